From an optimization exercise on the open Yosys and OpenROAD flow, aimed at small area; shortcuts taken in it are not production practice. RTL that was checked went through simulation tests only; none was proved equivalent to the original. Order is by start time. A run may have started before the one above it ended, and the first run may already hold edits. Some runs may be left out. An edit can pass the tests and still lose a function that they never use. The RTL of runs 3, 4 and 10 was laid out without a check of its function. The flow treats the clock pin as an ideal source, which a real chip does not have. Power is estimated from default activity; no workload was simulated.

[run.sh]
#!/bin/bash
# synth_recipe.tcl (not shown) runs the flow's synth.tcl, then flattens the netlist and writes it again
# the make line also repeats each setting of config.mk as NAME=value (left out here)
make -C /OpenROAD-flow-scripts/flow DESIGN_CONFIG=/design/flow/config.mk WORK_HOME=/design/flow/orfs CLKGATE_MAP_FILE= SYNTH_SCRIPT=/design/flow/synth_recipe.tcl finish
[config.mk]
export PLATFORM = sky130hd
export DESIGN_NAME = whack_a_mole
export DESIGN_NICKNAME = whack_a_mole
export VERILOG_FILES = /design/flow/design.v
export SDC_FILE = /design/flow/constraint.sdc
export NUM_CORES = 4
export LEC_CHECK = 0
export CAP_MARGIN = 20
export CORE_MARGIN = 2
export CORE_UTILIZATION = 40
export PLACE_DENSITY = 0.6
export SLEW_MARGIN = 20
[constraint.sdc]
create_clock -name core_clock -period 10.0 [get_ports {clk}]
set_input_delay 2.0000 -clock core_clock [delete_from_list [all_inputs] [get_ports {clk}]]
set_output_delay 2.0000 -clock core_clock [all_outputs]
set_load 0.01 [all_outputs]
[design.v]
`timescale 1ns / 1ps
module clock(
    clk     ,
    rst     ,
    difficulty  ,
    mole_tick,
    fast_tick,
    blink,
    sound_tick
    );
    input clk;
    input rst;
    input difficulty;
    output reg mole_tick;
    output reg fast_tick;
    output reg blink;
    output reg sound_tick;
    reg mole_clk;
    reg fast;
    reg sound;
    integer count1;
    integer count3;
    integer count4;
    integer count5;
    always @ (posedge clk)
    begin
        if (rst)
        begin
            mole_clk <= 0;
            mole_tick <= 0;
            count1 <= 0;
        end
        else
        begin
            mole_tick <= 0;
            if (difficulty)
            begin
                if (count1 >= 37_500)
                begin
                    mole_clk <= ~mole_clk;
                    mole_tick <= ~mole_clk;
                    count1 <= 0;
                end
                else
                    count1 <= count1 + 1;
            end
            else
            begin
                if (count1 >= 50_000)
                begin
                    mole_clk <= ~mole_clk;
                    mole_tick <= ~mole_clk;
                    count1 <= 0;
                end
                else
                    count1 <= count1 + 1;
            end
        end
    end
    always @ (posedge clk)
    begin
        if (rst)
        begin
            fast <= 0;
            fast_tick <= 0;
            count3 <= 0;
        end
        else if (count3 >= 31)
        begin
            fast <= ~fast;
            fast_tick <= ~fast;
            count3 <= 0;
        end
        else
        begin
            fast_tick <= 0;
            count3 <= count3 + 1;
        end
    end
    always @ (posedge clk)
    begin
        if (rst)
        begin
            blink <= 0;
            count4 <= 0;
        end
        else if (count4 >= 20000)
        begin
            blink <= ~blink;
            count4 <= 0;
        end
        else
            count4 <= count4 + 1;
    end
    always @ (posedge clk)
    begin
        if (rst)
        begin
            sound <= 0;
            sound_tick <= 0;
            count5 <= 0;
        end
        else if (count5 >= 20)
        begin
            sound <= ~sound;
            sound_tick <= ~sound;
            count5 <= 0;
        end
        else
        begin
            sound_tick <= 0;
            count5 <= count5 + 1;
        end
    end
endmodule
`timescale 1ns / 1ps
module reset(
    btn, clk, rst,
    reset
    );
    input btn;
    input clk;
    input rst;
    output reg reset;
    always @ (posedge clk)
    begin
        if (rst)
            reset <= 0;
        else if (btn)
            reset <= 1;
        else
            reset <= 0;
    end
endmodule
`timescale 1ns / 1ps
module start(
    btn, clk, rst, reset,
    enable
    );
    input btn;
    input clk;
    input rst;
    input reset;
    output reg enable;
    always @ (posedge clk)
    begin
    if (rst)
        enable <= 0;
    else if (reset)
        enable <= 0;
    else
        if (btn)
            enable <= 1;
    end
endmodule
`timescale 1ns / 1ps
module difficulty(
    clk, rst, tick, difficulty_btn,
    difficulty
    );
    input clk;
    input rst;
    input tick;
    input difficulty_btn;
    output reg difficulty;
    integer count;
    integer c;
    reg d;
    always @ (posedge clk)
    begin
        if (rst)
        begin
            difficulty <= 0;
            count <= 0;
        end
        else if (tick)
        begin
            c = count;
            d = difficulty;
            if (difficulty_btn)
            begin
                if (c == 0 || c >= 3000)
                begin
                    d = ~d;
                    c = 0;
                end
                c = c + 1;
            end
            else
                c = 0;
            count <= c;
            difficulty <= d;
        end
    end
endmodule
`timescale 1ns / 1ps
module random(
    clk, rst, tick, reset,
    data
    );
    input clk;
    input rst;
    input tick;
    input reset;
    output reg [4:0] data;
    reg [4:0] data_next;
    always @* begin
        data_next[4] = data[4]^data[1];
        data_next[3] = data[3]^data[0];
        data_next[2] = data[2]^data_next[4];
        data_next[1] = data[1]^data_next[3];
        data_next[0] = data[0]^data_next[2];
    end
    always @(posedge clk)
    begin
        if (rst)
            data <= 5'h1f;
        else if (tick)
        begin
            if (reset)
                data <= 5'h1f;
            else
                data <= data_next;
        end
    end
endmodule
`timescale 1ns / 1ps
module mole(
     enable, clk, rst, tick, reset, difficulty,
     led, mole, blink, end_enable, start_enable
    );
    input enable;
    input clk;
    input rst;
    input tick;
    input reset;
    input difficulty;
    input [4:0] mole;
    output reg [7:0] led;
    output reg blink;
    output reg end_enable;
    output reg start_enable;
    integer i;
    reg [4:0] data;
    integer i_v;
    reg [7:0] led_v;
    reg blink_v;
    reg end_v;
    reg start_v;
    always @ (posedge clk)
    begin
        if (rst)
        begin
            i <= 0;
            blink <= 0;
            led <= 0;
            end_enable <= 0;
            start_enable <= 0;
        end
        else if (tick)
        begin
            i_v = i;
            led_v = led;
            blink_v = blink;
            end_v = end_enable;
            start_v = start_enable;
            if (reset)
            begin
                i_v = 0;
                blink_v = 0;
                led_v = 0;
                end_v = 0;
            end
            else
            begin
                if (enable)
                begin
                    if (i_v == 31)  
                    begin
                        end_v = ~end_v;
                        blink_v = 1;
                        led_v = 0;
                    end
                    else if ( i_v == 0)
                    begin
                        start_v = ~start_v;
                        i_v = i_v + 1;
                    end
                    else
                    begin
                        start_v = 0;
                        end_v = 0;
                        if (difficulty)
                        begin
                            data = mole%16;
                            case (data)
                                  0 : led_v = 8'b01111111;
                                  1 : led_v = 8'b10111111;
                                  2 : led_v = 8'b11011111;
                                  3 : led_v = 8'b11101111;
                                  4 : led_v = 8'b11110111;
                                  5 : led_v = 8'b11111011;
                                  6 : led_v = 8'b11111101;
                                  7 : led_v = 8'b11111110;
                                  8 : led_v = 8'b01111110;
                                  9 : led_v = 8'b10110111;
                                  10: led_v = 8'b01011111;
                                  11: led_v = 8'b11101101;
                                  12: led_v = 8'b11100111;
                                  13: led_v = 8'b11111010;
                                  14: led_v = 8'b10111101;
                                  15: led_v = 8'b11011110;
                                  default: ;
                             endcase
                         end
                         else
                         begin
                            data = mole%8;
                            case (data)
                              0 : led_v = 8'b01111111;
                              1 : led_v = 8'b10111111;
                              2 : led_v = 8'b11011111;
                              3 : led_v = 8'b11101111;
                              4 : led_v = 8'b11110111;
                              5 : led_v = 8'b11111011;
                              6 : led_v = 8'b11111101;
                              7 : led_v = 8'b11111110;
                              default: ;
                            endcase
                         end
                         led_v = ~led_v;
                         i_v = i_v + 1;
                    end
                end
            end
            i <= i_v;
            led <= led_v;
            blink <= blink_v;
            end_enable <= end_v;
            start_enable <= start_v;
        end
    end
endmodule
`timescale 1ns / 1ps
module display(
    digit0,
    digit1,
    digit2,
    digit3,
    clk,
    rst,
    tick,
    blink,
    blink_enable,
    enable,
    btn,
    difficulty,
    AN,
    seg
    );
input [3:0] digit0;
input [3:0] digit1;
input [3:0] digit2;
input [3:0] digit3;
input clk;
input rst;
input tick;
input blink;
input blink_enable;
input enable;
input btn;
input difficulty;
output reg [3:0] AN;
output reg [7:0] seg;
integer count;
integer c;
reg [3:0] an_v;
reg [7:0] seg_v;
reg [3:0] dig;
always @ (posedge clk)
begin
    if (rst)
    begin
        count <= 0;
        AN <= 4'b1111;
        seg <= 8'b11111111;
    end
    else if (tick)
    begin
        c = count;
        an_v = AN;
        seg_v = seg;
        dig = 4'd0;
        c = c%4;
        if (btn && !enable)
        begin
            if (difficulty)
            begin
                 case (c)
                  0 : begin seg_v = 8'b10001001; an_v = 4'b0111; end
                  1 : begin seg_v = 8'b10001000; an_v = 4'b1011; end
                  2 : begin seg_v = 8'b10101111; an_v = 4'b1101; end
                  3 : begin seg_v = 8'b10100001; an_v = 4'b1110; end
                  default: ;
                 endcase
            end
            else
            begin
                 case (c)
                  0 : begin seg_v = 8'b10000110; an_v = 4'b0111; end
                  1 : begin seg_v = 8'b10001000; an_v = 4'b1011; end
                  2 : begin seg_v = 8'b10010010; an_v = 4'b1101; end
                  3 : begin seg_v = 8'b10010001; an_v = 4'b1110; end
                  default: ;
                 endcase
            end
        end
        else
        begin
             if (blink && blink_enable)
             begin
                  an_v = 4'b1111;
             end
             else
             begin
                 case (c)
                      0 : begin dig = digit0; an_v = 4'b0111; end
                      1 : begin dig = digit1; an_v = 4'b1011; end
                      2 : begin dig = digit2; an_v = 4'b1101; end
                      3 : begin dig = digit3; an_v = 4'b1110; end
                      default: ;
                 endcase
                 case (dig)
                      0 : seg_v = 8'b11000000;
                      1 : seg_v = 8'b11111001;
                      2 : seg_v = 8'b10100100;
                      3 : seg_v = 8'b10110000;
                      4 : seg_v = 8'b10011001;
                      5 : seg_v = 8'b10010010;
                      6 : seg_v = 8'b10000010;
                      7 : seg_v = 8'b11011000;
                      8 : seg_v = 8'b10000000;
                      9 : seg_v = 8'b10010000;
                      default: ;
                 endcase
            end
        end
        c = c + 1;
        count <= c;
        AN <= an_v;
        seg <= seg_v;
    end
end
endmodule
`timescale 1ns / 1ps
module whack(
    clk, rst, tick, sw, led, reset, god_mode,
    digit0, digit1, digit2, digit3, led_out, sound_enable
    );
    input clk;
    input rst;
    input tick;
    input [7:0] sw;
    input [7:0] led;
    input reset;
    input god_mode;
    reg [7:0] led_save;
    output reg [3:0] digit0;
    output reg [3:0] digit1;
    output reg [3:0] digit2;
    output reg [3:0] digit3;
    output reg [7:0] led_out;
    output reg sound_enable;
    reg [7:0] state;
    reg god;
    reg [7:0] led_save_v;
    reg [7:0] led_out_v;
    reg [7:0] state_v;
    reg god_v;
    reg snd_v;
    reg score;
    integer k;
    always @ (posedge clk)
    begin
        if (rst)
        begin
            digit0 <= 0;
            digit1 <= 0;
            digit2 <= 0;
            digit3 <= 0;
            state <= 0;
            led_save <= 0;
            led_out <= 0;
            sound_enable <= 0;
            god <= 0;
        end
        else if (tick)
        begin
            if (reset)
            begin
                digit0 <= 0;
                digit1 <= 0;
                digit2 <= 0;
                digit3 <= 0;
                state <= 0;
                led_save <= 0;
                led_out <= 0;
                sound_enable <= 0;
            end
            else
            begin
                led_save_v = led_save;
                led_out_v = led_out;
                state_v = state;
                god_v = god;
                snd_v = 0;
                score = 0;
                if (led_save_v != led)
                begin
                    led_save_v = led;
                    led_out_v = led_save_v;
                end
                if (god_mode)
                begin
                    led_out_v = 8'b11111111;
                    god_v = 1;
                end
                else if (god_v && !god_mode)
                begin
                    led_out_v = 0;
                    god_v = 0;
                end
                for (k = 0; k < 8; k = k + 1)
                begin
                    if (sw[k] != state_v[k])
                    begin
                        if (led_out_v[k] == 1)
                        begin
                            score = 1;
                            snd_v = 1;
                            led_out_v[k] = 0;
                        end
                        state_v[k] = sw[k];
                    end
                end
                if (score)
                begin
                    if (digit3 >= 9)
                    begin
                        if (digit2 >= 9)
                        begin
                            if (digit1 >= 9)
                            begin
                               if (digit0 < 9)
                               begin
                                    digit0 <= digit0 + 1;
                                    digit1 <= 0;
                               end
                               else
                                    digit0 <= 9;
                            end
                            else
                            begin
                                digit1 <= digit1 + 1;
                            end
                            digit2 <= 0;
                        end
                        else
                        begin
                            digit2 <= digit2 + 1;
                        end
                        digit3 <= 0;
                    end
                    else
                    begin
                        digit3 <= digit3 + 1;
                    end
                end
                led_save <= led_save_v;
                led_out <= led_out_v;
                state <= state_v;
                god <= god_v;
                sound_enable <= snd_v;
            end
        end
    end
endmodule
`timescale 1ns / 1ps
module sound(
    clk,
    rst,
    tick,
    enable,
    start_enable,
    end_enable,
    god_mode,
    speaker
    );
input clk;
input rst;
input tick;
input enable;
input start_enable;
input end_enable;
input god_mode;
output reg speaker;
reg activated;
integer count;
reg spk_v;
reg act_v;
integer c;
always@(posedge clk)
begin
    if (rst)
    begin
        speaker <= 0;
        activated <= 0;
        count <= 0;
    end
    else if (tick)
    begin
        spk_v = speaker;
        act_v = activated;
        c = count;
        if (enable || start_enable || end_enable)
        begin
            spk_v = ~spk_v;
            act_v = 1;
            c = 0;
        end
        else
            if (c >= 1000)
            begin
                spk_v = 0;
                act_v = 0;
            end
            else
                if (act_v)
                begin
                    spk_v = ~spk_v;
                end
        if (c < 1000)
            c = c + 1;
        speaker <= spk_v;
        activated <= act_v;
        count <= c;
    end
end
endmodule
`timescale 1ns / 1ps
module konami(
    up_btn, down_btn, left_btn, right_btn, mid_btn,
    clk, rst, tick,
    god_mode
    );
    input up_btn, down_btn, left_btn, right_btn, mid_btn;
    input clk;
    input rst;
    input tick;
    output reg god_mode;
    reg [8:0] mem;
    reg up_btn_sig;
    reg down_btn_sig;
    reg left_btn_sig;
    reg right_btn_sig;
    reg mid_btn_sig;
    reg [8:0] mem_v;
    reg god_v;
    reg up_v, down_v, left_v, right_v, mid_v;
    always @ (posedge clk)
    begin
        if (rst)
        begin
            god_mode <= 0;
            mem <= 0;
            up_btn_sig <= 0;
            down_btn_sig <= 0;
            left_btn_sig <= 0;
            right_btn_sig <= 0;
            mid_btn_sig <= 0;
        end
        else if (tick)
        begin
            mem_v = mem;
            god_v = god_mode;
            up_v = up_btn_sig;
            down_v = down_btn_sig;
            left_v = left_btn_sig;
            right_v = right_btn_sig;
            mid_v = mid_btn_sig;
            if (up_btn && !down_btn && !left_btn && !right_btn && !mid_btn)
                up_v = 1;
            else if (!up_btn && down_btn && !left_btn && !right_btn && !mid_btn)
                down_v = 1;
            else if (!up_btn && !down_btn && left_btn && !right_btn && !mid_btn)
                left_v = 1;
            else if (!up_btn && !down_btn && !left_btn && right_btn && !mid_btn)
                right_v = 1;
            else if (!up_btn && !down_btn && !left_btn && !right_btn && mid_btn)
                mid_v = 1;
            else if (!up_btn && !down_btn && !left_btn && !right_btn && !mid_btn)
            begin
                if (up_v)
                begin
                    if (mem_v == 0)
                        mem_v = 9'b100000000;
                    else
                        mem_v = 0;
                    up_v = 0;
                end
                else if (down_v)
                begin
                    if (mem_v == 9'b100000000)
                        mem_v = 9'b110000000;
                    else
                        mem_v = 0;
                    down_v = 0;
                end
                else if (left_v)
                begin
                    if (mem_v == 9'b110000000)
                        mem_v = 9'b111000000;
                    else
                        mem_v = 0;
                    left_v = 0;
                end
                else if (right_v)
                begin
                    if (mem_v == 9'b111000000)
                        mem_v = 9'b111100000;
                    else
                        mem_v = 0;
                    right_v = 0;
                end
            end
            if (mem_v == 9'b111100000)
            begin
                god_v = ~god_v;
                mem_v = 0;
            end
            mem <= mem_v;
            god_mode <= god_v;
            up_btn_sig <= up_v;
            down_btn_sig <= down_v;
            left_btn_sig <= left_v;
            right_btn_sig <= right_v;
            mid_btn_sig <= mid_v;
        end
    end
endmodule
`timescale 1ns / 1ps
module whack_a_mole(
     clk, rst, sw, start, reset_btn, difficulty_btn, left, down,
    led, seg, an, speaker
    );
    input clk;
    input rst;
    input [7:0] sw;
    input start;
    input reset_btn;
    input difficulty_btn;
    input left;
    input down;
    output [7:0] led;
    output [7:0] seg;
    output [3:0] an;
    output speaker;
    wire reset;
    wire enable;
    wire mole_tick;
    wire fast_tick;
    wire blink;
    wire blink_enable;
    wire sound_tick;
    wire sound_enable;
    wire end_enable;
    wire start_enable;
    wire [4:0] mole_num;
    wire [7:0] led_out;
    wire [3:0] digit0;
    wire [3:0] digit1;
    wire [3:0] digit2;
    wire [3:0] digit3;
    wire difficulty;
    wire god_mode;
    start btn (
        .btn(start),
        .clk(clk),
        .rst(rst),
        .reset(reset),
        .enable(enable)
    );
    reset rst_btn (
        .btn(reset_btn),
        .clk(clk),
        .rst(rst),
        .reset(reset)
    );
    difficulty diff(
        .clk(clk),
        .rst(rst),
        .tick(fast_tick),
        .difficulty_btn(difficulty_btn),
        .difficulty(difficulty)
    );
    clock clock (
        .clk(clk),
        .rst(rst),
        .difficulty(difficulty),
        .mole_tick(mole_tick),
        .fast_tick(fast_tick),
        .blink(blink),
        .sound_tick(sound_tick)
    );
    random random (
        .clk(clk),
        .rst(rst),
        .tick(fast_tick),
        .reset(reset),
        .data(mole_num)
    );
    mole mole (
        .reset(reset),
        .enable(enable),
        .clk(clk),
        .rst(rst),
        .tick(mole_tick),
        .difficulty(difficulty),
        .led(led_out),
        .mole(mole_num),
        .blink(blink_enable),
        .end_enable(end_enable),
        .start_enable(start_enable)
    );
    display display (
        .digit0(digit0),
        .digit1(digit1),
        .digit2(digit2),
        .digit3(digit3),
        .clk(clk),
        .rst(rst),
        .tick(fast_tick),
        .blink(blink),
        .blink_enable(blink_enable),
        .enable(enable),
        .btn(difficulty_btn),
        .difficulty(difficulty),
        .AN(an),
        .seg(seg)
    );
    whack whack (
        .reset(reset),
        .clk(clk),
        .rst(rst),
        .tick(fast_tick),
        .sw(sw),
        .god_mode(god_mode),
        .led(led_out),
        .digit0(digit0),
        .digit1(digit1),
        .digit2(digit2),
        .digit3(digit3),
        .led_out(led),
        .sound_enable(sound_enable)
    );
    sound sound(
        .clk(clk),
        .rst(rst),
        .tick(sound_tick),
        .enable(sound_enable),
        .start_enable(start_enable),
        .end_enable(end_enable),
        .speaker(speaker),
        .god_mode(god_mode)
    );
    konami konami(
        .up_btn(difficulty_btn),
        .down_btn(down),
        .left_btn(left),
        .right_btn(reset_btn),
        .mid_btn(start),
        .clk(clk),
        .rst(rst),
        .tick(fast_tick),
        .god_mode(god_mode)
    );
endmodule
==> flow_summary.toml, run 1 <==
[timing]
fin_crit_ps = 4250
drv_slew = 0
maxSlewHeadroom_pct = 30.8
min_period_over_period_pct = 42.5
setup_viol = 0
hold_viol = 0
finalClockSkew_ps = 9.44
fmax_ghz = 0.235
rsz0062_at_grt = "no"
tns_ps = 0
tightestPinTransition_ps = 1030

[power]
ir_drop_v = 0.0000971
leakagePower_nw = 6.36
p_total_mw = 2.79
powerDensity_mw_per_mm2 = 155

[logic_synthesis]
syn_nets = 2013
async_flop_share_pct = 0
synth_compound_area_share_pct = 13.4
syn_area_mm2 = 0.0159
yosys_warnings = 10
ys_ff_latch = 322
synth_fa_ha_area_share_pct = 2.04
synth.mux.area_fraction_pct = 1.03
ys_seq_area_share_pct = 40.4
yosys_most_used_dff = "dfxtp_1"
synth_area_per_cell_um2 = 8.09
synthXorXnorAreaFrac_pct = 10.8
synth_edf_count = 0
synth_top_family_by_area = "simple AND/OR/NAND/NOR gates"
synthCells = 1972
ys_types = 80
synth-simple-area-share_pct = 28.9

[setup_path]
cp-start-kind = "primary input"
critPathRequiredTime_ps = 10430
end_kind = "flip-flop"
critPathArrivalTime_ps = 4690
critPathMaxFanout = 19
path_class = "in2reg"

[finish]
mostFrequentLayoutCell = "dfxtp_1"
final_cell_area_mm2 = 0.0180
drive_gt1_share_pct = 5.22
fillers = 3876
nNetsFinal = 2009
mostFrequentLayoutCells = "dfxtp_1 (322), nor2_1 (305), nand2_1 (199)"
area_growth_syn_to_layout_pct = 12.8
multi_input_area_mm2 = 0.00896
diodes = 0
regArea_mm2 = 0.00645

[grt]
grt_pass1_vias = 12800
grt_max_degree = 95
antenna_found_initial = 0
grt_pass1_wl_um = 62200
overflow = 0
track_usage_pct = 17.7

[detailed_routing]
firstDrtPassIters = 7
avgRoutedWirePerCell_um = 14.4
dr.first_iter.drc_count = 967
routed_wl_um = 36200
route.detailed.drc = 0
vias = 13700
viasPerCell = 5.44
ant_nets = 0

[die]
placementRows = 73
die_x_um = 204
initial_core_util_pct = 40.3
dieHeight_um = 204
ioPinCount = 36
dieArea_mm2 = 0.0415
core_mm2 = 0.0395

[hold_path]
holdCritPathClass = "reg2reg"

[clock_network]
clkTransAtPathRegs_ps = 60
cts-htree-levels = 2
clock_latency_ps = 540
post-cts-setup-buffer-count = 0
root_buffer = "clkbuf_16"
cts_buffers = 38
ctsHoldBuffers = 0
cts_sinks = 322
cts_buffer_depth = 3
cts_tree = "yes"
cts_resized = 0

[placement]
dp_hpwl_um = 24200
portBuffers = 34
place_area_mm2 = 0.0167
gp_congestion = 0.840

[run_status]
outcome = "finished clean"

[job]
maxCapViolCount = 0
## synth_stat cells, types with 10 or more instances
library cell / instances / area (um2)
xor2_1: 129 / 1130
xnor2_1: 68 / 596
nor2_1: 306 / 1150
dfxtp_1: 322 / 6450
o31ai_1: 12 / 90.1
inv_1: 51 / 191
nor3_1: 43 / 215
a211oi_1: 10 / 75.1
nand3_1: 115 / 576
o21ai_0: 64 / 320
mux2i_1: 13 / 130
nand2_1: 199 / 747
nor2b_1: 12 / 75.1
clkbuf_1: 75 / 282
and4_1: 17 / 149
and3_1: 40 / 250
ha_1: 26 / 325
nand4_1: 66 / 413
nor4_1: 61 / 382
and2_1: 21 / 131
o21a_1: 14 / 105
a21oi_1: 84 / 420
a22oi_1: 30 / 225
o211ai_1: 18 / 135
or3_1: 20 / 125
## registers in the layout (all words and copies together), names as in the netlist, 4 cells and up
name and count:
whack.led_out 8, clock.count3 32, whack.digit2 4, diff.count 32, whack.led_save 8, display.AN 4
clock.count1 32, sound.count 32, mole.led 8, mole.i 32, konami.mem 9, whack.digit3 4
random.data 5, whack.digit0 4, display.seg 7, clock.count5 32, whack.state 8, clock.count4 32
whack.digit1 4
## cell type report
cell class	count	share of cell area, %
sequential	322	35.8
clock buffer	55	6.38
multi-input combinational	1509	49.8
tap	525	3.65
timing repair buffer	45	2.38
inverter	52	1.08
clock inverter	11	0.862
## worst max-delay path, cell delays in order
cell	delay (ps)
clkdlybuf4s50_1	410
buf_4	220
or3_4	450
nor4_4	330
nand2_1	90
a211o_1	320
a2111oi_4	490
nor2_1	100
a32o_1	270
## per-stage QoR
| step | setup WS [ps] | hold slack [ps] | utilization [%] | std cells |
|---|---|---|---|---|
| floorplan | 5930 | 419 | - | 1972 |
| global placement | 5280 | 426 | 42.1 | 2451 |
| detailed placement | 5220 | 429 | 42.1 | 2451 |
| CTS | 5790 | 437 | 45.4 | 2517 |
| global route | 5640 | 451 | 45.5 | 2519 |
| finish | 5750 | 436 | 45.5 | 2519 |
## kinds of logic after synthesis
group	count (synthesis)
other	1
muxes	16
adders and majority gates	26
AOI/OAI and AO/OA	320
and+or+nand+nor	949
xor gates and xnor gates	197
buffers and inverters	141
DFF	322
## final timing paths
| path | startpoint | endpoint | slack (ps) | cells after the start |
|---|---|---|---|---|
| worst max-delay path | difficulty_btn | konami.mem[7]$_SDFFE_PP0P_ | 5750 | 9 |
| worst min-delay path | konami.mem[3]$_SDFFE_PP0P_ | konami.mem[3]$_SDFFE_PP0P_ | 440 | 1 |
| worst max register to register | diff.count[23]$_SDFFE_PP0P_ | diff.count[26]$_SDFFE_PP0P_ | 6200 | 12 |
| worst min register to register | konami.mem[3]$_SDFFE_PP0P_ | konami.mem[3]$_SDFFE_PP0P_ | 440 | 1 |
## power breakdown
part           switching [mW]  internal, mW  leakage (nW)
sequential            0.00635          1.29          2.60
combinational          0.0439        0.0191          3.12
clock                   0.537         0.897         0.648
## per-layer routing
metal	track usage, %	vias to the layer above	wire length [um]
met3	2.80	56	1450
met4	6.02	0	811
li1	-	6933	-
met1	24.6	6471	18100
met5	0	-	0
met2	27.8	246	15800
==> run 2, diff against run 1 <==
==> design.v (replaced) <==
`timescale 1ns / 1ps
module clock(
    input clk,
    input rst,
    input difficulty,
    output reg mole_tick,
    output fast_tick,
    output [1:0] digit,
    output reg blink,
    output sound_tick
    );
    localparam [15:0] M_37500 = 16'ha0ea;
    localparam [15:0] M_50000 = 16'h0910;
    localparam [14:0] B_20000 = 15'h023c;
    localparam [4:0]  S_20    = 5'h1b;
    reg [15:0] m;
    reg past;
    reg mole_clk;
    reg [7:0] f;
    reg [14:0] b;
    reg [4:0] s;
    reg sound;
    wire m_37500 = (m == M_37500);
    wire m_wrap = difficulty ? (m_37500 | past) : (m == M_50000);
    wire b_wrap = (b == B_20000);
    wire s_wrap = (s == S_20);
    always @(posedge clk)
    begin
        if (rst || m_wrap)
            m <= 16'd0;
        else
            m <= {m[14:0], ~(m[15] ^ m[2])};
        if (rst || m_wrap)
            past <= 1'b0;
        else if (m_37500)
            past <= 1'b1;
        if (rst)
            mole_clk <= 1'b0;
        else if (m_wrap)
            mole_clk <= ~mole_clk;
        mole_tick <= ~rst & m_wrap & ~mole_clk;
        if (rst)
            f <= 8'd31;
        else
            f <= f + 8'd1;
        if (rst || b_wrap)
            b <= 15'd0;
        else
            b <= {b[13:0], ~(b[14] ^ b[0])};
        if (rst)
            blink <= 1'b0;
        else if (b_wrap)
            blink <= ~blink;
        if (rst || s_wrap)
            s <= 5'd0;
        else
            s <= {s[3:0], ~(s[4] ^ s[2])};
        if (rst)
            sound <= 1'b0;
        else if (s_wrap)
            sound <= ~sound;
    end
    assign fast_tick = &f[5:0];
    assign digit = f[7:6];
    assign sound_tick = sound & (s == 5'd0);
endmodule
`timescale 1ns / 1ps
module reset(
    input btn,
    input clk,
    input rst,
    output reg reset
    );
    always @(posedge clk)
        reset <= ~rst & btn;
endmodule
`timescale 1ns / 1ps
module start(
    input btn,
    input clk,
    input rst,
    input reset,
    output reg enable
    );
    always @(posedge clk)
    begin
        if (rst || reset)
            enable <= 1'b0;
        else if (btn)
            enable <= 1'b1;
    end
endmodule
`timescale 1ns / 1ps
module difficulty(
    input clk,
    input rst,
    input tick,
    input difficulty_btn,
    output reg difficulty
    );
    localparam [11:0] C_3000 = 12'he84;
    reg [11:0] c;
    wire c_0 = (c == 12'd0);
    wire c_3000 = (c == C_3000);
    always @(posedge clk)
    begin
        if (rst)
        begin
            difficulty <= 1'b0;
            c <= 12'd0;
        end
        else if (tick)
        begin
            if (!difficulty_btn)
                c <= 12'd0;
            else if (c_3000)
                c <= 12'd1;
            else
                c <= {c[10:0], ~(c[11] ^ c[10])};
            if (difficulty_btn && (c_0 || c_3000))
                difficulty <= ~difficulty;
        end
    end
endmodule
`timescale 1ns / 1ps
module random(
    clk, rst, tick, reset,
    data
    );
    input clk;
    input rst;
    input tick;
    input reset;
    output reg [4:0] data;
    reg [4:0] data_next;
    always @* begin
        data_next[4] = data[4]^data[1];
        data_next[3] = data[3]^data[0];
        data_next[2] = data[2]^data_next[4];
        data_next[1] = data[1]^data_next[3];
        data_next[0] = data[0]^data_next[2];
    end
    always @(posedge clk)
    begin
        if (rst)
            data <= 5'h1f;
        else if (tick)
        begin
            if (reset)
                data <= 5'h1f;
            else
                data <= data_next;
        end
    end
endmodule
`timescale 1ns / 1ps
module mole(
    input enable,
    input clk,
    input rst,
    input tick,
    input reset,
    input difficulty,
    input [4:0] mole,
    output reg [4:0] led,
    output reg blink,
    output reg end_enable,
    output reg start_enable
    );
    reg [4:0] i;
    wire i_31 = (i == 5'd31);
    wire i_0 = (i == 5'd0);
    always @(posedge clk)
    begin
        if (rst)
        begin
            i <= 5'd0;
            blink <= 1'b0;
            led <= 5'd0;
            end_enable <= 1'b0;
            start_enable <= 1'b0;
        end
        else if (tick)
        begin
            if (reset)
            begin
                i <= 5'd0;
                blink <= 1'b0;
                led <= 5'd0;
                end_enable <= 1'b0;
            end
            else if (enable)
            begin
                if (i_31)
                begin
                    end_enable <= ~end_enable;
                    blink <= 1'b1;
                    led <= 5'd0;
                end
                else if (i_0)
                begin
                    start_enable <= ~start_enable;
                    i <= 5'd1;
                end
                else
                begin
                    start_enable <= 1'b0;
                    end_enable <= 1'b0;
                    led <= {1'b1, difficulty & mole[3], mole[2:0]};
                    i <= i + 5'd1;
                end
            end
        end
    end
endmodule
`timescale 1ns / 1ps
module display(
    input [3:0] digit0,
    input [3:0] digit1,
    input [3:0] digit2,
    input [3:0] digit3,
    input clk,
    input rst,
    input tick,
    input [1:0] cnt,
    input blink,
    input blink_enable,
    input enable,
    input btn,
    input difficulty,
    output [3:0] AN,
    output [7:0] seg
    );
    reg blank;
    reg [6:0] s;
    wire mode = btn & ~enable;
    wire blank_v = ~mode & blink & blink_enable;
    reg [3:0] dig;
    reg [6:0] seg_v;
    always @*
    begin
        case (cnt)
            2'd0: dig = digit0;
            2'd1: dig = digit1;
            2'd2: dig = digit2;
            default: dig = digit3;
        endcase
        if (mode)
        begin
            case ({difficulty, cnt})
                3'b100: seg_v = 7'b0001001;
                3'b101: seg_v = 7'b0001000;
                3'b110: seg_v = 7'b0101111;
                3'b111: seg_v = 7'b0100001;
                3'b000: seg_v = 7'b0000110;
                3'b001: seg_v = 7'b0001000;
                3'b010: seg_v = 7'b0010010;
                default: seg_v = 7'b0010001;
            endcase
        end
        else
        begin
            case (dig)
                4'd0: seg_v = 7'b1000000;
                4'd1: seg_v = 7'b1111001;
                4'd2: seg_v = 7'b0100100;
                4'd3: seg_v = 7'b0110000;
                4'd4: seg_v = 7'b0011001;
                4'd5: seg_v = 7'b0010010;
                4'd6: seg_v = 7'b0000010;
                4'd7: seg_v = 7'b1011000;
                4'd8: seg_v = 7'b0000000;
                default: seg_v = 7'b0010000;
            endcase
        end
    end
    always @(posedge clk)
    begin
        if (rst)
        begin
            blank <= 1'b1;
            s <= 7'b1111111;
        end
        else if (tick)
        begin
            blank <= blank_v;
            if (!blank_v)
                s <= seg_v;
        end
    end
    assign AN = blank ? 4'b1111 : ~(4'b1000 >> (cnt - 2'd1));
    assign seg = {1'b1, s};
endmodule
`timescale 1ns / 1ps
module whack(
    input clk,
    input rst,
    input tick,
    input [7:0] sw,
    input [4:0] led,
    input reset,
    input god_mode,
    output reg [3:0] digit0,
    output reg [3:0] digit1,
    output reg [3:0] digit2,
    output reg [3:0] digit3,
    output reg [7:0] led_out,
    output reg sound_enable
    );
    reg [4:0] led_save;
    reg [7:0] state;
    reg god;
    reg [7:0] pat;
    always @*
    begin
        case (led[3:0])
            4'd0:  pat = 8'b10000000;
            4'd1:  pat = 8'b01000000;
            4'd2:  pat = 8'b00100000;
            4'd3:  pat = 8'b00010000;
            4'd4:  pat = 8'b00001000;
            4'd5:  pat = 8'b00000100;
            4'd6:  pat = 8'b00000010;
            4'd7:  pat = 8'b00000001;
            4'd8:  pat = 8'b10000001;
            4'd9:  pat = 8'b01001000;
            4'd10: pat = 8'b10100000;
            4'd11: pat = 8'b00010010;
            4'd12: pat = 8'b00011000;
            4'd13: pat = 8'b00000101;
            4'd14: pat = 8'b01000010;
            default: pat = 8'b00100001;
        endcase
        if (!led[4])
            pat = 8'd0;
    end
    wire [7:0] lo0 = (led_save != led) ? pat : led_out;
    wire [7:0] lo1 = god_mode ? 8'hff : (god ? 8'h00 : lo0);
    wire [7:0] flip = sw ^ state;
    wire hit = |(flip & lo1);
    function [3:0] inc;
        input [3:0] d;
        inc = {(d[2] & d[1] & d[0]) | (d[3] & ~d[0]),
               d[2] ^ (d[1] & d[0]),
               (d[1] ^ d[0]) & ~d[3],
               ~d[0]};
    endfunction
    wire n3 = digit3[3] & digit3[0];
    wire n2 = digit2[3] & digit2[0];
    wire n1 = digit1[3] & digit1[0];
    wire n0 = digit0[3] & digit0[0];
    always @(posedge clk)
    begin
        if (rst)
        begin
            digit0 <= 4'd0;
            digit1 <= 4'd0;
            digit2 <= 4'd0;
            digit3 <= 4'd0;
            state <= 8'd0;
            led_save <= 5'd0;
            led_out <= 8'd0;
            sound_enable <= 1'b0;
            god <= 1'b0;
        end
        else if (tick)
        begin
            if (reset)
            begin
                digit0 <= 4'd0;
                digit1 <= 4'd0;
                digit2 <= 4'd0;
                digit3 <= 4'd0;
                state <= 8'd0;
                led_save <= 5'd0;
                led_out <= 8'd0;
                sound_enable <= 1'b0;
            end
            else
            begin
                led_save <= led;
                led_out <= lo1 & ~flip;
                state <= sw;
                god <= god_mode;
                sound_enable <= hit;
                if (hit)
                begin
                    digit3 <= inc(digit3);
                    if (n3)
                    begin
                        digit2 <= inc(digit2);
                        if (n2)
                        begin
                            if (!n1)
                                digit1 <= inc(digit1);
                            else if (!n0)
                            begin
                                digit1 <= 4'd0;
                                digit0 <= inc(digit0);
                            end
                        end
                    end
                end
            end
        end
    end
endmodule
`timescale 1ns / 1ps
module sound(
    input clk,
    input rst,
    input tick,
    input enable,
    input start_enable,
    input end_enable,
    input god_mode,
    output reg speaker
    );
    localparam [9:0] C_1000 = 10'h2b2;
    reg [9:0] c;
    wire event_v = enable | start_enable | end_enable;
    wire idle = &c;
    wire c_1000 = (c == C_1000);
    always @(posedge clk)
    begin
        if (rst)
        begin
            speaker <= 1'b0;
            c <= 10'h3ff;
        end
        else if (tick)
        begin
            if (event_v)
            begin
                speaker <= ~speaker;
                c <= 10'd0;
            end
            else if (c_1000 || idle)
            begin
                speaker <= 1'b0;
                c <= 10'h3ff;
            end
            else
            begin
                speaker <= ~speaker;
                c <= {c[8:0], ~(c[9] ^ c[6])};
            end
        end
    end
endmodule
`timescale 1ns / 1ps
module konami(
    input up_btn, down_btn, left_btn, right_btn, mid_btn,
    input clk,
    input rst,
    input tick,
    output reg god_mode
    );
    reg [1:0] mem;
    reg up_s, down_s, left_s, right_s;
    wire [4:0] b = {up_btn, down_btn, left_btn, right_btn, mid_btn};
    always @(posedge clk)
    begin
        if (rst)
        begin
            god_mode <= 1'b0;
            mem <= 2'd0;
            up_s <= 1'b0;
            down_s <= 1'b0;
            left_s <= 1'b0;
            right_s <= 1'b0;
        end
        else if (tick)
        begin
            case (b)
                5'b10000: up_s <= 1'b1;
                5'b01000: down_s <= 1'b1;
                5'b00100: left_s <= 1'b1;
                5'b00010: right_s <= 1'b1;
                5'b00000:
                begin
                    if (up_s)
                    begin
                        mem <= (mem == 2'd0) ? 2'd1 : 2'd0;
                        up_s <= 1'b0;
                    end
                    else if (down_s)
                    begin
                        mem <= (mem == 2'd1) ? 2'd2 : 2'd0;
                        down_s <= 1'b0;
                    end
                    else if (left_s)
                    begin
                        mem <= (mem == 2'd2) ? 2'd3 : 2'd0;
                        left_s <= 1'b0;
                    end
                    else if (right_s)
                    begin
                        if (mem == 2'd3)
                            god_mode <= ~god_mode;
                        mem <= 2'd0;
                        right_s <= 1'b0;
                    end
                end
                default: ;
            endcase
        end
    end
endmodule
`timescale 1ns / 1ps
module whack_a_mole(
    input clk,
    input rst,
    input [7:0] sw,
    input start,
    input reset_btn,
    input difficulty_btn,
    input left,
    input down,
    output [7:0] led,
    output [7:0] seg,
    output [3:0] an,
    output speaker
    );
    wire reset;
    wire enable;
    wire mole_tick;
    wire fast_tick;
    wire [1:0] digit;
    wire blink;
    wire blink_enable;
    wire sound_tick;
    wire sound_enable;
    wire end_enable;
    wire start_enable;
    wire [4:0] mole_num;
    wire [4:0] led_code;
    wire [3:0] digit0, digit1, digit2, digit3;
    wire difficulty;
    wire god_mode;
    start btn (
        .btn(start), .clk(clk), .rst(rst), .reset(reset), .enable(enable));
    reset rst_btn (
        .btn(reset_btn), .clk(clk), .rst(rst), .reset(reset));
    difficulty diff (
        .clk(clk), .rst(rst), .tick(fast_tick),
        .difficulty_btn(difficulty_btn), .difficulty(difficulty));
    clock clock (
        .clk(clk), .rst(rst), .difficulty(difficulty),
        .mole_tick(mole_tick), .fast_tick(fast_tick), .digit(digit),
        .blink(blink), .sound_tick(sound_tick));
    random random (
        .clk(clk), .rst(rst), .tick(fast_tick), .reset(reset), .data(mole_num));
    mole mole (
        .reset(reset), .enable(enable), .clk(clk), .rst(rst), .tick(mole_tick),
        .difficulty(difficulty), .led(led_code), .mole(mole_num),
        .blink(blink_enable), .end_enable(end_enable),
        .start_enable(start_enable));
    display display (
        .digit0(digit0), .digit1(digit1), .digit2(digit2), .digit3(digit3),
        .clk(clk), .rst(rst), .tick(fast_tick), .cnt(digit), .blink(blink),
        .blink_enable(blink_enable), .enable(enable), .btn(difficulty_btn),
        .difficulty(difficulty), .AN(an), .seg(seg));
    whack whack (
        .reset(reset), .clk(clk), .rst(rst), .tick(fast_tick), .sw(sw),
        .god_mode(god_mode), .led(led_code),
        .digit0(digit0), .digit1(digit1), .digit2(digit2), .digit3(digit3),
        .led_out(led), .sound_enable(sound_enable));
    sound sound (
        .clk(clk), .rst(rst), .tick(sound_tick), .enable(sound_enable),
        .start_enable(start_enable), .end_enable(end_enable),
        .speaker(speaker), .god_mode(god_mode));
    konami konami (
        .up_btn(difficulty_btn), .down_btn(down), .left_btn(left),
        .right_btn(reset_btn), .mid_btn(start), .clk(clk), .rst(rst),
        .tick(fast_tick), .god_mode(god_mode));
endmodule
==> flow_summary.toml, run 2 <==
[run_status]
outcome = "finished clean"

[setup_path]
cp_num_cells = 9
cp_slowest_cell = "clkdlybuf4s50_1"
path_class = "in2reg"
critPathArrivalTime_ps = 4630
cp_num_buf_inv = 1
end_kind = "flip-flop"
max_stage_delay_ps = 510
worst_r2r_path_depth = 8
critPathRequiredTime_ps = 10310
cp_top_family = "compound AO/OA/AOI/OAI gates"
cp-start-kind = "primary input"
critPathMaxFanout = 8
crit_chain = "clkdlybuf4s50_1, xor2_1, a22oi_1, or2_2, o21ai_0, nor4_4, a21oi_1, o2bb2ai_1, a32o_1"

[finish]
top_register = "clock.m"
drive_gt1_share_pct = 7.05
diodes = 0
fillers = 1566
area_growth_syn_to_layout_pct = 16.0
largest_reg_flops = 16
top_regs = "clock.m (16), clock.b (15), diff.c (12)"
nNetsFinal = 824
mostFrequentLayoutCell = "dfxtp_1"
mostFrequentLayoutCells = "dfxtp_1 (155), nand2_1 (85), nor2_1 (65)"
utilization_pct = 47.7

[detailed_routing]
route.detailed.drc = 0
dr.first_iter.drc_count = 385
ant_nets = 0
firstDrtPassIters = 5
avgRoutedWirePerCell_um = 15.9
routed_wl_um = 16300
vias = 5809
viasPerCell = 5.65

[clock_network]
clkTransAtPathRegs_ps = 60
ctsHoldBuffers = 0
cts_buffers = 17
cts_tree = "yes"
clock_latency_ps = 420
cts_buffer_depth = 2
cts_resized = 0
root_buffer = "clkbuf_16"
cts-htree-levels = 4
post-cts-setup-buffer-count = 0
cts_sinks = 155

[power]
powerDensity_mw_per_mm2 = 175
leakagePower_nw = 3.03
ir_drop_v = 0.000117

[grt]
track_usage_pct = 18.4
grt_pass1_wl_um = 26900
grt_pass1_vias = 5520
overflow = 0
antenna_found_initial = 0
grt_max_degree = 50

[logic_synthesis]
post-synth-top-count-cell = "dfxtp_1"
async_flop_share_pct = 0
syn_nets = 805
syn_area_mm2 = 0.00687
synthCells = 776
ys_types = 68
synth_area_per_cell_um2 = 8.85
ys_ff_latch = 155
yosys-top-cells-area = "dfxtp_1 (45%), nand2_1 (4.6%), a21oi_1 (3.6%), nor2_1 (3.6%), and3_1 (3.3%)"
ys_seq_area_share_pct = 45.2
synth_edf_count = 0
yosys_warnings = 10
yosysTopAreaCell = "dfxtp_1"
yosys_most_used_dff = "dfxtp_1"
synth_common_cells = "dfxtp_1 (155), nand2_1 (85), nor2_1 (65)"
synth_top_area_share_pct = 45.2

[die]
die_x_um = 135
placementRows = 47
initial_core_util_pct = 41.1
ioPinCount = 36
core_mm2 = 0.0167
dieHeight_um = 135
dieArea_mm2 = 0.0182

[placement]
gp_congestion = 0.844
portBuffers = 34
dp_hpwl_um = 11000

[timing]
fmax_ghz = 0.231
fin_crit_ps = 4320
drv_slew = 0
maxSlewHeadroom_pct = 40.4
setup_viol = 0
rsz0062_at_grt = "no"
tightestPinTransition_ps = 891
hold_viol = 0
finalClockSkew_ps = 5.92
min_period_over_period_pct = 43.2
tns_ps = 0

[hold_path]
holdCritPathClass = "reg2reg"
holdPathStages = 1

[job]
maxCapViolCount = 0
## run 2: cell count changes in the layout (fill, tap and decap cells not counted), sizes merged, moves of 22 or more
cell / previous run / this run
a21oi: 85 / 50
nand4: 66 / 12
xnor2: 68 / 16
nand3: 115 / 27
nand2: 199 / 86
dfxtp: 322 / 155
o21ai: 65 / 30
nor4: 63 / 7
nor2: 306 / 65
inv: 51 / 29
clkbuf: 55 / 20
xor2: 129 / 17
## run 2: per-stage QoR
step	area, um2	hold slack (ps)	setup WS [ps]	power [mW]	std cells
finish	7970	413	5680	1.39	1028
global route	7970	452	5450	1.44	1028
CTS	7970	420	5720	1.41	1028
detailed placement	7370	406	5290	0.761	996
global placement	7370	381	5340	0.757	996
floorplan	6870	371	6150	0.723	776
## run 2: layout make-up
class                   count  area (um2)  area share, %
multi-input cells         555        3520           44.1
flip-flops and latches    155        3100           38.9
clock buffers              20         457           5.73
repair buffers             40         380           4.77
well taps                 220         275           3.45
clock inverters            12         139           1.74
inverters                  26        97.6           1.22
## run 2: path summary, 6_finish.rpt
path                       startpoint                            to  slack, ps
max reg2reg  mole.led[4]$_SDFFE_PP0N_  whack.digit3[3]$_SDFFE_PP0P_       6990
min             clock.f[0]$_SDFF_PP1_         clock.f[0]$_SDFF_PP1_        410
max                             sw[6]  whack.digit0[3]$_SDFFE_PP0P_       5680
min reg2reg     clock.f[0]$_SDFF_PP1_         clock.f[0]$_SDFF_PP1_        410
## run 2: cells by family (layout without fill, tap and decap cells)
| logic type | Yosys count | count (layout) | share of synthesized area [%] |
|---|---|---|---|
| DFF | 155 | 155 | 45.2 |
| other | 1 | 1 | 0.0546 |
| muxes | 12 | 12 | 2.48 |
| and+or+nand+nor | 311 | 311 | 23.0 |
| adders and majority gates | 14 | 14 | 2.55 |
| buffers and inverters | 66 | 98 | 3.81 |
| AOI/OAI and AO/OA | 184 | 184 | 18.5 |
| xor gates and xnor gates | 33 | 33 | 4.43 |
## run 2: metal layers
layer	up-vias	GRT usage, %	share of wire (%)
met1	2787	23.4	46
met2	138	30.0	47
met4	0	8.39	2.5
met3	32	3.68	3.8
li1	2852	-	-
met5	-	0	0
## run 2: power breakdown
group / leakage, nW / switching, mW / internal [mW]
logic: 1.49 / 0.0588 / 0.0393
registers: 1.25 / 0.0165 / 0.633
clock network: 0.285 / 0.261 / 0.384
total: 3.03 / 0.336 / 1.06
==> run 3, diff against run 2 <==
--- a/design.v
+++ b/design.v
@@ -39,5 +39,5 @@
         else if (m_wrap)
             mole_clk <= ~mole_clk;
-        mole_tick <= ~rst & m_wrap & ~mole_clk;
+        mole_tick <= m_wrap & ~mole_clk;
         if (rst)
             f <= 8'd31;
@@ -166,9 +166,15 @@
     output reg blink,
     output reg end_enable,
-    output reg start_enable
+    output reg start_enable,
+    output led_changed
     );
     reg [4:0] i;
     wire i_31 = (i == 5'd31);
     wire i_0 = (i == 5'd0);
+    wire [3:0] pat = {difficulty & mole[3], mole[2:0]};
+    wire clr = reset | i_31;
+    wire set = ~reset & ~i_31 & ~i_0;
+    assign led_changed = ~rst & tick & (reset | enable) &
+        (clr ? led[4] : (set & (~led[4] | (led[3:0] != pat))));
     always @(posedge clk)
     begin
@@ -207,5 +213,5 @@
                     start_enable <= 1'b0;
                     end_enable <= 1'b0;
-                    led <= {1'b1, difficulty & mole[3], mole[2:0]};
+                    led <= {1'b1, pat};
                     i <= i + 5'd1;
                 end
@@ -233,9 +239,8 @@
     );
     reg blank;
-    reg [6:0] s;
+    reg [4:0] v;
     wire mode = btn & ~enable;
     wire blank_v = ~mode & blink & blink_enable;
     reg [3:0] dig;
-    reg [6:0] seg_v;
     always @*
     begin
@@ -246,32 +251,4 @@
             default: dig = digit3;
         endcase
-        if (mode)
-        begin
-            case ({difficulty, cnt})
-                3'b100: seg_v = 7'b0001001;
-                3'b101: seg_v = 7'b0001000;
-                3'b110: seg_v = 7'b0101111;
-                3'b111: seg_v = 7'b0100001;
-                3'b000: seg_v = 7'b0000110;
-                3'b001: seg_v = 7'b0001000;
-                3'b010: seg_v = 7'b0010010;
-                default: seg_v = 7'b0010001;
-            endcase
-        end
-        else
-        begin
-            case (dig)
-                4'd0: seg_v = 7'b1000000;
-                4'd1: seg_v = 7'b1111001;
-                4'd2: seg_v = 7'b0100100;
-                4'd3: seg_v = 7'b0110000;
-                4'd4: seg_v = 7'b0011001;
-                4'd5: seg_v = 7'b0010010;
-                4'd6: seg_v = 7'b0000010;
-                4'd7: seg_v = 7'b1011000;
-                4'd8: seg_v = 7'b0000000;
-                default: seg_v = 7'b0010000;
-            endcase
-        end
     end
     always @(posedge clk)
@@ -280,5 +257,5 @@
         begin
             blank <= 1'b1;
-            s <= 7'b1111111;
+            v <= 5'd31;
         end
         else if (tick)
@@ -286,7 +263,16 @@
             blank <= blank_v;
             if (!blank_v)
-                s <= seg_v;
+                v <= mode ? {2'b10, difficulty, cnt} : {1'b0, dig};
         end
     end
+    wire [31:0] o = 32'd1 << v;
+    wire [6:0] s;
+    assign s[0] = ~(o[0] | o[2] | o[3] | o[5] | o[6] | o[7] | o[8] | o[9] | o[16] | o[17] | o[18] | o[21]);
+    assign s[1] = ~(o[0] | o[1] | o[2] | o[3] | o[4] | o[7] | o[8] | o[9] | o[17] | o[19] | o[20] | o[21] | o[23]);
+    assign s[2] = ~(o[0] | o[1] | o[3] | o[4] | o[5] | o[6] | o[7] | o[8] | o[9] | o[17] | o[18] | o[19] | o[20] | o[21] | o[23]);
+    assign s[3] = ~(o[0] | o[2] | o[3] | o[5] | o[6] | o[8] | o[9] | o[16] | o[18] | o[19] | o[23]);
+    assign s[4] = ~(o[0] | o[2] | o[6] | o[8] | o[16] | o[17] | o[20] | o[21] | o[22] | o[23]);
+    assign s[5] = ~(o[0] | o[4] | o[5] | o[6] | o[7] | o[8] | o[9] | o[16] | o[17] | o[18] | o[19] | o[20] | o[21]);
+    assign s[6] = ~(o[2] | o[3] | o[4] | o[5] | o[6] | o[8] | o[9] | o[16] | o[17] | o[18] | o[19] | o[20] | o[21] | o[22] | o[23]);
     assign AN = blank ? 4'b1111 : ~(4'b1000 >> (cnt - 2'd1));
     assign seg = {1'b1, s};
@@ -299,4 +285,5 @@
     input [7:0] sw,
     input [4:0] led,
+    input led_changed,
     input reset,
     input god_mode,
@@ -308,32 +295,21 @@
     output reg sound_enable
     );
-    reg [4:0] led_save;
+    reg z;
+    reg mchg;
     reg [7:0] state;
     reg god;
-    reg [7:0] pat;
-    always @*
-    begin
-        case (led[3:0])
-            4'd0:  pat = 8'b10000000;
-            4'd1:  pat = 8'b01000000;
-            4'd2:  pat = 8'b00100000;
-            4'd3:  pat = 8'b00010000;
-            4'd4:  pat = 8'b00001000;
-            4'd5:  pat = 8'b00000100;
-            4'd6:  pat = 8'b00000010;
-            4'd7:  pat = 8'b00000001;
-            4'd8:  pat = 8'b10000001;
-            4'd9:  pat = 8'b01001000;
-            4'd10: pat = 8'b10100000;
-            4'd11: pat = 8'b00010010;
-            4'd12: pat = 8'b00011000;
-            4'd13: pat = 8'b00000101;
-            4'd14: pat = 8'b01000010;
-            default: pat = 8'b00100001;
-        endcase
-        if (!led[4])
-            pat = 8'd0;
-    end
-    wire [7:0] lo0 = (led_save != led) ? pat : led_out;
+    wire [15:0] p;
+    assign p = 16'd1 << led[3:0];
+    wire [7:0] pat;
+    assign pat[7] = led[4] & (p[0] | p[8] | p[10]);
+    assign pat[6] = led[4] & (p[1] | p[9] | p[14]);
+    assign pat[5] = led[4] & (p[2] | p[10] | p[15]);
+    assign pat[4] = led[4] & (p[3] | p[11] | p[12]);
+    assign pat[3] = led[4] & (p[4] | p[9] | p[12]);
+    assign pat[2] = led[4] & (p[5] | p[13]);
+    assign pat[1] = led[4] & (p[6] | p[11] | p[14]);
+    assign pat[0] = led[4] & (p[7] | p[8] | p[13] | p[15]);
+    wire chg = z ? led[4] : mchg;
+    wire [7:0] lo0 = chg ? pat : led_out;
     wire [7:0] lo1 = god_mode ? 8'hff : (god ? 8'h00 : lo0);
     wire [7:0] flip = sw ^ state;
@@ -352,4 +328,13 @@
     always @(posedge clk)
     begin
+        if (tick)
+            z <= reset;
+        if (led_changed)
+            mchg <= 1'b1;
+        else if (tick)
+            mchg <= 1'b0;
+    end
+    always @(posedge clk)
+    begin
         if (rst)
         begin
@@ -358,6 +343,4 @@
             digit2 <= 4'd0;
             digit3 <= 4'd0;
-            state <= 8'd0;
-            led_save <= 5'd0;
             led_out <= 8'd0;
             sound_enable <= 1'b0;
@@ -373,5 +356,4 @@
                 digit3 <= 4'd0;
                 state <= 8'd0;
-                led_save <= 5'd0;
                 led_out <= 8'd0;
                 sound_enable <= 1'b0;
@@ -379,5 +361,4 @@
             else
             begin
-                led_save <= led;
                 led_out <= lo1 & ~flip;
                 state <= sw;
@@ -534,4 +515,5 @@
     wire end_enable;
     wire start_enable;
+    wire led_changed;
     wire [4:0] mole_num;
     wire [4:0] led_code;
@@ -556,5 +538,5 @@
         .difficulty(difficulty), .led(led_code), .mole(mole_num),
         .blink(blink_enable), .end_enable(end_enable),
-        .start_enable(start_enable));
+        .start_enable(start_enable), .led_changed(led_changed));
     display display (
         .digit0(digit0), .digit1(digit1), .digit2(digit2), .digit3(digit3),
@@ -564,5 +546,5 @@
     whack whack (
         .reset(reset), .clk(clk), .rst(rst), .tick(fast_tick), .sw(sw),
-        .god_mode(god_mode), .led(led_code),
+        .god_mode(god_mode), .led(led_code), .led_changed(led_changed),
         .digit0(digit0), .digit1(digit1), .digit2(digit2), .digit3(digit3),
         .led_out(led), .sound_enable(sound_enable));
--- a/config.mk
+++ b/config.mk
@@ -8,5 +8,5 @@
 export CAP_MARGIN = 20
 export CORE_MARGIN = 2
-export CORE_UTILIZATION = 40
-export PLACE_DENSITY = 0.6
+export CORE_UTILIZATION = 70
+export PLACE_DENSITY = 0.8
 export SLEW_MARGIN = 20
==> flow_summary.toml, run 3 <==
[setup_path]
end_kind = "output pin"
r2r-start = "clock.f[0]$_SDFF_PP1_"
cp-startpoint = "display.v[1]$_SDFFE_PP1P_"
cp-start-kind = "flip-flop"
critPathRequiredTime_ps = 8000
critPathMaxFanout = 13
critPathArrivalTime_ps = 2400
path_class = "reg2out"

[detailed_routing]
routed_wl_um = 15400
route.detailed.drc = 0
avgRoutedWirePerCell_um = 17.4
dr.first_iter.drc_count = 312
vias = 5729
firstDrtPassIters = 6
viasPerCell = 6.47
ant_nets = 0

[finish]
utilization_pct = 81.4
multi_input_area_mm2 = 0.00342
largest_reg_flops = 16
area_growth_syn_to_layout_pct = 13.4
nNetsFinal = 787
drive_gt1_share_pct = 6.84
diodes = 0
mostFrequentLayoutCells = "dfxtp_1 (133), nor2_1 (77), nand2_1 (73)"
top_register = "clock.m"
top_regs = "clock.m (16), clock.b (15), diff.c (12)"
regArea_mm2 = 0.00293
mostFrequentLayoutCell = "dfxtp_1"
fillers = 606

[power]
switching_power_mw = 0.351
ir_drop_v = 0.000133
powerDensity_mw_per_mm2 = 178
p_total_mw = 1.33
clkPwrFrac_pct = 45.5
leakagePower_nw = 2.86
p_sw_share_pct = 26.4
power_frac_comb_pct = 8.2
internal_power_mw = 0.979
pwr-share-seq_pct = 46.2

[logic_synthesis]
post-synth-top-count-cell = "dfxtp_1"
yosysTopAreaCell = "dfxtp_1"
ys_ff_latch = 142
syn_nets = 778
async_flop_share_pct = 0
yosys_warnings = 10
synth_top_area_share_pct = 40.3
syn_area_mm2 = 0.00661
yosys-top-cells-area = "dfxtp_1 (40%), nor2_1 (4.4%), nand2_1 (4.1%), edfxtp_1 (4.1%), a21oi_1 (3.3%)"
ys_seq_area_share_pct = 44.4
synth_edf_count = 9
ys_types = 71
synthCells = 753
synth_area_per_cell_um2 = 8.77
yosys_most_used_dff = "dfxtp_1"
synth_common_cells = "dfxtp_1 (133), nor2_1 (78), nand2_1 (73)"

[clock_network]
cts_tree = "yes"
cts_sinks = 142
ctsHoldBuffers = 0
cts-htree-levels = 4
cts_buffers = 17
clkTransAtPathRegs_ps = 60
cts_buffer_depth = 2
cts_resized = 0
root_buffer = "clkbuf_8"
clock_latency_ps = 530
post-cts-setup-buffer-count = 0

[timing]
min_period_over_period_pct = 44.0
finalClockSkew_ps = 8.16
tightestPinTransition_ps = 951
rsz0062_at_grt = "no"
tns_ps = 0
maxSlewHeadroom_pct = 36.1
hold_viol = 0
fmax_ghz = 0.227
fin_crit_ps = 4400
setup_viol = 0
drv_slew = 0

[grt]
grt_pass1_vias = 5292
grt_pass1_wl_um = 25000
antenna_found_initial = 0
grtUsageMet1_pct = 39.1
track_usage_pct = 31.1
top_usage_layer = "met2"
overflow = 0
grt_use_met3_pct = 6.69
grt_max_degree = 79
grtUsageMet2_pct = 52.0

[placement]
portBuffers = 34
gp_congestion = 0.922
dp_hpwl_um = 9930

[job]
maxCapViolCount = 0

[die]
initial_core_util_pct = 71.8
placementRows = 35
dieHeight_um = 101
dieArea_mm2 = 0.0102
ioPinCount = 36
core_mm2 = 0.00920
die_x_um = 101

[run_status]
outcome = "finished clean"

[hold_path]
min_from = "clock.f[0]$_SDFF_PP1_"
holdCritPathClass = "reg2reg"
## run 3: cell families (layout without fill, tap and decap cells)
kind of cell | count (synthesis) | after routing | synth area share [%]
AND/OR/NAND/NOR | 330 | 330 | 25.6
AO/OA/AOI/OAI | 166 | 166 | 18.1
flip-flops | 142 | 142 | 44.4
buffers and inverters | 66 | 88 | 4.03
XOR/XNOR | 30 | 30 | 3.98
adder cells (fa/ha/maj) | 10 | 10 | 1.89
multiplexers | 8 | 8 | 1.97
other | 1 | 1 | 0.0568
## run 3: worst max-delay path, cell delays in order, from the launching register on
cell             delay (ps)
dfxtp_1                 570
inv_1                   170
nand3_1                 110
a21oi_1                  70
a211oi_1                240
nor2_1                   60
a21oi_1                 120
clkdlybuf4s50_1         540
## run 3: power by group through the flow
| stage | clock network (mW) | registers (mW) | logic [mW] |
|---|---|---|---|
| after floorplan | 0 | 0.613 | 0.0878 |
| after global placement | 0 | 0.624 | 0.101 |
| after detailed placement | 0 | 0.626 | 0.106 |
| after CTS | 0.610 | 0.614 | 0.109 |
| after global routing | 0.636 | 0.618 | 0.120 |
| final | 0.605 | 0.615 | 0.110 |
## run 3: layout make-up
type | count | area share (%)
multi-input cells | 545 | 45.6
flip-flops and latches | 142 | 39.2
clock buffers | 18 | 5.71
repair buffers | 37 | 4.78
clock inverters | 14 | 1.92
well taps | 111 | 1.85
inverters | 19 | 0.952
## run 3: metal layers
metal / wire length (um) / vias to the layer above
met5: 0 / -
met4: 364 / 0
met3: 1050 / 38
met2: 7500 / 214
met1: 6490 / 2730
li1: - / 2747
## run 3: worst paths after layout
path	endpoint	slack, ps	cells after the start
worst max-delay path	seg[3]	5600	7
worst min-delay path	clock.f[0]$_SDFF_PP1_	450	1
worst max register to register	whack.digit1[3]$_SDFFE_PP0P_	6830	7
worst min register to register	clock.f[0]$_SDFF_PP1_	450	1
## run 3: metrics by stage
| stage | setup WS, ps | hold WS [ps] | cell area, um2 | instances |
|---|---|---|---|---|
| 4_1_cts | 5600 | 445 | 7480 | 886 |
| 5_1_grt | 5480 | 470 | 7490 | 886 |
| 6_report | 5600 | 451 | 7490 | 886 |
| 3_3_place_gp | 5790 | 419 | 6910 | 854 |
| 2_1_floorplan | 6510 | 404 | 6610 | 753 |
| 3_5_place_dp | 5750 | 429 | 6910 | 854 |
==> run 4, diff against run 3 <==
--- a/design.v
+++ b/design.v
@@ -10,8 +10,8 @@
     output sound_tick
     );
-    localparam [15:0] M_37500 = 16'ha0ea;
-    localparam [15:0] M_50000 = 16'h0910;
-    localparam [14:0] B_20000 = 15'h023c;
-    localparam [4:0]  S_20    = 5'h1b;
+    localparam [15:0] M_37500 = 16'h3f4c;
+    localparam [15:0] M_50000 = 16'h0e1f;
+    localparam [14:0] B_20000 = 15'h03d7;
+    localparam [4:0]  S_20    = 5'h1f;
     reg [15:0] m;
     reg past;
@@ -30,5 +30,5 @@
             m <= 16'd0;
         else
-            m <= {m[14:0], ~(m[15] ^ m[2])};
+            m <= {~m[14:0], m[15] ^ m[2]};
         if (rst || m_wrap)
             past <= 1'b0;
@@ -47,5 +47,5 @@
             b <= 15'd0;
         else
-            b <= {b[13:0], ~(b[14] ^ b[0])};
+            b <= {~b[13:0], b[14] ^ b[0]};
         if (rst)
             blink <= 1'b0;
@@ -55,5 +55,5 @@
             s <= 5'd0;
         else
-            s <= {s[3:0], ~(s[4] ^ s[2])};
+            s <= {~s[3:0], s[4] ^ s[0]};
         if (rst)
             sound <= 1'b0;
--- a/config.mk
+++ b/config.mk
@@ -9,4 +9,5 @@
 export CORE_MARGIN = 2
 export CORE_UTILIZATION = 70
+export CTS_BUF_LIST = sky130_fd_sc_hd__clkbuf_8
 export PLACE_DENSITY = 0.8
 export SLEW_MARGIN = 20
==> flow_summary.toml, run 4 <==
[setup_path]
critPathRequiredTime_ps = 8000
cp-start-kind = "flip-flop"
critPathArrivalTime_ps = 2290
path_class = "reg2out"
regToRegEndpoint = "diff.c[3]$_SDFFE_PP0P_"
r2r_slack_ps = 6650
worst_r2r_path_depth = 6
r2r-start = "clock.f[0]$_SDFF_PP1_"
end_kind = "output pin"
critPathMaxFanout = 13

[detailed_routing]
firstDrtPassIters = 5
met2_length_um = 6790
ant_nets = 0
top_layer_used = "met4"
routed_wl_um = 13900
routed-wl-met3_um = 769
route.detailed.drc = 0
vias = 5504
avgRoutedWirePerCell_um = 15.8
wl_met1_um = 6090
dr.first_iter.drc_count = 324
viasPerCell = 6.26

[logic_synthesis]
syn_nets = 771
ys_ff_latch = 142
syn_area_mm2 = 0.00648
synth_common_cells = "dfxtp_1 (133), nor2_1 (119), nand2_1 (52)"
synthCells = 746
ys_seq_area_share_pct = 45.2
synth_fa_ha_area_share_pct = 1.93
yosys-top-cells-area = "dfxtp_1 (41%), nor2_1 (6.9%), edfxtp_1 (4.2%), a21oi_1 (3.6%), nand2_1 (3.0%)"
synthXorXnorAreaFrac_pct = 4.05
synth_area_per_cell_um2 = 8.69
synth_top_family_by_area = "simple AND/OR/NAND/NOR gates"
synth_top_area_share_pct = 41.1
ys_types = 70
synth_compound_area_share_pct = 17.8
synth_edf_count = 9
synth-simple-area-share_pct = 24.8
synth.mux.area_fraction_pct = 2.24
async_flop_share_pct = 0
post-synth-top-count-cell = "dfxtp_1"
yosys_most_used_dff = "dfxtp_1"
yosys_warnings = 10
yosysTopAreaCell = "dfxtp_1"

[timing]
hold_viol = 0
worst_slack_ps = 5710
rsz0062_at_grt = "no"
min_period_over_period_pct = 42.9
finalClockSkew_ps = 13.7
hold_ws_ps = 420
drv_slew = 0
maxSlewHeadroom_pct = 33.8
tns_ps = 0
tightestPinTransition_ps = 991
fin_crit_ps = 4290
fmax_ghz = 0.233
setup_viol = 0

[clock_network]
cts_sinks = 142
cts_resized = 0
ctsHoldBuffers = 0
root_buffer = "clkbuf_8"
clkTransAtPathRegs_ps = 80
cts_tree = "yes"
clock_latency_ps = 440
cts-htree-levels = 4
cts_buffers = 17
cts_buffer_depth = 2
post-cts-setup-buffer-count = 0

[finish]
diodes = 0
fin_cells = 879
final_cell_area_mm2 = 0.00718
nNetsFinal = 781
largest_reg_flops = 16
mostFrequentLayoutCell = "dfxtp_1"
mostFrequentLayoutCells = "dfxtp_1 (133), nor2_1 (119), nand2_1 (52)"
drive_gt1_share_pct = 7.29
area_growth_syn_to_layout_pct = 10.7
top_regs = "clock.m (16), clock.b (15), diff.c (12)"
top_register = "clock.m"

[grt]
track_usage_pct = 28.5
grt_max_degree = 98
overflow = 0
grt_pass1_wl_um = 23100
antenna_found_initial = 0
grt_pass1_vias = 5037

[placement]
dp_slack_ps = 5750
portBuffers = 34
place_area_mm2 = 0.00679
dp_hpwl_um = 9280
gp_congestion = 0.840
dp_cells = 848

[run_status]
outcome = "finished clean"

[power]
internal_power_mw = 0.870
pwr-share-seq_pct = 52.5
switching_power_mw = 0.320
power_frac_comb_pct = 9.6
p_sw_share_pct = 26.9
ir_drop_v = 0.000112
powerDensity_mw_per_mm2 = 166
clkPwrFrac_pct = 38.0
leakagePower_nw = 2.67

[die]
core_mm2 = 0.00911
dieHeight_um = 100
ioPinCount = 36
dieArea_mm2 = 0.0101
placementRows = 35
initial_core_util_pct = 71.2
die_x_um = 100

[hold_path]
min_from = "clock.s[2]$_SDFF_PP0_"
holdPathStages = 1
min_to = "clock.s[3]$_SDFF_PP0_"
holdCritPathClass = "reg2reg"

[job]
maxCapViolCount = 0
-- run 4: worst max path at each step --
stage	start	end	slack (ps)
2_1_floorplan	rst	whack.state[0]$_SDFFCE_PP0P_	6530
3_3_place_gp	sw[1]	whack.digit2[0]$_SDFFE_PP0P_	5830
3_5_place_dp	sw[1]	whack.digit1[1]$_SDFFE_PP0P_	5750
4_1_cts	display.v[1]$_SDFFE_PP1P_	seg[3]	5680
5_1_grt	display.v[1]$_SDFFE_PP1P_	seg[3]	5520
6_report	display.v[1]$_SDFFE_PP1P_	seg[3]	5710
-- run 4: kinds of logic (layout without fill, tap and decap cells) --
kind of cell | count (synthesis) | in the layout
AOI/OAI and AO/OA | 169 | 169
DFF | 142 | 142
muxes | 9 | 9
buffers and inverters | 62 | 84
xor gates and xnor gates | 30 | 30
adders and majority gates | 10 | 10
and+or+nand+nor | 323 | 323
other | 1 | 1
-- run 4: metal layers --
metal  up-vias  track usage [%]
met3        26             6.20
met2       182             47.3
met5         -                0
met1      2597             36.7
met4         0             10.3
li1       2699                -
-- run 4: critical path: stages, from the launching register on --
cell and delay (ps):
dfxtp_1 560, inv_1 170, nand3_1 110, a21oi_1 80, a211oi_1 230, nor2_1 60
a21oi_1 120, clkdlybuf4s50_1 540
-- run 4: area by class of cell --
cell class / count / area [um2]
inverter: 15 / 56.3
fill: 637 / 1930
multi-input combinational: 542 / 3300
sequential: 142 / 2930
timing repair buffer: 38 / 365
clock inverter: 14 / 154
clock buffer: 17 / 234
tap: 111 / 139
-- run 4: stage by stage --
step                      util [%]  total power [mW]
after detailed placement      74.6             0.749
final                         78.8              1.19
after global placement        74.6             0.744
after CTS                     78.8              1.19
after global routing          78.8              1.24
after floorplan                  -             0.716
-- run 4: power by group through the flow --
stage	logic, mW	registers (mW)	clock network (mW)
floorplan	0.0923	0.624	0
global placement	0.108	0.636	0
detailed placement	0.112	0.637	0
CTS	0.113	0.624	0.456
global route	0.126	0.629	0.485
finish	0.114	0.625	0.452
==> run 5, diff against run 4 <==
--- a/design.v
+++ b/design.v
@@ -170,6 +170,7 @@
     );
     reg [4:0] i;
-    wire i_31 = (i == 5'd31);
+    wire i_31 = (i == 5'h15);
     wire i_0 = (i == 5'd0);
+    wire i_30 = (i == 5'h1f);
     wire [3:0] pat = {difficulty & mole[3], mole[2:0]};
     wire clr = reset | i_31;
@@ -207,5 +208,5 @@
                 begin
                     start_enable <= ~start_enable;
-                    i <= 5'd1;
+                    i <= {~i[3:0], i[4] ^ i[1]};
                 end
                 else
@@ -214,5 +215,5 @@
                     end_enable <= 1'b0;
                     led <= {1'b1, pat};
-                    i <= i + 5'd1;
+                    i <= i_30 ? 5'h15 : {~i[3:0], i[4] ^ i[1]};
                 end
             end
==> flow/run.sh (new file) <==
#!/bin/bash
# Layout flow: the standard flow (standard.sh, unchanged synthesis and
# steps), with smaller port buffers and a clock tree without dummy loads.
set -e
cp standard.sh standard.sh.copy
export BUFFER_PORTS_ARGS="-buffer_cell sky130_fd_sc_hd__buf_1"
export CTS_ARGS="-sink_clustering_enable -repair_clock_nets -dont_use_dummy_load -buf_list sky130_fd_sc_hd__clkbuf_8"
bash standard.sh > standard.log 2>&1
==> standard.sh (new file) <==
#!/bin/bash
# synth_recipe.tcl (not shown) runs the flow's synth.tcl, then flattens the netlist and writes it again
# the make line also repeats each setting of config.mk as NAME=value (left out here)
make -C /OpenROAD-flow-scripts/flow DESIGN_CONFIG=/design/flow/config.mk WORK_HOME=/design/flow/orfs CLKGATE_MAP_FILE= SYNTH_SCRIPT=/design/flow/synth_recipe.tcl "${@:-finish}"
--- a/config.mk
+++ b/config.mk
@@ -9,5 +9,4 @@
 export CORE_MARGIN = 2
 export CORE_UTILIZATION = 70
-export CTS_BUF_LIST = sky130_fd_sc_hd__clkbuf_8
 export PLACE_DENSITY = 0.8
 export SLEW_MARGIN = 20
removed: run.sh
==> flow_summary.toml, run 5 <==
[run_status]
outcome = "finished clean"

[finish]
nNetsFinal = 769
top_regs = "clock.m (16), clock.b (15), diff.c (12)"
mostFrequentLayoutCell = "dfxtp_1"
mostFrequentLayoutCells = "dfxtp_1 (133), nor2_1 (112), nand2_1 (65)"
fillers = 656
largest_reg_flops = 16
drive_gt1_share_pct = 4.97
top_register = "clock.m"
diodes = 0
utilization_pct = 76.3
area_growth_syn_to_layout_pct = 5.21

[timing]
hold_viol = 0
min_period_over_period_pct = 39.1
tns_ps = 0
finalClockSkew_ps = 26.0
fin_crit_ps = 3910
drv_slew = 0
tightestPinTransition_ps = 1050
setup_viol = 0
fmax_ghz = 0.255
rsz0062_at_grt = "no"
maxSlewHeadroom_pct = 29.9

[detailed_routing]
vias = 5422
route.detailed.drc = 0
routed_wl_um = 13600
ant_nets = 0
avgRoutedWirePerCell_um = 15.9
firstDrtPassIters = 5
viasPerCell = 6.36
dr.first_iter.drc_count = 387

[setup_path]
path_class = "reg2out"
end_kind = "output pin"
cp-start-kind = "flip-flop"
critPathArrivalTime_ps = 1910
critPathRequiredTime_ps = 8000
critPathMaxFanout = 13

[grt]
grt_pass1_wl_um = 23100
antenna_found_initial = 0
overflow = 0
grt_pass1_vias = 4956
track_usage_pct = 28.6
grt_max_degree = 72

[placement]
gp_congestion = 0.867
dp_hpwl_um = 9240
portBuffers = 34

[clock_network]
root_buffer = "clkbuf_8"
cts_tree = "yes"
cts-htree-levels = 4
clkTransAtPathRegs_ps = 80
ctsHoldBuffers = 0
cts_buffers = 17
cts_sinks = 142
clock_latency_ps = 430
cts_buffer_depth = 2
post-cts-setup-buffer-count = 0
cts_resized = 0

[logic_synthesis]
synth_common_cells = "dfxtp_1 (133), nor2_1 (112), nand2_1 (65)"
syn_area_mm2 = 0.00639
yosys_warnings = 10
synth_area_per_cell_um2 = 8.69
post-synth-top-count-cell = "dfxtp_1"
ys_ff_latch = 142
ys_types = 73
yosys_most_used_dff = "dfxtp_1"
synth_top_area_share_pct = 41.7
synth_edf_count = 9
yosys-top-cells-area = "dfxtp_1 (42%), nor2_1 (6.6%), edfxtp_1 (4.2%), nand2_1 (3.8%), a21oi_1 (3.8%)"
ys_seq_area_share_pct = 45.9
yosysTopAreaCell = "dfxtp_1"
synthCells = 735
async_flop_share_pct = 0
syn_nets = 757

[die]
core_mm2 = 0.00881
placementRows = 34
initial_core_util_pct = 72.5
die_x_um = 99.5
ioPinCount = 36
dieHeight_um = 99.5
dieArea_mm2 = 0.00991

[power]
ir_drop_v = 0.000115
powerDensity_mw_per_mm2 = 157
leakagePower_nw = 2.54

[hold_path]
holdCritPathClass = "reg2reg"

[job]
maxCapViolCount = 0
## run 5: logic make-up after synthesis
logic type	synth area share (%)
AOI/OAI and AO/OA	18.1
muxes	2.51
adders and majority gates	1.37
xor gates and xnor gates	4.25
and+or+nand+nor	23.8
buffers and inverters	4.05
other	0.0587
DFF	45.9
## run 5: cell type report
class | count | area (um2) | share of cell area, %
Sequential cell | 142 | 2930 | 43.6
Timing Repair Buffer | 37 | 151 | 2.25
Inverter | 19 | 71.3 | 1.06
Clock buffer | 17 | 234 | 3.48
Tap cell | 108 | 135 | 2.01
Multi-Input combinational cell | 530 | 3200 | 47.6
## run 5: critical path, cell delays in order (launching register included)
cell      delay, ps
dfxtp_1         570
inv_1           180
nand3_1         110
a21oi_1          80
a211oi_1        230
nor2_1           60
a21oi_1         120
buf_1           160
## run 5: stage by stage
stage	hold WS (ps)	worst slack [ps]	total power, mW	std cells	area [um2]
after floorplan	384	6540	0.712	735	6390
after global placement	396	6000	0.731	836	6490
after detailed placement	401	5940	0.737	836	6490
after CTS	409	6080	1.06	853	6720
after global routing	426	5890	1.10	853	6720
final	410	6090	1.06	853	6720
## run 5: where the power goes
group	total [mW]	internal [mW]	switching, mW
registers	0.625	0.597	0.0281
clock network	0.332	0.150	0.182
logic	0.102	0.0383	0.0633
total	1.06	0.785	0.273
## run 5: path summary, 6_finish.rpt
kind,from,endpoint,slack [ps],depth (start not counted)
worst max-delay path,display.v[1]$_SDFFE_PP1P_,seg[3],6090,7
worst min register to register,clock.b[9]$_SDFF_PP0_,clock.b[10]$_SDFF_PP0_,410,1
worst max register to register,mole.led[1]$_SDFFE_PP0P_,whack.digit1[1]$_SDFFE_PP0P_,7120,7
worst min-delay path,clock.b[9]$_SDFF_PP0_,clock.b[10]$_SDFF_PP0_,410,1
## run 5: metal layers
| layer | vias to the layer above | track usage (%) | routed length [um] |
|---|---|---|---|
| met2 | 191 | 45.5 | 6290 |
| met3 | 28 | 5.69 | 818 |
| met4 | 0 | 10.2 | 244 |
| met5 | - | 0 | 0 |
| li1 | 2642 | - | - |
| met1 | 2561 | 39.1 | 6250 |
==> run 6, diff against run 5 <==
==> flow/run.sh (replaced) <==
#!/bin/bash
# Layout flow: the standard flow (standard.sh, unchanged synthesis and
# steps), with smaller port buffers and a clock tree without dummy loads.
set -e
cp standard.sh standard.sh.copy
export BUFFER_PORTS_ARGS="-buffer_cell sky130_fd_sc_hd__buf_1"
export CTS_ARGS="-sink_clustering_enable -repair_clock_nets -dont_use_dummy_load -root_buf sky130_fd_sc_hd__clkbuf_8 -buf_list sky130_fd_sc_hd__clkbuf_8 -sink_buffer_max_cap_derate 0.3 -sink_clustering_size 30 -sink_clustering_max_diameter 60"
bash standard.sh > standard.log 2>&1
==> flow_summary.toml, run 6 <==
[placement]
dp_cells = 836
dp_hpwl_um = 9240
dp_slack_ps = 5940
portBuffers = 34
place_area_mm2 = 0.00649
gp_congestion = 0.867

[logic_synthesis]
synth_top_area_share_pct = 41.7
ys_ff_latch = 142
yosysTopAreaCell = "dfxtp_1"
ys_types = 73
ys_seq_area_share_pct = 45.9
synthCells = 735
yosys_most_used_dff = "dfxtp_1"
synth_area_per_cell_um2 = 8.69
synth_common_cells = "dfxtp_1 (133), nor2_1 (112), nand2_1 (65)"
syn_nets = 757
synth_edf_count = 9
yosys-top-cells-area = "dfxtp_1 (42%), nor2_1 (6.6%), edfxtp_1 (4.2%), nand2_1 (3.8%), a21oi_1 (3.8%)"
async_flop_share_pct = 0
post-synth-top-count-cell = "dfxtp_1"
syn_area_mm2 = 0.00639
yosys_warnings = 10

[timing]
fmax_ghz = 0.255
tightestPinTransition_ps = 1050
fin_crit_ps = 3910
min_period_over_period_pct = 39.1
worst_slack_ps = 6090
setup_viol = 0
rsz0062_at_grt = "no"
tns_ps = 0
finalClockSkew_ps = 26.0
drv_slew = 0
hold_viol = 0
maxSlewHeadroom_pct = 29.9
hold_ws_ps = 410

[power]
powerDensity_mw_per_mm2 = 157
ir_drop_v = 0.000115
leakagePower_nw = 2.54

[run_status]
outcome = "finished clean"

[clock_network]
clock_latency_ps = 430
cts-htree-levels = 4
cts_resized = 0
clkTransAtPathRegs_ps = 80
root_buffer = "clkbuf_8"
cts_sinks = 142
post-cts-setup-buffer-count = 0
ctsHoldBuffers = 0
cts_tree = "yes"
cts_buffer_depth = 2
cts_buffers = 17

[finish]
nNetsFinal = 769
top_register = "clock.m"
mostFrequentLayoutCells = "dfxtp_1 (133), nor2_1 (112), nand2_1 (65)"
largest_reg_flops = 16
drive_gt1_share_pct = 4.97
top_regs = "clock.m (16), clock.b (15), diff.c (12)"
fin_cells = 853
final_cell_area_mm2 = 0.00672
mostFrequentLayoutCell = "dfxtp_1"
diodes = 0
fillers = 656
area_growth_syn_to_layout_pct = 5.21

[grt]
grt_pass1_vias = 4956
grt_pass1_wl_um = 23100
grt_max_degree = 72
antenna_found_initial = 0
track_usage_pct = 28.6
overflow = 0

[die]
die_x_um = 99.5
core_mm2 = 0.00881
placementRows = 34
dieArea_mm2 = 0.00991
dieHeight_um = 99.5
initial_core_util_pct = 72.5
ioPinCount = 36

[setup_path]
cp-start-kind = "flip-flop"
critPathArrivalTime_ps = 1910
r2r-start = "mole.led[1]$_SDFFE_PP0P_"
critPathRequiredTime_ps = 8000
worst_r2r_path_depth = 7
regToRegEndpoint = "whack.digit1[1]$_SDFFE_PP0P_"
path_class = "reg2out"
end_kind = "output pin"
r2r_slack_ps = 7120
critPathMaxFanout = 13

[detailed_routing]
dr.first_iter.drc_count = 387
route.detailed.drc = 0
routed_wl_um = 13600
vias = 5422
avgRoutedWirePerCell_um = 15.9
ant_nets = 0
firstDrtPassIters = 5
viasPerCell = 6.36

[hold_path]
min_from = "clock.b[9]$_SDFF_PP0_"
holdCritPathClass = "reg2reg"
min_to = "clock.b[10]$_SDFF_PP0_"
holdPathStages = 1

[job]
maxCapViolCount = 0
[run 6: report_power, final]
part           total, mW  internal, mW  switching (mW)
clock network      0.332         0.150           0.182
registers          0.625         0.597          0.0281
logic              0.102        0.0383          0.0633
total               1.06         0.785           0.273
[run 6: layer usage]
layer / share of wire, % / up-vias / global-route usage, %
li1: - / 2642 / -
met3: 6.0 / 28 / 5.69
met4: 1.8 / 0 / 10.2
met1: 46 / 2561 / 39.1
met2: 46 / 191 / 45.5
met5: 0 / - / 0
[run 6: how the worst max path moves through the flow]
stage | startpoint | to | slack (ps) | cells after the start
after floorplan | sw[2] | whack.digit1[2]$_SDFFE_PP0P_ | 6540 | 9
after global placement | rst | clock.m[0]$_SDFF_PP0_ | 6000 | 5
after detailed placement | rst | clock.m[0]$_SDFF_PP0_ | 5940 | 5
after CTS | display.v[1]$_SDFFE_PP1P_ | seg[3] | 6080 | 7
after global routing | display.v[1]$_SDFFE_PP1P_ | seg[3] | 5890 | 7
final | display.v[1]$_SDFFE_PP1P_ | seg[3] | 6090 | 7
[run 6: critical path, stage by stage (launching register included)]
cell      delay (ps)
dfxtp_1          570
inv_1            180
nand3_1          110
a21oi_1           80
a211oi_1         230
nor2_1            60
a21oi_1          120
buf_1            160
[run 6: layout make-up]
| type | count | area, um2 | area share [%] |
|---|---|---|---|
| clock buffer | 17 | 234 | 3.48 |
| sequential | 142 | 2930 | 43.6 |
| timing repair buffer | 37 | 151 | 2.25 |
| inverter | 19 | 71.3 | 1.06 |
| tap | 108 | 135 | 2.01 |
| multi-input combinational | 530 | 3200 | 47.6 |
[run 6: kinds of logic after synthesis]
family / after synthesis / synth area share (%)
buffers and inverters: 63 / 4.05
adder cells (fa/ha/maj): 7 / 1.37
XOR/XNOR: 31 / 4.25
other: 1 / 0.0587
multiplexers: 12 / 2.51
AO/OA/AOI/OAI: 167 / 18.1
AND/OR/NAND/NOR: 312 / 23.8
flip-flops: 142 / 45.9
[run 6: per-stage QoR]
step	utilization [%]	power (mW)
4_1_cts	76.3	1.06
5_1_grt	76.3	1.10
6_report	76.3	1.06
2_1_floorplan	-	0.712
3_3_place_gp	73.7	0.731
3_5_place_dp	73.7	0.737
==> run 7, diff against run 6 <==
==> flow/run.sh (replaced) <==
#!/bin/bash
# Layout flow: the standard flow (standard.sh, unchanged synthesis and
# steps), with smaller port buffers and a clock tree without dummy loads.
set -e
cp standard.sh standard.sh.copy
export BUFFER_PORTS_ARGS="-buffer_cell sky130_fd_sc_hd__buf_1"
export CTS_ARGS="-sink_clustering_enable -repair_clock_nets -dont_use_dummy_load -root_buf sky130_fd_sc_hd__clkbuf_16 -buf_list sky130_fd_sc_hd__clkbuf_16 -sink_buffer_max_cap_derate 0.5 -sink_clustering_size 50 -sink_clustering_max_diameter 100"
bash standard.sh > standard.log 2>&1
==> flow_summary.toml, run 7 <==
[die]
initial_core_util_pct = 72.5
core_mm2 = 0.00881
ioPinCount = 36
die_x_um = 99.5
placementRows = 34
dieHeight_um = 99.5
dieArea_mm2 = 0.00991

[clock_network]
cts-htree-levels = 4
ctsHoldBuffers = 0
cts_tree = "yes"
clkTransAtPathRegs_ps = 50
post-cts-setup-buffer-count = 0
root_buffer = "clkbuf_16"
clock_latency_ps = 410
cts_sinks = 142
cts_buffers = 17
cts_buffer_depth = 2
cts_resized = 0

[setup_path]
critPathMostFrequentCell = "a21oi_1"
max_stage_delay_ps = 560
crit_chain = "inv_1, nand3_1, a21oi_1, a211oi_1, nor2_1, a21oi_1, buf_1"
cp_top_family = "flip-flops"
critPathRequiredTime_ps = 8000
r2r_slack_ps = 7110
critPathArrivalTime_ps = 1900
cp_num_buf_inv = 2
cp_slowest_cell = "dfxtp_1"
cp-start-kind = "flip-flop"
end_kind = "output pin"
path_class = "reg2out"
critPathMaxFanout = 13

[finish]
fin_cells = 853
fillers = 609
drive_gt1_share_pct = 4.97
top_regs = "clock.m (16), clock.b (15), diff.c (12)"
diodes = 0
mostFrequentLayoutCells = "dfxtp_1 (133), nor2_1 (112), nand2_1 (65)"
largest_reg_flops = 16
mostFrequentLayoutCell = "dfxtp_1"
nNetsFinal = 769
area_growth_syn_to_layout_pct = 8.21
top_register = "clock.m"
multi_input_area_mm2 = 0.00320
regArea_mm2 = 0.00293

[timing]
drv_slew = 0
maxSlewHeadroom_pct = 35.1
min_period_over_period_pct = 39.0
tns_ps = 0
worst_slack_ps = 6100
setup_viol = 0
rsz0062_at_grt = "no"
tightestPinTransition_ps = 970
hold_viol = 0
fmax_ghz = 0.257
fin_crit_ps = 3900
finalClockSkew_ps = 19.2

[grt]
track_usage_pct = 29.7
overflow = 0
grt_pass1_vias = 5124
grt_pass1_wl_um = 23900
antenna_found_initial = 0
grt_max_degree = 72

[logic_synthesis]
ys_seq_area_share_pct = 45.9
yosys_most_used_dff = "dfxtp_1"
synth_top_area_share_pct = 41.7
async_flop_share_pct = 0
syn_nets = 757
yosys_warnings = 10
syn_area_mm2 = 0.00639
synth_common_cells = "dfxtp_1 (133), nor2_1 (112), nand2_1 (65)"
yosysTopAreaCell = "dfxtp_1"
synth_edf_count = 9
synth_area_per_cell_um2 = 8.69
ys_ff_latch = 142
post-synth-top-count-cell = "dfxtp_1"
yosys-top-cells-area = "dfxtp_1 (42%), nor2_1 (6.6%), edfxtp_1 (4.2%), nand2_1 (3.8%), a21oi_1 (3.8%)"
ys_types = 73
synthCells = 735

[power]
ir_drop_v = 0.000115
powerDensity_mw_per_mm2 = 177
leakagePower_nw = 2.63

[detailed_routing]
routed_wl_um = 14100
route.detailed.drc = 0
viasPerCell = 6.37
ant_nets = 0
dr.first_iter.drc_count = 446
vias = 5430
firstDrtPassIters = 8
avgRoutedWirePerCell_um = 16.5

[placement]
dp_cells = 836
portBuffers = 34
gp_congestion = 0.867
dp_hpwl_um = 9240
dp_slack_ps = 5940

[job]
maxCapViolCount = 0

[run_status]
outcome = "finished clean"

[hold_path]
holdCritPathClass = "reg2reg"
[run 7: cell counts after synthesis]
No cell type changed its count.
[run 7: kinds of logic after synthesis]
logic type	synth area share (%)
fa+ha+maj	1.37
compound gates	18.1
simple gates	23.8
xor+xnor	4.25
buf+inv	4.05
other cells	0.0587
flops	45.9
mux	2.51
[run 7: per-stage QoR]
| step | hold WS, ps | power [mW] | utilization, % | cell area, um2 |
|---|---|---|---|---|
| after floorplan | 384 | 0.712 | - | 6390 |
| after global placement | 396 | 0.731 | 73.7 | 6490 |
| after detailed placement | 401 | 0.737 | 73.7 | 6490 |
| after CTS | 413 | 1.22 | 78.5 | 6910 |
| after global routing | 425 | 1.27 | 78.5 | 6910 |
| final | 409 | 1.22 | 78.5 | 6910 |
[run 7: area by class of cell]
class / count / area share, %
tap: 108 / 1.95
inverter: 19 / 1.03
timing repair buffer: 37 / 2.19
sequential: 142 / 42.4
multi-input combinational: 530 / 46.2
clock buffer: 17 / 6.15
[run 7: worst paths after layout]
path	depth (start not counted)	start	to
worst max-delay path	7	display.v[1]$_SDFFE_PP1P_	seg[3]
worst min-delay path	1	clock.f[0]$_SDFF_PP1_	clock.f[0]$_SDFF_PP1_
worst max register to register	7	mole.led[1]$_SDFFE_PP0P_	whack.digit1[1]$_SDFFE_PP0P_
worst min register to register	1	clock.f[0]$_SDFF_PP1_	clock.f[0]$_SDFF_PP1_
[run 7: where the power goes]
group,internal [mW],switching (mW)
Combinational,0.0383,0.0642
Clock,0.293,0.200
Sequential,0.598,0.0282
Total,0.930,0.293
[run 7: per-layer routing]
layer | track usage, % | vias up | wire, um
met1 | 39.0 | 2566 | 6220
li1 | - | 2643 | -
met4 | 11.4 | 0 | 250
met2 | 48.1 | 192 | 6730
met5 | 0 | - | 0
met3 | 6.47 | 29 | 867
==> run 8, diff against run 7 <==
==> flow/run.sh (replaced) <==
#!/bin/bash
# Layout flow: the standard flow (standard.sh, unchanged synthesis and
# steps), with smaller port buffers and a clock tree without dummy loads.
set -e
cp standard.sh standard.sh.copy
export BUFFER_PORTS_ARGS="-buffer_cell sky130_fd_sc_hd__buf_1"
export CTS_ARGS="-sink_clustering_enable -repair_clock_nets -dont_use_dummy_load -root_buf sky130_fd_sc_hd__clkbuf_8 -buf_list sky130_fd_sc_hd__clkbuf_8"
bash standard.sh > standard.log 2>&1
--- a/config.mk
+++ b/config.mk
@@ -8,5 +8,5 @@
 export CAP_MARGIN = 20
 export CORE_MARGIN = 2
-export CORE_UTILIZATION = 70
-export PLACE_DENSITY = 0.8
+export CORE_UTILIZATION = 85
+export PLACE_DENSITY = 0.9
 export SLEW_MARGIN = 20
==> flow_summary.toml, run 8 <==
[logic_synthesis]
syn_area_mm2 = 0.00639
syn_nets = 757
post-synth-top-count-cell = "dfxtp_1"
ys_types = 73
async_flop_share_pct = 0
synth_area_per_cell_um2 = 8.69
ys_seq_area_share_pct = 45.9
synthCells = 735
synth_top_area_share_pct = 41.7
ys_ff_latch = 142
yosysTopAreaCell = "dfxtp_1"
synth_edf_count = 9
yosys-top-cells-area = "dfxtp_1 (42%), nor2_1 (6.6%), edfxtp_1 (4.2%), nand2_1 (3.8%), a21oi_1 (3.8%)"
synth_common_cells = "dfxtp_1 (133), nor2_1 (112), nand2_1 (65)"
yosys_warnings = 10
yosys_most_used_dff = "dfxtp_1"

[timing]
min_period_over_period_pct = 40.3
tns_ps = 0
tightestPinTransition_ps = 985
fin_crit_ps = 4030
maxSlewHeadroom_pct = 34.1
drv_slew = 0
hold_viol = 0
rsz0062_at_grt = "no"
fmax_ghz = 0.248
worst_slack_ps = 5970
setup_viol = 0
hold_ws_ps = 418
finalClockSkew_ps = 40.3

[setup_path]
cp-endpoint = "seg[3]"
critPathMaxFanout = 13
r2r_slack_ps = 7020
cp_top_family = "flip-flops"
crit_chain = "inv_1, nand3_1, a21oi_1, a211oi_1, nor2_1, a21oi_1, buf_1"
cp_slowest_cell = "dfxtp_1"
path_class = "reg2out"
end_kind = "output pin"
cp-startpoint = "display.v[1]$_SDFFE_PP1P_"
critPathRequiredTime_ps = 8000
critPathArrivalTime_ps = 2030
r2r-start = "mole.led[4]$_SDFFE_PP0P_"
max_stage_delay_ps = 550
cp-start-kind = "flip-flop"
critPathMostFrequentCell = "a21oi_1"
cp_num_buf_inv = 2
worst_r2r_path_depth = 7
cp_num_cells = 7
regToRegEndpoint = "whack.digit1[3]$_SDFFE_PP0P_"

[finish]
fin_cells = 844
regArea_mm2 = 0.00293
final_cell_area_mm2 = 0.00671
utilization_pct = 92.5
multi_input_area_mm2 = 0.00320
mostFrequentLayoutCells = "dfxtp_1 (133), nor2_1 (112), nand2_1 (65)"
diodes = 0
nNetsFinal = 769
drive_gt1_share_pct = 4.97
mostFrequentLayoutCell = "dfxtp_1"
fillers = 280
area_growth_syn_to_layout_pct = 5.03
largest_reg_flops = 16
top_register = "clock.m"
top_regs = "clock.m (16), clock.b (15), diff.c (12)"

[grt]
overflow = 0
track_usage_pct = 43.0
grt_max_degree = 72
grt_pass1_vias = 5866
grt_pass1_wl_um = 28500
antenna_found_initial = 0

[hold_path]
holdCritPathClass = "reg2reg"
holdPathStages = 1

[power]
leakagePower_nw = 2.54
p_total_mw = 1.08
ir_drop_v = 0.000150
powerDensity_mw_per_mm2 = 160

[die]
die_x_um = 90.7
ioPinCount = 36
core_mm2 = 0.00725
dieArea_mm2 = 0.00823
placementRows = 31
dieHeight_um = 90.7
initial_core_util_pct = 88.1

[placement]
gp_congestion = 0.872
dp_hpwl_um = 10400
portBuffers = 34
dp_cells = 827
dp_slack_ps = 5950
place_area_mm2 = 0.00648

[clock_network]
cts_buffer_depth = 2
clock_latency_ps = 460
cts-htree-levels = 4
cts_buffers = 17
ctsHoldBuffers = 0
cts_tree = "yes"
post-cts-setup-buffer-count = 0
cts_sinks = 142
root_buffer = "clkbuf_8"
cts_resized = 0
clkTransAtPathRegs_ps = 80

[detailed_routing]
vias = 6133
firstDrtPassIters = 7
avgRoutedWirePerCell_um = 21.0
routed_wl_um = 17700
route.detailed.drc = 0
ant_nets = 0
dr.first_iter.drc_count = 776
viasPerCell = 7.27

[run_status]
outcome = "finished clean"

[job]
maxCapViolCount = 0
-- run 8: per-layer routing --
metal / vias to the layer above / track usage (%) / share of wire (%)
met1: 2866 / 50.5 / 37
met4: 0 / 22.3 / 5.3
met3: 137 / 10.8 / 9.5
met2: 494 / 72.8 / 49
met5: - / 0 / 0
li1: 2636 / - / -
-- run 8: kinds of logic (layout without fill, tap and decap cells) --
group / after synthesis / after routing / synth area share, %
adders and majority gates: 7 / 7 / 1.37
and+or+nand+nor: 312 / 312 / 23.8
other: 1 / 1 / 0.0587
AOI/OAI and AO/OA: 167 / 167 / 18.1
muxes: 12 / 12 / 2.51
DFF: 142 / 142 / 45.9
buffers and inverters: 63 / 73 / 4.05
xor gates and xnor gates: 31 / 31 / 4.25
-- run 8: layout make-up --
cell class / instances / share of cell area (%)
multi-input combinational: 530 / 47.6
sequential: 142 / 43.7
clock buffer: 17 / 3.49
timing repair buffer: 37 / 2.26
tap: 99 / 1.85
inverter: 19 / 1.06
-- run 8: how the worst min path moves through the flow --
stage                                   endpoint                   start
after detailed placement  clock.m[11]$_SDFF_PP0_  clock.m[10]$_SDFF_PP0_
after global routing       clock.b[9]$_SDFF_PP0_   clock.b[8]$_SDFF_PP0_
after floorplan            clock.f[0]$_SDFF_PP1_   clock.f[0]$_SDFF_PP1_
after CTS                  clock.b[9]$_SDFF_PP0_   clock.b[8]$_SDFF_PP0_
after global placement     clock.b[2]$_SDFF_PP0_   clock.b[1]$_SDFF_PP0_
final                     clock.b[14]$_SDFF_PP0_  clock.b[13]$_SDFF_PP0_
-- run 8: power by group --
group / leakage, nW / total [mW] / switching (mW) / internal, mW
combinational: 1.25 / 0.110 / 0.0714 / 0.0385
sequential: 1.17 / 0.630 / 0.0323 / 0.597
clock: 0.122 / 0.337 / 0.187 / 0.150
total: 2.54 / 1.08 / 0.291 / 0.785
==> run 9, diff against run 8 <==
==> flow/run.sh (replaced) <==
#!/bin/bash
# Layout flow: the standard flow (standard.sh: the standard synthesis and
# ORFS steps, unchanged), with three changes to how the layout is made:
#  - the port buffers are buf_1 instead of ORFS's default choice;
#  - CTS uses clkbuf_4 (root clkbuf_8) and no dummy loads;
#  - after CTS, post_cts.tcl gives the clock buffers whose flip-flop clock
#    pins would see a slow slew a clkbuf_8 instead, and legalizes again.
# Each tool's full output goes to standard.log (and ORFS's own logs under
# orfs/logs).
set -e
export BUFFER_PORTS_ARGS="-buffer_cell sky130_fd_sc_hd__buf_1"
export CTS_ARGS="-sink_clustering_enable -repair_clock_nets -dont_use_dummy_load -root_buf sky130_fd_sc_hd__clkbuf_8 -buf_list sky130_fd_sc_hd__clkbuf_4"
export POST_CTS_TCL="$PWD/flow/post_cts.tcl"
bash standard.sh > standard.log 2>&1
==> flow/post_cts.tcl (new file) <==
# After CTS: give each clock buffer that drives flip-flop clock pins with a
# slow slew the next larger clock buffer, then legalize the placement again.
proc my_fix_clock_slew { limit_ns } {
  estimate_parasitics -placement
  set changed 0
  foreach inst [get_cells clkbuf_*] {
    set cell [get_property [get_lib_cells -of_objects $inst] name]
    if { $cell != "sky130_fd_sc_hd__clkbuf_4" } { continue }
    set worst 0
    foreach pin [get_pins -of_objects [get_nets -of_objects [get_pins [get_name $inst]/X]] -filter "direction == input"] {
      set s [get_property $pin slew_max]
      if { $s > $worst } { set worst $s }
    }
    if { $worst > $limit_ns } {
      replace_cell $inst sky130_fd_sc_hd__clkbuf_8
      incr changed
    }
  }
  puts "my_fix_clock_slew: $changed clock buffers upsized"
  return $changed
}
if { [my_fix_clock_slew 0.110] > 0 } {
  detailed_placement
  check_placement -verbose
  estimate_parasitics -placement
}
--- a/config.mk
+++ b/config.mk
@@ -8,5 +8,5 @@
 export CAP_MARGIN = 20
 export CORE_MARGIN = 2
-export CORE_UTILIZATION = 85
-export PLACE_DENSITY = 0.9
+export CORE_UTILIZATION = 70
+export PLACE_DENSITY = 0.8
 export SLEW_MARGIN = 20
==> flow_summary.toml, run 9 <==
[die]
placementRows = 34
dieHeight_um = 99.5
dieArea_mm2 = 0.00991
die_x_um = 99.5
ioPinCount = 36
core_mm2 = 0.00881
initial_core_util_pct = 72.5

[finish]
nNetsFinal = 769
mostFrequentLayoutCells = "dfxtp_1 (133), nor2_1 (112), nand2_1 (65)"
fillers = 678
area_growth_syn_to_layout_pct = 4.13
mostFrequentLayoutCell = "dfxtp_1"
largest_reg_flops = 16
fin_cells = 853
utilization_pct = 75.5
regArea_mm2 = 0.00293
top_regs = "clock.m (16), clock.b (15), diff.c (12)"
diodes = 0
multi_input_area_mm2 = 0.00320
drive_gt1_share_pct = 4.97
top_register = "clock.m"

[logic_synthesis]
synth_top_area_share_pct = 41.7
synth_common_cells = "dfxtp_1 (133), nor2_1 (112), nand2_1 (65)"
synth_edf_count = 9
synth_area_per_cell_um2 = 8.69
async_flop_share_pct = 0
ys_seq_area_share_pct = 45.9
syn_nets = 757
ys_types = 73
ys_ff_latch = 142
syn_area_mm2 = 0.00639
yosys-top-cells-area = "dfxtp_1 (42%), nor2_1 (6.6%), edfxtp_1 (4.2%), nand2_1 (3.8%), a21oi_1 (3.8%)"
yosys_warnings = 10
yosysTopAreaCell = "dfxtp_1"
synthCells = 735
yosys_most_used_dff = "dfxtp_1"
post-synth-top-count-cell = "dfxtp_1"

[timing]
drv_slew = 0
worst_slack_ps = 6080
maxSlewHeadroom_pct = 29.8
setup_viol = 0
hold_viol = 0
rsz0062_at_grt = "no"
fmax_ghz = 0.255
min_period_over_period_pct = 39.2
finalClockSkew_ps = 29.3
fin_crit_ps = 3920
tns_ps = 0
tightestPinTransition_ps = 1050

[clock_network]
clock_latency_ps = 420
cts_tree = "yes"
clkTransAtPathRegs_ps = 90
cts_sinks = 142

[setup_path]
critPathRequiredTime_ps = 8000
cp_num_buf_inv = 2
worst_r2r_path_depth = 7
critPathArrivalTime_ps = 1920
r2r-start = "whack.z$_DFFE_PP_"
cp_top_family = "flip-flops"
cp-start-kind = "flip-flop"
cp-endpoint = "seg[3]"
regToRegEndpoint = "whack.digit1[1]$_SDFFE_PP0P_"
cp_num_cells = 7
r2r_slack_ps = 7120
end_kind = "output pin"
cp-startpoint = "display.v[1]$_SDFFE_PP1P_"
critPathMostFrequentCell = "a21oi_1"
critPathMaxFanout = 13
crit_chain = "inv_1, nand3_1, a21oi_1, a211oi_1, nor2_1, a21oi_1, buf_1"
path_class = "reg2out"
max_stage_delay_ps = 580
cp_slowest_cell = "dfxtp_1"

[detailed_routing]
dr.first_iter.drc_count = 364
route.detailed.drc = 0
vias = 5372
viasPerCell = 6.30
ant_nets = 0
firstDrtPassIters = 7
avgRoutedWirePerCell_um = 15.9
routed_wl_um = 13600

[grt]
grt_max_degree = 72
overflow = 0
track_usage_pct = 28.5
grt_pass1_vias = 4964
antenna_found_initial = 0
grt_pass1_wl_um = 23000

[placement]
dp_cells = 836
gp_congestion = 0.867
portBuffers = 34
dp_hpwl_um = 9240
dp_slack_ps = 5940

[power]
ir_drop_v = 0.000108
leakagePower_nw = 2.51
powerDensity_mw_per_mm2 = 151

[hold_path]
holdCritPathClass = "reg2reg"

[job]
maxCapViolCount = 0

[run_status]
outcome = "finished clean"
-- run 9: worst reg2reg max path: cells and delay by family (launching register included) --
kind	cells	cell delay (ps)
mux	1	200
simple gates	3	1150
flops	1	430
compound gates	3	1010
-- run 9: power breakdown --
group / leakage, nW / total [mW] / internal, mW / switching [mW]
clock: 0.0937 / 0.277 / 0.105 / 0.173
sequential: 1.17 / 0.625 / 0.597 / 0.0280
combinational: 1.25 / 0.102 / 0.0383 / 0.0633
total: 2.51 / 1.00 / 0.739 / 0.264
-- run 9: routing by layer --
layer  GRT usage [%]  share of wire [%]  wire length (um)
met1            39.2                 47              6410
met2            45.5                 46              6300
met3            5.69                5.5               749
met4            9.48               0.77               104
met5               0                  0                 0
-- run 9: final cells by class --
| class | instances | area share [%] |
|---|---|---|
| timing repair buffer | 37 | 2.28 |
| multi-input combinational | 530 | 48.1 |
| sequential | 142 | 44.1 |
| tap | 108 | 2.03 |
| clock buffer | 17 | 2.48 |
| inverter | 19 | 1.07 |
-- run 9: how the worst min path moves through the flow --
stage | start | end | depth (start not counted)
5_1_grt | clock.b[1]$_SDFF_PP0_ | clock.b[2]$_SDFF_PP0_ | 1
2_1_floorplan | clock.f[0]$_SDFF_PP1_ | clock.f[0]$_SDFF_PP1_ | 1
3_3_place_gp | clock.f[0]$_SDFF_PP1_ | clock.f[0]$_SDFF_PP1_ | 1
3_5_place_dp | clock.f[0]$_SDFF_PP1_ | clock.f[0]$_SDFF_PP1_ | 1
6_report | clock.b[2]$_SDFF_PP0_ | clock.b[3]$_SDFF_PP0_ | 1
-- run 9: kinds of logic after synthesis --
logic type / synth area share, %
simple gates: 23.8
compound gates: 18.1
flops: 45.9
buf+inv: 4.05
xor+xnor: 4.25
mux: 2.51
fa+ha+maj: 1.37
other cells: 0.0587
-- run 9: through the flow --
stage          cell area (um2)  hold slack (ps)  total power, mW
2_1_floorplan             6390              384            0.712
3_3_place_gp              6490              396            0.731
3_5_place_dp              6490              401            0.737
5_1_grt                   6650              429             1.05
6_report                  6650              410             1.00
==> run 10, diff against run 9 <==
--- a/design.v
+++ b/design.v
@@ -143,9 +143,7 @@
     always @(posedge clk)
     begin
-        if (rst)
-            data <= 5'h1f;
-        else if (tick)
+        if (tick | rst)
         begin
-            if (reset)
+            if (reset | rst)
                 data <= 5'h1f;
             else
@@ -176,19 +174,11 @@
     wire clr = reset | i_31;
     wire set = ~reset & ~i_31 & ~i_0;
-    assign led_changed = ~rst & tick & (reset | enable) &
+    assign led_changed = tick & (reset | enable) &
         (clr ? led[4] : (set & (~led[4] | (led[3:0] != pat))));
     always @(posedge clk)
     begin
-        if (rst)
+        if (tick | rst)
         begin
-            i <= 5'd0;
-            blink <= 1'b0;
-            led <= 5'd0;
-            end_enable <= 1'b0;
-            start_enable <= 1'b0;
-        end
-        else if (tick)
-        begin
-            if (reset)
+            if (reset | rst)
             begin
                 i <= 5'd0;
@@ -196,4 +186,6 @@
                 led <= 5'd0;
                 end_enable <= 1'b0;
+                if (rst)
+                    start_enable <= 1'b0;
             end
             else if (enable)
@@ -336,19 +328,13 @@
             mchg <= 1'b0;
     end
+    wire en = tick | rst;
+    wire clr = reset | rst;
+    wire c2 = hit & n3;
+    wire c1 = c2 & n2;
     always @(posedge clk)
     begin
-        if (rst)
-        begin
-            digit0 <= 4'd0;
-            digit1 <= 4'd0;
-            digit2 <= 4'd0;
-            digit3 <= 4'd0;
-            led_out <= 8'd0;
-            sound_enable <= 1'b0;
-            god <= 1'b0;
-        end
-        else if (tick)
+        if (en)
         begin
-            if (reset)
+            if (clr)
             begin
                 digit0 <= 4'd0;
@@ -359,4 +345,6 @@
                 led_out <= 8'd0;
                 sound_enable <= 1'b0;
+                if (rst)
+                    god <= 1'b0;
             end
             else
@@ -367,21 +355,11 @@
                 sound_enable <= hit;
                 if (hit)
-                begin
                     digit3 <= inc(digit3);
-                    if (n3)
-                    begin
-                        digit2 <= inc(digit2);
-                        if (n2)
-                        begin
-                            if (!n1)
-                                digit1 <= inc(digit1);
-                            else if (!n0)
-                            begin
-                                digit1 <= 4'd0;
-                                digit0 <= inc(digit0);
-                            end
-                        end
-                    end
-                end
+                if (c2)
+                    digit2 <= inc(digit2);
+                if (c1 & ~(n1 & n0))
+                    digit1 <= inc(digit1);
+                if (c1 & n1 & ~n0)
+                    digit0 <= inc(digit0);
             end
         end
==> flow_summary.toml, run 10 <==
[logic_synthesis]
ys_ff_latch = 142
ys_seq_area_share_pct = 53.7
post-synth-top-count-cell = "nor2_1"
yosys_warnings = 10
yosys_most_used_dff = "dfxtp_1"
syn_nets = 653
yosys-top-cells-area = "dfxtp_1 (28%), edfxtp_1 (25%), nor2_1 (5.6%), nand2_1 (3.2%), xnor2_1 (3.1%)"
syn_area_mm2 = 0.00628
synth_edf_count = 53
ys_types = 62
synth_top_area_share_pct = 28.4
synthCells = 631
yosysTopAreaCell = "dfxtp_1"
async_flop_share_pct = 0
synth_common_cells = "nor2_1 (94), dfxtp_1 (89), edfxtp_1 (53), nand2_1 (53), a21oi_1 (33)"
synth_area_per_cell_um2 = 9.95

[power]
ir_drop_v = 0.000120
leakagePower_nw = 2.38
switching_power_mw = 0.279
powerDensity_mw_per_mm2 = 164
p_sw_share_pct = 26.0
p_total_mw = 1.08
clkPwrFrac_pct = 23.4
internal_power_mw = 0.797
pwr-share-seq_pct = 64.0
power_frac_comb_pct = 12.6

[detailed_routing]
vias = 4582
ant_nets = 0
viasPerCell = 6.03
wl_met1_um = 5550
dr.first_iter.drc_count = 234
routed_wl_um = 11600
route.detailed.drc = 0
met2_length_um = 5510
routed-wl-met3_um = 457
top_layer_used = "met4"
firstDrtPassIters = 5
avgRoutedWirePerCell_um = 15.3

[hold_path]
holdCritPathClass = "reg2reg"
min_from = "clock.b[7]$_SDFF_PP0_"
holdPathStages = 1
min_to = "clock.b[8]$_SDFF_PP0_"

[finish]
nNetsFinal = 676
diodes = 0
top_regs = "clock.m (16), clock.b (15), diff.c (12)"
top_register = "clock.m"
fin_cells = 760
mostFrequentLayoutCells = "nor2_1 (94), dfxtp_1 (89), nand2_1 (53), edfxtp_1 (53)"
drive_gt1_share_pct = 5.52
fillers = 633
mostFrequentLayoutCell = "nor2_1"
final_cell_area_mm2 = 0.00654
area_growth_syn_to_layout_pct = 4.27
largest_reg_flops = 16

[placement]
portBuffers = 34
dp_hpwl_um = 8170
dp_cells = 743
gp_congestion = 0.848
place_area_mm2 = 0.00640

[setup_path]
cp-start-kind = "primary input"
regToRegEndpoint = "whack.digit2[3]$_SDFFCE_PN0P_"
cp_slowest_cell = "inv_1"
crit_chain = "clkbuf_2, buf_4, nor2_1, inv_1, nand3_1, o21ai_0"
worst_r2r_path_depth = 7
r2r_slack_ps = 6600
end_kind = "flip-flop"
r2r-start = "clock.f[0]$_SDFF_PP1_"
critPathRequiredTime_ps = 10030
path_class = "in2reg"
max_stage_delay_ps = 800
critPathArrivalTime_ps = 4280
critPathMaxFanout = 57

[grt]
grt_pass1_wl_um = 20100
track_usage_pct = 25.4
grt_max_degree = 58
grt_pass1_vias = 4376
antenna_found_initial = 0
overflow = 0

[timing]
tns_ps = 0
hold_ws_ps = 397
drv_slew = 0
min_period_over_period_pct = 42.6
tightestPinTransition_ps = 987
fmax_ghz = 0.235
fin_crit_ps = 4260
hold_viol = 0
setup_viol = 0
finalClockSkew_ps = 25.9
rsz0062_at_grt = "no"
maxSlewHeadroom_pct = 34.1

[die]
dieArea_mm2 = 0.00974
initial_core_util_pct = 72.0
dieHeight_um = 98.7
ioPinCount = 36
placementRows = 34
die_x_um = 98.7
core_mm2 = 0.00872

[job]
maxCapViolCount = 0

[clock_network]
clkTransAtPathRegs_ps = 110
cts_tree = "yes"
cts_sinks = 142
clock_latency_ps = 410

[run_status]
outcome = "finished clean"
## run 10: cell types whose count changed after synthesis, sizes merged, moves of 9 or more
cell,delta
o211ai,-11
nand2,-12
xnor2,+9
nand3,-17
a31oi,-11
edfxtp,+44
nor2,-18
dfxtp,-44
clkbuf,-13
a21oi,-14
## run 10: per-layer routing
metal | global-route usage (%) | up-vias
li1 | - | 2274
met1 | 35.5 | 2200
met2 | 40.6 | 94
met3 | 5.11 | 14
met4 | 7.59 | 0
met5 | 0 | -
## run 10: worst max-delay path by stage
| stage | end | startpoint | cells after the start | slack (ps) |
|---|---|---|---|---|
| floorplan | whack.digit2[0]$_SDFFCE_PN0P_ | rst | 5 | 6240 |
| global placement | whack.digit2[1]$_SDFFCE_PN0P_ | rst | 6 | 5410 |
| detailed placement | whack.digit2[2]$_SDFFCE_PN0P_ | rst | 6 | 5340 |
| global route | whack.digit2[0]$_SDFFCE_PN0P_ | rst | 6 | 5570 |
| finish | whack.digit2[3]$_SDFFCE_PN0P_ | rst | 6 | 5740 |
## run 10: cells by family after synthesis
group	share of synthesized area [%]
AOI/OAI and AO/OA	12.1
xor gates and xnor gates	5.02
adders and majority gates	1.40
buffers and inverters	3.17
DFF	53.7
muxes	2.67
other	0.0598
and+or+nand+nor	21.9
## run 10: per-stage QoR
stage	util [%]	worst slack [ps]
3_3_place_gp	73.4	5410
5_1_grt	75.0	5570
3_5_place_dp	73.4	5340
2_1_floorplan	-	6240
6_report	75.0	5740
## run 10: worst max-delay path: cells and delay by family
kind / cells / cell delay [ps]
buffers and inverters: 3 / 1320
AND/OR/NAND/NOR: 2 / 480
AO/OA/AOI/OAI: 1 / 460
## run 10: power by group through the flow
| stage | clock network (mW) | registers [mW] | logic, mW |
|---|---|---|---|
| after detailed placement | 0 | 0.701 | 0.135 |
| final | 0.252 | 0.689 | 0.136 |
| after global placement | 0 | 0.698 | 0.130 |
| after global routing | 0.280 | 0.696 | 0.153 |
| after floorplan | 0 | 0.683 | 0.116 |
## run 10: final cells by class
type                            count  area, um2  area share, %
Tap cell                          108        135           2.07
Clock buffer                       17        146           2.24
Inverter                           13       48.8          0.746
Timing Repair Buffer               35        136           2.08
Multi-Input combinational cell    445       2700           41.3
Sequential cell                   142       3370           51.5
==> run 11, diff against run 10 <==
--- a/design.v
+++ b/design.v
@@ -21,8 +21,8 @@
     reg [4:0] s;
     reg sound;
-    wire m_37500 = (m == M_37500);
-    wire m_wrap = difficulty ? (m_37500 | past) : (m == M_50000);
-    wire b_wrap = (b == B_20000);
-    wire s_wrap = (s == S_20);
+    wire m_37500 = ((m & 16'hefdf) == (M_37500 & 16'hefdf));
+    wire m_wrap = difficulty ? (m_37500 | past) : ((m & 16'hf7fb) == (M_50000 & 16'hf7fb));
+    wire b_wrap = ((b & 15'h7fdb) == (B_20000 & 15'h7fdb));
+    wire s_wrap = ((s & 5'h0f) == (S_20 & 5'h0f));
     always @(posedge clk)
     begin
@@ -63,5 +63,5 @@
     assign fast_tick = &f[5:0];
     assign digit = f[7:6];
-    assign sound_tick = sound & (s == 5'd0);
+    assign sound_tick = sound & ((s & 5'h1b) == 5'd0);
 endmodule
 `timescale 1ns / 1ps
@@ -101,6 +101,6 @@
     localparam [11:0] C_3000 = 12'he84;
     reg [11:0] c;
-    wire c_0 = (c == 12'd0);
-    wire c_3000 = (c == C_3000);
+    wire c_0 = ((c & 12'h7fb) == 12'd0);
+    wire c_3000 = ((c & 12'hfb7) == (C_3000 & 12'hfb7));
     always @(posedge clk)
     begin
==> flow_summary.toml, run 11 <==
[clock_network]
clock_latency_ps = 400
clkTransAtPathRegs_ps = 100
cts_tree = "yes"
cts_sinks = 142

[finish]
area_growth_syn_to_layout_pct = 4.60
drive_gt1_share_pct = 5.44
nNetsFinal = 666
mostFrequentLayoutCells = "nor2_1 (95), dfxtp_1 (89), edfxtp_1 (53)"
top_register = "clock.m"
diodes = 0
mostFrequentLayoutCell = "nor2_1"
largest_reg_flops = 16
fillers = 630
top_regs = "clock.m (16), clock.b (15), diff.c (12)"

[logic_synthesis]
async_flop_share_pct = 0
syn_nets = 644
synth_top_area_share_pct = 28.6
yosys_most_used_dff = "dfxtp_1"
synth_area_per_cell_um2 = 10.0
yosys-top-cells-area = "dfxtp_1 (29%), edfxtp_1 (26%), nor2_1 (5.7%), nand2_1 (3.1%), xnor2_1 (3.0%)"
yosysTopAreaCell = "dfxtp_1"
ys_ff_latch = 142
synth_common_cells = "nor2_1 (95), dfxtp_1 (89), edfxtp_1 (53)"
ys_seq_area_share_pct = 54.1
yosys_warnings = 10
synth_edf_count = 53
synthCells = 623
syn_area_mm2 = 0.00623
post-synth-top-count-cell = "nor2_1"
ys_types = 59

[timing]
min_period_over_period_pct = 42.8
fmax_ghz = 0.234
hold_viol = 0
tns_ps = 0
rsz0062_at_grt = "no"
tightestPinTransition_ps = 915
fin_crit_ps = 4280
drv_slew = 0
setup_viol = 0
hold_ws_ps = 395
finalClockSkew_ps = 28.7
maxSlewHeadroom_pct = 38.8

[detailed_routing]
dr.first_iter.drc_count = 275
routed_wl_um = 11700
route.detailed.drc = 0
vias = 4603
avgRoutedWirePerCell_um = 15.6
firstDrtPassIters = 5
viasPerCell = 6.13
ant_nets = 0

[grt]
track_usage_pct = 25.2
grt_max_degree = 60
overflow = 0
antenna_found_initial = 0
grt_pass1_wl_um = 19900
grt_pass1_vias = 4350

[power]
internal_power_mw = 0.797
power_frac_comb_pct = 12.8
powerDensity_mw_per_mm2 = 166
clkPwrFrac_pct = 23.6
p_sw_share_pct = 26.4
pwr-share-seq_pct = 63.6
switching_power_mw = 0.286
ir_drop_v = 0.0000976
leakagePower_nw = 2.38

[hold_path]
holdPathStages = 1
min_to = "clock.b[3]$_SDFF_PP0_"
min_from = "clock.b[2]$_SDFF_PP0_"
holdCritPathClass = "reg2reg"

[die]
core_mm2 = 0.00868
die_x_um = 98.4
ioPinCount = 36
dieArea_mm2 = 0.00968
dieHeight_um = 98.4
initial_core_util_pct = 71.8
placementRows = 34

[setup_path]
path_class = "in2reg"
critPathArrivalTime_ps = 4370
max_stage_delay_ps = 780
cp_num_cells = 6
cp_num_buf_inv = 3
cp_top_family = "simple AND/OR/NAND/NOR gates"
r2r_slack_ps = 6540
worst_r2r_path_depth = 7
cp_slowest_cell = "nor2_1"
crit_chain = "clkbuf_2, buf_4, nor2_1, inv_1, nand2_1, o31ai_1"
regToRegEndpoint = "whack.digit0[2]$_SDFFCE_PN0P_"
end_kind = "flip-flop"
cp-start-kind = "primary input"
critPathRequiredTime_ps = 10090
critPathMaxFanout = 59
r2r-start = "clock.f[0]$_SDFF_PP1_"
cp-startpoint = "rst"

[job]
maxCapViolCount = 0

[placement]
dp_hpwl_um = 8070
gp_congestion = 0.825
portBuffers = 34

[run_status]
outcome = "finished clean"
-- run 11: layer usage --
layer  wire length, um  vias up  global-route usage (%)
met5                 0        -                       0
met4                58        0                    6.74
met3               468        5                    5.01
met2              5710      100                    41.5
met1              5490     2237                    34.3
li1                  -     2261                       -
-- run 11: how the worst max path moves through the flow --
stage          slack (ps)                            end
6_report             5720  whack.digit0[2]$_SDFFCE_PN0P_
5_1_grt              5540  whack.digit1[2]$_SDFFCE_PN0P_
3_5_place_dp         5330  whack.digit0[0]$_SDFFCE_PN0P_
3_3_place_gp         5400  whack.digit0[0]$_SDFFCE_PN0P_
2_1_floorplan        6420     konami.mem[1]$_SDFFE_PP0P_
-- run 11: area by class of cell --
type	count	area, um2	share of cell area, %
repair buffers	35	136	2.09
multi-input cells	440	2700	41.3
flip-flops and latches	142	3370	51.7
inverters	9	33.8	0.518
clock buffers	17	146	2.25
well taps	108	135	2.07
-- run 11: metrics by stage --
stage          power [mW]  instance area, um2  util (%)  cells  setup WS, ps
6_report             1.08                6520      75.1    751          5720
5_1_grt              1.13                6520      75.1    751          5540
3_5_place_dp        0.840                6370      73.4    734          5330
3_3_place_gp        0.831                6370      73.4    734          5400
2_1_floorplan       0.802                6230         -    623          6420
-- run 11: logic make-up (layout without fill, tap and decap cells) --
family	Yosys count	in the layout	share of synthesized area [%]
AND/OR/NAND/NOR	274	274	22.5
flip-flops	142	142	54.1
AO/OA/AOI/OAI	115	115	12.7
buffers and inverters	41	61	2.65
XOR/XNOR	35	35	4.92
multiplexers	9	9	1.87
adder cells (fa/ha/maj)	6	6	1.20
other	1	1	0.0602
-- run 11: power groups by stage --
stage / Clock (mW) / Sequential (mW) / Combinational [mW]
global route: 0.283 / 0.696 / 0.155
finish: 0.256 / 0.690 / 0.138
detailed placement: 0 / 0.702 / 0.138
global placement: 0 / 0.699 / 0.132
floorplan: 0 / 0.684 / 0.118
==> run 12, diff against run 11 <==
--- a/design.v
+++ b/design.v
@@ -13,5 +13,4 @@
     localparam [15:0] M_50000 = 16'h0e1f;
     localparam [14:0] B_20000 = 15'h03d7;
-    localparam [4:0]  S_20    = 5'h1f;
     reg [15:0] m;
     reg past;
@@ -19,10 +18,9 @@
     reg [7:0] f;
     reg [14:0] b;
-    reg [4:0] s;
-    reg sound;
+    reg [5:0] s;
     wire m_37500 = ((m & 16'hefdf) == (M_37500 & 16'hefdf));
     wire m_wrap = difficulty ? (m_37500 | past) : ((m & 16'hf7fb) == (M_50000 & 16'hf7fb));
     wire b_wrap = ((b & 15'h7fdb) == (B_20000 & 15'h7fdb));
-    wire s_wrap = ((s & 5'h0f) == (S_20 & 5'h0f));
+    wire s_wrap = ((s & 6'h1d) == 6'h14);
     always @(posedge clk)
     begin
@@ -53,15 +51,11 @@
             blink <= ~blink;
         if (rst || s_wrap)
-            s <= 5'd0;
+            s <= 6'd0;
         else
-            s <= {~s[3:0], s[4] ^ s[0]};
-        if (rst)
-            sound <= 1'b0;
-        else if (s_wrap)
-            sound <= ~sound;
+            s <= {~s[4:0], s[5] ^ s[0]};
     end
     assign fast_tick = &f[5:0];
     assign digit = f[7:6];
-    assign sound_tick = sound & ((s & 5'h1b) == 5'd0);
+    assign sound_tick = ((s & 6'h2f) == 6'h06);
 endmodule
 `timescale 1ns / 1ps
@@ -250,5 +244,5 @@
         begin
             blank <= 1'b1;
-            v <= 5'd31;
+            v <= 5'd30;
         end
         else if (tick)
@@ -259,13 +253,12 @@
         end
     end
-    wire [31:0] o = 32'd1 << v;
     wire [6:0] s;
-    assign s[0] = ~(o[0] | o[2] | o[3] | o[5] | o[6] | o[7] | o[8] | o[9] | o[16] | o[17] | o[18] | o[21]);
-    assign s[1] = ~(o[0] | o[1] | o[2] | o[3] | o[4] | o[7] | o[8] | o[9] | o[17] | o[19] | o[20] | o[21] | o[23]);
-    assign s[2] = ~(o[0] | o[1] | o[3] | o[4] | o[5] | o[6] | o[7] | o[8] | o[9] | o[17] | o[18] | o[19] | o[20] | o[21] | o[23]);
-    assign s[3] = ~(o[0] | o[2] | o[3] | o[5] | o[6] | o[8] | o[9] | o[16] | o[18] | o[19] | o[23]);
-    assign s[4] = ~(o[0] | o[2] | o[6] | o[8] | o[16] | o[17] | o[20] | o[21] | o[22] | o[23]);
-    assign s[5] = ~(o[0] | o[4] | o[5] | o[6] | o[7] | o[8] | o[9] | o[16] | o[17] | o[18] | o[19] | o[20] | o[21]);
-    assign s[6] = ~(o[2] | o[3] | o[4] | o[5] | o[6] | o[8] | o[9] | o[16] | o[17] | o[18] | o[19] | o[20] | o[21] | o[22] | o[23]);
+    assign s[0] = ~((~v[0] & ~v[2]) | (v[1] & ~v[4]) | (v[0] & ~v[1] & v[2]) | (v[3] & ~v[4]) | (~v[1] & ~v[2] & v[4]));
+    assign s[1] = ~((~v[2] & ~v[4]) | (v[0] & v[4]) | (~v[0] & ~v[1] & v[2]) | (v[0] & v[1]));
+    assign s[2] = ~((v[0]) | (~v[1] & ~v[4]) | (v[2] & ~v[4]) | (~v[1] & v[2]) | (v[1] & ~v[2] & v[4]));
+    assign s[3] = ~((~v[0] & ~v[2]) | (v[1] & ~v[2]) | (v[3] & ~v[4]) | (~v[0] & v[1] & ~v[4]) | (v[0] & v[1] & v[4]) | (v[0] & ~v[1] & v[2] & ~v[4]));
+    assign s[4] = (v[0] & ~v[4]) | (v[1] & ~v[2] & v[4]) | (v[1] & v[3]) | (~v[1] & v[2] & ~v[4]);
+    assign s[5] = (v[1] & v[2] & v[4]) | (v[1] & ~v[2] & ~v[4]) | (v[0] & ~v[2] & ~v[3] & ~v[4]);
+    assign s[6] = (~v[1] & ~v[2] & ~v[3] & ~v[4]) | (v[1] & v[3]) | (v[0] & v[1] & v[2] & ~v[4]);
     assign AN = blank ? 4'b1111 : ~(4'b1000 >> (cnt - 2'd1));
     assign seg = {1'b1, s};
==> flow_summary.toml, run 12 <==
[finish]
top_register = "clock.m"
diodes = 0
area_growth_syn_to_layout_pct = 4.59
nNetsFinal = 666
drive_gt1_share_pct = 5.60
top_regs = "clock.m (16), clock.b (15), diff.c (12)"
final_cell_area_mm2 = 0.00647
largest_reg_flops = 16
mostFrequentLayoutCells = "nor2_1 (98), dfxtp_1 (89), edfxtp_1 (53)"
mostFrequentLayoutCell = "nor2_1"

[logic_synthesis]
synthCells = 621
post-synth-top-count-cell = "nor2_1"
synth_edf_count = 53
yosys_warnings = 10
ys_types = 65
async_flop_share_pct = 0
yosys-top-cells-area = "dfxtp_1 (29%), edfxtp_1 (26%), nor2_1 (5.9%), xnor2_1 (3.4%), a21oi_1 (3.0%)"
syn_area_mm2 = 0.00619
yosys_most_used_dff = "dfxtp_1"
synth_top_area_share_pct = 28.8
syn_nets = 642
synth_area_per_cell_um2 = 9.96
ys_ff_latch = 142
synth_common_cells = "nor2_1 (98), dfxtp_1 (89), edfxtp_1 (53)"
yosysTopAreaCell = "dfxtp_1"
ys_seq_area_share_pct = 54.5

[detailed_routing]
ant_nets = 0
viasPerCell = 6.13
routed_wl_um = 11700
dr.first_iter.drc_count = 339
firstDrtPassIters = 5
avgRoutedWirePerCell_um = 15.6
vias = 4603
route.detailed.drc = 0

[die]
dieHeight_um = 98.0
core_mm2 = 0.00864
dieArea_mm2 = 0.00960
die_x_um = 98.0
placementRows = 34
initial_core_util_pct = 71.6
ioPinCount = 36

[timing]
fin_crit_ps = 4130
finalClockSkew_ps = 55.0
min_period_over_period_pct = 41.3
maxSlewHeadroom_pct = 36.7
tightestPinTransition_ps = 949
worst_slack_ps = 5870
drv_slew = 0
setup_viol = 0
hold_viol = 0
rsz0062_at_grt = "no"
fmax_ghz = 0.242
tns_ps = 0
hold_ws_ps = 388

[clock_network]
clkTransAtPathRegs_ps = 120
cts_tree = "yes"
cts_sinks = 142
clock_latency_ps = 410

[setup_path]
worst_r2r_path_depth = 7
critPathRequiredTime_ps = 10090
critPathMaxFanout = 60
cp-start-kind = "primary input"
end_kind = "flip-flop"
path_class = "in2reg"
critPathArrivalTime_ps = 4220

[grt]
track_usage_pct = 25.4
overflow = 0
antenna_found_initial = 0
grt_max_degree = 61
grt_pass1_wl_um = 19800
grt_pass1_vias = 4444

[power]
p_total_mw = 1.09
leakagePower_nw = 2.39
ir_drop_v = 0.000122
powerDensity_mw_per_mm2 = 168

[hold_path]
holdCritPathClass = "reg2reg"
holdPathStages = 1

[placement]
dp_hpwl_um = 8290
gp_congestion = 0.797
portBuffers = 34
place_area_mm2 = 0.00632
dp_slack_ps = 5480

[run_status]
outcome = "finished clean"

[job]
maxCapViolCount = 0
==> run 12: metrics by stage <==
step           instances  utilization (%)
2_1_floorplan        621                -
3_3_place_gp         734             73.2
3_5_place_dp         734             73.2
5_1_grt              751             74.9
6_report             751             74.9
==> run 12: metal layers <==
layer	global-route usage [%]	wire length (um)	up-vias
li1	-	-	2249
met1	32.5	5170	2201
met2	42.0	5710	135
met3	7.16	666	18
met4	8.01	161	0
met5	0	0	-
==> run 12: cells by family after synthesis <==
kind of cell | count (synthesis) | synth area share [%]
fa+ha+maj | 6 | 1.21
xor+xnor | 35 | 4.96
other cells | 1 | 0.0606
mux | 6 | 1.40
simple gates | 267 | 21.4
buf+inv | 45 | 3.07
flops | 142 | 54.5
compound gates | 119 | 13.4
==> run 12: layout make-up <==
class	count	area (um2)
Sequential cell	142	3370
Multi-Input combinational cell	434	2620
Fill cell	651	2170
Clock buffer	17	146
Timing Repair Buffer	35	136
Tap cell	108	135
Inverter	15	56.3
==> run 12: final timing paths <==
| kind | start | end | slack (ps) |
|---|---|---|---|
| worst max-delay path | rst | whack.digit2[1]$_SDFFCE_PN0P_ | 5870 |
| worst min-delay path | clock.b[5]$_SDFF_PP0_ | clock.b[6]$_SDFF_PP0_ | 390 |
| worst max register to register | clock.f[0]$_SDFF_PP1_ | whack.digit2[1]$_SDFFCE_PN0P_ | 6540 |
| worst min register to register | clock.b[5]$_SDFF_PP0_ | clock.b[6]$_SDFF_PP0_ | 390 |
==> run 12: worst max-delay path, stage by stage <==
cell and delay (ps):
clkbuf_2 70, buf_4 480, nor2_1 320, inv_1 780, nand3_1 190, o21ai_1 360
==> run 12: power by group <==
group	leakage, nW	switching (mW)	internal [mW]
combinational	1.04	0.0893	0.0620
sequential	1.26	0.0408	0.647
clock	0.0860	0.159	0.0919
total	2.39	0.289	0.801
==> run 13, diff against run 12 <==
--- a/flow/run.sh
+++ b/flow/run.sh
@@ -12,3 +12,4 @@
 export CTS_ARGS="-sink_clustering_enable -repair_clock_nets -dont_use_dummy_load -root_buf sky130_fd_sc_hd__clkbuf_8 -buf_list sky130_fd_sc_hd__clkbuf_4"
 export POST_CTS_TCL="$PWD/flow/post_cts.tcl"
+export RECOVER_POWER=100
 bash standard.sh > standard.log 2>&1
==> flow_summary.toml, run 13 <==
[run_status]
outcome = "finished with violations"
violations = "capacitance limit, slew limit"

[placement]
dp_slack_ps = 5480
dp_hpwl_um = 8290
portBuffers = 34
gp_congestion = 0.797

[finish]
nNetsFinal = 666
multi_input_area_mm2 = 0.00262
top_register = "clock.m"
largest_reg_flops = 16
mostFrequentLayoutCell = "nor2_1"
diodes = 0
area_growth_syn_to_layout_pct = 4.53
regArea_mm2 = 0.00337
top_regs = "clock.m (16), clock.b (15), diff.c (12)"
drive_gt1_share_pct = 4.98
fillers = 651
mostFrequentLayoutCells = "nor2_1 (98), dfxtp_1 (89), edfxtp_1 (53)"

[grt]
grt_pass1_vias = 4444
overflow = 0
track_usage_pct = 25.4
antenna_found_initial = 0
grt_max_degree = 61
grt_pass1_wl_um = 19800

[logic_synthesis]
synthXorXnorAreaFrac_pct = 4.96
post-synth-top-count-cell = "nor2_1"
synth_edf_count = 53
syn_area_mm2 = 0.00619
async_flop_share_pct = 0
ys_ff_latch = 142
yosys-top-cells-area = "dfxtp_1 (29%), edfxtp_1 (26%), nor2_1 (5.9%), xnor2_1 (3.4%), a21oi_1 (3.0%)"
synth-simple-area-share_pct = 21.4
synth_top_area_share_pct = 28.8
ys_seq_area_share_pct = 54.5
synth_common_cells = "nor2_1 (98), dfxtp_1 (89), edfxtp_1 (53)"
syn_nets = 642
synth_top_family_by_area = "simple AND/OR/NAND/NOR gates"
synth_area_per_cell_um2 = 9.96
synth_fa_ha_area_share_pct = 1.21
yosys_warnings = 10
synth_compound_area_share_pct = 13.4
synthCells = 621
yosysTopAreaCell = "dfxtp_1"
yosys_most_used_dff = "dfxtp_1"
ys_types = 65
synth.mux.area_fraction_pct = 1.40

[clock_network]
clock_latency_ps = 410
cts_tree = "yes"
clkTransAtPathRegs_ps = 90
cts_sinks = 142

[setup_path]
critPathRequiredTime_ps = 10040
end_kind = "flip-flop"
cp-startpoint = "rst"
cp-start-kind = "primary input"
r2r-start = "clock.f[0]$_SDFF_PP1_"
critPathArrivalTime_ps = 6750
path_class = "in2reg"
regToRegEndpoint = "whack.digit2[1]$_SDFFCE_PN0P_"
cp-endpoint = "whack.digit3[1]$_SDFFCE_PN0P_"
r2r_slack_ps = 6250
critPathMaxFanout = 60
worst_r2r_path_depth = 7

[die]
core_mm2 = 0.00864
placementRows = 34
dieHeight_um = 98.0
dieArea_mm2 = 0.00960
die_x_um = 98.0
initial_core_util_pct = 71.6
ioPinCount = 36

[detailed_routing]
firstDrtPassIters = 5
routed-wl-met3_um = 702
avgRoutedWirePerCell_um = 15.6
top_layer_used = "met4"
viasPerCell = 6.14
route.detailed.drc = 0
vias = 4613
met2_length_um = 5740
wl_met1_um = 5130
dr.first_iter.drc_count = 279
ant_nets = 0
routed_wl_um = 11700

[timing]
min_period_over_period_pct = 67.1
hold_viol = 0
fin_crit_ps = 6710
setup_viol = 0
rsz0062_at_grt = "no"
maxSlewHeadroom_pct = -64.1
drv_slew = 98
worst_slack_ps = 3290
tns_ps = 0
tightestPinTransition_ps = 2460
fmax_ghz = 0.149
finalClockSkew_ps = 53.8

[job]
maxCapViolCount = 2

[power]
powerDensity_mw_per_mm2 = 168
leakagePower_nw = 2.37
ir_drop_v = 0.000122

[hold_path]
min_from = "clock.b[5]$_SDFF_PP0_"
holdCritPathClass = "reg2reg"
-- run 13: worst min-delay path by stage --
stage                                       end  slack (ps)  depth (start not counted)
after global routing      clock.b[6]$_SDFF_PP0_         390                          1
after global placement    clock.b[6]$_SDFF_PP0_         370                          1
final                     clock.b[6]$_SDFF_PP0_         390                          1
after floorplan           clock.b[3]$_SDFF_PP0_         370                          1
after detailed placement  clock.b[6]$_SDFF_PP0_         380                          1
-- run 13: cell families (layout without fill, tap and decap cells) --
family,Yosys count,in the layout
xor+xnor,35,35
flops,142,142
mux,6,6
buf+inv,45,67
fa+ha+maj,6,6
compound gates,119,119
other cells,1,1
simple gates,267,267
-- run 13: worst max-delay path, stage by stage --
cell      delay, ps
clkbuf_2         70
clkbuf_1       1740
or2_0          1560
inv_1           780
a21oi_1         580
-- run 13: final cells by class --
type | count | area share, %
clock buffers | 17 | 2.26
repair buffers | 35 | 2.05
flip-flops and latches | 142 | 52.2
multi-input cells | 434 | 40.6
inverters | 15 | 0.871
well taps | 108 | 2.09
-- run 13: stage by stage --
step | util, % | power, mW | area (um2) | std cells | hold WS (ps)
2_1_floorplan | - | 0.807 | 6190 | 621 | 368
3_3_place_gp | 73.2 | 0.840 | 6320 | 734 | 371
3_5_place_dp | 73.2 | 0.849 | 6320 | 734 | 379
5_1_grt | 74.9 | 1.14 | 6470 | 751 | 394
6_report | 74.9 | 1.09 | 6470 | 751 | 388
-- run 13: metal layers --
layer  vias to the layer above  track usage [%]
met5                         -                0
met3                        19             7.16
met1                      2208             32.5
li1                       2248                -
met2                       138             42.0
met4                         0             8.01
-- run 13: power breakdown --
group          total [mW]  internal (mW)  leakage, nW  switching [mW]
clock network       0.250         0.0920       0.0860           0.158
registers           0.688          0.647         1.26          0.0411
logic               0.151         0.0623         1.03          0.0890
total                1.09          0.801         2.37           0.288
==> run 14, diff against run 13 <==
--- a/design.v
+++ b/design.v
@@ -37,5 +37,5 @@
         else if (m_wrap)
             mole_clk <= ~mole_clk;
-        mole_tick <= m_wrap & ~mole_clk;
+        mole_tick <= ~rst & m_wrap & ~mole_clk;
         if (rst)
             f <= 8'd31;
@@ -314,10 +314,18 @@
     always @(posedge clk)
     begin
-        if (tick)
-            z <= reset;
-        if (led_changed)
-            mchg <= 1'b1;
-        else if (tick)
+        if (rst)
+        begin
+            z <= 1'b1;
             mchg <= 1'b0;
+        end
+        else
+        begin
+            if (tick)
+                z <= reset;
+            if (led_changed)
+                mchg <= 1'b1;
+            else if (tick)
+                mchg <= 1'b0;
+        end
     end
     wire en = tick | rst;
--- a/flow/run.sh
+++ b/flow/run.sh
@@ -12,4 +12,3 @@
 export CTS_ARGS="-sink_clustering_enable -repair_clock_nets -dont_use_dummy_load -root_buf sky130_fd_sc_hd__clkbuf_8 -buf_list sky130_fd_sc_hd__clkbuf_4"
 export POST_CTS_TCL="$PWD/flow/post_cts.tcl"
-export RECOVER_POWER=100
 bash standard.sh > standard.log 2>&1
==> flow_summary.toml, run 14 <==
[placement]
portBuffers = 34
dp_cells = 744
place_area_mm2 = 0.00633
gp_congestion = 0.853
dp_hpwl_um = 8330

[finish]
diodes = 0
top_regs = "clock.m (16), clock.b (15), diff.c (12)"
largest_reg_flops = 16
nNetsFinal = 676
top_register = "clock.m"
mostFrequentLayoutCell = "nor2_1"
area_growth_syn_to_layout_pct = 4.56
regArea_mm2 = 0.00336
final_cell_area_mm2 = 0.00648
fin_cells = 761
fillers = 605
mostFrequentLayoutCells = "nor2_1 (98), dfxtp_1 (90), nand2_1 (63)"
multi_input_area_mm2 = 0.00265
utilization_pct = 75.1
drive_gt1_share_pct = 5.51

[logic_synthesis]
synthCells = 632
synth_common_cells = "nor2_1 (98), dfxtp_1 (90), nand2_1 (63)"
yosys_most_used_dff = "dfxtp_1"
syn_nets = 653
ys_types = 65
ys_ff_latch = 142
ys_seq_area_share_pct = 54.3
synth_top_area_share_pct = 29.1
post-synth-top-count-cell = "nor2_1"
synth_area_per_cell_um2 = 9.81
yosys_warnings = 10
async_flop_share_pct = 0
synth_edf_count = 52
yosysTopAreaCell = "dfxtp_1"
syn_area_mm2 = 0.00620
yosys-top-cells-area = "dfxtp_1 (29%), edfxtp_1 (25%), nor2_1 (5.9%), nand2_1 (3.8%), xnor2_1 (3.7%)"

[detailed_routing]
route.detailed.drc = 0
routed_wl_um = 12000
firstDrtPassIters = 6
vias = 4600
avgRoutedWirePerCell_um = 15.8
dr.first_iter.drc_count = 252
viasPerCell = 6.04
ant_nets = 0

[die]
initial_core_util_pct = 71.8
die_x_um = 98.1
ioPinCount = 36
placementRows = 34
dieArea_mm2 = 0.00962
core_mm2 = 0.00864
dieHeight_um = 98.1

[timing]
rsz0062_at_grt = "no"
tns_ps = 0
fmax_ghz = 0.233
min_period_over_period_pct = 42.9
tightestPinTransition_ps = 1070
drv_slew = 0
setup_viol = 0
hold_viol = 0
fin_crit_ps = 4290
maxSlewHeadroom_pct = 28.9
finalClockSkew_ps = 33.7

[hold_path]
holdPathStages = 1
holdCritPathClass = "reg2reg"
min_from = "clock.b[5]$_SDFF_PP0_"
min_to = "clock.b[6]$_SDFF_PP0_"

[grt]
grtUsageMet2_pct = 42.4
grtUsageMet1_pct = 36.2
grt_max_degree = 64
grt_pass1_wl_um = 20500
track_usage_pct = 26.2
grt_use_met3_pct = 5.80
antenna_found_initial = 0
top_usage_layer = "met2"
grt_pass1_vias = 4494
overflow = 0

[setup_path]
regToRegEndpoint = "whack.digit0[1]$_SDFFCE_PN0P_"
r2r_slack_ps = 7120
cp-start-kind = "primary input"
max_stage_delay_ps = 900
cp_slowest_cell = "or2_1"
path_class = "in2reg"
r2r-start = "mole.led[2]$_SDFFCE_PN0P_"
cp-startpoint = "rst"
critPathMaxFanout = 63
worst_r2r_path_depth = 6
end_kind = "flip-flop"
critPathRequiredTime_ps = 10070
critPathArrivalTime_ps = 4360
crit_chain = "clkbuf_2, buf_4, or2_1, inv_2, a21oi_1"

[power]
ir_drop_v = 0.000120
p_total_mw = 1.10
leakagePower_nw = 2.39
powerDensity_mw_per_mm2 = 170

[clock_network]
clock_latency_ps = 400
cts_sinks = 142
cts_tree = "yes"
clkTransAtPathRegs_ps = 110

[run_status]
outcome = "finished clean"

[job]
maxCapViolCount = 0
-- run 14: layout make-up --
type,instances,share of cell area (%)
inverters,10,0.579
clock buffers,17,2.36
flip-flops and latches,142,51.9
repair buffers,36,2.22
well taps,108,2.08
multi-input cells,448,40.9
-- run 14: worst max path at each step --
stage / slack, ps / cells after the start / endpoint
2_1_floorplan: 6510 / 5 / whack.digit0[0]$_SDFFCE_PN0P_
3_3_place_gp: 5410 / 5 / whack.digit3[0]$_SDFFCE_PN0P_
3_5_place_dp: 5280 / 5 / whack.digit3[3]$_SDFFCE_PN0P_
5_1_grt: 5440 / 5 / whack.digit3[3]$_SDFFCE_PN0P_
6_report: 5710 / 5 / whack.digit3[3]$_SDFFCE_PN0P_
-- run 14: power by group --
part / switching, mW / total, mW / internal, mW
clock: 0.164 / 0.260 / 0.0962
sequential: 0.0421 / 0.688 / 0.646
combinational: 0.0887 / 0.152 / 0.0631
-- run 14: cells by family (layout without fill, tap and decap cells) --
kind of cell / Yosys count / in the layout / synth area share (%)
AND/OR/NAND/NOR: 289 / 289 / 23.0
flip-flops: 142 / 142 / 54.3
AO/OA/AOI/OAI: 111 / 111 / 11.7
buffers and inverters: 42 / 63 / 3.01
XOR/XNOR: 35 / 35 / 4.95
adder cells (fa/ha/maj): 6 / 6 / 1.21
multiplexers: 6 / 6 / 1.78
other: 1 / 1 / 0.0605
-- run 14: critical path: cells and delay by family --
family	cells	cell delay, ps
buffers and inverters	3	960
and+or+nand+nor	1	900
AOI/OAI and AO/OA	1	450
-- run 14: per-stage QoR --
stage,setup slack (ps),hold slack [ps]
detailed placement,5280,384
global route,5440,396
finish,5710,378
floorplan,6510,368
global placement,5410,376
-- run 14: metal layers --
metal	vias to the layer above	wire length [um]
li1	2274	-
met1	2192	5540
met2	126	5780
met3	8	599
met4	0	102
met5	-	0
==> run 15, diff against run 14 <==
--- a/design.v
+++ b/design.v
@@ -192,8 +192,5 @@
                 end
                 else if (i_0)
-                begin
                     start_enable <= ~start_enable;
-                    i <= {~i[3:0], i[4] ^ i[1]};
-                end
                 else
                 begin
@@ -201,6 +198,6 @@
                     end_enable <= 1'b0;
                     led <= {1'b1, pat};
-                    i <= i_30 ? 5'h15 : {~i[3:0], i[4] ^ i[1]};
                 end
+                i <= i_30 ? 5'h15 : {~i[3:0], i[4] ^ i[1]};
             end
         end
@@ -393,18 +390,10 @@
         begin
             if (event_v)
-            begin
-                speaker <= ~speaker;
                 c <= 10'd0;
-            end
-            else if (c_1000 || idle)
-            begin
-                speaker <= 1'b0;
+            else if (c_1000)
                 c <= 10'h3ff;
-            end
             else
-            begin
-                speaker <= ~speaker;
                 c <= {c[8:0], ~(c[9] ^ c[6])};
-            end
+            speaker <= (event_v || !(c_1000 || idle)) & ~speaker;
         end
     end
==> flow_summary.toml, run 15 <==
[setup_path]
critPathRequiredTime_ps = 10080
r2r_slack_ps = 7070
cp-start-kind = "primary input"
path_class = "in2reg"
cp_top_family = "buffers and inverters"
cp-startpoint = "rst"
crit_chain = "clkbuf_2, buf_4, nor2_1, inv_1, and3_1, a32o_1"
cp_slowest_cell = "inv_1"
end_kind = "flip-flop"
critPathMaxFanout = 62
r2r-start = "clock.f[0]$_SDFF_PP1_"
cp_num_buf_inv = 3
max_stage_delay_ps = 820
critPathArrivalTime_ps = 4280
cp_num_cells = 6
cp-endpoint = "whack.digit1[1]$_SDFFCE_PP0P_"
worst_r2r_path_depth = 8
regToRegEndpoint = "whack.digit1[1]$_SDFFCE_PP0P_"

[placement]
dp_cells = 727
dp_hpwl_um = 8070
gp_congestion = 0.835
portBuffers = 34

[logic_synthesis]
async_flop_share_pct = 0
yosys_most_used_dff = "dfxtp_1"
synth_edf_count = 52
ys_seq_area_share_pct = 55.0
syn_area_mm2 = 0.00611
yosys-top-cells-area = "dfxtp_1 (29%), edfxtp_1 (26%), nor2_1 (6.4%), a21oi_1 (3.0%), xnor2_1 (2.9%)"
synth_common_cells = "nor2_1 (105), dfxtp_1 (90), edfxtp_1 (52)"
yosys_warnings = 10
synth_area_per_cell_um2 = 10.0
synthCells = 610
post-synth-top-count-cell = "nor2_1"
ys_ff_latch = 142
ys_types = 63
yosysTopAreaCell = "dfxtp_1"
synth_top_area_share_pct = 29.5
syn_nets = 631

[die]
initial_core_util_pct = 71.1
dieArea_mm2 = 0.00949
ioPinCount = 36
core_mm2 = 0.00859
dieHeight_um = 97.4
placementRows = 34
die_x_um = 97.4

[power]
clkPwrFrac_pct = 24.1
leakagePower_nw = 2.37
ir_drop_v = 0.000123
power_frac_comb_pct = 13.3
switching_power_mw = 0.292
pwr-share-seq_pct = 62.6
powerDensity_mw_per_mm2 = 170
p_sw_share_pct = 26.7
internal_power_mw = 0.804

[finish]
area_growth_syn_to_layout_pct = 5.20
mostFrequentLayoutCell = "nor2_1"
diodes = 0
drive_gt1_share_pct = 5.50
fin_cells = 744
top_regs = "clock.m (16), clock.b (15), diff.c (12)"
nNetsFinal = 659
largest_reg_flops = 16
top_register = "clock.m"
mostFrequentLayoutCells = "nor2_1 (105), dfxtp_1 (90), edfxtp_1 (52)"

[hold_path]
holdCritPathClass = "reg2reg"

[job]
maxCapViolCount = 0

[timing]
hold_viol = 0
min_period_over_period_pct = 41.9
drv_slew = 0
setup_viol = 0
fin_crit_ps = 4190
maxSlewHeadroom_pct = 30.2
finalClockSkew_ps = 44.2
rsz0062_at_grt = "no"
fmax_ghz = 0.238
tns_ps = 0
tightestPinTransition_ps = 1050

[detailed_routing]
dr.first_iter.drc_count = 229
avgRoutedWirePerCell_um = 15.6
firstDrtPassIters = 4
viasPerCell = 6.03
vias = 4488
route.detailed.drc = 0
routed_wl_um = 11600
ant_nets = 0

[run_status]
outcome = "finished clean"

[clock_network]
clkTransAtPathRegs_ps = 90
cts_tree = "yes"
cts_sinks = 142
clock_latency_ps = 410

[grt]
track_usage_pct = 25.3
grt_max_degree = 63
overflow = 0
antenna_found_initial = 0
grt_pass1_vias = 4248
grt_pass1_wl_um = 19600
## run 15: cell count changes after synthesis, sizes merged, moves of 5 or more
cell,delta
nor3,-8
clkbuf,-7
a221oi,-6
nor3b,+7
o21ai,-5
xor2,+6
nand2,-25
xnor2,-6
nor2,+7
a221o,+5
## run 15: metrics by stage
| step | util (%) | setup WS [ps] | cell area (um2) | hold slack [ps] | power [mW] |
|---|---|---|---|---|---|
| 2_1_floorplan | - | 6220 | 6110 | 368 | 0.801 |
| 3_5_place_dp | 73.0 | 5420 | 6280 | 378 | 0.843 |
| 6_report | 74.8 | 5810 | 6430 | 387 | 1.10 |
| 5_1_grt | 74.8 | 5660 | 6430 | 398 | 1.15 |
| 3_3_place_gp | 73.0 | 5490 | 6280 | 375 | 0.836 |
## run 15: layout make-up
| class | instances | area [um2] |
|---|---|---|
| Inverter | 13 | 48.8 |
| Multi-Input combinational cell | 427 | 2580 |
| Tap cell | 108 | 135 |
| Timing Repair Buffer | 37 | 151 |
| Clock buffer | 17 | 153 |
| Sequential cell | 142 | 3360 |
| Fill cell | 639 | 2160 |
## run 15: metal layers
metal	up-vias	part of all wire [%]	GRT usage [%]
met1	2138	44	33.9
li1	2215	-	-
met5	-	0	0
met3	14	5.5	5.97
met2	121	49	42.0
met4	0	1.0	5.98
## run 15: cell families after synthesis
family | count (synthesis) | synth area share, %
AO/OA/AOI/OAI | 115 | 13.1
XOR/XNOR | 35 | 5.02
adder cells (fa/ha/maj) | 6 | 1.23
buffers and inverters | 41 | 2.78
flip-flops | 142 | 55.0
multiplexers | 7 | 1.78
other | 1 | 0.0614
AND/OR/NAND/NOR | 263 | 21.0
## run 15: power groups by stage
stage / combinational (mW) / sequential, mW / clock (mW)
2_1_floorplan: 0.117 / 0.684 / 0
3_3_place_gp: 0.140 / 0.696 / 0
3_5_place_dp: 0.145 / 0.698 / 0
5_1_grt: 0.163 / 0.693 / 0.290
6_report: 0.146 / 0.686 / 0.264
## run 15: worst min path at each step
stage	slack (ps)	cells after the start	endpoint	start
final	390	1	clock.b[3]$_SDFF_PP0_	clock.b[2]$_SDFF_PP0_
after global routing	400	1	clock.b[3]$_SDFF_PP0_	clock.b[2]$_SDFF_PP0_
after detailed placement	380	1	clock.b[3]$_SDFF_PP0_	clock.b[2]$_SDFF_PP0_
after global placement	380	1	clock.b[3]$_SDFF_PP0_	clock.b[2]$_SDFF_PP0_
after floorplan	370	1	clock.b[3]$_SDFF_PP0_	clock.b[2]$_SDFF_PP0_
==> run 16, diff against run 15 <==
--- a/design.v
+++ b/design.v
@@ -432,20 +432,20 @@
                     if (up_s)
                     begin
-                        mem <= (mem == 2'd0) ? 2'd1 : 2'd0;
+                        mem <= (mem == 2'b00) ? 2'b01 : 2'b00;
                         up_s <= 1'b0;
                     end
                     else if (down_s)
                     begin
-                        mem <= (mem == 2'd1) ? 2'd2 : 2'd0;
+                        mem <= (mem == 2'b01) ? 2'b11 : 2'b00;
                         down_s <= 1'b0;
                     end
                     else if (left_s)
                     begin
-                        mem <= (mem == 2'd2) ? 2'd3 : 2'd0;
+                        mem <= (mem == 2'b11) ? 2'b10 : 2'b00;
                         left_s <= 1'b0;
                     end
                     else if (right_s)
                     begin
-                        if (mem == 2'd3)
+                        if (mem == 2'b10)
                             god_mode <= ~god_mode;
                         mem <= 2'd0;
==> flow_summary.toml, run 16 <==
[die]
die_x_um = 97.5
ioPinCount = 36
initial_core_util_pct = 71.2
dieHeight_um = 97.5
placementRows = 34
dieArea_mm2 = 0.00950
core_mm2 = 0.00859

[grt]
overflow = 0
antenna_found_initial = 0
grt_max_degree = 63
grt_pass1_wl_um = 20300
grt_pass1_vias = 4261
track_usage_pct = 26.5

[clock_network]
cts_tree = "yes"
clock_latency_ps = 410
cts_sinks = 142
clkTransAtPathRegs_ps = 100

[logic_synthesis]
synth-simple-area-share_pct = 21.2
synth.mux.area_fraction_pct = 1.78
ys_ff_latch = 142
synth_edf_count = 52
synth_fa_ha_area_share_pct = 1.23
synthCells = 606
syn_area_mm2 = 0.00612
yosysTopAreaCell = "dfxtp_1"
synthXorXnorAreaFrac_pct = 5.01
post-synth-top-count-cell = "nor2_1"
synth_top_area_share_pct = 29.5
ys_types = 65
syn_nets = 627
yosys_warnings = 10
synth_common_cells = "nor2_1 (98), dfxtp_1 (90), edfxtp_1 (52)"
yosys-top-cells-area = "dfxtp_1 (29%), edfxtp_1 (26%), nor2_1 (6.0%), a21oi_1 (3.0%), xnor2_1 (2.9%)"
async_flop_share_pct = 0
ys_seq_area_share_pct = 55.0
synth_area_per_cell_um2 = 10.1
yosys_most_used_dff = "dfxtp_1"
synth_top_family_by_area = "simple AND/OR/NAND/NOR gates"
synth_compound_area_share_pct = 13.0

[timing]
min_period_over_period_pct = 42.3
rsz0062_at_grt = "no"
maxSlewHeadroom_pct = 29.4
hold_viol = 0
tightestPinTransition_ps = 1060
setup_viol = 0
drv_slew = 0
fmax_ghz = 0.236
tns_ps = 0
fin_crit_ps = 4230
finalClockSkew_ps = 42.7

[setup_path]
cp_slowest_cell = "inv_1"
worst_r2r_path_depth = 7
critPathMaxFanout = 62
crit_chain = "clkbuf_2, buf_4, nor2_1, inv_1, and3_1, a32o_1"
critPathArrivalTime_ps = 4320
cp_top_family = "buffers and inverters"
cp-start-kind = "primary input"
max_stage_delay_ps = 840
critPathRequiredTime_ps = 10090
cp_num_buf_inv = 3
cp_num_cells = 6
path_class = "in2reg"
end_kind = "flip-flop"

[power]
switching_power_mw = 0.295
leakagePower_nw = 2.35
ir_drop_v = 0.000129
power_frac_comb_pct = 13.4
pwr-share-seq_pct = 62.7
p_total_mw = 1.10
clkPwrFrac_pct = 23.9
powerDensity_mw_per_mm2 = 171
p_sw_share_pct = 26.8
internal_power_mw = 0.803

[detailed_routing]
firstDrtPassIters = 6
routed_wl_um = 12100
vias = 4539
route.detailed.drc = 0
avgRoutedWirePerCell_um = 16.4
ant_nets = 0
viasPerCell = 6.15
dr.first_iter.drc_count = 226

[finish]
fin_cells = 738
diodes = 0
mostFrequentLayoutCell = "nor2_1"
multi_input_area_mm2 = 0.00258
top_register = "clock.m"
largest_reg_flops = 16
fillers = 632
mostFrequentLayoutCells = "nor2_1 (98), dfxtp_1 (90), edfxtp_1 (52)"
drive_gt1_share_pct = 6.03
regArea_mm2 = 0.00336
utilization_pct = 74.7
area_growth_syn_to_layout_pct = 4.97
nNetsFinal = 653
top_regs = "clock.m (16), clock.b (15), diff.c (12)"

[placement]
dp_hpwl_um = 8390
gp_congestion = 0.817
portBuffers = 34
dp_cells = 721

[run_status]
outcome = "finished clean"

[hold_path]
holdPathStages = 1
holdCritPathClass = "reg2reg"

[job]
maxCapViolCount = 0
-- run 16: layer usage --
layer,up-vias,routed length (um),track usage [%]
li1,2209,-,-
met1,2158,5350,34.3
met2,155,5930,44.0
met3,17,658,6.62
met4,0,144,8.55
met5,-,0,0
-- run 16: logic make-up (layout without fill, tap and decap cells) --
group,count (synthesis),after routing
AND/OR/NAND/NOR,259,259
flip-flops,142,142
AO/OA/AOI/OAI,115,115
buffers and inverters,41,65
XOR/XNOR,35,35
multiplexers,7,7
adder cells (fa/ha/maj),6,6
other,1,1
-- run 16: worst paths after layout --
kind,from,end,slack (ps)
worst min-delay path,clock.b[2]$_SDFF_PP0_,clock.b[3]$_SDFF_PP0_,380
worst max-delay path,rst,whack.digit1[0]$_SDFFCE_PP0P_,5770
worst max register to register,clock.f[0]$_SDFF_PP1_,whack.digit1[0]$_SDFFCE_PP0P_,6660
worst min register to register,clock.b[2]$_SDFF_PP0_,clock.b[3]$_SDFF_PP0_,380
-- run 16: final cells by class --
| class | instances | area share (%) |
|---|---|---|
| Clock buffer | 17 | 2.38 |
| Sequential cell | 142 | 52.4 |
| Tap cell | 108 | 2.10 |
| Inverter | 13 | 0.760 |
| Multi-Input combinational cell | 423 | 40.3 |
| Timing Repair Buffer | 35 | 2.12 |
-- run 16: worst reg2reg max path: cells and delay by family (launching register included) --
| kind | cells | cell delay (ps) |
|---|---|---|
| flops | 1 | 400 |
| simple gates | 4 | 1310 |
| fa+ha+maj | 1 | 220 |
| compound gates | 1 | 280 |
| buf+inv | 1 | 840 |
-- run 16: through the flow --
step                      hold slack [ps]  setup WS, ps  cell area, um2
after floorplan                       368          6220            6120
after global placement                376          5480            6270
after detailed placement              386          5310            6270
after global routing                  400          5660            6420
final                                 381          5770            6420
-- run 16: power by group through the flow --
stage                     clock (mW)  sequential [mW]  combinational (mW)
final                          0.263            0.688               0.147
after global routing           0.294            0.694               0.164
after detailed placement           0            0.700               0.146
after global placement             0            0.697               0.139
after floorplan                    0            0.685               0.117
==> run 17, diff against run 16 <==
--- a/design.v
+++ b/design.v
@@ -241,5 +241,5 @@
         begin
             blank <= 1'b1;
-            v <= 5'd30;
+            v <= 5'd15;
         end
         else if (tick)
@@ -247,15 +247,15 @@
             blank <= blank_v;
             if (!blank_v)
-                v <= mode ? {2'b10, difficulty, cnt} : {1'b0, dig};
+                v <= mode ? {1'b1, cnt[1], difficulty, cnt[0], 1'b0} : {1'b0, dig};
         end
     end
     wire [6:0] s;
-    assign s[0] = ~((~v[0] & ~v[2]) | (v[1] & ~v[4]) | (v[0] & ~v[1] & v[2]) | (v[3] & ~v[4]) | (~v[1] & ~v[2] & v[4]));
-    assign s[1] = ~((~v[2] & ~v[4]) | (v[0] & v[4]) | (~v[0] & ~v[1] & v[2]) | (v[0] & v[1]));
-    assign s[2] = ~((v[0]) | (~v[1] & ~v[4]) | (v[2] & ~v[4]) | (~v[1] & v[2]) | (v[1] & ~v[2] & v[4]));
-    assign s[3] = ~((~v[0] & ~v[2]) | (v[1] & ~v[2]) | (v[3] & ~v[4]) | (~v[0] & v[1] & ~v[4]) | (v[0] & v[1] & v[4]) | (v[0] & ~v[1] & v[2] & ~v[4]));
-    assign s[4] = (v[0] & ~v[4]) | (v[1] & ~v[2] & v[4]) | (v[1] & v[3]) | (~v[1] & v[2] & ~v[4]);
-    assign s[5] = (v[1] & v[2] & v[4]) | (v[1] & ~v[2] & ~v[4]) | (v[0] & ~v[2] & ~v[3] & ~v[4]);
-    assign s[6] = (~v[1] & ~v[2] & ~v[3] & ~v[4]) | (v[1] & v[3]) | (v[0] & v[1] & v[2] & ~v[4]);
+    assign s[0] = (v[1] & v[3]) | (~v[0] & ~v[1] & v[2]) | (v[0] & ~v[1] & ~v[2] & ~v[3]);
+    assign s[1] = ~((~v[2] & ~v[4]) | (v[1] & v[4]) | (~v[0] & ~v[1] & v[2] & ~v[3]) | (v[0] & v[1] & ~v[3]));
+    assign s[2] = ~((v[2] & ~v[3]) | (~v[1] & ~v[4]) | (v[1] & v[4]) | (~v[2] & v[3]) | (v[0] & ~v[2]));
+    assign s[3] = (~v[0] & ~v[1] & v[2]) | (v[1] & ~v[3] & v[4]) | (v[0] & v[1] & v[2]) | (v[0] & ~v[1] & ~v[2] & ~v[3]);
+    assign s[4] = (v[0]) | (~v[2] & v[3] & v[4]) | (~v[1] & v[2] & ~v[4]);
+    assign s[5] = (v[2] & v[3]) | (v[0] & ~v[2] & ~v[3]) | (v[1] & ~v[2] & ~v[4]);
+    assign s[6] = (v[0] & v[1] & v[2]) | (~v[1] & ~v[2] & ~v[3] & ~v[4]);
     assign AN = blank ? 4'b1111 : ~(4'b1000 >> (cnt - 2'd1));
     assign seg = {1'b1, s};
==> flow_summary.toml, run 17 <==
[run_status]
outcome = "finished clean"

[detailed_routing]
routed_wl_um = 11300
avgRoutedWirePerCell_um = 15.8
firstDrtPassIters = 4
vias = 4345
viasPerCell = 6.09
route.detailed.drc = 0
dr.first_iter.drc_count = 212
ant_nets = 0

[logic_synthesis]
synthCells = 583
yosys-top-cells-area = "dfxtp_1 (30%), edfxtp_1 (26%), nor2_1 (5.0%), a21oi_1 (2.8%), xnor2_1 (2.8%)"
ys_ff_latch = 142
synth_area_per_cell_um2 = 10.3
ys_seq_area_share_pct = 55.7
synth_top_area_share_pct = 29.9
yosys_most_used_dff = "dfxtp_1"
synth_edf_count = 52
syn_nets = 604
post-synth-top-count-cell = "dfxtp_1"
synth_common_cells = "dfxtp_1 (90), nor2_1 (80), edfxtp_1 (52)"
syn_area_mm2 = 0.00603
yosys_warnings = 10
yosysTopAreaCell = "dfxtp_1"
ys_types = 58
async_flop_share_pct = 0

[timing]
maxSlewHeadroom_pct = 38.9
tightestPinTransition_ps = 904
fin_crit_ps = 4040
min_period_over_period_pct = 40.4
hold_viol = 0
worst_slack_ps = 5960
rsz0062_at_grt = "no"
fmax_ghz = 0.247
setup_viol = 0
tns_ps = 0
finalClockSkew_ps = 38.8
drv_slew = 0

[setup_path]
path_class = "in2reg"
max_stage_delay_ps = 640
critPathMaxFanout = 60
cp_slowest_cell = "or2_2"
critPathRequiredTime_ps = 10050
crit_chain = "clkbuf_2, buf_4, or2_2, inv_1, a21oi_1"
critPathArrivalTime_ps = 4090
cp_num_buf_inv = 3
cp-start-kind = "primary input"
end_kind = "flip-flop"
cp_top_family = "buffers and inverters"

[hold_path]
holdCritPathClass = "reg2reg"

[clock_network]
cts_sinks = 142
clock_latency_ps = 400
cts_tree = "yes"
clkTransAtPathRegs_ps = 100

[die]
placementRows = 33
die_x_um = 96.8
core_mm2 = 0.00830
ioPinCount = 36
initial_core_util_pct = 72.7
dieHeight_um = 96.8
dieArea_mm2 = 0.00938

[finish]
final_cell_area_mm2 = 0.00635
nNetsFinal = 631
diodes = 0
utilization_pct = 76.5
drive_gt1_share_pct = 6.74
mostFrequentLayoutCells = "dfxtp_1 (90), nor2_1 (80), edfxtp_1 (52)"
area_growth_syn_to_layout_pct = 5.21
mostFrequentLayoutCell = "dfxtp_1"
largest_reg_flops = 16
top_register = "clock.m"
top_regs = "clock.m (16), clock.b (15), diff.c (12)"
fin_cells = 713

[grt]
track_usage_pct = 24.8
grt_use_met3_pct = 6.00
antenna_found_initial = 0
grtUsageMet1_pct = 32.8
grt_pass1_wl_um = 19100
top_usage_layer = "met2"
overflow = 0
grt_max_degree = 61
grt_pass1_vias = 4151
grtUsageMet2_pct = 41.0

[power]
leakagePower_nw = 2.28
powerDensity_mw_per_mm2 = 171
ir_drop_v = 0.000131

[placement]
place_area_mm2 = 0.00619
dp_cells = 696
portBuffers = 34
dp_slack_ps = 5460
gp_congestion = 0.867
dp_hpwl_um = 7890

[job]
maxCapViolCount = 0
[run 17: final cells by class]
| type | count | area [um2] |
|---|---|---|
| clock buffers | 17 | 153 |
| flip-flops and latches | 142 | 3360 |
| inverters | 8 | 30.0 |
| fillers | 598 | 1950 |
| multi-input cells | 405 | 2530 |
| repair buffers | 36 | 144 |
| well taps | 105 | 131 |
[run 17: kinds of logic after synthesis]
| group | Yosys count | share of synthesized area (%) |
|---|---|---|
| mux | 7 | 1.99 |
| simple gates | 253 | 21.7 |
| flops | 142 | 55.7 |
| xor+xnor | 35 | 5.08 |
| buf+inv | 36 | 2.38 |
| other cells | 1 | 0.0622 |
| fa+ha+maj | 6 | 1.24 |
| compound gates | 103 | 11.8 |
[run 17: final timing paths]
check | from | end | slack, ps | depth (start not counted)
min reg2reg | clock.m[5]$_SDFF_PP0_ | clock.m[6]$_SDFF_PP0_ | 380 | 1
min | clock.m[5]$_SDFF_PP0_ | clock.m[6]$_SDFF_PP0_ | 380 | 1
max | rst | whack.digit3[3]$_SDFFCE_PP0P_ | 5960 | 5
max reg2reg | clock.f[0]$_SDFF_PP1_ | whack.digit2[0]$_SDFFCE_PP0P_ | 7080 | 8
[run 17: stage by stage]
stage / hold slack (ps) / total power, mW
after floorplan: 368 / 0.796
after global placement: 370 / 0.829
after detailed placement: 376 / 0.838
after global routing: 393 / 1.13
final: 382 / 1.09
[run 17: power by group]
part           internal (mW)  switching [mW]  leakage, nW  total [mW]
Clock                 0.0962           0.163       0.0886       0.259
Combinational         0.0601          0.0804        0.932       0.140
Sequential             0.646          0.0404         1.26       0.686
Total                  0.802           0.284         2.28        1.09
[run 17: per-layer routing]
layer	routed length [um]	vias up
li1	-	2143
met2	5510	96
met1	5290	2095
met4	126	0
met3	371	11
met5	0	-
==> run 18, diff against run 17 <==
--- a/design.v
+++ b/design.v
@@ -241,5 +241,5 @@
         begin
             blank <= 1'b1;
-            v <= 5'd15;
+            v <= 5'd28;
         end
         else if (tick)
@@ -247,15 +247,15 @@
             blank <= blank_v;
             if (!blank_v)
-                v <= mode ? {1'b1, cnt[1], difficulty, cnt[0], 1'b0} : {1'b0, dig};
+                v <= mode ? {1'b1, cnt[1], difficulty, cnt[0], 1'b1} : {1'b0, dig};
         end
     end
     wire [6:0] s;
-    assign s[0] = (v[1] & v[3]) | (~v[0] & ~v[1] & v[2]) | (v[0] & ~v[1] & ~v[2] & ~v[3]);
-    assign s[1] = ~((~v[2] & ~v[4]) | (v[1] & v[4]) | (~v[0] & ~v[1] & v[2] & ~v[3]) | (v[0] & v[1] & ~v[3]));
-    assign s[2] = ~((v[2] & ~v[3]) | (~v[1] & ~v[4]) | (v[1] & v[4]) | (~v[2] & v[3]) | (v[0] & ~v[2]));
-    assign s[3] = (~v[0] & ~v[1] & v[2]) | (v[1] & ~v[3] & v[4]) | (v[0] & v[1] & v[2]) | (v[0] & ~v[1] & ~v[2] & ~v[3]);
-    assign s[4] = (v[0]) | (~v[2] & v[3] & v[4]) | (~v[1] & v[2] & ~v[4]);
-    assign s[5] = (v[2] & v[3]) | (v[0] & ~v[2] & ~v[3]) | (v[1] & ~v[2] & ~v[4]);
-    assign s[6] = (v[0] & v[1] & v[2]) | (~v[1] & ~v[2] & ~v[3] & ~v[4]);
+    assign s[0] = (v[0] & v[1] & v[3]) | (~v[1] & v[2] & v[4]) | (v[1] & v[2] & v[3]);
+    assign s[1] = (~v[1] & v[3]) | (~v[1] & ~v[2] & v[4]);
+    assign s[2] = ~((v[0] & v[1]) | (~v[1] & ~v[4]) | (v[1] & v[3]) | (v[2] & ~v[3]) | (~v[2] & v[3]));
+    assign s[3] = ~((~v[1] & ~v[2]) | (~v[0] & ~v[2]) | (v[1] & v[3] & v[4]) | (v[0] & v[2] & ~v[4]));
+    assign s[4] = (~v[2] & v[3]) | (~v[0] & v[2]) | (v[0] & ~v[2] & ~v[4]);
+    assign s[5] = (~v[0] & v[1]) | (v[2] & v[3] & v[4]);
+    assign s[6] = ~((v[0]) | (v[1] & ~v[2]));
     assign AN = blank ? 4'b1111 : ~(4'b1000 >> (cnt - 2'd1));
     assign seg = {1'b1, s};
@@ -298,15 +298,16 @@
     wire [7:0] flip = sw ^ state;
     wire hit = |(flip & lo1);
+    function is9;
+        input [3:0] d;
+        is9 = d[0] & ~d[2] & ~d[3];
+    endfunction
     function [3:0] inc;
         input [3:0] d;
-        inc = {(d[2] & d[1] & d[0]) | (d[3] & ~d[0]),
-               d[2] ^ (d[1] & d[0]),
-               (d[1] ^ d[0]) & ~d[3],
-               ~d[0]};
+        inc = is9(d) ? 4'd0 : {~d[2:0], d[3] ^ d[2]};
     endfunction
-    wire n3 = digit3[3] & digit3[0];
-    wire n2 = digit2[3] & digit2[0];
-    wire n1 = digit1[3] & digit1[0];
-    wire n0 = digit0[3] & digit0[0];
+    wire n3 = is9(digit3);
+    wire n2 = is9(digit2);
+    wire n1 = is9(digit1);
+    wire n0 = is9(digit0);
     always @(posedge clk)
     begin
==> flow_summary.toml, run 18 <==
[logic_synthesis]
synth_top_area_share_pct = 30.0
ys_seq_area_share_pct = 56.0
synth_area_per_cell_um2 = 10.1
syn_area_mm2 = 0.00600
post-synth-top-count-cell = "dfxtp_1"
syn_nets = 613
async_flop_share_pct = 0
ys_ff_latch = 142
yosys-top-cells-area = "dfxtp_1 (30%), edfxtp_1 (26%), nor2_1 (5.5%), nand2_1 (3.3%), xnor2_1 (2.9%)"
synth_edf_count = 52
ys_types = 60
yosys_most_used_dff = "dfxtp_1"
yosys_warnings = 10
yosysTopAreaCell = "dfxtp_1"
synth_common_cells = "dfxtp_1 (90), nor2_1 (88), nand2_1 (53)"
synthCells = 596

[detailed_routing]
firstDrtPassIters = 5
ant_nets = 0
viasPerCell = 6.10
avgRoutedWirePerCell_um = 15.6
dr.first_iter.drc_count = 322
routed_wl_um = 11300
vias = 4392
route.detailed.drc = 0

[power]
powerDensity_mw_per_mm2 = 170
internal_power_mw = 0.792
power_frac_comb_pct = 12.4
clkPwrFrac_pct = 23.6
ir_drop_v = 0.000110
pwr-share-seq_pct = 64.0
leakagePower_nw = 2.25
switching_power_mw = 0.274
p_sw_share_pct = 25.7

[finish]
mostFrequentLayoutCells = "dfxtp_1 (90), nor2_1 (88), nand2_1 (53)"
top_register = "clock.m"
nNetsFinal = 634
fillers = 594
top_regs = "clock.m (16), clock.b (15), diff.c (12)"
mostFrequentLayoutCell = "dfxtp_1"
fin_cells = 720
area_growth_syn_to_layout_pct = 4.40
largest_reg_flops = 16
diodes = 0
utilization_pct = 75.9
drive_gt1_share_pct = 6.50

[grt]
overflow = 0
grt_pass1_wl_um = 19100
grt_pass1_vias = 4072
track_usage_pct = 24.8
antenna_found_initial = 0
grt_max_degree = 52

[run_status]
outcome = "finished clean"

[clock_network]
clock_latency_ps = 390
cts_sinks = 142
clkTransAtPathRegs_ps = 90
cts_tree = "yes"

[placement]
dp_hpwl_um = 8020
dp_cells = 703
portBuffers = 34
dp_slack_ps = 5450
gp_congestion = 0.858

[timing]
drv_slew = 0
rsz0062_at_grt = "no"
min_period_over_period_pct = 41.5
hold_viol = 0
maxSlewHeadroom_pct = 37.5
fmax_ghz = 0.241
tns_ps = 0
fin_crit_ps = 4150
tightestPinTransition_ps = 936
worst_slack_ps = 5850
finalClockSkew_ps = 36.1
setup_viol = 0

[setup_path]
critPathRequiredTime_ps = 10050
critPathArrivalTime_ps = 4200
cp-start-kind = "primary input"
path_class = "in2reg"
cp-startpoint = "rst"
r2r-start = "clock.f[1]$_SDFF_PP1_"
critPathMaxFanout = 51
end_kind = "flip-flop"

[die]
die_x_um = 96.6
core_mm2 = 0.00826
dieArea_mm2 = 0.00933
dieHeight_um = 96.6
initial_core_util_pct = 72.7
ioPinCount = 36
placementRows = 33

[hold_path]
min_from = "clock.b[5]$_SDFF_PP0_"
holdCritPathClass = "reg2reg"

[job]
maxCapViolCount = 0
run 18: cell count changes after synthesis, sizes merged, moves of 4 or more:
cell,delta
nand2b,-8
nor2b,+9
ha,-4
nor3b,-8
nand2,+10
nor2,+8
a22oi,-4
o21ai,+7
nor3,+6
or2,-4
o22ai,+6
run 18: power groups by stage:
stage          combinational (mW)  sequential (mW)  clock (mW)
6_report                    0.133            0.682       0.251
5_1_grt                     0.148            0.688       0.280
3_5_place_dp                0.132            0.694           0
3_3_place_gp                0.127            0.692           0
2_1_floorplan               0.109            0.681           0
run 18: through the flow:
step	hold WS (ps)	instance area, um2	total power, mW
final	377	6270	1.07
after global routing	402	6270	1.12
after detailed placement	382	6120	0.826
after global placement	378	6120	0.819
after floorplan	368	6000	0.790
run 18: final cells by class:
type	count	area, um2	area share, %
tap	105	131	2.10
multi-input combinational	412	2460	39.2
clock buffer	17	146	2.34
timing repair buffer	35	136	2.18
sequential	142	3360	53.7
inverter	9	33.8	0.539
run 18: cells by family after synthesis:
group / synth area share (%)
xor+xnor: 5.11
fa+ha+maj: 0.417
compound gates: 11.7
flops: 56.0
other cells: 0.0625
mux: 1.44
buf+inv: 3.06
simple gates: 22.2
run 18: metal layers:
layer / part of all wire (%) / wire length, um / global-route usage (%)
met5: 0 / 0 / 0
met4: 0.91 / 102 / 5.74
met3: 5.4 / 603 / 6.58
met2: 48 / 5430 / 40.0
met1: 46 / 5130 / 33.9
run 18: path summary, 6_finish.rpt:
check	depth (start not counted)	slack (ps)	end
worst max-delay path	6	5850	whack.digit1[1]$_SDFFCE_PP0P_
worst min-delay path	1	380	clock.b[6]$_SDFF_PP0_
worst min register to register	1	380	clock.b[6]$_SDFF_PP0_
worst max register to register	6	7020	whack.digit1[1]$_SDFFCE_PP0P_
run 18: critical path, stage by stage:
cell and delay [ps]:
clkbuf_2 80, buf_4 430, nor2_1 330, inv_1 770, nand4_1 180, o22ai_1 400
==> run 19, diff against run 18 <==
--- a/design.v
+++ b/design.v
@@ -16,5 +16,6 @@
     reg past;
     reg mole_clk;
-    reg [7:0] f;
+    reg [5:0] f;
+    reg [1:0] d;
     reg [14:0] b;
     reg [5:0] s;
@@ -39,7 +40,11 @@
         mole_tick <= ~rst & m_wrap & ~mole_clk;
         if (rst)
-            f <= 8'd31;
+            f <= 6'd0;
         else
-            f <= f + 8'd1;
+            f <= {f[4:0], f[5] ^ f[4] ^ (f[4:0] == 5'd0)};
+        if (rst)
+            d <= 2'd0;
+        else if (fast_tick)
+            d <= d + 2'd1;
         if (rst || b_wrap)
             b <= 15'd0;
@@ -55,6 +60,6 @@
             s <= {~s[4:0], s[5] ^ s[0]};
     end
-    assign fast_tick = &f[5:0];
-    assign digit = f[7:6];
+    assign fast_tick = (f == 6'h24);
+    assign digit = d;
     assign sound_tick = ((s & 6'h2f) == 6'h06);
 endmodule
@@ -172,7 +177,15 @@
     always @(posedge clk)
     begin
-        if (tick | rst)
+        if (rst)
         begin
-            if (reset | rst)
+            i <= 5'd0;
+            blink <= 1'b0;
+            led <= 5'd0;
+            end_enable <= 1'b0;
+            start_enable <= 1'b0;
+        end
+        else if (tick)
+        begin
+            if (reset)
             begin
                 i <= 5'd0;
@@ -180,6 +193,4 @@
                 led <= 5'd0;
                 end_enable <= 1'b0;
-                if (rst)
-                    start_enable <= 1'b0;
             end
             else if (enable)
==> flow_summary.toml, run 19 <==
[run_status]
outcome = "finished clean"

[logic_synthesis]
synth.mux.area_fraction_pct = 0.542
synth_compound_area_share_pct = 14.4
synth_top_area_share_pct = 34.3
synthXorXnorAreaFrac_pct = 4.67
ys_seq_area_share_pct = 53.8
synth_area_per_cell_um2 = 9.93
syn_area_mm2 = 0.00601
async_flop_share_pct = 0
post-synth-top-count-cell = "dfxtp_1"
synth-simple-area-share_pct = 21.5
yosysTopAreaCell = "dfxtp_1"
syn_nets = 627
yosys-top-cells-area = "dfxtp_1 (34%), edfxtp_1 (19%), nor2_1 (6.3%), xnor2_1 (2.8%), a21oi_1 (2.5%)"
synth_top_family_by_area = "simple AND/OR/NAND/NOR gates"
yosys_warnings = 10
yosys_most_used_dff = "dfxtp_1"
ys_ff_latch = 142
ys_types = 70
synth_edf_count = 39
synth_fa_ha_area_share_pct = 1.46
synth_common_cells = "dfxtp_1 (103), nor2_1 (101), edfxtp_1 (39)"
synthCells = 605

[setup_path]
path_class = "in2reg"
cp-startpoint = "rst"
critPathMaxFanout = 71
critPathRequiredTime_ps = 10140
cp_num_buf_inv = 3
r2r-start = "clock.f[4]$_SDFF_PP0_"
crit_chain = "clkbuf_2, buf_4, nor2_1, inv_1, a31o_1"
cp-start-kind = "primary input"
end_kind = "flip-flop"
worst_r2r_path_depth = 6
regToRegEndpoint = "whack.digit2[1]$_SDFFCE_PP0P_"
cp_slowest_cell = "nor2_1"
cp_num_cells = 5
max_stage_delay_ps = 740
cp_top_family = "buffers and inverters"
cp-endpoint = "whack.digit2[1]$_SDFFCE_PP0P_"
critPathArrivalTime_ps = 4280
r2r_slack_ps = 7030

[hold_path]
holdCritPathClass = "reg2reg"

[timing]
fmax_ghz = 0.242
rsz0062_at_grt = "no"
min_period_over_period_pct = 41.4
fin_crit_ps = 4140
tns_ps = 0
setup_viol = 0
hold_viol = 0
drv_slew = 0
finalClockSkew_ps = 31.5
worst_slack_ps = 5860
maxSlewHeadroom_pct = 38.0
tightestPinTransition_ps = 929

[finish]
regArea_mm2 = 0.00323
mostFrequentLayoutCell = "dfxtp_1"
fillers = 615
area_growth_syn_to_layout_pct = 4.25
diodes = 0
utilization_pct = 75.8
nNetsFinal = 647
largest_reg_flops = 16
top_regs = "clock.m (16), clock.b (15), diff.c (12)"
top_register = "clock.m"
multi_input_area_mm2 = 0.00256
drive_gt1_share_pct = 6.42
mostFrequentLayoutCells = "dfxtp_1 (103), nor2_1 (100), edfxtp_1 (39)"

[clock_network]
cts_sinks = 142
cts_tree = "yes"
clkTransAtPathRegs_ps = 100
clock_latency_ps = 410

[placement]
gp_congestion = 0.905
dp_slack_ps = 5470
dp_hpwl_um = 7710
portBuffers = 34

[power]
powerDensity_mw_per_mm2 = 155
ir_drop_v = 0.000136
leakagePower_nw = 2.28

[detailed_routing]
routed-wl-met3_um = 399
ant_nets = 0
route.detailed.drc = 0
vias = 4391
wl_met1_um = 5180
avgRoutedWirePerCell_um = 15.1
routed_wl_um = 11000
viasPerCell = 6.03
top_layer_used = "met4"
met2_length_um = 5330
dr.first_iter.drc_count = 208
firstDrtPassIters = 5

[grt]
grt_pass1_vias = 4170
antenna_found_initial = 0
grt_pass1_wl_um = 19000
overflow = 0
track_usage_pct = 24.6
grt_max_degree = 72

[die]
dieArea_mm2 = 0.00934
dieHeight_um = 96.6
placementRows = 33
ioPinCount = 36
die_x_um = 96.6
core_mm2 = 0.00826
initial_core_util_pct = 72.7

[job]
maxCapViolCount = 0
run 19: cell count changes after synthesis, sizes merged, moves of 6 or more:
cell    previous run  this run
nand3             16        10
dfxtp             90       103
edfxtp            52        39
nand2             54        38
a22oi              0         7
nor2              88       101
run 19: cell type report:
class / instances / area share [%]
clock buffers: 17 / 2.54
inverters: 10 / 0.600
well taps: 105 / 2.10
repair buffers: 35 / 2.18
flip-flops and latches: 142 / 51.6
multi-input cells: 419 / 40.9
run 19: worst min path at each step:
stage | startpoint | slack [ps] | endpoint | depth (start not counted)
floorplan | clock.b[2]$_SDFF_PP0_ | 370 | clock.b[3]$_SDFF_PP0_ | 1
global placement | clock.b[2]$_SDFF_PP0_ | 370 | clock.b[3]$_SDFF_PP0_ | 1
detailed placement | clock.b[5]$_SDFF_PP0_ | 380 | clock.b[6]$_SDFF_PP0_ | 1
global route | clock.b[5]$_SDFF_PP0_ | 390 | clock.b[6]$_SDFF_PP0_ | 1
finish | clock.b[5]$_SDFF_PP0_ | 380 | clock.b[6]$_SDFF_PP0_ | 1
run 19: stage by stage:
stage | area [um2] | hold WS, ps | cells | power, mW
floorplan | 6010 | 368 | 605 | 0.701
global placement | 6100 | 373 | 711 | 0.715
detailed placement | 6100 | 380 | 711 | 0.720
global route | 6260 | 388 | 728 | 1.01
finish | 6260 | 379 | 728 | 0.972
run 19: per-layer routing:
metal  track usage, %  vias to the layer above
met3             6.14                       12
met5                0                        -
li1                 -                     2191
met2             39.5                       96
met4             6.83                        0
met1             33.4                     2092
run 19: where the power goes:
group	internal (mW)	total, mW	leakage [nW]	switching, mW
clock network	0.100	0.264	0.0912	0.164
registers	0.618	0.637	1.23	0.0186
logic	0.0284	0.0704	0.961	0.0420
total	0.747	0.972	2.28	0.225
run 19: kinds of logic after synthesis:
group,after synthesis
AND/OR/NAND/NOR,256
flip-flops,142
AO/OA/AOI/OAI,120
buffers and inverters,44
XOR/XNOR,32
adder cells (fa/ha/maj),7
multiplexers,3
other,1

==> afterwards: timing with drivers on the ports <==
How much do the figures lean on ideal ports? The routed layouts below were timed once more, with nothing changed but the port constraints. Step 1 assumes that a clkbuf_16 drives the clock port and a buf_2 every other input. Step 2 adds t to the input delays and takes it off the output delays; t is the mean of the earliest and latest rising clock arrival at the registers after step 1. Input paths then give back, and output paths get back, about the clock's delay inside the block. Three values: ideal, step 1, step 2; two values: the first two.
run	shift t [ns]	setup WS [ns]	worst setup path after step 2
run 1	0.590	5.748 / 5.752 / 5.162	input to register
run 2	0.459	5.679 / 5.691 / 5.233	input to register
run 3	0.558	5.597 / 5.562 / 5.660	input to register
run 4	0.465	5.705 / 5.671 / 5.691	input to register
run 5	0.455	6.086 / 6.052 / 5.876	input to register
run 6	0.455	6.086 / 6.052 / 5.876	input to register
run 7	0.444	6.104 / 6.065 / 5.882	input to register
run 8	0.473	5.969 / 5.938 / 5.818	input to register
run 9	0.438	6.083 / 6.050 / 5.881	input to register
run 10	0.425	5.742 / 5.753 / 5.327	input to register
run 11	0.415	5.718 / 5.730 / 5.315	input to register
run 12	0.416	5.874 / 5.883 / 5.467	input to register
run 13	0.414	3.295 / 3.305 / 2.891	input to register
run 14	0.424	5.706 / 5.720 / 5.296	input to register
run 15	0.417	5.806 / 5.811 / 5.394	input to register
run 16	0.425	5.770 / 5.781 / 5.355	input to register
run 17	0.418	5.958 / 5.968 / 5.549	input to register
run 18	0.408	5.854 / 5.865 / 5.457	input to register
run 19	0.426	5.864 / 5.876 / 5.449	input to register
The setup slack of run 1, which loses most, moves by +0.004 ns with the drivers and by -0.586 ns with both steps.
